Context: an optimization exercise on an open-source flow, tuned for a short achievable clock period and few clock cycles. The choices shown serve that exercise and are no tape-out recipe. Only simulation tests tie the RTL to the original design; equivalence was not proved. Runs are listed by start time; runs that overlapped did not see each other's results, and the first one shown may already differ from the original design. The series may have gaps, and a smaller design here may also do less where the tests do not look.

==> flow/design.v <==
`timescale 1ns / 1ps
module pc_stage(
    input wire clk,
    input wire rst,
    input wire stall, 
    input wire pc_redir_en,
    input wire  [63 : 0] pre_pc,
    input wire  [63 : 0] pc_redir,
    output wire [63 : 0] pc,
    input  wire [31 : 0] imem_rdata,
    output wire [31 : 0] inst
    );
    parameter PC_START_RESET = 64'h00000000_80000000;
    wire [63:0] pc_d;
    reg [63:0]  pc_q;
    always @(posedge clk or posedge rst) begin 
        if (rst) 
            pc_q <= PC_START_RESET; 
        else if (1'b1) 
            pc_q <= pc_d; 
    end
    assign pc_d = pc_redir_en ? pc_redir : stall ? pc_q : pre_pc;
    assign pc   = pc_q;
    assign inst = imem_rdata;
endmodule
module if_pre_decode(
    input wire [63:0]   pc_i,
    input wire [31:0]     inst_i,
    output wire predict_is_yes,
    output wire [63:0]  pre_pc_o
);
    wire is_bxx    = (inst_i[6:0] == 7'b1100011);    
    wire is_jal    = (inst_i[6:0] == 7'b1101111   );    
    wire is_jalr   = (inst_i[6:0] == 7'b1100111  ) && (inst_i[14:12] == 3'b000);
    wire [11:0] B_imm       = {inst_i[31],inst_i[7],inst_i[30:25],inst_i[11:8]  };
     wire [63:0]  rv64_b_imm = {{51{inst_i[31]}},B_imm,1'b0};
    wire [63:0] j_imm   = {{44{inst_i[31]}}, inst_i[19:12], inst_i[20], inst_i[30:21], 1'b0};
    wire [63:0] branch_target =  
                                 is_jal                      ? j_imm :
                                (is_bxx & rv64_b_imm[63])    ? rv64_b_imm : 'd4;
   assign predict_is_yes = (is_bxx & rv64_b_imm[63]) || (is_jalr);
    assign pre_pc_o  =  pc_i + branch_target;
endmodule
module if_pipline(
    input wire clk,
    input wire rst,
    input wire flush,
    input wire stall,
    input wire [63:0] pc_i,
    input wire [31:0] inst_i,
    input wire predict_is_yes_i,
    output reg difftest_flush_o,
    output reg predict_is_yes_o,
    output reg [63:0] pc_o,
    output reg [31:0] inst_o
);
    wire [63:0] pc_d;
    wire [31:0] inst_d;
    wire predict_is_yes_d;
    always @(posedge clk or posedge rst) begin 
        if (rst) 
            pc_o <= 'd0; 
        else if (1'b1) 
            pc_o <= pc_d; 
    end
    assign pc_d   = flush ? 'd0 : stall ? pc_o : pc_i;
    always @(posedge clk or posedge rst) begin 
        if (rst) 
            inst_o <= 'd0; 
        else if (1'b1) 
            inst_o <= inst_d; 
    end
    assign inst_d = flush ? 'd0 : stall ? inst_o : inst_i;
    always @(posedge clk or posedge rst) begin 
        if (rst) 
            predict_is_yes_o <= 'd0; 
        else if (1'b1) 
            predict_is_yes_o <= predict_is_yes_d; 
    end
    assign predict_is_yes_d = flush ? 'd0 : stall ? predict_is_yes_o : predict_is_yes_i;
    always @(posedge clk or posedge rst) begin 
        if (rst) 
            difftest_flush_o <= 'd0; 
        else if (1'b1) 
            difftest_flush_o <= flush; 
    end
endmodule
module decode(
    input wire [63:0]  pc_i,
    input wire [31:0]  inst_i,
    input wire predict_is_yes_i,
    input wire [63:0]  wb_data_i,
    input wire [63:0]  ex_data_comb_i,
    input wire [63:0]  mem_data_comb_i,
    input wire [1:0]   if_rs1_foward_type_i,
    input wire [1:0]   if_rs2_foward_type_i,
    input wire [63:0]  load_data_i,
    input wire         load_forward_rs1_en,
    input wire         load_forward_rs2_en,
    input wire [63:0]  rs1_data_i,
    input wire [63:0]  rs2_data_i,
    output wire flush_and_pc_redir_en,
    output wire [63:0] pc_redir,
    output wire [4:0] rs1_addr_o,
    output wire [4:0] rs2_addr_o,
    output wire       rs1_r_en_o,
    output wire       rs2_r_en_o,
    output wire [7:0]   aluop_o, 
    output wire [2:0]  alusel_o, 
    output wire [63:0]        rs1_data_o,
    output wire [63:0]        rs2_data_o,
    output wire [63:0]        pc_addr_o,
    output wire [4:0]         wb_addr_o, 
    output wire               wb_en_o,
    output wire               mem_r_en_o,
    output wire               mem_w_en_o,
    output wire [7:0]         mem_mask_o,
    output wire               mem_load_is_signed_o,
    output wire [63:0]        difftest_pc_o,
    output wire [63:0]        mem_wr_data_o
);
  wire [63:0] id_rs1;
  wire [63:0] id_rs2;
  wire [31:0]              branch_add_result;
  wire [31:0]              branch_rs2_complement_sel;
  wire [31:0]         branch_pc_addr;
  wire branch_check;
  wire [1:0] branch_check_type;
  wire [6:0] opcode       = inst_i[6:0];
  wire [4:0] rv64_rd_addr = inst_i[11:7];
  wire [2:0] rv64_func3   = inst_i[14:12];
  wire [6:0] rv64_func7   = inst_i[31:25];
  wire [4:0] rv64_rs1     = inst_i[19:15];
  wire [4:0] rv64_rs2     = inst_i[24:20];
  wire [11:0] I_imm       = inst_i[31:20];
  wire [19:0] U_imm       = inst_i[31:12];
  wire [19:0] J_imm       = {inst_i[31],inst_i[19:12],inst_i[20],inst_i[30:21]};
  wire [11:0] B_imm       = {inst_i[31],inst_i[7],inst_i[30:25],inst_i[11:8]  };
  wire [11:0] S_imm       = {inst_i[31:25],inst_i[11:7]};
  wire opcode_1_0_00  = (opcode[1:0] == 2'b00 );
  wire opcode_1_0_01  = (opcode[1:0] == 2'b01 );
  wire opcode_1_0_10  = (opcode[1:0] == 2'b10 );
  wire opcode_1_0_11  = (opcode[1:0] == 2'b11 );
  wire opcode_4_2_000 = (opcode[4:2] == 3'b000);
  wire opcode_4_2_001 = (opcode[4:2] == 3'b001);
  wire opcode_4_2_010 = (opcode[4:2] == 3'b010);
  wire opcode_4_2_011 = (opcode[4:2] == 3'b011);
  wire opcode_4_2_100 = (opcode[4:2] == 3'b100);
  wire opcode_4_2_101 = (opcode[4:2] == 3'b101);
  wire opcode_4_2_110 = (opcode[4:2] == 3'b110);
  wire opcode_4_2_111 = (opcode[4:2] == 3'b111);
  wire opcode_6_5_00  = (opcode[6:5] == 2'b00 );
  wire opcode_6_5_01  = (opcode[6:5] == 2'b01 );
  wire opcode_6_5_10  = (opcode[6:5] == 2'b10 );
  wire opcode_6_5_11  = (opcode[6:5] == 2'b11 );
  wire rv64_func3_000 = (rv64_func3 == 3'b000);
  wire rv64_func3_001 = (rv64_func3 == 3'b001);
  wire rv64_func3_010 = (rv64_func3 == 3'b010);
  wire rv64_func3_011 = (rv64_func3 == 3'b011);
  wire rv64_func3_100 = (rv64_func3 == 3'b100);
  wire rv64_func3_101 = (rv64_func3 == 3'b101);
  wire rv64_func3_110 = (rv64_func3 == 3'b110);
  wire rv64_func3_111 = (rv64_func3 == 3'b111);
  wire rv64_func7_0000000 = (rv64_func7 == 7'b0000000);
  wire rv64_func7_0100000 = (rv64_func7 == 7'b0100000);
  wire rv64_func7_0000001 = (rv64_func7 == 7'b0000001);
  wire rv64_func7_0000101 = (rv64_func7 == 7'b0000101);
  wire rv64_func7_0001001 = (rv64_func7 == 7'b0001001);
  wire rv64_func7_0001101 = (rv64_func7 == 7'b0001101);
  wire rv64_func7_0010101 = (rv64_func7 == 7'b0010101);
  wire rv64_func7_0100001 = (rv64_func7 == 7'b0100001);
  wire rv64_func7_0010001 = (rv64_func7 == 7'b0010001);
  wire rv64_func7_0101101 = (rv64_func7 == 7'b0101101);
  wire rv64_func7_1111111 = (rv64_func7 == 7'b1111111);
  wire rv64_func7_0000100 = (rv64_func7 == 7'b0000100); 
  wire rv64_func7_0001000 = (rv64_func7 == 7'b0001000); 
  wire rv64_func7_0001100 = (rv64_func7 == 7'b0001100); 
  wire rv64_func7_0101100 = (rv64_func7 == 7'b0101100); 
  wire rv64_func7_0010000 = (rv64_func7 == 7'b0010000); 
  wire rv64_func7_0010100 = (rv64_func7 == 7'b0010100); 
  wire rv64_func7_1100000 = (rv64_func7 == 7'b1100000); 
  wire rv64_func7_1110000 = (rv64_func7 == 7'b1110000); 
  wire rv64_func7_1010000 = (rv64_func7 == 7'b1010000); 
  wire rv64_func7_1101000 = (rv64_func7 == 7'b1101000); 
  wire rv64_func7_1111000 = (rv64_func7 == 7'b1111000); 
  wire rv64_func7_1010001 = (rv64_func7 == 7'b1010001);  
  wire rv64_func7_1110001 = (rv64_func7 == 7'b1110001);  
  wire rv64_func7_1100001 = (rv64_func7 == 7'b1100001);  
  wire rv64_func7_1101001 = (rv64_func7 == 7'b1101001);  
  wire rv64_rs1_x0        = (rv64_rs1      == 5'b00000);
  wire rv64_rd_addr_x0    = (rv64_rd_addr  == 5'b00000);
  wire rv64_rd_addr_x2    = (rv64_rd_addr  == 5'b00010);
  wire rv64_rs2_x0        = (rv64_rs2      == 5'b00000);
  wire rv64_rs1_x31       = (rv64_rs1      == 5'b11111);
  wire rv64_rd_addr_x31   = (rv64_rd_addr  == 5'b11111);
  wire rv64_op_I     = opcode_6_5_00 & opcode_4_2_110 & opcode_1_0_11;
  wire rv32_op_imm   = opcode_6_5_00 & opcode_4_2_100 & opcode_1_0_11;
  wire rv64_op_csr   = opcode_6_5_11 & opcode_4_2_100 & opcode_1_0_11;
  wire rv64_op_load  = opcode_6_5_00 & opcode_4_2_000 & opcode_1_0_11; 
  wire rv64_op_lui   = opcode_6_5_01 & opcode_4_2_101 & opcode_1_0_11;
  wire rv32_op_R     = opcode_6_5_01 & opcode_4_2_100 & opcode_1_0_11;
  wire rv64_op_R     = opcode_6_5_01 & opcode_4_2_110 & opcode_1_0_11;
  wire rv64_op_auipc = opcode_6_5_00 & opcode_4_2_101 & opcode_1_0_11;
  wire rv64_op_jal   = opcode_6_5_11 & opcode_4_2_011 & opcode_1_0_11;
  wire rv64_op_jalr  = opcode_6_5_11 & opcode_4_2_001 & opcode_1_0_11;
  wire rv64_op_B     = opcode_6_5_11 & opcode_4_2_000 & opcode_1_0_11;
  wire rv64_op_S     = opcode_6_5_01 & opcode_4_2_000 & opcode_1_0_11;
  wire I_type  = rv32_op_imm | rv64_op_load | rv64_op_I;
  wire U_type  = rv64_op_lui | rv64_op_auipc;
  wire R_type  = rv32_op_R   | rv64_op_R;
  wire J_type  = rv64_op_jal | rv64_op_jalr;
  wire B_type  = rv64_op_B;
  wire S_type  = rv64_op_S;
  wire CSR_type= rv64_op_csr;
  wire rv64_imm_sel_i = I_type;               
  wire rv64_imm_sel_u = U_type;
  wire rv64_imm_sel_j = J_type;
  wire rv64_imm_sel_b = B_type;
  wire rv64_imm_sel_s = S_type;
  wire [63:0]  rv64_i_imm = {{52{inst_i[31]}},I_imm};
  wire [63:0]  rv64_u_imm = {{32{U_imm[19]}},U_imm,{12{1'b0}}};
  wire [63:0]  rv64_j_imm = {{43{inst_i[31]}},J_imm,1'b0};
  wire [63:0]  rv64_b_imm = {{51{inst_i[31]}},B_imm,1'b0};
  wire [63:0]  rv64_s_imm = {{52{inst_i[31]}},S_imm};
  wire [63:0]  rv64_imm   = ({64{rv64_imm_sel_i}} & rv64_i_imm)
                          | ({64{rv64_imm_sel_u}} & rv64_u_imm)
                          | ({64{rv64_imm_sel_j}} & rv64_j_imm)
                          | ({64{rv64_imm_sel_s}} & rv64_s_imm)
                          | ({64{rv64_imm_sel_b}} & rv64_b_imm);
  wire rv64_inst_addiw = rv64_op_I    && rv64_func3_000;
  wire rv64_inst_addi  = rv32_op_imm  && rv64_func3_000;
  wire rv64_inst_ori   = rv32_op_imm  && rv64_func3_110;
  wire rv64_inst_andi  = rv32_op_imm  && rv64_func3_111;
  wire rv64_inst_xori  = rv32_op_imm  && rv64_func3_100;
  wire rv64_inst_slli  = rv32_op_imm  && rv64_func3_001;
  wire rv64_inst_srli  = rv32_op_imm  && rv64_func3_101;
  wire rv64_inst_srai  = rv32_op_imm  && rv64_func3_101 && I_imm[10];
  wire rv64_inst_slti  = rv32_op_imm  && rv64_func3_010;
  wire rv64_inst_sltiu = rv32_op_imm  && rv64_func3_011;
  wire rv64_inst_sraiw = rv64_op_I    && rv64_func3_101 && rv64_func7_0100000;
  wire rv64_inst_srliw = rv64_op_I    && rv64_func3_101 && rv64_func7_0000000;
  wire rv64_inst_slliw = rv64_op_I    && rv64_func3_001 && rv64_func7_0000000;
  wire rv64_inst_jalr  = rv64_op_jalr && rv64_func3_000;
  wire rv64_inst_lb    = rv64_op_load && rv64_func3_000;
  wire rv64_inst_lh    = rv64_op_load && rv64_func3_001;
  wire rv64_inst_lw    = rv64_op_load && rv64_func3_010;
  wire rv64_inst_lwu   = rv64_op_load && rv64_func3_110;
  wire rv64_inst_lbu   = rv64_op_load && rv64_func3_100;
  wire rv64_inst_lhu   = rv64_op_load && rv64_func3_101;
  wire rv64_inst_ld    = rv64_op_load && rv64_func3_011;
  wire rv64_inst_lui   = rv64_op_lui;
  wire rv64_inst_auipc = rv64_op_auipc;
  wire rv64_inst_jal   = rv64_op_jal;  
  wire rv64_inst_beq   = rv64_op_B && rv64_func3_000;
  wire rv64_inst_bne   = rv64_op_B && rv64_func3_001;
  wire rv64_inst_blt   = rv64_op_B && rv64_func3_100;
  wire rv64_inst_bge   = rv64_op_B && rv64_func3_101;
  wire rv64_inst_bltu  = rv64_op_B && rv64_func3_110;
  wire rv64_inst_bgeu  = rv64_op_B && rv64_func3_111;
  wire beq_cond;
  wire bne_cond;
  wire blt_cond;
  wire bge_cond;
  wire bltu_cond;
  wire bgeu_cond;
  wire rv64_inst_add   = rv32_op_R && rv64_func3_000 && rv64_func7_0000000;
  wire rv64_inst_sub   = rv32_op_R && rv64_func3_000 && rv64_func7_0100000;
  wire rv64_inst_and   = rv32_op_R && rv64_func3_111 && rv64_func7_0000000;
  wire rv64_inst_xor   = rv32_op_R && rv64_func3_100 && rv64_func7_0000000;
  wire rv64_inst_or    = rv32_op_R && rv64_func3_110 && rv64_func7_0000000;
  wire rv64_inst_sll   = rv32_op_R && rv64_func3_001 && rv64_func7_0000000;
  wire rv64_inst_srl   = rv32_op_R && rv64_func3_101 && rv64_func7_0000000;
  wire rv64_inst_srlw  = rv64_op_R && rv64_func3_101 && rv64_func7_0000000;
  wire rv64_inst_sra   = rv32_op_R && rv64_func3_101 && rv64_func7_0100000;
  wire rv64_inst_slt   = rv32_op_R && rv64_func3_010 && rv64_func7_0000000;
  wire rv64_inst_sltu  = rv32_op_R && rv64_func3_011 && rv64_func7_0000000;
  wire rv64_inst_sllw  = rv64_op_R && rv64_func3_001 && rv64_func7_0000000;
  wire rv64_inst_sraw  = rv64_op_R && rv64_func3_101 && rv64_func7_0100000;
  wire rv64_inst_addw  = rv64_op_R && rv64_func3_000 && rv64_func7_0000000;
  wire rv64_inst_subw  = rv64_op_R && rv64_func3_000 && rv64_func7_0100000;
  wire rv64_inst_div   = rv32_op_R && rv64_func3_100 && rv64_func7_0000001;
  wire rv64_inst_divu  = rv32_op_R && rv64_func3_101 && rv64_func7_0000001;
  wire rv64_inst_rem   = rv32_op_R && rv64_func3_110 && rv64_func7_0000001;
  wire rv64_inst_remu  = rv32_op_R && rv64_func3_111 && rv64_func7_0000001;
  wire rv64_inst_sb  = rv64_op_S && rv64_func3_000;
  wire rv64_inst_sh  = rv64_op_S && rv64_func3_001;
  wire rv64_inst_sw  = rv64_op_S && rv64_func3_010;
  wire rv64_inst_sd  = rv64_op_S && rv64_func3_011;
  wire rv64_rd_en           = I_type | U_type | R_type | J_type;
  wire rv64_rs1_en          = I_type | R_type | B_type | S_type;
  wire rv64_rs2_en          = R_type | B_type | S_type;
  wire rs2_is_imm           = I_type | U_type | S_type;
  wire rs1_is_pc            = J_type | rv64_inst_auipc;
  assign id_rs1 = (if_rs1_foward_type_i == 2'b01) ? ex_data_comb_i  :
                  load_forward_rs1_en ? load_data_i:
                  (if_rs1_foward_type_i == 2'b11) ? mem_data_comb_i : 
                  (if_rs1_foward_type_i == 2'b10) ? wb_data_i       :
                                                    rs1_data_i      ;
  assign id_rs2 = (if_rs2_foward_type_i == 2'b01) ? ex_data_comb_i  :
                  load_forward_rs2_en ? load_data_i :
                  (if_rs2_foward_type_i == 2'b11) ? mem_data_comb_i : 
                  (if_rs2_foward_type_i == 2'b10) ? wb_data_i       :
                                                    rs2_data_i  ;             
  assign flush_and_pc_redir_en =  rv64_inst_jalr ? 'd1 : (branch_check != predict_is_yes_i) ? 'd1: 'd0;
  assign branch_check_type     =  rv64_inst_jalr ? 2'b10 : (
                                  ({2{(predict_is_yes_i & (!branch_check))}} & 2'b01)   
                                | ({2{((!predict_is_yes_i) & (branch_check))}} & 2'b11)); 
  assign mem_mask_o = ({8{(rv64_inst_sb | rv64_inst_lb | rv64_inst_lbu)}}                   & 8'b0000_0001 )
                    | ({8{(rv64_inst_sh | rv64_inst_lh | rv64_inst_lhu)}}                   & 8'b0000_0011 )
                    | ({8{(rv64_inst_sw | rv64_inst_lw | rv64_inst_lwu)}}                   & 8'b0000_1111 )
                    | ({8{(rv64_inst_sd | rv64_inst_ld )}}                                  & 8'b1111_1111 );
  assign mem_load_is_signed_o = !(rv64_inst_lbu | rv64_inst_lhu | rv64_inst_lwu);
  assign rs1_r_en_o   = rv64_rs1_en | rv64_inst_jalr;
  assign rs2_r_en_o   = rv64_rs2_en;
  assign rs1_addr_o    = rv64_rs1&{5{rv64_rs1_en| | rv64_inst_jalr}};
  assign rs2_addr_o    = rv64_rs2&{5{rv64_rs2_en}};
  assign beq_cond = (id_rs1 == id_rs2) && rv64_inst_beq;
  assign bne_cond = (id_rs1 != id_rs2) && rv64_inst_bne;
  assign blt_cond = ($signed(id_rs1) < $signed(id_rs2)) && rv64_inst_blt;
  assign bge_cond = ($signed(id_rs1) >= $signed(id_rs2)) && rv64_inst_bge;
  assign bltu_cond = (id_rs1 < id_rs2) && rv64_inst_bltu;
  assign bgeu_cond = (id_rs1 >= id_rs2) && rv64_inst_bgeu;
  assign branch_check = beq_cond | bne_cond | blt_cond | bge_cond | bltu_cond | bgeu_cond ;
  assign alusel_o =   ({3{(rv64_inst_ori |rv64_inst_xori |rv64_inst_andi|rv64_inst_lui |rv64_inst_and|rv64_inst_xor|rv64_inst_or)}} & 3'b001)
                    | ({3{(rv64_inst_sll |rv64_inst_slli |rv64_inst_srl |rv64_inst_srlw| rv64_inst_srliw|rv64_inst_srli|rv64_inst_sra|rv64_inst_srai| rv64_inst_sraiw | rv64_inst_sllw | rv64_inst_sraw | rv64_inst_slliw)}} & 3'b010)
                    | ({3{(rv64_inst_sltiu|rv64_inst_sltu|rv64_inst_slti | rv64_inst_slt )}} & 3'b110)
                    | ({3{(rv64_inst_subw)}} & 3'b011)
                    | ({3{(rv64_inst_ld|rv64_inst_lwu|rv64_inst_sd|rv64_inst_sw|rv64_inst_sh|rv64_inst_sb|rv64_inst_auipc|rv64_inst_addw|rv64_inst_lw|rv64_inst_addiw|rv64_inst_addi|rv64_inst_add  |rv64_inst_sub |rv64_inst_slti|rv64_inst_sltiu|rv64_inst_slt|rv64_inst_sltu|rv64_op_load|rv64_inst_jal | rv64_inst_jalr)}} & 3'b100);
  assign aluop_o  =   ({8{(rv64_inst_ori  |rv64_inst_lui|rv64_inst_or)}}                   & 8'b0010_0101    )
                    | ({8{(rv64_inst_xori |rv64_inst_xor )}}                               & 8'b0101_1011  )
                    | ({8{(rv64_inst_andi |rv64_inst_and )}}                               & 8'b0101_1001  )
                    | ({8{(rv64_inst_sll  |rv64_inst_slli)}}                               & 8'b0111_1100   )
                    | ({8{(rv64_inst_srl  |rv64_inst_srli)}}                               & 8'b0000_0010   )
                    | ({8{(rv64_inst_addi |rv64_inst_add |rv64_op_load|rv64_inst_sb|rv64_inst_sh|rv64_inst_sw|rv64_inst_sd| rv64_inst_ld
                          |rv64_inst_lwu  |rv64_inst_jal | rv64_inst_auipc | rv64_inst_jalr|rv64_inst_lw)}}  & 8'b0010_0000   )
                    | ({8{(rv64_inst_sub )}}                                               & 8'b0010_0010   )
                    | ({8{(rv64_inst_sra  |rv64_inst_srai)}}                               & 8'b0000_0011   )
                    | ({8{(rv64_inst_slti |rv64_inst_slt )}}                               & 8'b0010_1010  )
                    | ({8{(rv64_inst_sltiu|rv64_inst_sltu)}}                               & 8'b0010_1011  )
                    | ({8{(rv64_inst_srlw | rv64_inst_srliw)}}                             & 8'b1100_0000  )
                    | ({8{(rv64_inst_subw)}}                                               & 8'b0010_1111  )
                    | ({8{(rv64_inst_div)}}                                                & 8'b00011010   )
                    | ({8{(rv64_inst_divu)}}                                               & 8'b00011011  )
                    | ({8{(rv64_inst_rem)}}                                                & 8'b1011_0000   )
                    | ({8{(rv64_inst_remu)}}                                               & 8'b1011_0001  )
                    | ({8{rv64_inst_addiw | rv64_inst_addw}}                               & 8'b0101_1101  )
                    | ({8{rv64_inst_sllw  | rv64_inst_slliw}}                              & 8'b0101_1111  )
                    | ({8{rv64_inst_sraiw | rv64_inst_sraw }}                              & 8'b1000_0000  );
  assign pc_addr_o = pc_i;  
  assign pc_redir = ((pc_i + 64'd4)    &{64{(branch_check_type == 2'b01)}})
                  | (((id_rs1+rv64_i_imm)&(64'hffff_ffff_ffff_fffe)) &{64{(branch_check_type == 2'b10)}})
                  | ((pc_i+ rv64_b_imm)&{64{(branch_check_type == 2'b11)}}) ;
  assign mem_r_en_o = rv64_inst_lb | rv64_inst_lbu | rv64_inst_lh | rv64_inst_lhu | rv64_inst_lw | rv64_inst_lwu | rv64_inst_ld;
  assign mem_w_en_o = rv64_inst_sb | rv64_inst_sh  | rv64_inst_sw | rv64_inst_sd;
  assign mem_wr_data_o = rv64_inst_sb ? {56'd0,id_rs2[7:0]} : 
                         rv64_inst_sh ? {48'd0,id_rs2[15:0]}:
                         rv64_inst_sw ? {32'd0,id_rs2[31:0]}: 
                         rv64_inst_sd ? id_rs2:'d0;
  assign wb_en_o    =  rv64_rd_en; 
  assign wb_addr_o  =  {5{rv64_rd_en}}&rv64_rd_addr;
  assign rs1_data_o = rv64_rs1_en ? id_rs1 : 
                      rs1_is_pc   ? pc_i   :
                                 64'h00000000_00000000;
  assign rs2_data_o = rs2_is_imm  ? rv64_imm : 
                      rv64_rs2_en ? id_rs2   : 
                      (rv64_op_jal|rv64_inst_jalr) ?  'd4     :
                       64'h00000000_00000000;
  assign difftest_pc_o = pc_i; 
endmodule
module hazard(
    input wire       id_inst_is_load_i,
    input wire [4:0] id_rd_addr_i,
    input wire [4:0] if_rs1_addr_i,
    input wire [4:0] if_rs2_addr_i,
    output wire stall
);
    wire addr_is_eq = (id_rd_addr_i ==  if_rs1_addr_i) || (id_rd_addr_i ==  if_rs2_addr_i);
    assign stall = id_inst_is_load_i && addr_is_eq;
endmodule
module id_pipline(
    input wire clk,
    input wire rst,
    input wire [31:0] inst_i,
    input wire [7:0]   aluop_i, 
    input wire [2:0]  alusel_i, 
    input wire [63:0]        rs1_data_i,
    input wire [63:0]        rs2_data_i,
    input wire [63:0]        pc_addr_i,
    input wire [4:0]         wb_addr_i, 
    input wire               wb_en_i,
    input wire               hazard_flush_i,
    input wire               mem_r_en_i,
    input wire               mem_w_en_i,
    input wire               mem_is_signed_i,
    input wire [7:0]         mem_mask_i,
    input wire [63:0]        mem_wr_data_i,
    input wire [4:0]         rs1_addr_id_i,
    input wire [4:0]         rs2_addr_id_i,
    input wire [63:0]        difftest_pc_i,
    input wire               difftest_flush_i,
    output reg               mem_is_signed_o,
    output reg               difftest_flush_o,
    output reg [31:0]        inst_o,
    output reg [63:0]        difftest_pc_o,
    output reg [4:0]         rs1_addr_id_o,
    output reg [4:0]         rs2_addr_id_o,
    output reg [7:0]   aluop_o, 
    output reg [2:0]  alusel_o, 
    output reg [63:0]        rs1_data_pipline_o,
    output reg [63:0]        rs2_data_pipline_o,
    output reg [63:0]        pc_addr_o,
    output reg [4:0]         wb_addr_o, 
    output reg               wb_en_o,
    output reg               mem_r_en_o,
    output reg               mem_w_en_o,
    output reg [7:0]         mem_mask_o,
    output reg [63:0]        mem_wr_data_o
);
wire [7:0] aluop_new_i;
    always @(posedge clk or posedge rst) begin 
        if (rst) 
            aluop_o <= 'd0; 
        else if (1'b1) 
            aluop_o <= aluop_new_i; 
    end
assign aluop_new_i = hazard_flush_i ? 'd0 : aluop_i;
wire [2:0] alusel_new_i;
    always @(posedge clk or posedge rst) begin 
        if (rst) 
            alusel_o <= 'd0; 
        else if (1'b1) 
            alusel_o <= alusel_new_i; 
    end
assign alusel_new_i = hazard_flush_i ? 'd0 : alusel_i;
wire [63:0] rs1_data_new_i;
    always @(posedge clk or posedge rst) begin 
        if (rst) 
            rs1_data_pipline_o <= 'd0; 
        else if (1'b1) 
            rs1_data_pipline_o <= rs1_data_new_i; 
    end
assign rs1_data_new_i = hazard_flush_i ? 'd0 : rs1_data_i;
wire [63:0] rs2_data_new_i;
    always @(posedge clk or posedge rst) begin 
        if (rst) 
            rs2_data_pipline_o <= 'd0; 
        else if (1'b1) 
            rs2_data_pipline_o <= rs2_data_new_i; 
    end
assign rs2_data_new_i = hazard_flush_i ? 'd0 : rs2_data_i;
wire [63:0] pc_addr_new_i;
    always @(posedge clk or posedge rst) begin 
        if (rst) 
            pc_addr_o <= 'd0; 
        else if (1'b1) 
            pc_addr_o <= pc_addr_new_i; 
    end
assign pc_addr_new_i = hazard_flush_i ? 'd0 : pc_addr_i;
wire [4:0] wb_addr_new_i;
    always @(posedge clk or posedge rst) begin 
        if (rst) 
            wb_addr_o <= 'd0; 
        else if (1'b1) 
            wb_addr_o <= wb_addr_new_i; 
    end
assign wb_addr_new_i = hazard_flush_i ? 'd0 : wb_addr_i;
wire wb_en_new_i;
    always @(posedge clk or posedge rst) begin 
        if (rst) 
            wb_en_o <= 'd0; 
        else if (1'b1) 
            wb_en_o <= wb_en_new_i; 
    end
assign wb_en_new_i = hazard_flush_i ? 'd0 : wb_en_i;
wire mem_is_signed_new_i;
    always @(posedge clk or posedge rst) begin 
        if (rst) 
            mem_is_signed_o <= 'd0; 
        else if (1'b1) 
            mem_is_signed_o <= mem_is_signed_new_i; 
    end
assign mem_is_signed_new_i = hazard_flush_i ? 'd0 : mem_is_signed_i;
wire mem_r_en_new_i;
    always @(posedge clk or posedge rst) begin 
        if (rst) 
            mem_r_en_o <= 'd0; 
        else if (1'b1) 
            mem_r_en_o <= mem_r_en_new_i; 
    end
assign mem_r_en_new_i = hazard_flush_i ? 'd0 : mem_r_en_i;
wire mem_w_en_new_i;
    always @(posedge clk or posedge rst) begin 
        if (rst) 
            mem_w_en_o <= 'd0; 
        else if (1'b1) 
            mem_w_en_o <= mem_w_en_new_i; 
    end
assign mem_w_en_new_i = hazard_flush_i ? 'd0 : mem_w_en_i;
wire [7:0] mem_mask_new_i;
    always @(posedge clk or posedge rst) begin 
        if (rst) 
            mem_mask_o <= 'd0; 
        else if (1'b1) 
            mem_mask_o <= mem_mask_new_i; 
    end
assign mem_mask_new_i = hazard_flush_i ? 'd0 : mem_mask_i;
wire[63:0] mem_wr_data_new_i;
    always @(posedge clk or posedge rst) begin 
        if (rst) 
            mem_wr_data_o <= 'd0; 
        else if (1'b1) 
            mem_wr_data_o <= mem_wr_data_new_i; 
    end
assign mem_wr_data_new_i = hazard_flush_i ? 'd0 : mem_wr_data_i;
wire [4:0] rs1_addr_id_new_i;
    always @(posedge clk or posedge rst) begin 
        if (rst) 
            rs1_addr_id_o <= 'd0; 
        else if (1'b1) 
            rs1_addr_id_o <= rs1_addr_id_new_i; 
    end
assign rs1_addr_id_new_i = hazard_flush_i ? 'd0 : rs1_addr_id_i;
wire [4:0] rs2_addr_id_new_i;
    always @(posedge clk or posedge rst) begin 
        if (rst) 
            rs2_addr_id_o <= 'd0; 
        else if (1'b1) 
            rs2_addr_id_o <= rs2_addr_id_new_i; 
    end
assign rs2_addr_id_new_i = hazard_flush_i ? 'd0 : rs2_addr_id_i;
wire [31:0] inst_new_i;
    always @(posedge clk or posedge rst) begin 
        if (rst) 
            inst_o <= 'd0; 
        else if (1'b1) 
            inst_o <= inst_new_i; 
    end
assign inst_new_i = hazard_flush_i ? 'd0 : inst_i;
wire[63:0] difftest_pc_new_i;
    always @(posedge clk or posedge rst) begin 
        if (rst) 
            difftest_pc_o <= 'd0; 
        else if (1'b1) 
            difftest_pc_o <= difftest_pc_new_i; 
    end
assign difftest_pc_new_i = hazard_flush_i ? 'd0 : difftest_pc_i;
wire  difftest_flush_new_i;
    always @(posedge clk or posedge rst) begin 
        if (rst) 
            difftest_flush_o <= 'd0; 
        else if (1'b1) 
            difftest_flush_o <= difftest_flush_new_i; 
    end
assign difftest_flush_new_i = hazard_flush_i ? 'd1 : difftest_flush_i;
endmodule
module alu(
    input wire [7:0]    aluop_i,
    input wire [2:0]   alusel_i,
    input wire [63:0]         rs1_data_i,
    input wire [63:0]         rs2_data_i,
    input wire [63:0]         forward_load_data_i,
    input wire                forward_load_rs1_en,
    input wire                forward_load_rs2_en,
    output wire [63:0]     wb_data_o
);
    wire [63:0] pccount;
    wire [63:0] logiccount;
    reg [63:0]  shiftcount;
    reg  [63:0] arithmeticcount;
    wire [63:0] add_result;
    wire [63:0] rs2_complement_sel;
    wire compare_result;
    wire rv32_aluop_or             = ( aluop_i  == 8'b0010_0101  );
    wire rv32_aluop_and            = ( aluop_i  == 8'b0101_1001);
    wire rv32_aluop_xor            = ( aluop_i  == 8'b0101_1011);
    wire rv32_aluop_shift_left     = ( aluop_i  == 8'b0111_1100 );
    wire rv32_aluop_shift_signed   = ( aluop_i  == 8'b0000_0011 );
    wire rv32_aluop_shift_right    = ( aluop_i  == 8'b0000_0010 );
    wire rv32_aluop_add            = ( aluop_i  == 8'b0010_0000 );
    wire rv32_aluop_sub            = ( aluop_i  == 8'b0010_0010 );
    wire rv32_aluop_slti           = ( aluop_i  == 8'b0010_1010);
    wire rv32_aluop_sltu           = ( aluop_i  == 8'b0010_1011);
    wire rv32_aluop_divu           = ( aluop_i  == 8'b00011011);
    wire rv32_aluop_div            = ( aluop_i  == 8'b00011010 );
    wire rv32_aluop_remu           = ( aluop_i  == 8'b1011_0001);
    wire rv32_aluop_rem            = ( aluop_i  == 8'b1011_0000 );
    wire rv64_aluop_addiw          = ( aluop_i  == 8'b0101_1101);
    wire rv32_alusel_logic         = ( alusel_i == 3'b001);
    wire rv32_alusel_shift         = ( alusel_i == 3'b010);
    wire rv32_alusel_arithmetic    = ( alusel_i == 3'b100);
    wire rv32_alusel_compare       = ( alusel_i == 3'b110);
    wire rv32_alusel_subw          = ( alusel_i == 3'b011);
    wire [63:0] alu_rs1;
    wire [63:0] alu_rs2;
    wire [63:0] rv64_alu_result;
    wire [31:0] rv32_arithmetic_result=((({32{alu_rs1[31]}})<<(6'd32-({1'b0,alu_rs2[4:0]}))) | (alu_rs1[31:0]>>alu_rs2[4:0]));
    wire [64:0]   sltu_intern = {1'b0,alu_rs1} - {1'b0,alu_rs2};   
    wire [63:0] unsigned_result;
    reg  [63:0] subwcount;
    wire [63:0]   sltu_result = {63'b0 , sltu_intern[64]};  
    wire [31:0]   sub_result  = alu_rs1[31:0] - alu_rs2[31:0];
    wire [63:0]   slt_result  = {63'b0, compare_result};
    reg  [63:0]   signed_result;
    reg [63:0]   comparecount; 
    assign alu_rs1 = forward_load_rs1_en ? forward_load_data_i :  rs1_data_i;
    assign alu_rs2 = forward_load_rs2_en ? forward_load_data_i :  rs2_data_i;
    assign rs2_complement_sel   = (rv32_aluop_sub||rv32_aluop_slti) ?((~alu_rs2)+1):(alu_rs2);
    assign add_result = alu_rs1 + rs2_complement_sel;
    assign compare_result =  ( alu_rs1[63] && (~alu_rs2[63]))                    
                        || (((~alu_rs1[63])&& (~alu_rs2[63]))&&add_result[63])
                        || ((( alu_rs1[63])&& ( alu_rs2[63]))&&add_result[63]); 
    always @(*) signed_result  = {63'd0,compare_result};
always @(*) begin
    arithmeticcount = 'd0;
    shiftcount      = 'd0;
    case (aluop_i)
      8'b0010_0000:   arithmeticcount = add_result;
      8'b0010_0010:   arithmeticcount = alu_rs1 - alu_rs2;
      8'b0101_1101:  begin 
                     arithmeticcount[31:0] = alu_rs1[31:0] + alu_rs2[31:0];
                     arithmeticcount[63:32] = {32{arithmeticcount[31]}};  
                     end
        8'b0111_1100:   shiftcount = alu_rs1 << alu_rs2[5:0];
        8'b0000_0010:   shiftcount = alu_rs1 >> alu_rs2[5:0];
        8'b0000_0011:   shiftcount = ((({64{alu_rs1[63]}})<<(7'd64-({1'b0,alu_rs2[5:0]}))) | (alu_rs1>>alu_rs2[5:0]));
        8'b0101_1111:  begin shiftcount[31:0] = alu_rs1[31:0] << alu_rs2[4:0];
                             shiftcount[63:32] = {32{shiftcount[31]}};  
                       end
        8'b1000_0000:  begin 
                      shiftcount[31:0] = rv32_arithmetic_result;               
                      shiftcount[63:32] = {32{alu_rs1[31]}};  
                      end
        8'b1100_0000:begin 
                      shiftcount[31:0]  = alu_rs1[31:0] >> alu_rs2[4:0];              
                      shiftcount[63:32] = {32{shiftcount[31]}};  
                      end
      default:   begin 
                      arithmeticcount = 'd0;
                      shiftcount      = 'd0; 
                 end
    endcase
  end
  always @(*) begin
    case (aluop_i)
      8'b0010_1010: comparecount = slt_result;
      8'b0010_1011: comparecount = sltu_result; 
      default: comparecount = 'd0; 
    endcase
  end
   always @(*) begin
    case (aluop_i)
      8'b0010_1111: begin
                    subwcount[31:0]  = sub_result;
                    subwcount[63:32] ={32{sub_result[31]}}; 
                    end
      default: subwcount = 'd0; 
    endcase
  end
    assign logiccount =  ({64{rv32_aluop_or }}   & (alu_rs1 | alu_rs2))
                       | ({64{rv32_aluop_and}}   & (alu_rs1 & alu_rs2))
                       | ({64{rv32_aluop_xor}}   & (alu_rs1 ^ alu_rs2));
    assign wb_data_o  = ({64{rv32_alusel_logic}}      & logiccount)
                       |({64{rv32_alusel_shift}}      & shiftcount)
                       |({64{rv32_alusel_compare}}    & comparecount)
                       |({64{rv32_alusel_subw}}       & subwcount)
                       |({64{rv32_alusel_arithmetic}} & arithmeticcount);
endmodule 
module fowarding(
    input  wire [4:0] if_rs1_addr_i,
    input  wire [4:0] if_rs2_addr_i,
    input  wire [4:0] id_rs1_addr_i,
    input  wire [4:0] id_rs2_addr_i,
    input  wire [4:0] ex_rd_addr_i,
    input  wire       ex_rd_en_i,
    input  wire       ex_inst_is_load_i,
    input  wire [4:0] mem_rd_addr_i,
    input  wire       mem_rd_en_i,
    input wire  wb_inst_is_load_i,
    input  wire [4:0] wb_rd_addr_i,
    input  wire       wb_rd_en_i,
    output wire       id_foward_rs1_en,
    output wire       id_foward_rs2_en,
    output wire       load_forward_rs1_en,
    output wire       load_forward_rs2_en,
    output wire [1:0] if_rs1_foward_type,
    output wire [1:0] if_rs2_foward_type 
);
    wire ex_cond  = ex_rd_en_i  && (ex_rd_addr_i != 'd0);
    wire mem_cond = mem_rd_en_i && (mem_rd_addr_i != 'd0);
    wire wb_cond  = wb_rd_en_i  && (wb_rd_addr_i != 'd0);
    assign if_rs1_foward_type = (ex_cond  && (if_rs1_addr_i == ex_rd_addr_i))   ? 2'b01 : 
                                (mem_cond && (if_rs1_addr_i == mem_rd_addr_i))  ? 2'b11 :
                                (wb_cond  && (if_rs1_addr_i == wb_rd_addr_i))   ? 2'b10 :
                                                                                  2'd0  ;
    assign if_rs2_foward_type = (ex_cond  && (if_rs2_addr_i == ex_rd_addr_i))   ? 2'b01 : 
                                (mem_cond && (if_rs2_addr_i == mem_rd_addr_i))  ? 2'b11 :
                                (wb_cond  && (if_rs2_addr_i == wb_rd_addr_i))   ? 2'b10 : 
                                                                                  2'd0  ;
    assign load_forward_rs1_en = (id_rs1_addr_i == wb_rd_addr_i) && wb_cond && wb_inst_is_load_i;
    assign load_forward_rs2_en = (id_rs2_addr_i == wb_rd_addr_i) && wb_cond && wb_inst_is_load_i;
    assign id_foward_rs1_en = (if_rs1_addr_i == mem_rd_addr_i) && mem_cond && ex_inst_is_load_i;
    assign id_foward_rs2_en = (if_rs2_addr_i == mem_rd_addr_i) && mem_cond && ex_inst_is_load_i;
endmodule
module ex_pipline(
    input wire clk,
    input wire rst,
    input wire [63:0]     wb_data_i,
    input wire [4:0]      wb_addr_i, 
    input wire            wb_en_i,
    input wire [31:0]     inst_i,
    input wire [63:0]     pc_i, 
    input wire            difftest_flush_i, 
    input wire            mem_is_signed_i,
    input wire            mem_r_en_i,
    input wire            mem_w_en_i,
    input wire [7:0]      mem_mask_i,
    input wire [63:0]     mem_wr_data_i,
    output reg [31:0]     inst_o,
    output reg [63:0]     pc_o,
    output reg [63:0]     wb_data_o,
    output reg [4:0]      wb_addr_o, 
    output reg            wb_en_o,
    output reg            difftest_flush_o,
    output reg            mem_is_signed_o,
    output reg            mem_r_en_o,
    output reg            mem_w_en_o,
    output reg [7:0]      mem_mask_o,
    output reg [63:0]     mem_wr_data_o
);
wire [63:0] mem_wr_data_temp_i;
    always @(posedge clk or posedge rst) begin 
        if (rst) 
            wb_data_o <= 'd0; 
        else if (1'b1) 
            wb_data_o <= wb_data_i; 
    end
    always @(posedge clk or posedge rst) begin 
        if (rst) 
            wb_addr_o <= 'd0; 
        else if (1'b1) 
            wb_addr_o <= wb_addr_i; 
    end
    always @(posedge clk or posedge rst) begin 
        if (rst) 
            wb_en_o <= 'd0; 
        else if (1'b1) 
            wb_en_o <= wb_en_i; 
    end
    always @(posedge clk or posedge rst) begin 
        if (rst) 
            mem_r_en_o <= 'd0; 
        else if (1'b1) 
            mem_r_en_o <= mem_r_en_i; 
    end
    always @(posedge clk or posedge rst) begin 
        if (rst) 
            mem_w_en_o <= 'd0; 
        else if (1'b1) 
            mem_w_en_o <= mem_w_en_i; 
    end
    always @(posedge clk or posedge rst) begin 
        if (rst) 
            mem_mask_o <= 'd0; 
        else if (1'b1) 
            mem_mask_o <= mem_mask_i; 
    end
    always @(posedge clk or posedge rst) begin 
        if (rst) 
            mem_wr_data_o <= 'd0; 
        else if (1'b1) 
            mem_wr_data_o <= mem_wr_data_temp_i; 
    end
assign mem_wr_data_temp_i = mem_wr_data_i; 
    always @(posedge clk or posedge rst) begin 
        if (rst) 
            inst_o <= 'd0; 
        else if (1'b1) 
            inst_o <= inst_i; 
    end
    always @(posedge clk or posedge rst) begin 
        if (rst) 
            pc_o <= 'd0; 
        else if (1'b1) 
            pc_o <= pc_i; 
    end
    always @(posedge clk or posedge rst) begin 
        if (rst) 
            difftest_flush_o <= 'd0; 
        else if (1'b1) 
            difftest_flush_o <= difftest_flush_i; 
    end
    always @(posedge clk or posedge rst) begin 
        if (rst) 
            mem_is_signed_o <= 'd0; 
        else if (1'b1) 
            mem_is_signed_o <= mem_is_signed_i; 
    end
endmodule
module mem_ctrl(
    input rst,
    input clk,
    input wire mem_load_is_signed,
    input wire [7:0]mem_byte_enble,  
    input wire [63:0]mem_addr, 
    input wire mem_rd_en,
    input wire mem_wr_en,
    input wire [63:0]mem_wr_data, 
    output reg [63:0]mem_rd_data,
    output wire ram_wr_en,
    output wire ram_rd_en,
    output reg  [63:0]ram_wmask,
    output wire [63:0]ram_addr,
    output reg  [63:0]ram_wr_data,
    input  wire [63:0]ram_rd_data
);
    reg [63:0] sb_ram_wmask   ;
    reg [63:0] sb_ram_wr_data ;
    reg [63:0] sh_ram_wmask   ;
    reg [63:0] sh_ram_wr_data ;
    reg [63:0] sw_ram_wmask   ;
    reg [63:0] sw_ram_wr_data ;
    reg [63:0] sd_ram_wmask   ;
    reg [63:0] sd_ram_wr_data ;
    reg [63:0] lb_ram_rd_data ;
    reg [63:0] lh_ram_rd_data ;
    reg [63:0] lw_ram_rd_data ;
    reg [63:0] ld_ram_rd_data ;
    assign ram_addr = mem_addr;
    assign ram_wr_en = rst ? 0 : mem_wr_en;
    assign ram_rd_en = rst ? 0 : mem_rd_en;
    wire sb_signal = mem_wr_en & (mem_byte_enble == 8'b0000_0001);
    wire sh_signal = mem_wr_en & (mem_byte_enble == 8'b0000_0011);
    wire sw_signal = mem_wr_en & (mem_byte_enble == 8'b0000_1111);
    wire sd_signal = mem_wr_en & (mem_byte_enble == 8'b1111_1111);
    wire lb_signal = mem_rd_en & (mem_byte_enble == 8'b0000_0001);
    wire lh_signal = mem_rd_en & (mem_byte_enble == 8'b0000_0011);
    wire lw_signal = mem_rd_en & (mem_byte_enble == 8'b0000_1111);
    wire ld_signal = mem_rd_en & (mem_byte_enble == 8'b1111_1111);
    always @(*) begin
        if(rst)begin
            ram_wmask   = 64'h00000000_00000000;
            ram_wr_data = 64'h00000000_00000000;
        end 
        else if(sb_signal)begin
            ram_wmask   = sb_ram_wmask  ;
            ram_wr_data = sb_ram_wr_data;
        end 
        else if(sh_signal)begin
            ram_wmask   = sh_ram_wmask  ;
            ram_wr_data = sh_ram_wr_data;
        end
        else if(sw_signal)begin
            ram_wmask   = sw_ram_wmask  ;
            ram_wr_data = sw_ram_wr_data;           
        end
        else if(sd_signal)begin
            ram_wmask   = sd_ram_wmask  ;
            ram_wr_data = sd_ram_wr_data;        
        end
        else begin
            ram_wmask   = 64'h00000000_00000000;
            ram_wr_data = 64'h00000000_00000000;
        end
    end
    always @(*) begin
        if(rst)
            mem_rd_data = 64'h00000000_00000000;
        else if(lb_signal)
            mem_rd_data = lb_ram_rd_data;
        else if(lh_signal)
            mem_rd_data = lh_ram_rd_data;
        else if(lw_signal)
            mem_rd_data = lw_ram_rd_data;
        else if(ld_signal)
            mem_rd_data = ld_ram_rd_data;
        else
            mem_rd_data = 64'h00000000_00000000;
    end
    always @(sb_signal or mem_addr[2:0] or mem_wr_data[7:0]) begin
        if(sb_signal)begin
            case(mem_addr[2:0])
                3'd0:begin 
                    sb_ram_wmask   = 64'h0000_0000_0000_00FF;
                    sb_ram_wr_data = {56'd0,mem_wr_data[7:0]};
                end
                3'd1:begin 
                    sb_ram_wmask   = 64'h0000_0000_0000_FF00;
                    sb_ram_wr_data = {48'd0,mem_wr_data[7:0],8'd0};
                end
                3'd2:begin 
                    sb_ram_wmask   = 64'h0000_0000_00FF_0000;
                    sb_ram_wr_data = {40'd0,mem_wr_data[7:0],16'd0};
                end
                3'd3:begin 
                    sb_ram_wmask   = 64'h0000_0000_FF00_0000;
                    sb_ram_wr_data = {32'd0,mem_wr_data[7:0],24'd0};
                end
                3'd4:begin 
                    sb_ram_wmask   = 64'h0000_00FF_0000_0000;
                    sb_ram_wr_data = {24'd0,mem_wr_data[7:0],32'd0};
                end
                3'd5:begin 
                    sb_ram_wmask   = 64'h0000_FF00_0000_0000;
                    sb_ram_wr_data = {16'd0,mem_wr_data[7:0],40'd0};
                end
                3'd6:begin 
                    sb_ram_wmask   = 64'h00FF_0000_0000_0000;
                    sb_ram_wr_data = {8'd0,mem_wr_data[7:0],48'd0};
                end
                3'd7:begin 
                    sb_ram_wmask   = 64'hFF00_0000_0000_0000;
                    sb_ram_wr_data = {mem_wr_data[7:0],56'd0};
                end
            endcase
        end
        else begin
            sb_ram_wmask   = 64'h00000000_00000000;
            sb_ram_wr_data = 64'h00000000_00000000;
        end
    end
    always @(sh_signal or mem_addr[2:1] or mem_wr_data[15:0]) begin
        if(sh_signal)begin
            case(mem_addr[2:1])
                2'd0:begin  
                    sh_ram_wmask   = 64'h0000_0000_0000_FFFF;
                    sh_ram_wr_data = {48'd0,mem_wr_data[15:0]};
                end
                2'd1:begin  
                    sh_ram_wmask   = 64'h0000_0000_FFFF_0000;
                    sh_ram_wr_data = {32'd0,mem_wr_data[15:0],16'd0};
                end
                2'd2:begin  
                    sh_ram_wmask   = 64'h0000_FFFF_0000_0000;
                    sh_ram_wr_data = {16'd0,mem_wr_data[15:0],32'd0};
                end
                2'd3:begin  
                    sh_ram_wmask   = 64'hFFFF_0000_0000_0000;
                    sh_ram_wr_data = {mem_wr_data[15:0],48'd0};
                end
            endcase
        end
        else begin
            sh_ram_wmask   = 64'h00000000_00000000;
            sh_ram_wr_data = 64'h00000000_00000000;
        end
    end
    always @(sw_signal or mem_addr[2] or mem_wr_data[31:0]) begin
        if(sw_signal)begin
            case(mem_addr[2])
                1'b0:begin  
                    sw_ram_wmask   = 64'h0000_0000_FFFF_FFFF;
                    sw_ram_wr_data = {32'd0,mem_wr_data[31:0]};
                end
                1'b1:begin  
                    sw_ram_wmask   = 64'hFFFF_FFFF_0000_0000;
                    sw_ram_wr_data = {mem_wr_data[31:0],32'd0};
                end
            endcase
        end
        else begin
            sw_ram_wmask   = 64'h00000000_00000000;
            sw_ram_wr_data = 64'h00000000_00000000;
        end
    end
    always @(sd_signal or mem_wr_data) begin
        if(sd_signal) begin
            sd_ram_wmask   = 64'hFFFF_FFFF_FFFF_FFFF;
            sd_ram_wr_data = mem_wr_data;
        end
        else begin
            sd_ram_wmask   = 64'h00000000_00000000;
            sd_ram_wr_data = 64'h00000000_00000000;
        end
    end
    always @(lb_signal or mem_addr[2:0] or ram_rd_data or mem_load_is_signed) begin
        if(lb_signal)
            case(mem_addr[2:0])
                3'd0:lb_ram_rd_data = {{56{mem_load_is_signed ? ram_rd_data [7]:1'b0}},ram_rd_data[ 7: 0]};
                3'd1:lb_ram_rd_data = {{56{mem_load_is_signed ? ram_rd_data[15]:1'b0}},ram_rd_data[15: 8]};
                3'd2:lb_ram_rd_data = {{56{mem_load_is_signed ? ram_rd_data[23]:1'b0}},ram_rd_data[23:16]};
                3'd3:lb_ram_rd_data = {{56{mem_load_is_signed ? ram_rd_data[31]:1'b0}},ram_rd_data[31:24]};
                3'd4:lb_ram_rd_data = {{56{mem_load_is_signed ? ram_rd_data[39]:1'b0}},ram_rd_data[39:32]};
                3'd5:lb_ram_rd_data = {{56{mem_load_is_signed ? ram_rd_data[47]:1'b0}},ram_rd_data[47:40]};
                3'd6:lb_ram_rd_data = {{56{mem_load_is_signed ? ram_rd_data[55]:1'b0}},ram_rd_data[55:48]};
                3'd7:lb_ram_rd_data = {{56{mem_load_is_signed ? ram_rd_data[63]:1'b0}},ram_rd_data[63:56]};
            endcase
        else 
            lb_ram_rd_data = 64'h00000000_00000000;
    end
    always @(lh_signal or mem_addr[2:1] or ram_rd_data or mem_load_is_signed) begin
        if(lh_signal)
            case(mem_addr[2:1])
                2'd0:lh_ram_rd_data = {{48{mem_load_is_signed ? ram_rd_data[15]:1'b0}},ram_rd_data[15: 0]};
                2'd1:lh_ram_rd_data = {{48{mem_load_is_signed ? ram_rd_data[31]:1'b0}},ram_rd_data[31:16]};
                2'd2:lh_ram_rd_data = {{48{mem_load_is_signed ? ram_rd_data[47]:1'b0}},ram_rd_data[47:32]};
                2'd3:lh_ram_rd_data = {{48{mem_load_is_signed ? ram_rd_data[63]:1'b0}},ram_rd_data[63:48]};
            endcase
        else
            lh_ram_rd_data = 64'h00000000_00000000;
    end
    always @(lw_signal or mem_addr[2] or ram_rd_data or mem_load_is_signed) begin
        if(lw_signal)
            case(mem_addr[2])
            1'b0:lw_ram_rd_data = {{32{mem_load_is_signed ? ram_rd_data[31]:1'b0}},ram_rd_data[31: 0]};
            1'b1:lw_ram_rd_data = {{32{mem_load_is_signed ? ram_rd_data[63]:1'b0}},ram_rd_data[63:32]};
            endcase
        else
            lw_ram_rd_data = 64'h00000000_00000000;
    end
    always @(ld_signal or ram_rd_data) begin
        if(ld_signal)
            ld_ram_rd_data = ram_rd_data;
        else
            ld_ram_rd_data = 64'h00000000_00000000;
    end
endmodule
module mem_pipline(
    input wire clk,
    input wire rst,
    input wire [63:0]     mem_load_data_i,
    input wire [63:0]     wb_data_i,
    input wire [4:0]      wb_addr_i, 
    input wire            wb_en_i,
    input wire [31:0]     inst_i,
    input wire [63:0]     pc_i,
    input wire            difftest_flush_i,
    output reg            difftest_flush_o,
    input wire            inst_is_load_i,
    output reg [63:0]     pc_o,
    output reg [31:0]     inst_o,
    output reg [63:0]     mem_load_data_o,
    output reg [63:0]     wb_data_o,
    output reg [4:0]      wb_addr_o, 
    output reg            wb_en_o,
    output reg            inst_is_load_o         
);
    always @(posedge clk or posedge rst) begin 
        if (rst) 
            wb_data_o <= 'd0; 
        else if (1'b1) 
            wb_data_o <= wb_data_i; 
    end
    always @(posedge clk or posedge rst) begin 
        if (rst) 
            wb_addr_o <= 'd0; 
        else if (1'b1) 
            wb_addr_o <= wb_addr_i; 
    end
    always @(posedge clk or posedge rst) begin 
        if (rst) 
            wb_en_o <= 'd0; 
        else if (1'b1) 
            wb_en_o <= wb_en_i; 
    end
    always @(posedge clk or posedge rst) begin 
        if (rst) 
            inst_is_load_o <= 'd0; 
        else if (1'b1) 
            inst_is_load_o <= inst_is_load_i; 
    end
    always @(posedge clk or posedge rst) begin 
        if (rst) 
            mem_load_data_o <= 'd0; 
        else if (1'b1) 
            mem_load_data_o <= mem_load_data_i; 
    end
    always @(posedge clk or posedge rst) begin 
        if (rst) 
            inst_o <= 'd0; 
        else if (1'b1) 
            inst_o <= inst_i; 
    end
    always @(posedge clk or posedge rst) begin 
        if (rst) 
            pc_o <= 'd0; 
        else if (1'b1) 
            pc_o <= pc_i; 
    end
    always @(posedge clk or posedge rst) begin 
        if (rst) 
            difftest_flush_o <= 'd0; 
        else if (1'b1) 
            difftest_flush_o <= difftest_flush_i; 
    end
endmodule
module wbu(
    input  wire [63:0]     mem_load_data_i,
    input  wire [63:0]     wb_data_i,
    input  wire            wb_en_i,
    input  wire            inst_is_load_i,
    output wire [63:0]     wb_data_result         
);
    assign wb_data_result = (wb_en_i && inst_is_load_i) ? mem_load_data_i : wb_data_i;
endmodule
module regfile(
    input  wire clk,
	input  wire rst,
	input  wire  [4  : 0] w_addr,
	input  wire  [63 : 0] w_data,
	input  wire 		  w_ena,
	input  wire  [4  : 0] r_addr1,
	output reg   [63 : 0] r_data1,
	input  wire 		  r_ena1,
	input  wire  [4  : 0] r_addr2,
	output reg   [63 : 0] r_data2,
	input  wire 		  r_ena2
    );
	reg [63 : 0] 	regs[0 : 31];
	always @(posedge clk) 
	begin
		if ( rst == 1'b1 ) 
		begin
			regs[ 0] <= 64'h00000000_00000000;
			regs[ 1] <= 64'h00000000_00000000;
			regs[ 2] <= 64'h00000000_00000000;
			regs[ 3] <= 64'h00000000_00000000;
			regs[ 4] <= 64'h00000000_00000000;
			regs[ 5] <= 64'h00000000_00000000;
			regs[ 6] <= 64'h00000000_00000000;
			regs[ 7] <= 64'h00000000_00000000;
			regs[ 8] <= 64'h00000000_00000000;
			regs[ 9] <= 64'h00000000_00000000;
			regs[10] <= 64'h00000000_00000000;
			regs[11] <= 64'h00000000_00000000;
			regs[12] <= 64'h00000000_00000000;
			regs[13] <= 64'h00000000_00000000;
			regs[14] <= 64'h00000000_00000000;
			regs[15] <= 64'h00000000_00000000;
			regs[16] <= 64'h00000000_00000000;
			regs[17] <= 64'h00000000_00000000;
			regs[18] <= 64'h00000000_00000000;
			regs[19] <= 64'h00000000_00000000;
			regs[20] <= 64'h00000000_00000000;
			regs[21] <= 64'h00000000_00000000;
			regs[22] <= 64'h00000000_00000000;
			regs[23] <= 64'h00000000_00000000;
			regs[24] <= 64'h00000000_00000000;
			regs[25] <= 64'h00000000_00000000;
			regs[26] <= 64'h00000000_00000000;
			regs[27] <= 64'h00000000_00000000;
			regs[28] <= 64'h00000000_00000000;
			regs[29] <= 64'h00000000_00000000;
			regs[30] <= 64'h00000000_00000000;
			regs[31] <= 64'h00000000_00000000;
		end
		else 
		begin
			if ((w_ena == 1'b1) && (w_addr != 5'h00))	
				regs[w_addr] <= w_data;
		end
	end
	always @(*) begin
		if (rst == 1'b1)
			r_data1 = 64'h00000000_00000000;
		else if (r_ena1 == 1'b1)
			r_data1 = regs[r_addr1];
		else
			r_data1 = 64'h00000000_00000000;
	end
	always @(*) begin
		if (rst == 1'b1)
			r_data2 = 64'h00000000_00000000;
		else if (r_ena2 == 1'b1)
			r_data2 = regs[r_addr2];
		else
			r_data2 = 64'h00000000_00000000;
	end
endmodule
module ljt_core(
    input         clock,
    input         reset,
    output [63:0] imem_addr,
    input  [31:0] imem_rdata,
    output [63:0] dmem_addr,
    output        dmem_ren,
    input  [63:0] dmem_rdata,
    output        dmem_wen,
    output [7:0]  dmem_wstrb,
    output [63:0] dmem_wdata,
    output        commit_valid,
    output [63:0] commit_pc,
    output [31:0] commit_inst,
    output        commit_rd_wen,
    output [4:0]  commit_rd,
    output [63:0] commit_rd_wdata
);
wire decode_redir_en;
wire [63:0] ram_wmask;
wire [63 : 0] pc;
wire [31 : 0] inst;
wire pc_redir_en;
wire [63 : 0] pc_redir;
wire [63:0] if_pipline_pc;
wire [31:0] if_pipline_inst;
wire [63:0] pre_pc;
wire predict_is_yes;
wire predict_is_yes_o;
wire flush_and_pc_redir_en;
wire [4:0] rs1_addr_id,rs2_addr_id; 
wire [7:0]   aluop_decode;
wire [2:0]  alusel_decode;
wire rs1_r_en_o,rs2_r_en_o;
wire [63:0] rs1_data_o;
wire [63:0] rs2_data_o;
wire [63:0] pc_addr_o;
wire [4:0] wb_addr_o;
wire wb_en_o;
wire mem_r_en_o,mem_w_en_o;
wire [7:0] mem_mask_o;
wire [63:0] mem_wr_data_o,difftest_pc_o,difftest_pc_id;
wire [31:0] inst_id_o,inst_ex_o,inst_mem_o;
wire rs1_r_ena;
wire [4 : 0]rs1_r_addr;
wire rs2_r_ena;
wire [4 : 0]rs2_r_addr;
wire rd_w_ena;
wire [4 : 0]rd_w_addr;
wire [4 : 0]inst_type;
wire [7 : 0]inst_opcode;
wire [63 : 0]op1;
wire [63 : 0]op2;
wire [63 : 0] r_data1;
wire [63 : 0] r_data2;
wire [63:0] pc_addr_id,pc_addr_id_i;
wire [63:0] rs1_data_i,rs2_data_i,pc_addr_i;
wire wb_en_i;
wire [4:0] wb_addr_i;
wire mem_r_en_i,mem_w_en_i;
wire [7:0] mem_mask_i;
wire [63:0] mem_wr_data_i;
wire [7:0] aluop_id,aluop_i;
wire [2:0]  alusel_id,alusel_i;
wire [4:0] rs1_addr_id_i,rs2_addr_id_i;
wire stall;
wire [4:0] wb_addr_exe,wb_addr_alu;
wire       wb_en_exe,wb_en_alu;
wire [63:0] wb_data_alu;
wire [7:0]  mem_mask_alu;
wire [63:0] mem_wr_data_alu;
wire mem_r_en_alu,mem_w_en_alu;
wire [63:0] rs1_data_alu;
wire [63:0] rs2_data_alu;
wire [4 : 0]inst_type_o;
wire [1:0] alu_rs1_foward_type,if_rs1_foward_type;
wire [1:0] alu_rs2_foward_type,if_rs2_foward_type;
wire [63:0] pc_o_ex;
wire [63:0] pc_o_mem;
wire [63 : 0]rd_data;
wire mem_rd_en;
wire mem_wr_en;
wire [63:0] mem_addr;
wire [63:0] mem_wr_data,mem_rd_data;
wire [7:0] mem_byte_enble;
wire [63:0] mem_load_data;
wire [63:0] wb_regfile_data;
wire [4:0]  wb_addr;
wire        wb_w_en;
wire        inst_is_load_mem;
wire [63:0]   wb_data_result;
pc_stage u_pc_stage(
  .clk                (clock),
  .rst                (reset),
  .stall              (stall),
  .pc_redir_en        (flush_and_pc_redir_en),
  .pre_pc             (pre_pc),
  .pc_redir           (pc_redir),
  .imem_rdata         (imem_rdata),
  .pc                 (pc),
  .inst               (inst)
);
if_pre_decode u_if_pre_decode(
  .pc_i               (pc),
  .inst_i             (inst),
  .predict_is_yes     (predict_is_yes),
  .pre_pc_o           (pre_pc)
);
wire difftest_flush_o;
if_pipline  u_if_pipline (
    .clk              ( clock  ),
    .rst              ( reset  ),
    .flush            (flush_and_pc_redir_en),
    .stall            (stall),
    .pc_i             ( pc     ),
    .inst_i           ( inst   ),
    .predict_is_yes_i (predict_is_yes),
    .difftest_flush_o (difftest_flush_o),
    .predict_is_yes_o (predict_is_yes_o),
    .pc_o             ( if_pipline_pc    ),
    .inst_o           ( if_pipline_inst  )
);
wire mem_load_is_signed_id_comb;
decode  u_decode (
    .pc_i                    ( if_pipline_pc           ),
    .inst_i                  ( if_pipline_inst         ),
    .load_data_i             ( mem_rd_data),
    .load_forward_rs1_en     ( id_foward_rs1_en),
    .load_forward_rs2_en     ( id_foward_rs2_en),
    .wb_data_i               ( wb_data_result          ),
    .predict_is_yes_i        ( predict_is_yes_o        ),
    .rs1_data_i              ( rs1_data_i              ),
    .rs2_data_i              ( rs2_data_i              ),
    .ex_data_comb_i          ( wb_data_alu                ),
    .mem_data_comb_i         ( mem_addr          ),
    .if_rs1_foward_type_i    ( if_rs1_foward_type      ),
    .if_rs2_foward_type_i    ( if_rs2_foward_type      ),
    .flush_and_pc_redir_en   ( decode_redir_en         ),
    .pc_redir                ( pc_redir                ),
    .aluop_o                 ( aluop_i                 ),
    .alusel_o                ( alusel_i                ),
    .rs1_addr_o              ( rs1_addr_id_i           ),
    .rs2_addr_o              ( rs2_addr_id_i           ),
    .rs1_r_en_o              ( rs1_r_en_o              ),
    .rs2_r_en_o              ( rs2_r_en_o              ),
    .rs1_data_o              ( rs1_data_o              ),
    .rs2_data_o              ( rs2_data_o              ),
    .pc_addr_o               ( pc_addr_o               ),
    .wb_addr_o               ( wb_addr_o               ),
    .wb_en_o                 ( wb_en_o                 ),
    .difftest_pc_o           ( difftest_pc_o           ),
    .mem_r_en_o              ( mem_r_en_o              ),
    .mem_w_en_o              ( mem_w_en_o              ),
    .mem_mask_o              ( mem_mask_o              ),
    .mem_load_is_signed_o    ( mem_load_is_signed_id_comb),
    .mem_wr_data_o           ( mem_wr_data_o           )
);
hazard  u_hazard (
    .id_inst_is_load_i       ( mem_r_en_alu        ),
    .id_rd_addr_i            ( wb_addr_alu         ),
    .if_rs1_addr_i           ( rs1_addr_id_i       ),
    .if_rs2_addr_i           ( rs2_addr_id_i       ),
    .stall                   ( stall               )
);
wire difftest_flush_id_o;
wire mem_is_signed_id_o;
id_pipline  u_id_pipline (
    .clk                     ( clock           ),
    .rst                     ( reset           ),
    .mem_is_signed_i         (mem_load_is_signed_id_comb),
    .difftest_pc_i            (difftest_pc_o   ), 
    .inst_i                  ( if_pipline_inst ),
    .aluop_i                 ( aluop_i         ),
    .alusel_i                ( alusel_i        ),
    .hazard_flush_i          ( stall           ),
    .rs1_data_i              ( rs1_data_o      ),
    .rs2_data_i              ( rs2_data_o      ),
    .pc_addr_i               ( if_pipline_pc       ),
    .wb_addr_i               ( wb_addr_o       ),
    .wb_en_i                 ( wb_en_o         ),
    .mem_r_en_i              ( mem_r_en_o      ),
    .mem_w_en_i              ( mem_w_en_o      ),
    .mem_mask_i              ( mem_mask_o      ),
    .mem_wr_data_i           ( mem_wr_data_o   ),
    .rs1_addr_id_i           ( rs1_addr_id_i),
    .rs2_addr_id_i           ( rs2_addr_id_i),
    .difftest_flush_i        ( difftest_flush_o || stall),
    .difftest_pc_o           ( difftest_pc_id    ),
    .difftest_flush_o        ( difftest_flush_id_o),
    .inst_o                  ( inst_id_o),
    .aluop_o                 ( aluop_id),
    .alusel_o                ( alusel_id),
    .rs1_addr_id_o           ( rs1_addr_id), 
    .rs2_addr_id_o           ( rs2_addr_id), 
    .rs1_data_pipline_o      ( rs1_data_alu      ),
    .rs2_data_pipline_o      ( rs2_data_alu      ),
    .pc_addr_o               ( pc_addr_id      ),
    .wb_addr_o               ( wb_addr_alu       ),
    .wb_en_o                 ( wb_en_alu         ),
    .mem_r_en_o              ( mem_r_en_alu      ),
    .mem_w_en_o              ( mem_w_en_alu      ),
    .mem_mask_o              ( mem_mask_alu      ),
    .mem_is_signed_o         ( mem_is_signed_id_o),
    .mem_wr_data_o           ( mem_wr_data_alu   )
);
alu  u_alu (
    .rs1_data_i              ( rs1_data_alu          ),
    .rs2_data_i              ( rs2_data_alu          ),
    .aluop_i                 (aluop_id),
    .alusel_i                (alusel_id),
    .forward_load_rs1_en     (1'b0),
    .forward_load_rs2_en     (1'b0),
    .forward_load_data_i     (mem_load_data),
    .wb_data_o               ( wb_data_alu           )
);
wire load_forward_rs1_en,load_forward_rs2_en;
wire id_foward_rs1_en,id_foward_rs2_en;
fowarding  u_fowarding (
    .if_rs1_addr_i           ( rs1_addr_id_i     ),
    .if_rs2_addr_i           ( rs2_addr_id_i    ),
    .id_rs1_addr_i           ( rs1_addr_id     ),
    .id_rs2_addr_i           ( rs2_addr_id    ),
    .wb_rd_addr_i            ( wb_addr     ), 
    .wb_rd_en_i              ( wb_w_en     ), 
    .wb_inst_is_load_i       ( inst_is_load_mem),
    .ex_rd_addr_i            ( wb_addr_alu      ),
    .ex_rd_en_i              ( wb_en_alu        ),
    .ex_inst_is_load_i       ( mem_rd_en),
    .id_foward_rs1_en        ( id_foward_rs1_en),
    .id_foward_rs2_en        ( id_foward_rs2_en),
    .mem_rd_addr_i           ( wb_addr_exe    ),
    .mem_rd_en_i             ( wb_en_exe       ),
    .if_rs1_foward_type         ( if_rs1_foward_type   ),
    .if_rs2_foward_type         ( if_rs2_foward_type   ),
    .load_forward_rs1_en     ( load_forward_rs1_en   ),
    .load_forward_rs2_en     ( load_forward_rs2_en   )
);
wire difftest_flush_ex_o;
wire mem_is_signed_ex_o;
ex_pipline  u_ex_pipline (
    .clk                     ( clock             ),
    .rst                     ( reset             ),
    .inst_i                  ( inst_id_o         ),
    .pc_i                    ( difftest_pc_id        ),
    .wb_data_i               ( wb_data_alu       ),
    .wb_addr_i               ( wb_addr_alu       ),
    .wb_en_i                 ( wb_en_alu         ),
    .mem_is_signed_i         ( mem_is_signed_id_o),
    .mem_r_en_i              ( mem_r_en_alu      ),
    .mem_w_en_i              ( mem_w_en_alu    ),
    .mem_mask_i              ( mem_mask_alu      ),
    .mem_wr_data_i           ( mem_wr_data_alu   ),
    .difftest_flush_i        ( difftest_flush_id_o),
    .difftest_flush_o        ( difftest_flush_ex_o),
    .inst_o                  ( inst_ex_o         ),
    .pc_o                    ( pc_o_ex           ),
    .wb_data_o               ( mem_addr       ),
    .wb_addr_o               ( wb_addr_exe     ),
    .wb_en_o                 ( wb_en_exe         ),
    .mem_is_signed_o         ( mem_is_signed_ex_o),
    .mem_r_en_o              ( mem_rd_en      ),
    .mem_w_en_o              ( mem_wr_en      ),
    .mem_mask_o              ( mem_byte_enble  ),
    .mem_wr_data_o           ( mem_wr_data     )
);
mem_ctrl  u_mem_ctrl (
    .rst                     ( reset                   ),
    .clk                     ( clock                   ),
    .mem_load_is_signed      ( mem_is_signed_ex_o),
    .mem_byte_enble          ( mem_byte_enble        ),
    .mem_addr                ( mem_addr              ),
    .mem_rd_en               ( mem_rd_en             ),
    .mem_wr_en               ( mem_wr_en             ),
    .mem_wr_data             ( mem_wr_data           ),
    .mem_rd_data             ( mem_rd_data           ),
    .ram_wr_en               ( dmem_wen              ),
    .ram_rd_en               ( dmem_ren              ),
    .ram_wmask               ( ram_wmask             ),
    .ram_addr                ( dmem_addr             ),
    .ram_wr_data             ( dmem_wdata            ),
    .ram_rd_data             ( dmem_rdata            )
);
wire difftest_flush_mem_o;
mem_pipline  u_mem_pipline (
    .clk                     ( clock               ),
    .rst                     ( reset               ),
    .mem_load_data_i         ( mem_rd_data   ),
    .wb_data_i               ( mem_addr         ),
    .wb_addr_i               ( wb_addr_exe         ),
    .wb_en_i                 ( wb_en_exe           ),
    .inst_is_load_i          ( mem_rd_en    ),
    .inst_i                  ( inst_ex_o    ),
    .pc_i                    ( pc_o_ex),
    .difftest_flush_i        (difftest_flush_ex_o),
    .difftest_flush_o        (difftest_flush_mem_o),
    .pc_o                    ( pc_o_mem),
    .inst_o                  ( inst_mem_o   ),
    .mem_load_data_o         ( mem_load_data   ),
    .wb_data_o               ( wb_regfile_data   ),
    .wb_addr_o               ( wb_addr         ),
    .wb_en_o                 ( wb_w_en           ),
    .inst_is_load_o          ( inst_is_load_mem   )
);
wbu  u_wbu (
    .mem_load_data_i         ( mem_load_data     ),
    .wb_data_i               ( wb_regfile_data   ),
    .wb_en_i                 ( wb_w_en           ),
    .inst_is_load_i          ( inst_is_load_mem  ),
    .wb_data_result          ( wb_data_result    )
);
regfile Regfile(
  .clk                (clock),
  .rst                (reset),
  .w_addr             (wb_addr),
  .w_data             (wb_data_result),
  .w_ena              (wb_w_en),
  .r_addr1            (rs1_addr_id_i),
  .r_data1            (rs1_data_i),
  .r_ena1             (rs1_r_en_o),
  .r_addr2            (rs2_addr_id_i),
  .r_data2            (rs2_data_i),
  .r_ena2             (rs2_r_en_o)
);
assign flush_and_pc_redir_en = decode_redir_en & ~stall;
assign imem_addr = pc;
assign dmem_wstrb = {ram_wmask[56], ram_wmask[48], ram_wmask[40], ram_wmask[32],
                     ram_wmask[24], ram_wmask[16], ram_wmask[8],  ram_wmask[0]};
assign commit_valid    = (inst_mem_o != 32'd0) && (difftest_flush_mem_o != 1'b1);
assign commit_pc       = pc_o_mem;
assign commit_inst     = inst_mem_o;
assign commit_rd_wen   = wb_w_en;
assign commit_rd       = wb_addr;
assign commit_rd_wdata = wb_data_result;
endmodule
==> flow/run.sh <==
#!/bin/bash
# synth_recipe.tcl (not shown) runs the flow's synth.tcl, then flattens the netlist and writes it again
# the make line also repeats each setting of config.mk as NAME=value (left out here)
make -C /OpenROAD-flow-scripts/flow DESIGN_CONFIG=/design/flow/config.mk WORK_HOME=/design/flow/orfs CLKGATE_MAP_FILE= SYNTH_SCRIPT=/design/flow/synth_recipe.tcl finish
==> flow/config.mk <==
export PLATFORM = sky130hd
export DESIGN_NAME = ljt_core
export DESIGN_NICKNAME = ljt_core
export VERILOG_FILES = /design/flow/design.v
export SDC_FILE = /design/flow/constraint.sdc
export NUM_CORES = 4
export LEC_CHECK = 0
export CAP_MARGIN = 20
export CELL_PAD_IN_SITES_DETAIL_PLACEMENT = 1
export CELL_PAD_IN_SITES_GLOBAL_PLACEMENT = 1
export CORE_MARGIN = 2
export CORE_UTILIZATION = 22
export PLACE_DENSITY = 0.35
export SLEW_MARGIN = 20
==> flow/constraint.sdc <==
create_clock -name core_clock -period 13.0 [get_ports {clock}]
set_input_delay 2.6000 -clock core_clock [delete_from_list [all_inputs] [get_ports {clock}]]
set_output_delay 2.6000 -clock core_clock [all_outputs]
set_load 0.01 [all_outputs]
==> run notes, run 1 <==
Outcome: no timing/DRC/antenna violations
Fin crit period: 12460 ps
Worst clock skew: 143 ps
Cell Area, Synth: 182000 µm²
DR pass1 iterations: 12
Clock root cell: clkbuf_16
Final Hold Vio Count: 0
Final wirelength: 1410000 µm
Residual DRC: 0
Sequential-to-total area share from yosys stat: 46.7%
Std cell rows: 334
H-tree levels: 5
Maximum clock path buffer count: 4
Ratio of cells with drive above 1 in the final layout: 10.5%
Post-synth top area share: 33.7%
Worst EP required: 13990 ps
Top reg by flops: Regfile.regs
Core Region: 827000 µm²
Remaining global-route overflow: 0
Top FF cell, synth: edfxtp_1
Critical path startpoint category: flip-flop
Clock-pin slew on the worst setup and hold paths: 60 ps
Vias: 177000
Final Setup Violations: 0
Largest net degree at the start of global routing: 160
Hold path cells: 0
R2R cell count: 42
Measured slew at the worst slew-check pin: 1410 ps
Yosys Warn Count: 8
DP HPWL: 986000 µm
Vias per cell: 5.60
Max-slew violations: 0
FMAX: 80.2 MHz
# Post-CTS Setup Buffers: 0
Routed Antenna Nets: 0
Vias in the first global route: 177000
Crit-path slowest cell: nor3_1
Top cells by area, synth: edfxtp_1, dfrtp_1, nor2_1
Worst min path class: flip-flop to flip-flop
Post-synthesis average cell area: 9.08 µm²
Yosys reg bits: 2993
Gpl congestion: 0.995
Crit. End Element: flip-flop
Synth Instances: 20100
GRT Total Usage: 32.4%
Num CTS Buffers: 410
EDFF count, synth: 2048
Slew HR: 6.15%
Setup ws final: 535 ps
Routed wire length per instance: 44.6 µm
Initial antenna violation count: 179
Max-Cap Viols: 0
Die area: 836000 µm²
Largest register FFs: 2048
Worst-path fanout max: 25
Drt initial violations: 19300
Die Ht: 915 µm
Count leader, synth: nor2_1
Clock sinks: 2993
Worst skew pair latency: 1160 ps
Starting density of the core: 22.1%
CP max stage delay: 1090 ps
# IOs: 467
Area grow syn2layout: 19.7%
Share of synthesized registers carrying an async set or reset: 31.6%
Most instantiated cells after synthesis: nor2_1, nand2_1, edfxtp_1
Final #Nets: 20800
DIE WIDTH: 915 µm
WP data arrival: 13460 ps
# port buffers: 466
Yosys top cell by area: edfxtp_1
Place WS: -563 ps
Crit Path Class: flip-flop to flip-flop
Final critical-path share of the clock period: 95.9%
WHS: 275 ps
Synth cell types: 98
Most used cell along the critical path: buf_4
CTS tree: yes
First-pass GRT wire length: 1830000 µm
[through the flow]
step	util [%]	TNS, ps	instance area, µm²	cells
5_1_grt	26.4	-13.4	218000	31500
4_1_cts	26.4	0	218000	31500
6_report	26.4	0	218000	31600
3_3_place_gp	24.7	-36550	205000	30700
3_5_place_dp	24.8	-51690	205000	30700
2_1_floorplan	-	0	183000	20200
[cell type report]
cell class	count	area, µm²
timing repair buffer	1476	13400
clock buffer	528	11200
tap	10900	13700
clock inverter	227	2220
inverter	421	1590
antenna	88	220
fill	94000	608000
sequential	2993	85200
multi-input combinational	14900	90900
[layout by cell type, fill, tap and decap left out, types with 246 or more instances in the layout]
cell type / instances
a211oi_1: 904
a21oi_1: 1357
a221oi_1: 266
a311oi_1: 246
a31oi_1: 409
buf_4: 912
clkbuf_16: 417
clkdlybuf4s50_1: 465
dfrtp_1: 929
edfxtp_1: 2048
ha_1: 508
inv_1: 411
mux2i_1: 297
nand2_1: 2689
nand3_1: 305
nor2_1: 3012
nor2b_1: 579
nor3_1: 248
o21ai_0: 736
xnor2_1: 291
[kinds of logic (layout without fill, tap and decap cells)]
kind of cell	after synthesis	in the layout	synth area share [%]
xor gates and xnor gates	426	426	2.05
and+or+nand+nor	7597	7597	17.8
DFF	2993	2993	46.7
muxes	576	576	3.75
adders and majority gates	514	514	3.55
AOI/OAI and AO/OA	5735	5735	21.5
buffers and inverters	2254	2652	4.69
other	1	152	0.00206
[final timing paths]
kind	start	end	slack [ps]
max	u_id_pipline.aluop_o[6]	u_if_pipline.pc_o[60]	540
min	u_ex_pipline.inst_o[5]	u_mem_pipline.inst_o[5]	280
max reg2reg	u_id_pipline.aluop_o[6]	u_if_pipline.pc_o[60]	540
min reg2reg	u_ex_pipline.inst_o[5]	u_mem_pipline.inst_o[5]	280
max in group asynchronous	reset	u_if_pipline.pc_o[4]	7690
min in group asynchronous	reset	u_mem_pipline.mem_load_data_o[7]	1760
[worst max-delay path, delay by kind of cell, from the launching register on]
family	cells	cell delay (ps)
AO/OA/AOI/OAI	19	5350
flip-flops	1	460
adder cells (fa/ha/maj)	3	1030
XOR/XNOR	1	140
buffers and inverters	6	1510
AND/OR/NAND/NOR	13	3800
[routing by layer]
metal | vias to the layer above | routed length [µm] | track usage (%)
met5 | - | 287 | 0
met4 | 40 | 75600 | 14.3
met3 | 1518 | 74600 | 3.95
met2 | 6425 | 622000 | 50.7
met1 | 95100 | 635000 | 44.8
li1 | 73700 | - | -
[what timing repair did]
item / in CTS / in global routing
endpoints found under the setup margin: 159 / 159
hold buffers: 0 / 0
resized for setup: 4 / 12
pin swaps: 0 / 1
Testbench counts, summed over its fixed seeds: cycles 201,464.
Power of run 1 is not shown: the default activity estimate is doubtful for this run.
==> run 2: changes to the inputs <==
==> flow/design.v (replaced) <==
module ljt_core(
    input         clock,
    input         reset,
    output [63:0] imem_addr,
    input  [31:0] imem_rdata,
    output [63:0] dmem_addr,
    output        dmem_ren,
    input  [63:0] dmem_rdata,
    output        dmem_wen,
    output [7:0]  dmem_wstrb,
    output [63:0] dmem_wdata,
    output        commit_valid,
    output [63:0] commit_pc,
    output [31:0] commit_inst,
    output        commit_rd_wen,
    output [4:0]  commit_rd,
    output [63:0] commit_rd_wdata
);
localparam [63:0] PC_START = 64'h0000_0000_8000_0000;
localparam BTB_N   = 32;      
localparam BTB_IB  = 5;       
localparam BTB_TB  = 14;      
localparam BIM_IB  = 8;       
localparam [1:0] K_BR  = 2'd0;
localparam [1:0] K_JMP = 2'd1;
localparam [1:0] K_RET = 2'd2;
reg  [63:0] pc_f;
reg         d_valid;
reg  [31:0] d_inst;
reg  [63:0] d_pc;
reg  [63:0] d_npc;
reg  [1:0]  d_ctr;
reg         e_valid;
reg  [63:0] e_pc;
reg  [31:0] e_inst;
reg  [63:0] e_npc;
reg  [63:0] e_a, e_b, e_sd, e_imm;
reg  [1:0]  e_sela, e_selb, e_sels;      
reg         e_op_add, e_op_sub, e_op_addw, e_op_subw;
reg         e_op_sll, e_op_srl, e_op_sra, e_op_sllw, e_op_srlw, e_op_sraw;
reg         e_op_slt, e_op_sltu, e_op_xor, e_op_or, e_op_and, e_op_passb;
reg         e_is_load, e_is_store, e_is_br, e_is_jalr, e_is_ret;
reg  [2:0]  e_f3;
reg         e_wen;
reg  [4:0]  e_rd;
reg  [1:0]  e_ctr;
reg  [63:0] e_btarget, e_pc4;
reg         m_valid;
reg  [63:0] m_pc;
reg  [31:0] m_inst;
reg  [63:0] m_res;
reg         m_ren, m_wr;
reg  [7:0]  m_wstrb;
reg  [63:0] m_wdata;
reg  [2:0]  m_f3;
reg         m_wen;
reg  [4:0]  m_rd;
reg         w_valid;
reg  [63:0] w_pc;
reg  [31:0] w_inst;
reg  [63:0] w_data;
reg         w_wen;
reg  [4:0]  w_rd;
reg                 btb_v   [0:BTB_N-1];
reg  [BTB_TB-1:0]   btb_tag [0:BTB_N-1];
reg  [1:0]          btb_k   [0:BTB_N-1];
reg  [31:1]         btb_t   [0:BTB_N-1];
reg  [1:0]          bim     [0:(1<<BIM_IB)-1];
reg  [63:0]         ras0, ras1, ras2, ras3;
reg                 rst_q;
reg  [63:0] rf [0:31];
wire [BTB_IB-1:0] f_bi   = pc_f[BTB_IB+1:2];
wire [BTB_TB-1:0] f_tag  = pc_f[BTB_TB+BTB_IB+1:BTB_IB+2];
wire              f_hit  = btb_v[f_bi] && (btb_tag[f_bi] == f_tag);
wire [1:0]        f_k    = btb_k[f_bi];
wire [1:0]        f_ctr  = bim[pc_f[BIM_IB+1:2]];
wire              f_take = f_hit && ((f_k != K_BR) || f_ctr[1]);
wire [63:0]       f_tgt  = (f_k == K_RET) ? ras0 : {pc_f[63:32], btb_t[f_bi], 1'b0};
wire [63:0]       f_pc4  = pc_f + 64'd4;
wire [63:0]       f_npc  = f_take ? f_tgt : f_pc4;
wire [6:0] d_opc = d_inst[6:0];
wire [4:0] d_rd  = d_inst[11:7];
wire [2:0] d_f3  = d_inst[14:12];
wire [4:0] d_rs1 = d_inst[19:15];
wire [4:0] d_rs2 = d_inst[24:20];
wire       d_f7b5 = d_inst[30];
wire d_lui   = (d_opc == 7'b0110111);
wire d_auipc = (d_opc == 7'b0010111);
wire d_jal   = (d_opc == 7'b1101111);
wire d_jalr  = (d_opc == 7'b1100111);
wire d_br    = (d_opc == 7'b1100011);
wire d_load  = (d_opc == 7'b0000011);
wire d_store = (d_opc == 7'b0100011);
wire d_opi   = (d_opc == 7'b0010011);
wire d_opiw  = (d_opc == 7'b0011011);
wire d_opr   = (d_opc == 7'b0110011);
wire d_oprw  = (d_opc == 7'b0111011);
wire [63:0] d_immi = {{52{d_inst[31]}}, d_inst[31:20]};
wire [63:0] d_imms = {{52{d_inst[31]}}, d_inst[31:25], d_inst[11:7]};
wire [63:0] d_immb = {{52{d_inst[31]}}, d_inst[7], d_inst[30:25], d_inst[11:8], 1'b0};
wire [63:0] d_immu = {{32{d_inst[31]}}, d_inst[31:12], 12'd0};
wire [63:0] d_immj = {{44{d_inst[31]}}, d_inst[19:12], d_inst[20], d_inst[30:21], 1'b0};
wire d_uses_rs1 = d_jalr | d_br | d_load | d_store | d_opi | d_opiw | d_opr | d_oprw;
wire d_uses_rs2 = d_br | d_store | d_opr | d_oprw;
wire d_b_is_rs2 = d_br | d_opr | d_oprw;
wire d_writes   = d_lui | d_auipc | d_jal | d_jalr | d_load | d_opi | d_opiw | d_opr | d_oprw;
wire d_is_link_rd  = (d_rd  == 5'd1) || (d_rd  == 5'd5);
wire d_is_link_rs1 = (d_rs1 == 5'd1) || (d_rs1 == 5'd5);
wire d_call  = (d_jal | d_jalr) & d_is_link_rd;
wire d_ret   = d_jalr & d_is_link_rs1 & ~d_is_link_rd;
wire [2:0] f3 = d_f3;
wire d_alu_r  = d_opr;
wire d_alu_i  = d_opi;
wire d_op_add  = d_load | d_store | (d_alu_i & f3 == 3'd0) | (d_alu_r & f3 == 3'd0 & ~d_f7b5);
wire d_op_sub  = d_alu_r & f3 == 3'd0 & d_f7b5;
wire d_op_addw = (d_opiw & f3 == 3'd0) | (d_oprw & f3 == 3'd0 & ~d_f7b5);
wire d_op_subw = d_oprw & f3 == 3'd0 & d_f7b5;
wire d_op_sll  = (d_alu_i | d_alu_r) & f3 == 3'd1;
wire d_op_srl  = (d_alu_i | d_alu_r) & f3 == 3'd5 & ~d_f7b5;
wire d_op_sra  = (d_alu_i | d_alu_r) & f3 == 3'd5 & d_f7b5;
wire d_op_sllw = (d_opiw | d_oprw) & f3 == 3'd1;
wire d_op_srlw = (d_opiw | d_oprw) & f3 == 3'd5 & ~d_f7b5;
wire d_op_sraw = (d_opiw | d_oprw) & f3 == 3'd5 & d_f7b5;
wire d_op_slt  = (d_alu_i | d_alu_r) & f3 == 3'd2;
wire d_op_sltu = (d_alu_i | d_alu_r) & f3 == 3'd3;
wire d_op_xor  = (d_alu_i | d_alu_r) & f3 == 3'd4;
wire d_op_or   = (d_alu_i | d_alu_r) & f3 == 3'd6;
wire d_op_and  = (d_alu_i | d_alu_r) & f3 == 3'd7;
wire d_op_passb = d_lui | d_auipc | d_jal | d_jalr;
wire w_fwd = w_valid & w_wen & (w_rd != 5'd0);
wire [63:0] d_rf1 = (d_rs1 == 5'd0) ? 64'd0 : rf[d_rs1];
wire [63:0] d_rf2 = (d_rs2 == 5'd0) ? 64'd0 : rf[d_rs2];
wire [63:0] d_r1  = (w_fwd && w_rd == d_rs1) ? w_data : d_rf1;
wire [63:0] d_r2  = (w_fwd && w_rd == d_rs2) ? w_data : d_rf2;
wire        d_take_pred = d_jal | (d_br & d_ctr[1]);
wire [63:0] d_tgt_imm   = d_jal ? d_immj : d_br ? d_immb : d_immu;
wire [63:0] d_pcimm     = d_pc + d_tgt_imm;             
wire [63:0] d_pc4       = d_pc + 64'd4;
wire [63:0] d_chk_imm = d_take_pred ? d_tgt_imm : 64'd4;
wire [63:0] d_cx  = d_pc ^ d_chk_imm ^ d_npc;
wire [63:0] d_cco = (d_pc & d_chk_imm) | ((d_pc ^ d_chk_imm) & d_cx);
wire        d_npc_ok = ~d_cx[0] & (d_cx[63:1] == d_cco[62:0]);
wire [63:0] d_target = d_take_pred ? d_pcimm : d_pc4;
wire [63:0] d_a = d_r1;
wire [63:0] d_b = d_b_is_rs2 ? d_r2 :
                  (d_jal | d_jalr) ? d_pc4 :
                  d_auipc ? d_pcimm :
                  d_lui ? d_immu :
                  d_store ? d_imms : d_immi;
wire e_fwdable = e_valid & e_wen & (e_rd != 5'd0);
wire m_fwdable = m_valid & m_wen & (m_rd != 5'd0);
wire d_a_m = d_uses_rs1 & e_fwdable & (e_rd == d_rs1);
wire d_a_w = d_uses_rs1 & m_fwdable & (m_rd == d_rs1);
wire d_b_m = d_b_is_rs2 & e_fwdable & (e_rd == d_rs2);
wire d_b_w = d_b_is_rs2 & m_fwdable & (m_rd == d_rs2);
wire d_s_m = d_store & e_fwdable & (e_rd == d_rs2);
wire d_s_w = d_store & m_fwdable & (m_rd == d_rs2);
wire stall = d_valid & e_valid & e_is_load & (e_rd != 5'd0) &
             ((d_uses_rs1 & (e_rd == d_rs1)) | (d_uses_rs2 & (e_rd == d_rs2)));
wire [63:0] ea = e_sela[1] ? m_res : e_sela[0] ? w_data : e_a;
wire [63:0] eb = e_selb[1] ? m_res : e_selb[0] ? w_data : e_b;
wire [63:0] es = e_sels[1] ? m_res : e_sels[0] ? w_data : e_sd;
wire [63:0] e_sum  = ea + eb;
wire [63:0] e_dif  = ea - eb;
wire        e_lts  = $signed(ea) < $signed(eb);
wire        e_ltu  = ea < eb;
wire        e_eq   = (ea == eb);
wire [5:0]  e_sh   = eb[5:0];
wire [63:0] e_sll  = ea << e_sh;
wire [63:0] e_srl  = ea >> e_sh;
wire [63:0] e_sra  = $signed(ea) >>> e_sh;
wire [31:0] e_sllw = ea[31:0] << eb[4:0];
wire [31:0] e_srlw = ea[31:0] >> eb[4:0];
wire [31:0] e_sraw = $signed(ea[31:0]) >>> eb[4:0];
wire [63:0] e_res =
      ({64{e_op_add}}   & e_sum)
    | ({64{e_op_sub}}   & e_dif)
    | ({64{e_op_addw}}  & {{32{e_sum[31]}}, e_sum[31:0]})
    | ({64{e_op_subw}}  & {{32{e_dif[31]}}, e_dif[31:0]})
    | ({64{e_op_sll}}   & e_sll)
    | ({64{e_op_srl}}   & e_srl)
    | ({64{e_op_sra}}   & e_sra)
    | ({64{e_op_sllw}}  & {{32{e_sllw[31]}}, e_sllw})
    | ({64{e_op_srlw}}  & {{32{e_srlw[31]}}, e_srlw})
    | ({64{e_op_sraw}}  & {{32{e_sraw[31]}}, e_sraw})
    | {63'd0, (e_op_slt & e_lts) | (e_op_sltu & e_ltu)}
    | ({64{e_op_xor}}   & (ea ^ eb))
    | ({64{e_op_or}}    & (ea | eb))
    | ({64{e_op_and}}   & (ea & eb))
    | ({64{e_op_passb}} & eb);
reg e_taken;
always @(*) begin
    case (e_f3)
        3'd0: e_taken = e_eq;
        3'd1: e_taken = ~e_eq;
        3'd4: e_taken = e_lts;
        3'd5: e_taken = ~e_lts;
        3'd6: e_taken = e_ltu;
        3'd7: e_taken = ~e_ltu;
        default: e_taken = 1'b0;
    endcase
end
wire [63:0] e_jt   = {e_npc[63:1], ea[0] ^ e_imm[0]};
wire [63:0] e_cx   = ea ^ e_imm ^ e_jt;
wire [63:0] e_cco  = (ea & e_imm) | ((ea ^ e_imm) & e_cx);
wire        e_jalr_ok = (e_cx[63:1] == e_cco[62:0]);
wire [63:0] e_jsum = ea + e_imm;
wire [63:0] e_jtarget = {e_jsum[63:1], 1'b0};
wire e_br_wrong   = e_is_br & (e_taken != e_ctr[1]);
wire e_jalr_wrong = e_is_jalr & ~e_jalr_ok;
wire e_redirect   = e_valid & (e_br_wrong | e_jalr_wrong);
wire [63:0] e_target = e_is_jalr ? e_jtarget : (e_ctr[1] ? e_pc4 : e_btarget);
wire [2:0]  e_off   = ea[2:0] + eb[2:0];
wire [7:0]  e_smask = (e_f3[1:0] == 2'd0) ? 8'h01 :
                      (e_f3[1:0] == 2'd1) ? 8'h03 :
                      (e_f3[1:0] == 2'd2) ? 8'h0f : 8'hff;
wire [7:0]  e_wstrb = e_smask << e_off;
wire [63:0] e_wdata = es << {e_off, 3'b000};
wire d_redirect = d_valid & ~stall & ~d_jalr & ~d_npc_ok;
wire [63:0] m_sh = dmem_rdata >> {m_res[2:0], 3'b000};
reg  [63:0] m_ld;
always @(*) begin
    case (m_f3)
        3'd0: m_ld = {{56{m_sh[7]}},  m_sh[7:0]};
        3'd1: m_ld = {{48{m_sh[15]}}, m_sh[15:0]};
        3'd2: m_ld = {{32{m_sh[31]}}, m_sh[31:0]};
        3'd4: m_ld = {56'd0, m_sh[7:0]};
        3'd5: m_ld = {48'd0, m_sh[15:0]};
        3'd6: m_ld = {32'd0, m_sh[31:0]};
        default: m_ld = m_sh;
    endcase
end
always @(posedge clock or posedge reset) begin
    if (reset) begin
        pc_f    <= PC_START;
        d_valid <= 1'b0;
        e_valid <= 1'b0;
        m_valid <= 1'b0;
        m_ren   <= 1'b0;
        m_wr    <= 1'b0;
        w_valid <= 1'b0;
    end else begin
        if (e_redirect)      pc_f <= e_target;
        else if (d_redirect) pc_f <= d_target;
        else if (!stall)     pc_f <= f_npc;
        if (e_redirect)      d_valid <= 1'b0;
        else if (!stall)     d_valid <= ~d_redirect;
        e_valid <= d_valid & ~stall & ~e_redirect;
        m_valid <= e_valid;
        m_ren   <= e_valid & e_is_load;
        m_wr    <= e_valid & e_is_store;
        w_valid <= m_valid;
    end
end
always @(posedge clock) begin
    if (!stall) begin
        d_inst <= imem_rdata;
        d_pc   <= pc_f;
        d_npc  <= f_npc;
        d_ctr  <= f_ctr;
    end
    e_pc      <= d_pc;
    e_inst    <= d_inst;
    e_npc     <= d_npc;
    e_a       <= d_a;
    e_b       <= d_b;
    e_sd      <= d_r2;
    e_imm     <= d_immi;
    e_sela    <= {d_a_m, d_a_w & ~d_a_m};
    e_selb    <= {d_b_m, d_b_w & ~d_b_m};
    e_sels    <= {d_s_m, d_s_w & ~d_s_m};
    e_op_add  <= d_op_add;
    e_op_sub  <= d_op_sub;
    e_op_addw <= d_op_addw;
    e_op_subw <= d_op_subw;
    e_op_sll  <= d_op_sll;
    e_op_srl  <= d_op_srl;
    e_op_sra  <= d_op_sra;
    e_op_sllw <= d_op_sllw;
    e_op_srlw <= d_op_srlw;
    e_op_sraw <= d_op_sraw;
    e_op_slt  <= d_op_slt;
    e_op_sltu <= d_op_sltu;
    e_op_xor  <= d_op_xor;
    e_op_or   <= d_op_or;
    e_op_and  <= d_op_and;
    e_op_passb <= d_op_passb;
    e_is_load <= d_load;
    e_is_store <= d_store;
    e_is_br   <= d_br;
    e_is_jalr <= d_jalr;
    e_is_ret  <= d_ret;
    e_f3      <= d_f3;
    e_wen     <= d_writes;
    e_rd      <= d_rd;
    e_ctr     <= d_ctr;
    e_btarget <= d_pcimm;
    e_pc4     <= d_pc4;
    m_pc    <= e_pc;
    m_inst  <= e_inst;
    m_res   <= e_res;
    m_wstrb <= e_wstrb;
    m_wdata <= e_wdata;
    m_f3    <= e_f3;
    m_wen   <= e_wen;
    m_rd    <= e_rd;
    w_pc   <= m_pc;
    w_inst <= m_inst;
    w_data <= m_ren ? m_ld : m_res;
    w_wen  <= m_wen;
    w_rd   <= m_rd;
    if (w_valid && w_wen && w_rd != 5'd0)
        rf[w_rd] <= w_data;
end
always @(posedge clock) rst_q <= reset;
wire e_upd_br   = e_valid & e_is_br;
wire e_btb_wr   = e_redirect & (e_is_jalr | e_taken);
wire d_btb_wr   = d_redirect & ~e_redirect;
wire [BTB_IB-1:0] btb_wi   = e_btb_wr ? e_pc[BTB_IB+1:2] : d_pc[BTB_IB+1:2];
wire [BTB_TB-1:0] btb_wtag = e_btb_wr ? e_pc[BTB_TB+BTB_IB+1:BTB_IB+2] : d_pc[BTB_TB+BTB_IB+1:BTB_IB+2];
wire [1:0]        btb_wk   = e_btb_wr ? (e_is_jalr ? (e_is_ret ? K_RET : K_JMP) : K_BR)
                                      : (d_jal ? K_JMP : K_BR);
wire [31:1]       btb_wt   = e_btb_wr ? (e_is_jalr ? e_jtarget[31:1] : e_btarget[31:1]) : d_pcimm[31:1];
wire              btb_wv   = e_btb_wr | d_take_pred;
integer i;
always @(posedge clock) begin
    if (rst_q) begin
        for (i = 0; i < BTB_N; i = i + 1) btb_v[i] <= 1'b0;
        for (i = 0; i < (1<<BIM_IB); i = i + 1) bim[i] <= 2'b01;
    end else begin
        if (e_btb_wr | d_btb_wr)
            btb_v[btb_wi] <= btb_wv;
        if (e_upd_br)
            bim[e_pc[BIM_IB+1:2]] <= e_taken ? ((e_ctr == 2'b11) ? 2'b11 : e_ctr + 2'b01)
                                             : ((e_ctr == 2'b00) ? 2'b00 : e_ctr - 2'b01);
    end
end
always @(posedge clock) begin
    if (e_btb_wr | d_btb_wr) begin
        btb_tag[btb_wi] <= btb_wtag;
        btb_k[btb_wi]   <= btb_wk;
        btb_t[btb_wi]   <= btb_wt;
    end
end
wire d_adv = d_valid & ~stall & ~e_redirect;
always @(posedge clock) begin
    if (rst_q) begin
        ras0 <= 64'd0; ras1 <= 64'd0; ras2 <= 64'd0; ras3 <= 64'd0;
    end else if (d_adv & d_call & d_ret) begin
        ras0 <= d_pc4;
    end else if (d_adv & d_call) begin
        ras0 <= d_pc4; ras1 <= ras0; ras2 <= ras1; ras3 <= ras2;
    end else if (d_adv & d_ret) begin
        ras0 <= ras1; ras1 <= ras2; ras2 <= ras3;
    end
end
assign imem_addr  = pc_f;
assign dmem_addr  = m_res;
assign dmem_ren   = m_ren;
assign dmem_wen   = m_wr;
assign dmem_wstrb = m_wstrb;
assign dmem_wdata = m_wdata;
assign commit_valid    = w_valid;
assign commit_pc       = w_pc;
assign commit_inst     = w_inst;
assign commit_rd_wen   = w_wen;
assign commit_rd       = w_rd;
assign commit_rd_wdata = w_data;
endmodule
==> run 2 against run 1 <==
Wire length increased by 2.7%; largest cell class is now registers; still clean on timing, DRC and antenna; synthesized cell count is 5.9% lower; critical endpoint is now btb_tag[13][11]; via count is 2.9% higher.
==> run notes, run 2 <==
Outcome: no timing/DRC/antenna violations
DR pass1 iterations: 6 (-6)
Clock sinks: 5495 (+84%)
Std cell rows: 402 (+20%)
Hold_buf cts: 0 (unchanged)
WP data arrival: 11430 ps (-2030 ps)
Clock root cell: clkbuf_16
Vias in the first global route: 188000 (+6.6%)
Post-CTS resize count: 0 (-4)
Final Setup Violations: 0 (unchanged)
Sequential-to-total area share from yosys stat: 58.0% (+11 points)
Maximum clock path buffer count: 5 (+1)
Yosys reg bits: 5495 (+84%)
Num CTS Buffers: 703 (+71%)
Post-synthesis average cell area: 13.9 µm² (+54%)
Share of synthesized registers carrying an async set or reset: 1.27% (-30 points)
FMAX: 93.5 MHz (+17%)
Final Hold Vio Count: 0 (unchanged)
Residual DRC: 0 (unchanged)
Most common cell after layout, fill and taps aside: edfxtp_1
Largest net degree at the start of global routing: 162 (+1.3%)
Max-Cap Viols: 0 (unchanged)
# IOs: 467 (unchanged)
Final #Nets: 20100 (-3.4%)
CTS tree: yes
Ratio of cells with drive above 1 in the final layout: 21.5% (+11 points)
Crit. End Element: flip-flop
Worst clock skew: 153 ps (+10.1 ps)
Yosys Warn Count: 1 (-7)
Regs by FF count: rf (2048), btb_t (992), bim (512)
EDFF count, synth: 4258 (+110%)
Worst EP required: 13740 ps (-250 ps)
Slew HR: 9.13% (+3.0 points)
Post-synth top area share: 48.5% (+15 points)
Yosys top cell by area: edfxtp_1
Most frequent cells in the layout: edfxtp_1, mux4_2, nand2_1
Cell Area, Synth: 264000 µm² (+45%)
Vias per cell: 5.01 (-11%)
Top FF cell, synth: edfxtp_1
# fillers: 128000 (+36%)
Clock-pin slew on the worst setup and hold paths: 60 ps (about the same)
DP HPWL: 1020000 µm (+3.1%)
Routed wire length per instance: 39.8 µm (-11%)
Critical path startpoint category: flip-flop
Vias: 182000 (+2.9%)
Crit Path Class: flip-flop to flip-flop
Largest register FFs: 2048 (unchanged)
# port buffers: 466 (unchanged)
Die Ht: 1100 µm (+20%)
H-tree levels: 6 (+1)
Most instantiated cells after synthesis: edfxtp_1, mux4_2, nand2_1
Worst-path fanout max: 27 (+8.0%)
Gpl congestion: 0.931 (-6.4%)
Remaining global-route overflow: 0 (unchanged)
Setup TNS: 0 ps (unchanged)
Area grow syn2layout: 19.5%
Xor/xnor share of the synthesized area: 1.30% (-0.74 points)
Starting density of the core: 22.0% (-0.026 points)
Simple-gate portion of the synthesized area: 6.91% (-11 points)
Worst min path class: flip-flop to flip-flop
Routed Antenna Nets: 0 (unchanged)
Count leader, synth: edfxtp_1
Synth Instances: 18900 (-5.9%)
Largest family of logic cells by synthesized area: multiplexers
Measured slew at the worst slew-check pin: 1350 ps (-54.5 ps)
Final wirelength: 1450000 µm (+2.7%)
Adder and majority cell fraction of the synthesized area: 2.52% (-1.0 points)
Drt initial violations: 17200 (-11%)
Core Region: 1200000 µm² (+45%)
DIE WIDTH: 1100 µm (+20%)
Die area: 1210000 µm² (+44%)
Multi-input gate area: 105000 µm² (+15%)
Post-synthesis compound-gate area fraction: 9.13% (-12 points)
Register Area: 153000 µm² (+80%)
Initial antenna violation count: 147 (-18%)
First-pass GRT wire length: 1900000 µm (+3.8%)
Synth cell types: 101 (+3.1%)
Top reg by flops: rf
Fin crit period: 10690 ps (-1770 ps)
Worst skew pair latency: 1210 ps (+50 ps)
# Post-CTS Setup Buffers: 0 (unchanged)
Top cells by area, synth: edfxtp_1, mux4_2, dfxtp_1
Final critical-path share of the clock period: 82.3% (-14 points)
Max-slew violations: 0 (unchanged)
RSZ-0062 raised after global routing: no
Post-synthesis mux area share: 19.3% (+16 points)
GRT Total Usage: 23.2% (-9.1 points)
[run 2: changes by cell type after synthesis, moves of 206 or more]
cell / delta
a311oi_1: -243
dfrtp_1: -875
a31oi_1: -337
nor2b_1: -489
mux4_2: +1791
nand2_1: -1214
dfxtp_1: +1167
a211oi_1: -770
a22o_1: -206
nor2_1: -2048
edfxtp_1: +2210
mux2i_1: +462
clkbuf_1: -479
[run 2: area by class of cell]
class | instances | share of cell area, %
sequential | 5495 | 48.6
multi-input combinational | 11600 | 33.3
tap | 16000 | 6.33
clock buffer | 962 | 6.18
timing repair buffer | 1359 | 3.82
clock inverter | 337 | 1.06
inverter | 436 | 0.528
antenna | 194 | 0.154
[run 2: kinds of logic (layout without fill, tap and decap cells)]
kind of cell	count (synthesis)	after routing
other cells	1	258
xor+xnor	392	392
fa+ha+maj	454	454
buf+inv	1911	3094
simple gates	4071	4071
mux	2750	2750
compound gates	3843	3843
flops	5495	5495
[run 2: path summary, 6_finish.rpt]
path                            slack [ps]  cells past startpoint      start               to
max in group asynchronous             9710                      3      reset         pc_f[42]
worst min-delay path                   280                      0    m_f3[1]       w_inst[13]
worst max register to register        2310                     21  e_selb[0]  btb_tag[13][11]
worst min register to register         280                      0    m_f3[1]       w_inst[13]
min in group asynchronous             1940                      2      reset         pc_f[10]
worst max-delay path                  2310                     21  e_selb[0]  btb_tag[13][11]
[run 2: critical path, stage by stage, from the launching register on]
cell	delay, ps
dfxtp_4	750
buf_4	490
mux2i_1	130
o21ai_0	780
inv_1	230
ha_1	510
or3_1	450
nor3_1	830
nand4_1	710
a31oi_1	600
or3_1	270
o311ai_4	140
buf_4	220
xnor2_1	330
o21ai_4	100
buf_4	320
nor2_2	900
buf_4	400
a32oi_2	140
buf_4	310
nor2_4	860
buf_4	620
[run 2: routing by layer]
metal	track usage, %	share of wire, %	up-vias
li1	-	-	75300
met1	30.9	44	100000
met2	38.6	48	5027
met3	2.63	3.9	1465
met4	9.46	4.6	30
met5	0	0.014	-
[run 2: per-stage QoR]
| stage | util, % | hold slack, ps | cell area, µm² | cells | worst slack, ps |
|---|---|---|---|---|---|
| 2_1_floorplan | - | 310 | 264000 | 19000 | 3910 |
| 3_3_place_gp | 24.3 | 310 | 291000 | 34800 | 2430 |
| 3_5_place_dp | 24.4 | 313 | 292000 | 34800 | 2430 |
| 4_1_cts | 26.3 | 289 | 315000 | 36100 | 2450 |
| 5_1_grt | 26.3 | 295 | 315000 | 36300 | 2340 |
| 6_report | 26.3 | 284 | 315000 | 36300 | 2310 |
Testbench counts for the RTL of run 2, summed over its fixed seeds: cycles 191,668.
Power of run 2 is not shown: the default activity estimate is doubtful for this run.
==> run 3: changes to the inputs <==
--- a/flow/design.v
+++ b/flow/design.v
@@ -18,11 +18,8 @@
 );
 localparam [63:0] PC_START = 64'h0000_0000_8000_0000;
-localparam BTB_N   = 32;      
-localparam BTB_IB  = 5;       
-localparam BTB_TB  = 14;      
+localparam BTB_N   = 8;       
+localparam BTB_IB  = 3;       
+localparam BTB_TB  = 12;      
 localparam BIM_IB  = 8;       
-localparam [1:0] K_BR  = 2'd0;
-localparam [1:0] K_JMP = 2'd1;
-localparam [1:0] K_RET = 2'd2;
 reg  [63:0] pc_f;
 reg         d_valid;
@@ -37,8 +34,9 @@
 reg  [63:0] e_a, e_b, e_sd, e_imm;
 reg  [1:0]  e_sela, e_selb, e_sels;      
+reg         e_la, e_lb, e_ls;            
 reg         e_op_add, e_op_sub, e_op_addw, e_op_subw;
 reg         e_op_sll, e_op_srl, e_op_sra, e_op_sllw, e_op_srlw, e_op_sraw;
 reg         e_op_slt, e_op_sltu, e_op_xor, e_op_or, e_op_and, e_op_passb;
-reg         e_is_load, e_is_store, e_is_br, e_is_jalr, e_is_ret;
+reg         e_is_load, e_is_store, e_is_br, e_is_jalr, e_is_ret, e_is_call;
 reg  [2:0]  e_f3;
 reg         e_wen;
@@ -64,5 +62,4 @@
 reg                 btb_v   [0:BTB_N-1];
 reg  [BTB_TB-1:0]   btb_tag [0:BTB_N-1];
-reg  [1:0]          btb_k   [0:BTB_N-1];
 reg  [31:1]         btb_t   [0:BTB_N-1];
 reg  [1:0]          bim     [0:(1<<BIM_IB)-1];
@@ -73,10 +70,20 @@
 wire [BTB_TB-1:0] f_tag  = pc_f[BTB_TB+BTB_IB+1:BTB_IB+2];
 wire              f_hit  = btb_v[f_bi] && (btb_tag[f_bi] == f_tag);
-wire [1:0]        f_k    = btb_k[f_bi];
 wire [1:0]        f_ctr  = bim[pc_f[BIM_IB+1:2]];
-wire              f_take = f_hit && ((f_k != K_BR) || f_ctr[1]);
-wire [63:0]       f_tgt  = (f_k == K_RET) ? ras0 : {pc_f[63:32], btb_t[f_bi], 1'b0};
+wire [63:0]       f_jtgt = {pc_f[63:32], btb_t[f_bi], 1'b0};
 wire [63:0]       f_pc4  = pc_f + 64'd4;
-wire [63:0]       f_npc  = f_take ? f_tgt : f_pc4;
+wire [63:0]       f_ras  = (e_valid & e_is_call) ? e_pc4 : ras0;
+wire [31:0]       fi     = imem_rdata;
+wire              f_jal  = (fi[6:0] == 7'b1101111);
+wire              f_br   = (fi[6:0] == 7'b1100011);
+wire              f_jalr = (fi[6:0] == 7'b1100111);
+wire              f_ret  = f_jalr & ((fi[19:15] == 5'd1) | (fi[19:15] == 5'd5)) &
+                           ~((fi[11:7] == 5'd1) | (fi[11:7] == 5'd5));
+wire [63:0]       f_off  = f_jal ? {{44{fi[31]}}, fi[19:12], fi[20], fi[30:21], 1'b0}
+                                 : {{52{fi[31]}}, fi[7], fi[30:25], fi[11:8], 1'b0};
+wire [63:0]       f_tgt  = pc_f + f_off;
+wire              f_take = f_jal | (f_br & f_ctr[1]);
+wire [63:0]       f_npc  = f_take ? f_tgt :
+                           (f_ret ? f_ras : ((f_jalr & f_hit) ? f_jtgt : f_pc4));
 wire [6:0] d_opc = d_inst[6:0];
 wire [4:0] d_rd  = d_inst[11:7];
@@ -133,13 +140,6 @@
 wire [63:0] d_r1  = (w_fwd && w_rd == d_rs1) ? w_data : d_rf1;
 wire [63:0] d_r2  = (w_fwd && w_rd == d_rs2) ? w_data : d_rf2;
-wire        d_take_pred = d_jal | (d_br & d_ctr[1]);
-wire [63:0] d_tgt_imm   = d_jal ? d_immj : d_br ? d_immb : d_immu;
-wire [63:0] d_pcimm     = d_pc + d_tgt_imm;             
+wire [63:0] d_pcimm     = d_pc + (d_br ? d_immb : d_immu);    
 wire [63:0] d_pc4       = d_pc + 64'd4;
-wire [63:0] d_chk_imm = d_take_pred ? d_tgt_imm : 64'd4;
-wire [63:0] d_cx  = d_pc ^ d_chk_imm ^ d_npc;
-wire [63:0] d_cco = (d_pc & d_chk_imm) | ((d_pc ^ d_chk_imm) & d_cx);
-wire        d_npc_ok = ~d_cx[0] & (d_cx[63:1] == d_cco[62:0]);
-wire [63:0] d_target = d_take_pred ? d_pcimm : d_pc4;
 wire [63:0] d_a = d_r1;
 wire [63:0] d_b = d_b_is_rs2 ? d_r2 :
@@ -150,4 +150,8 @@
 wire e_fwdable = e_valid & e_wen & (e_rd != 5'd0);
 wire m_fwdable = m_valid & m_wen & (m_rd != 5'd0);
+wire e_ldfwd = e_valid & e_is_load & (e_rd != 5'd0);
+wire d_a_l = d_uses_rs1 & e_ldfwd & (e_rd == d_rs1);
+wire d_b_l = d_b_is_rs2 & e_ldfwd & (e_rd == d_rs2);
+wire d_s_l = d_store & e_ldfwd & (e_rd == d_rs2);
 wire d_a_m = d_uses_rs1 & e_fwdable & (e_rd == d_rs1);
 wire d_a_w = d_uses_rs1 & m_fwdable & (m_rd == d_rs1);
@@ -156,14 +160,31 @@
 wire d_s_m = d_store & e_fwdable & (e_rd == d_rs2);
 wire d_s_w = d_store & m_fwdable & (m_rd == d_rs2);
-wire stall = d_valid & e_valid & e_is_load & (e_rd != 5'd0) &
+wire stall = d_valid & (d_br | d_jalr) & e_ldfwd &
              ((d_uses_rs1 & (e_rd == d_rs1)) | (d_uses_rs2 & (e_rd == d_rs2)));
-wire [63:0] ea = e_sela[1] ? m_res : e_sela[0] ? w_data : e_a;
-wire [63:0] eb = e_selb[1] ? m_res : e_selb[0] ? w_data : e_b;
-wire [63:0] es = e_sels[1] ? m_res : e_sels[0] ? w_data : e_sd;
+wire [63:0] m_sh = dmem_rdata >> {m_res[2:0], 3'b000};
+reg  [63:0] m_ld;
+always @(*) begin
+    case (m_f3)
+        3'd0: m_ld = {{56{m_sh[7]}},  m_sh[7:0]};
+        3'd1: m_ld = {{48{m_sh[15]}}, m_sh[15:0]};
+        3'd2: m_ld = {{32{m_sh[31]}}, m_sh[31:0]};
+        3'd4: m_ld = {56'd0, m_sh[7:0]};
+        3'd5: m_ld = {48'd0, m_sh[15:0]};
+        3'd6: m_ld = {32'd0, m_sh[31:0]};
+        default: m_ld = m_sh;
+    endcase
+end
+wire [63:0] ba = e_sela[1] ? m_res : e_sela[0] ? w_data : e_a;
+wire [63:0] bb = e_selb[1] ? m_res : e_selb[0] ? w_data : e_b;
+wire [63:0] ea = e_la ? m_ld : ba;
+wire [63:0] eb = e_lb ? m_ld : bb;
+wire [63:0] es = e_ls ? m_ld : (e_sels[1] ? m_res : e_sels[0] ? w_data : e_sd);
 wire [63:0] e_sum  = ea + eb;
 wire [63:0] e_dif  = ea - eb;
 wire        e_lts  = $signed(ea) < $signed(eb);
 wire        e_ltu  = ea < eb;
-wire        e_eq   = (ea == eb);
+wire        b_lts  = $signed(ba) < $signed(bb);
+wire        b_ltu  = ba < bb;
+wire        b_eq   = (ba == bb);
 wire [5:0]  e_sh   = eb[5:0];
 wire [63:0] e_sll  = ea << e_sh;
@@ -192,18 +213,18 @@
 always @(*) begin
     case (e_f3)
-        3'd0: e_taken = e_eq;
-        3'd1: e_taken = ~e_eq;
-        3'd4: e_taken = e_lts;
-        3'd5: e_taken = ~e_lts;
-        3'd6: e_taken = e_ltu;
-        3'd7: e_taken = ~e_ltu;
+        3'd0: e_taken = b_eq;
+        3'd1: e_taken = ~b_eq;
+        3'd4: e_taken = b_lts;
+        3'd5: e_taken = ~b_lts;
+        3'd6: e_taken = b_ltu;
+        3'd7: e_taken = ~b_ltu;
         default: e_taken = 1'b0;
     endcase
 end
-wire [63:0] e_jt   = {e_npc[63:1], ea[0] ^ e_imm[0]};
-wire [63:0] e_cx   = ea ^ e_imm ^ e_jt;
-wire [63:0] e_cco  = (ea & e_imm) | ((ea ^ e_imm) & e_cx);
+wire [63:0] e_jt   = {e_npc[63:1], ba[0] ^ e_imm[0]};
+wire [63:0] e_cx   = ba ^ e_imm ^ e_jt;
+wire [63:0] e_cco  = (ba & e_imm) | ((ba ^ e_imm) & e_cx);
 wire        e_jalr_ok = (e_cx[63:1] == e_cco[62:0]);
-wire [63:0] e_jsum = ea + e_imm;
+wire [63:0] e_jsum = ba + e_imm;
 wire [63:0] e_jtarget = {e_jsum[63:1], 1'b0};
 wire e_br_wrong   = e_is_br & (e_taken != e_ctr[1]);
@@ -217,18 +238,5 @@
 wire [7:0]  e_wstrb = e_smask << e_off;
 wire [63:0] e_wdata = es << {e_off, 3'b000};
-wire d_redirect = d_valid & ~stall & ~d_jalr & ~d_npc_ok;
-wire [63:0] m_sh = dmem_rdata >> {m_res[2:0], 3'b000};
-reg  [63:0] m_ld;
-always @(*) begin
-    case (m_f3)
-        3'd0: m_ld = {{56{m_sh[7]}},  m_sh[7:0]};
-        3'd1: m_ld = {{48{m_sh[15]}}, m_sh[15:0]};
-        3'd2: m_ld = {{32{m_sh[31]}}, m_sh[31:0]};
-        3'd4: m_ld = {56'd0, m_sh[7:0]};
-        3'd5: m_ld = {48'd0, m_sh[15:0]};
-        3'd6: m_ld = {32'd0, m_sh[31:0]};
-        default: m_ld = m_sh;
-    endcase
-end
+wire [63:0] pc_next = e_redirect ? e_target : stall ? pc_f : f_npc;
 always @(posedge clock or posedge reset) begin
     if (reset) begin
@@ -241,9 +249,7 @@
         w_valid <= 1'b0;
     end else begin
-        if (e_redirect)      pc_f <= e_target;
-        else if (d_redirect) pc_f <= d_target;
-        else if (!stall)     pc_f <= f_npc;
+        pc_f <= pc_next;
         if (e_redirect)      d_valid <= 1'b0;
-        else if (!stall)     d_valid <= ~d_redirect;
+        else if (!stall)     d_valid <= 1'b1;
         e_valid <= d_valid & ~stall & ~e_redirect;
         m_valid <= e_valid;
@@ -267,7 +273,10 @@
     e_sd      <= d_r2;
     e_imm     <= d_immi;
-    e_sela    <= {d_a_m, d_a_w & ~d_a_m};
-    e_selb    <= {d_b_m, d_b_w & ~d_b_m};
-    e_sels    <= {d_s_m, d_s_w & ~d_s_m};
+    e_sela    <= {d_a_m & ~d_a_l, d_a_w & ~d_a_m};
+    e_selb    <= {d_b_m & ~d_b_l, d_b_w & ~d_b_m};
+    e_sels    <= {d_s_m & ~d_s_l, d_s_w & ~d_s_m};
+    e_la      <= d_a_l;
+    e_lb      <= d_b_l;
+    e_ls      <= d_s_l;
     e_op_add  <= d_op_add;
     e_op_sub  <= d_op_sub;
@@ -291,4 +300,5 @@
     e_is_jalr <= d_jalr;
     e_is_ret  <= d_ret;
+    e_is_call <= d_call;
     e_f3      <= d_f3;
     e_wen     <= d_writes;
@@ -315,12 +325,22 @@
 always @(posedge clock) rst_q <= reset;
 wire e_upd_br   = e_valid & e_is_br;
-wire e_btb_wr   = e_redirect & (e_is_jalr | e_taken);
-wire d_btb_wr   = d_redirect & ~e_redirect;
-wire [BTB_IB-1:0] btb_wi   = e_btb_wr ? e_pc[BTB_IB+1:2] : d_pc[BTB_IB+1:2];
-wire [BTB_TB-1:0] btb_wtag = e_btb_wr ? e_pc[BTB_TB+BTB_IB+1:BTB_IB+2] : d_pc[BTB_TB+BTB_IB+1:BTB_IB+2];
-wire [1:0]        btb_wk   = e_btb_wr ? (e_is_jalr ? (e_is_ret ? K_RET : K_JMP) : K_BR)
-                                      : (d_jal ? K_JMP : K_BR);
-wire [31:1]       btb_wt   = e_btb_wr ? (e_is_jalr ? e_jtarget[31:1] : e_btarget[31:1]) : d_pcimm[31:1];
-wire              btb_wv   = e_btb_wr | d_take_pred;
+wire e_btb_wr   = e_valid & e_is_jalr & ~e_is_ret & ~e_jalr_ok;
+reg                 u_btb;
+reg  [BTB_IB-1:0]   u_bi;
+reg  [BTB_TB-1:0]   u_tag;
+reg  [31:1]         u_t;
+reg                 u_bim;
+reg  [BIM_IB-1:0]   u_bimi;
+reg  [1:0]          u_ctr;
+always @(posedge clock) begin
+    u_btb  <= e_btb_wr & ~rst_q;
+    u_bi   <= e_pc[BTB_IB+1:2];
+    u_tag  <= e_pc[BTB_TB+BTB_IB+1:BTB_IB+2];
+    u_t    <= e_jtarget[31:1];
+    u_bim  <= e_upd_br & ~rst_q;
+    u_bimi <= e_pc[BIM_IB+1:2];
+    u_ctr  <= e_taken ? ((e_ctr == 2'b11) ? 2'b11 : e_ctr + 2'b01)
+                      : ((e_ctr == 2'b00) ? 2'b00 : e_ctr - 2'b01);
+end
 integer i;
 always @(posedge clock) begin
@@ -329,41 +349,59 @@
         for (i = 0; i < (1<<BIM_IB); i = i + 1) bim[i] <= 2'b01;
     end else begin
-        if (e_btb_wr | d_btb_wr)
-            btb_v[btb_wi] <= btb_wv;
-        if (e_upd_br)
-            bim[e_pc[BIM_IB+1:2]] <= e_taken ? ((e_ctr == 2'b11) ? 2'b11 : e_ctr + 2'b01)
-                                             : ((e_ctr == 2'b00) ? 2'b00 : e_ctr - 2'b01);
+        if (u_btb)
+            btb_v[u_bi] <= 1'b1;
+        if (u_bim)
+            bim[u_bimi] <= u_ctr;
     end
 end
 always @(posedge clock) begin
-    if (e_btb_wr | d_btb_wr) begin
-        btb_tag[btb_wi] <= btb_wtag;
-        btb_k[btb_wi]   <= btb_wk;
-        btb_t[btb_wi]   <= btb_wt;
+    if (u_btb) begin
+        btb_tag[u_bi] <= u_tag;
+        btb_t[u_bi]   <= u_t;
     end
 end
-wire d_adv = d_valid & ~stall & ~e_redirect;
+wire e_push = e_valid & e_is_call;
+wire e_pop  = e_valid & e_is_ret;
 always @(posedge clock) begin
     if (rst_q) begin
         ras0 <= 64'd0; ras1 <= 64'd0; ras2 <= 64'd0; ras3 <= 64'd0;
-    end else if (d_adv & d_call & d_ret) begin
-        ras0 <= d_pc4;
-    end else if (d_adv & d_call) begin
-        ras0 <= d_pc4; ras1 <= ras0; ras2 <= ras1; ras3 <= ras2;
-    end else if (d_adv & d_ret) begin
+    end else if (e_push & e_pop) begin
+        ras0 <= e_pc4;
+    end else if (e_push) begin
+        ras0 <= e_pc4; ras1 <= ras0; ras2 <= ras1; ras3 <= ras2;
+    end else if (e_pop) begin
         ras0 <= ras1; ras1 <= ras2; ras2 <= ras3;
     end
 end
-assign imem_addr  = pc_f;
-assign dmem_addr  = m_res;
-assign dmem_ren   = m_ren;
+reg  [63:0] o_pc;
+reg  [63:0] o_daddr;
+reg         o_ren;
+reg         o_cvalid;
+reg  [63:0] o_cdata;
+reg         o_cwen;
+reg  [4:0]  o_crd;
+always @(posedge clock) begin
+    o_pc     <= reset ? PC_START : pc_next;
+    if (e_valid & (e_is_load | e_is_store))
+        o_daddr <= e_res;
+    o_ren    <= e_valid & e_is_load;
+    o_cvalid <= reset ? 1'b0 : m_valid;
+    if (m_valid) begin
+        o_cdata <= m_ren ? m_ld : m_res;
+        o_cwen  <= m_wen;
+        o_crd   <= m_rd;
+    end
+end
+assign imem_addr  = o_pc;
+assign dmem_addr  = o_daddr;
+assign dmem_ren   = o_ren;
 assign dmem_wen   = m_wr;
 assign dmem_wstrb = m_wstrb;
 assign dmem_wdata = m_wdata;
-assign commit_valid    = w_valid;
+assign commit_valid    = o_cvalid;
 assign commit_pc       = w_pc;
 assign commit_inst     = w_inst;
-assign commit_rd_wen   = w_wen;
-assign commit_rd       = w_rd;
-assign commit_rd_wdata = w_data;
+assign commit_rd_wen   = o_cwen;
+assign commit_rd       = o_crd;
+assign commit_rd_wdata = o_cdata;
 endmodule
==> flow/flow/run.sh (new file) <==
#!/bin/bash
set -o pipefail
bash standard.sh SETUP_SLACK_MARGIN=8.5 finish > standard_flow.log 2>&1
==> flow/standard.sh (new file) <==
#!/bin/bash
# synth_recipe.tcl (not shown) runs the flow's synth.tcl, then flattens the netlist and writes it again
# the make line also repeats each setting of config.mk as NAME=value (left out here)
make -C /OpenROAD-flow-scripts/flow DESIGN_CONFIG=/design/flow/config.mk WORK_HOME=/design/flow/orfs CLKGATE_MAP_FILE= SYNTH_SCRIPT=/design/flow/synth_recipe.tcl "${@:-finish}"
--- a/flow/config.mk
+++ b/flow/config.mk
@@ -10,5 +10,5 @@
 export CELL_PAD_IN_SITES_GLOBAL_PLACEMENT = 1
 export CORE_MARGIN = 2
-export CORE_UTILIZATION = 22
-export PLACE_DENSITY = 0.35
+export CORE_UTILIZATION = 45
+export PLACE_DENSITY = 0.55
 export SLEW_MARGIN = 20
removed: flow/run.sh
==> run 3 against run 2 <==
Critical path depth grew 1; critical path type is now primary input to flip-flop; area after synthesis shrank 13%; worst setup slack gained 3400 ps; sequential share of layout area shrank 4.5 points; cell count shrank 27%.
==> run notes, run 3 <==
Final wirelength: 1140000 µm (-21%)
Worst clock skew: 110 ps (-42.8 ps)
Top FF cell, synth: edfxtp_1
Largest register FFs: 2048 (unchanged)
Final #Nets: 19900 (-0.98%)
Final critical-path share of the clock period: 56.0% (-26 points)
R2R setup slack: 6160 ps (+3850 ps)
CTS tree: yes
Routed Antenna Nets: 0 (unchanged)
Most instantiated cells after synthesis: edfxtp_1, nand2_1, nor2_1
Clock-pin slew on the worst setup and hold paths: 60 ps (about the same)
CP max stage delay: 610 ps (-290 ps)
Post-synthesis average cell area: 12.7 µm² (-9.0%)
Regs by FF count: rf (2048), bim (512), btb_t (248)
# port buffers: 466 (unchanged)
Worst skew pair latency: 1160 ps (-50 ps)
Slew HR: 7.75% (-1.4 points)
Most common cell after layout, fill and taps aside: edfxtp_1
Maximum clock path buffer count: 4 (-1)
Gpl congestion: 1.06 (+14%)
R2R cell count: 17 (-19%)
EDFF count, synth: 3199 (-25%)
First-pass GRT wire length: 1530000 µm (-19%)
DP HPWL: 787000 µm (-23%)
Std cell rows: 262 (-35%)
# IOs: 467 (unchanged)
Count leader, synth: edfxtp_1
Yosys top cell by area: edfxtp_1
Routed wire length per instance: 42.9 µm (+7.7%)
FMAX: 137 MHz (+47%)
Starting density of the core: 45.2% (+23 points)
Die area: 518000 µm² (-57%)
RSZ-0062 raised after global routing: yes
Drt initial violations: 25300 (+47%)
Critical path startpoint category: primary input
Residual DRC: 0 (unchanged)
Final Setup Violations: 0 (unchanged)
Max-Cap Viols: 0 (unchanged)
Vias per cell: 6.86 (+37%)
GRT Total Usage: 42.8% (+20 points)
Remaining global-route overflow: 0 (unchanged)
DIE WIDTH: 720 µm (-35%)
Most frequent cells in the layout: edfxtp_1, nand2_1, mux4_2
Max-slew violations: 0 (unchanged)
Synth Instances: 18200 (-3.9%)
Worst EP required: 13800 ps (+60 ps)
Setup TNS: 0 ps (unchanged)
Crit Path Class: primary input to flip-flop
Cell Area, Synth: 231000 µm² (-13%)
Share of synthesized registers carrying an async set or reset: 1.54% (+0.26 points)
Ratio of cells with drive above 1 in the final layout: 28.6% (+7.1 points)
Num CTS Buffers: 481 (-32%)
Crit-path slowest cell: mux4_2
Initial antenna violation count: 135 (-8.2%)
Hold path cells: 0 (unchanged)
Worst-path cell chain: buf_8, mux2i_2, mux4_2, or4b_4, buf_12, buf_12, and3_4, nor2_4, nand2_1, o21ai_0, ha_1, inv_1, nand4_1, o21ai_0, a21oi_1, o21bai_1, o31ai_4, buf_6, o211ai_1, a311oi_2, nor3_4, o221ai_2
Measured slew at the worst slew-check pin: 1370 ps (+16.0 ps)
Largest net degree at the start of global routing: 180 (+11%)
Post-synth top area share: 41.7% (-6.8 points)
Final Hold Vio Count: 0 (unchanged)
R2R Path End: o_daddr[62]
Synth cell types: 106 (+5.0%)
# fillers: 49700 (-61%)
DR pass1 iterations: 8 (+2)
Area grow syn2layout: 21.6%
Worst min path class: flip-flop to flip-flop
Top reg by flops: rf
Crit. End Element: flip-flop
Outcome: no timing/DRC/antenna violations
Vias: 182000 (+0.028%)
Crit path from: dmem_rdata[23]
Reg2reg start: e_la
Sequential-to-total area share from yosys stat: 53.5% (-4.5 points)
Die Ht: 720 µm (-35%)
Clock sinks: 4549 (-17%)
Yosys reg bits: 4549 (-17%)
Worst setup path endpoint: o_daddr[0]
Fin crit period: 7270 ps (-3420 ps)
WHS: 278 ps (-5.80 ps)
Clock root cell: clkbuf_16
Yosys Warn Count: 1 (unchanged)
H-tree levels: 5 (-1)
Worst-path fanout max: 10 (-63%)
Top cells by area, synth: edfxtp_1, mux4_2, dfxtp_1
Core Region: 510000 µm² (-57%)
WP data arrival: 8070 ps (-3360 ps)
Vias in the first global route: 178000 (-5.6%)
run 3: cells by family (layout without fill, tap and decap cells):
group | Yosys count | in the layout | synth area share, %
muxes | 2533 | 2536 | 19.5
other | 1 | 167 | 0.00163
xor gates and xnor gates | 431 | 431 | 1.64
AOI/OAI and AO/OA | 3905 | 3906 | 10.9
adders and majority gates | 516 | 516 | 3.02
buffers and inverters | 1739 | 3215 | 2.91
and+or+nand+nor | 4502 | 4506 | 8.52
DFF | 4549 | 4549 | 53.5
run 3: worst min-delay path by stage:
stage	from	end	slack [ps]
2_1_floorplan	e_inst[0]	m_inst[0]	310
3_3_place_gp	e_pc[46]	m_pc[46]	310
3_5_place_dp	m_inst[4]	w_inst[4]	310
4_1_cts	m_pc[26]	w_pc[26]	270
5_1_grt	e_pc[2]	m_pc[2]	270
6_report	m_pc[26]	w_pc[26]	280
run 3: metal layers:
layer	share of wire (%)	track usage, %
met1	38	56.8
met2	42	60.9
met3	12	13.3
met4	7.9	27.1
met5	0.088	0.176
run 3: what timing repair did:
action	4_1_cts	5_1_grt
gates resized for setup	2471	676
cloned	32	8
setup buffers	557	235
hold buffers	0	0
setup endpoints to repair	1196	594
pin swaps	337	342
run 3: area by class of cell:
class	count	area, µm²	area share, %
inverters	388	1630	0.580
flip-flops and latches	4549	124000	44.1
well taps	6732	8420	3.00
repair inverters	1	8.76	0.00312
clock inverters	275	2760	0.985
multi-input cells	12000	112000	40.0
repair buffers	1929	18500	6.59
clock buffers	622	13100	4.68
diodes	103	258	0.0919
run 3: worst max-delay path, delay by kind of cell:
kind	cells	cell delay, ps
AO/OA/AOI/OAI	8	1920
AND/OR/NAND/NOR	6	1570
buffers and inverters	5	770
multiplexers	2	690
adder cells (fa/ha/maj)	1	510
run 3: stage by stage:
step	area (µm²)	instances	util [%]	worst slack, ps
6_report	280000	26600	55.0	5730
5_1_grt	280000	26500	55.0	5640
4_1_cts	275000	26200	53.9	5890
3_5_place_dp	246000	24700	48.3	2610
3_3_place_gp	246000	24700	48.2	2610
2_1_floorplan	233000	18200	-	5460
Testbench counts for the RTL of run 3, summed over its fixed seeds: cycles 181,375.
Power of run 3 is not shown: the default activity estimate is doubtful for this run.
==> run 4: changes to the inputs <==
--- a/flow/design.v
+++ b/flow/design.v
@@ -18,6 +18,6 @@
 );
 localparam [63:0] PC_START = 64'h0000_0000_8000_0000;
-localparam BTB_N   = 8;       
-localparam BTB_IB  = 3;       
+localparam BTB_N   = 32;      
+localparam BTB_IB  = 5;       
 localparam BTB_TB  = 12;      
 localparam BIM_IB  = 8;       
@@ -32,10 +32,9 @@
 reg  [31:0] e_inst;
 reg  [63:0] e_npc;
-reg  [63:0] e_a, e_b, e_sd, e_imm;
-reg  [1:0]  e_sela, e_selb, e_sels;      
-reg         e_la, e_lb, e_ls;            
+reg  [63:0] e_a, e_b, e_sd;
+reg         e_ls;                        
 reg         e_op_add, e_op_sub, e_op_addw, e_op_subw;
 reg         e_op_sll, e_op_srl, e_op_sra, e_op_sllw, e_op_srlw, e_op_sraw;
-reg         e_op_slt, e_op_sltu, e_op_xor, e_op_or, e_op_and, e_op_passb;
+reg         e_op_slt, e_op_sltu, e_op_xor, e_op_or, e_op_and, e_op_passb, e_op_link;
 reg         e_is_load, e_is_store, e_is_br, e_is_jalr, e_is_ret, e_is_call;
 reg  [2:0]  e_f3;
@@ -71,5 +70,5 @@
 wire              f_hit  = btb_v[f_bi] && (btb_tag[f_bi] == f_tag);
 wire [1:0]        f_ctr  = bim[pc_f[BIM_IB+1:2]];
-wire [63:0]       f_jtgt = {pc_f[63:32], btb_t[f_bi], 1'b0};
+wire [63:0]       f_btgt = {pc_f[63:32], btb_t[f_bi], 1'b0};
 wire [63:0]       f_pc4  = pc_f + 64'd4;
 wire [63:0]       f_ras  = (e_valid & e_is_call) ? e_pc4 : ras0;
@@ -80,10 +79,6 @@
 wire              f_ret  = f_jalr & ((fi[19:15] == 5'd1) | (fi[19:15] == 5'd5)) &
                            ~((fi[11:7] == 5'd1) | (fi[11:7] == 5'd5));
-wire [63:0]       f_off  = f_jal ? {{44{fi[31]}}, fi[19:12], fi[20], fi[30:21], 1'b0}
-                                 : {{52{fi[31]}}, fi[7], fi[30:25], fi[11:8], 1'b0};
-wire [63:0]       f_tgt  = pc_f + f_off;
-wire              f_take = f_jal | (f_br & f_ctr[1]);
-wire [63:0]       f_npc  = f_take ? f_tgt :
-                           (f_ret ? f_ras : ((f_jalr & f_hit) ? f_jtgt : f_pc4));
+wire              f_take = f_jal | (f_br & f_ctr[1]) | (f_jalr & ~f_ret);
+wire [63:0]       f_npc  = f_ret ? f_ras : ((f_take & f_hit) ? f_btgt : f_pc4);
 wire [6:0] d_opc = d_inst[6:0];
 wire [4:0] d_rd  = d_inst[11:7];
@@ -134,5 +129,6 @@
 wire d_op_or   = (d_alu_i | d_alu_r) & f3 == 3'd6;
 wire d_op_and  = (d_alu_i | d_alu_r) & f3 == 3'd7;
-wire d_op_passb = d_lui | d_auipc | d_jal | d_jalr;
+wire d_op_passb = d_lui | d_auipc;
+wire d_op_link  = d_jal | d_jalr;
 wire w_fwd = w_valid & w_wen & (w_rd != 5'd0);
 wire [63:0] d_rf1 = (d_rs1 == 5'd0) ? 64'd0 : rf[d_rs1];
@@ -140,26 +136,31 @@
 wire [63:0] d_r1  = (w_fwd && w_rd == d_rs1) ? w_data : d_rf1;
 wire [63:0] d_r2  = (w_fwd && w_rd == d_rs2) ? w_data : d_rf2;
-wire [63:0] d_pcimm     = d_pc + (d_br ? d_immb : d_immu);    
+wire        d_take   = d_jal | (d_br & d_ctr[1]);
+wire [63:0] d_off    = d_jal ? d_immj : d_immb;
+wire [63:0] d_tgt    = d_pc + d_off;
+wire [63:0] d_cx     = d_pc ^ d_off ^ d_npc;
+wire [63:0] d_cco    = (d_pc & d_off) | ((d_pc ^ d_off) & d_cx);
+wire        d_npc_ok = ~d_cx[0] & (d_cx[63:1] == d_cco[62:0]);
+wire        d_redirect = d_valid & d_take & ~d_npc_ok & ~stall;
+wire [63:0] d_auipc_v   = d_pc + d_immu;
 wire [63:0] d_pc4       = d_pc + 64'd4;
-wire [63:0] d_a = d_r1;
-wire [63:0] d_b = d_b_is_rs2 ? d_r2 :
-                  (d_jal | d_jalr) ? d_pc4 :
-                  d_auipc ? d_pcimm :
-                  d_lui ? d_immu :
-                  d_store ? d_imms : d_immi;
-wire e_fwdable = e_valid & e_wen & (e_rd != 5'd0);
+wire d_sel_imms = d_store;
+wire d_sel_immi = d_load | d_opi | d_opiw | d_jalr;
+wire [63:0] d_b_other = ({64{d_auipc}}    & d_auipc_v)
+                      | ({64{d_lui}}      & d_immu)
+                      | ({64{d_sel_imms}} & d_imms)
+                      | ({64{d_sel_immi}} & d_immi);
+wire e_fwdable = e_valid & e_wen & (e_rd != 5'd0) & ~e_is_load;
 wire m_fwdable = m_valid & m_wen & (m_rd != 5'd0);
 wire e_ldfwd = e_valid & e_is_load & (e_rd != 5'd0);
-wire d_a_l = d_uses_rs1 & e_ldfwd & (e_rd == d_rs1);
-wire d_b_l = d_b_is_rs2 & e_ldfwd & (e_rd == d_rs2);
 wire d_s_l = d_store & e_ldfwd & (e_rd == d_rs2);
-wire d_a_m = d_uses_rs1 & e_fwdable & (e_rd == d_rs1);
-wire d_a_w = d_uses_rs1 & m_fwdable & (m_rd == d_rs1);
-wire d_b_m = d_b_is_rs2 & e_fwdable & (e_rd == d_rs2);
-wire d_b_w = d_b_is_rs2 & m_fwdable & (m_rd == d_rs2);
-wire d_s_m = d_store & e_fwdable & (e_rd == d_rs2);
-wire d_s_w = d_store & m_fwdable & (m_rd == d_rs2);
-wire stall = d_valid & (d_br | d_jalr) & e_ldfwd &
-             ((d_uses_rs1 & (e_rd == d_rs1)) | (d_uses_rs2 & (e_rd == d_rs2)));
+wire d_a_e = d_uses_rs1 & e_fwdable & (e_rd == d_rs1);
+wire d_a_m = d_uses_rs1 & m_fwdable & (m_rd == d_rs1);
+wire d_b_e = d_b_is_rs2 & e_fwdable & (e_rd == d_rs2);
+wire d_b_m = d_b_is_rs2 & m_fwdable & (m_rd == d_rs2);
+wire d_s_e = d_store & e_fwdable & (e_rd == d_rs2);
+wire d_s_m = d_store & m_fwdable & (m_rd == d_rs2);
+wire stall = d_valid & e_ldfwd &
+             ((d_uses_rs1 & (e_rd == d_rs1)) | (d_b_is_rs2 & (e_rd == d_rs2)));
 wire [63:0] m_sh = dmem_rdata >> {m_res[2:0], 3'b000};
 reg  [63:0] m_ld;
@@ -175,16 +176,16 @@
     endcase
 end
-wire [63:0] ba = e_sela[1] ? m_res : e_sela[0] ? w_data : e_a;
-wire [63:0] bb = e_selb[1] ? m_res : e_selb[0] ? w_data : e_b;
-wire [63:0] ea = e_la ? m_ld : ba;
-wire [63:0] eb = e_lb ? m_ld : bb;
-wire [63:0] es = e_ls ? m_ld : (e_sels[1] ? m_res : e_sels[0] ? w_data : e_sd);
+wire [63:0] m_fin = m_ren ? m_ld : m_res;
+wire [63:0] ea = e_a;
+wire [63:0] eb = e_b;
+wire [63:0] es = e_ls ? m_ld : e_sd;
 wire [63:0] e_sum  = ea + eb;
-wire [63:0] e_dif  = ea - eb;
-wire        e_lts  = $signed(ea) < $signed(eb);
-wire        e_ltu  = ea < eb;
-wire        b_lts  = $signed(ba) < $signed(bb);
-wire        b_ltu  = ba < bb;
-wire        b_eq   = (ba == bb);
+wire [64:0] e_dif65 = {1'b0, ea} - {1'b0, eb};
+wire [63:0] e_dif  = e_dif65[63:0];
+wire        e_ltu  = e_dif65[64];
+wire        e_lts  = (ea[63] ^ eb[63]) ? ea[63] : e_dif65[63];
+wire        b_lts  = e_lts;
+wire        b_ltu  = e_ltu;
+wire        b_eq   = (ea == eb);
 wire [5:0]  e_sh   = eb[5:0];
 wire [63:0] e_sll  = ea << e_sh;
@@ -209,5 +210,6 @@
     | ({64{e_op_or}}    & (ea | eb))
     | ({64{e_op_and}}   & (ea & eb))
-    | ({64{e_op_passb}} & eb);
+    | ({64{e_op_passb}} & eb)
+    | ({64{e_op_link}}  & e_pc4);
 reg e_taken;
 always @(*) begin
@@ -222,10 +224,9 @@
     endcase
 end
-wire [63:0] e_jt   = {e_npc[63:1], ba[0] ^ e_imm[0]};
-wire [63:0] e_cx   = ba ^ e_imm ^ e_jt;
-wire [63:0] e_cco  = (ba & e_imm) | ((ba ^ e_imm) & e_cx);
+wire [63:0] e_jt   = {e_npc[63:1], ea[0] ^ eb[0]};
+wire [63:0] e_cx   = ea ^ eb ^ e_jt;
+wire [63:0] e_cco  = (ea & eb) | ((ea ^ eb) & e_cx);
 wire        e_jalr_ok = (e_cx[63:1] == e_cco[62:0]);
-wire [63:0] e_jsum = ba + e_imm;
-wire [63:0] e_jtarget = {e_jsum[63:1], 1'b0};
+wire [63:0] e_jtarget = {e_sum[63:1], 1'b0};
 wire e_br_wrong   = e_is_br & (e_taken != e_ctr[1]);
 wire e_jalr_wrong = e_is_jalr & ~e_jalr_ok;
@@ -238,5 +239,5 @@
 wire [7:0]  e_wstrb = e_smask << e_off;
 wire [63:0] e_wdata = es << {e_off, 3'b000};
-wire [63:0] pc_next = e_redirect ? e_target : stall ? pc_f : f_npc;
+wire [63:0] pc_next = e_redirect ? e_target : d_redirect ? d_tgt : stall ? pc_f : f_npc;
 always @(posedge clock or posedge reset) begin
     if (reset) begin
@@ -251,5 +252,5 @@
         pc_f <= pc_next;
         if (e_redirect)      d_valid <= 1'b0;
-        else if (!stall)     d_valid <= 1'b1;
+        else if (!stall)     d_valid <= ~d_redirect;
         e_valid <= d_valid & ~stall & ~e_redirect;
         m_valid <= e_valid;
@@ -269,13 +270,7 @@
     e_inst    <= d_inst;
     e_npc     <= d_npc;
-    e_a       <= d_a;
-    e_b       <= d_b;
-    e_sd      <= d_r2;
-    e_imm     <= d_immi;
-    e_sela    <= {d_a_m & ~d_a_l, d_a_w & ~d_a_m};
-    e_selb    <= {d_b_m & ~d_b_l, d_b_w & ~d_b_m};
-    e_sels    <= {d_s_m & ~d_s_l, d_s_w & ~d_s_m};
-    e_la      <= d_a_l;
-    e_lb      <= d_b_l;
+    e_a       <= d_a_e ? e_res : d_a_m ? m_fin : d_r1;
+    e_b       <= d_b_e ? e_res : d_b_m ? m_fin : (d_b_is_rs2 ? d_r2 : d_b_other);
+    e_sd      <= d_s_e ? e_res : d_s_m ? m_fin : d_r2;
     e_ls      <= d_s_l;
     e_op_add  <= d_op_add;
@@ -295,4 +290,5 @@
     e_op_and  <= d_op_and;
     e_op_passb <= d_op_passb;
+    e_op_link <= d_op_link;
     e_is_load <= d_load;
     e_is_store <= d_store;
@@ -305,5 +301,5 @@
     e_rd      <= d_rd;
     e_ctr     <= d_ctr;
-    e_btarget <= d_pcimm;
+    e_btarget <= d_tgt;
     e_pc4     <= d_pc4;
     m_pc    <= e_pc;
@@ -317,5 +313,5 @@
     w_pc   <= m_pc;
     w_inst <= m_inst;
-    w_data <= m_ren ? m_ld : m_res;
+    w_data <= m_fin;
     w_wen  <= m_wen;
     w_rd   <= m_rd;
@@ -325,5 +321,7 @@
 always @(posedge clock) rst_q <= reset;
 wire e_upd_br   = e_valid & e_is_br;
-wire e_btb_wr   = e_valid & e_is_jalr & ~e_is_ret & ~e_jalr_ok;
+wire e_btb_jr   = e_valid & e_is_jalr & ~e_is_ret & ~e_jalr_ok;
+wire e_btb_br   = e_valid & e_is_br & e_taken & ~e_ctr[1];
+wire d_btb_wr   = d_redirect & ~e_redirect;
 reg                 u_btb;
 reg  [BTB_IB-1:0]   u_bi;
@@ -334,8 +332,8 @@
 reg  [1:0]          u_ctr;
 always @(posedge clock) begin
-    u_btb  <= e_btb_wr & ~rst_q;
-    u_bi   <= e_pc[BTB_IB+1:2];
-    u_tag  <= e_pc[BTB_TB+BTB_IB+1:BTB_IB+2];
-    u_t    <= e_jtarget[31:1];
+    u_btb  <= (e_btb_jr | e_btb_br | d_btb_wr) & ~rst_q;
+    u_bi   <= (e_btb_jr | e_btb_br) ? e_pc[BTB_IB+1:2] : d_pc[BTB_IB+1:2];
+    u_tag  <= (e_btb_jr | e_btb_br) ? e_pc[BTB_TB+BTB_IB+1:BTB_IB+2] : d_pc[BTB_TB+BTB_IB+1:BTB_IB+2];
+    u_t    <= (e_btb_jr | e_btb_br) ? (e_is_jalr ? e_jtarget[31:1] : e_btarget[31:1]) : d_tgt[31:1];
     u_bim  <= e_upd_br & ~rst_q;
     u_bimi <= e_pc[BIM_IB+1:2];
@@ -388,5 +386,5 @@
     o_cvalid <= reset ? 1'b0 : m_valid;
     if (m_valid) begin
-        o_cdata <= m_ren ? m_ld : m_res;
+        o_cdata <= m_fin;
         o_cwen  <= m_wen;
         o_crd   <= m_rd;
==> run 4 against run 3 <==
Register-to-register slack better by 1300 ps; critical path depth is 7 higher; non-clock buffer count is 66 lower; the layout now fails its checks (max-capacitance violations, max-slew violations).
==> run notes, run 4 <==
Maximum clock path buffer count: 4 (unchanged)
Die area: 596000 µm² (+15%)
DIE WIDTH: 772 µm (+7.3%)
Largest net degree at the start of global routing: 181 (+0.56%)
H-tree levels: 6 (+1)
Worst-path fanout max: 4 (-6)
Clock-pin slew on the worst setup and hold paths: 70 ps (about the same)
# port buffers: 466 (unchanged)
Post-synthesis compound-gate area fraction: 8.88% (-2.0 points)
Final Hold Vio Count: 0 (unchanged)
Top FF cell, synth: edfxtp_1
Clock root cell: clkbuf_16
Synth cell types: 106 (unchanged)
Area grow syn2layout: 20.3%
DP HPWL: 844000 µm (+7.2%)
Most used cell along the critical path: buf_6
Ratio of cells with drive above 1 in the final layout: 29.4% (+0.75 points)
GRT Total Usage: 41.5% (-1.3 points)
Worst EP required: 14040 ps (+240 ps)
Std cell rows: 282 (+7.6%)
Yosys Warn Count: 1 (unchanged)
Worst clock skew: 66.4 ps (-43.7 ps)
Most common cell after layout, fill and taps aside: edfxtp_1
Crit-path slowest cell: or4_4
Family with the most delay on the worst path: compound AO/OA/AOI/OAI gates
Fin crit period: 5570 ps (-1710 ps)
CP max stage delay: 520 ps (-90 ps)
Clock sinks: 5616 (+23%)
Vias in the first global route: 188000 (+6.0%)
Largest family of logic cells by synthesized area: multiplexers
Post-synthesis average cell area: 14.0 µm² (+10%)
Vias: 194000 (+6.5%)
Post-synthesis mux area share: 19.1% (-0.35 points)
# fillers: 55800 (+12%)
DR pass1 iterations: 6 (-2)
Top cells by area, synth: edfxtp_1, mux4_2, dfxtp_1
Max-slew violations: 4 (+4)
Largest register FFs: 2048 (unchanged)
Worst min path class: flip-flop to flip-flop
Hold_buf cts: 0 (unchanged)
Starting density of the core: 45.1% (-0.15 points)
Die Ht: 772 µm (+7.3%)
Setup TNS: 0 ps (unchanged)
FMAX: 180 MHz (+31%)
Final critical-path share of the clock period: 42.8% (-13 points)
Top reg by flops: rf
Core Region: 589000 µm² (+16%)
Routed wire length per instance: 44.4 µm (+3.7%)
Crit Path Class: flip-flop to flip-flop
Drt initial violations: 27100 (+7.1%)
Residual DRC: 0 (unchanged)
Gpl congestion: 1.08 (+1.8%)
Final #Nets: 20600 (+3.4%)
CTS tree: yes
WP data arrival: 6610 ps (-1460 ps)
Slew HR: -1.59% (-9.3 points)
First-pass GRT wire length: 1680000 µm (+9.7%)
Final wirelength: 1270000 µm (+11%)
Routed Antenna Nets: 0 (unchanged)
Most Used Layer, Global Route: met2
Most frequent cells in the layout: edfxtp_1, mux4_2, nor2_1
Max-Cap Viols: 1 (+1)
Crit. End Element: flip-flop
Blocking Checks: max-capacitance violations, max-slew violations
Xor/xnor share of the synthesized area: 1.54% (-0.093 points)
Initial antenna violation count: 151 (+12%)
Post-synth top area share: 47.9% (+6.2 points)
Critical path startpoint category: flip-flop
Cell Area, Synth: 266000 µm² (+15%)
Regs by FF count: rf (2048), btb_t (992), bim (512)
M1 GR Usage: 55.9% (-0.85 points)
Outcome: finished with violations
RSZ-0062 raised after global routing: yes
GR Util met3: 12.2% (-1.1 points)
Simple-gate portion of the synthesized area: 6.87% (-1.7 points)
Remaining global-route overflow: 0 (unchanged)
Count leader, synth: edfxtp_1
Yosys reg bits: 5616 (+23%)
EDFF count, synth: 4232 (+32%)
Yosys top cell by area: edfxtp_1
Most instantiated cells after synthesis: edfxtp_1, mux4_2, nor2_1
Final Setup Violations: 0 (unchanged)
Share of synthesized registers carrying an async set or reset: 1.25% (-0.29 points)
Worst path buffer plus inverter count: 8 (+3)
Measured slew at the worst slew-check pin: 1510 ps (+138 ps)
Synth Instances: 18900 (+4.2%)
Adder and majority cell fraction of the synthesized area: 2.37% (-0.64 points)
Sequential-to-total area share from yosys stat: 58.4% (+4.9 points)
Num CTS Buffers: 616 (+28%)
Met2 Use GR: 59.1% (-1.8 points)
# IOs: 467 (unchanged)
Worst skew pair latency: 1150 ps (about the same)
Vias per cell: 6.80 (-0.79%)
run 4: worst paths after layout:
check | slack, ps | cells past startpoint | to | startpoint
worst max register to register | 7430 | 29 | o_pc[0] | e_a[16]
worst min register to register | 320 | 0 | w_pc[53] | m_pc[53]
max in group asynchronous | 9950 | 3 | m_ren | reset
worst min-delay path | 320 | 0 | w_pc[53] | m_pc[53]
min in group asynchronous | 1840 | 2 | pc_f[3] | reset
worst max-delay path | 7430 | 29 | o_pc[0] | e_a[16]
run 4: final cells by class:
class | count | area (µm²) | share of cell area [%]
Antenna cell | 102 | 255 | 0.0799
Clock buffer | 797 | 16500 | 5.17
Clock inverter | 333 | 3360 | 1.05
Inverter | 482 | 1970 | 0.616
Multi-Input combinational cell | 11500 | 112000 | 35.2
Sequential cell | 5616 | 156000 | 48.7
Tap cell | 7810 | 9770 | 3.06
Timing Repair Buffer | 1863 | 19500 | 6.10
run 4: kinds of logic (layout without fill, tap and decap cells):
kind of cell    Yosys count  after routing
mux                    2631           2631
compound gates         3611           3614
buf+inv                1908           3475
simple gates           4281           4290
xor+xnor                468            468
fa+ha+maj               427            427
flops                  5616           5616
other cells               1            166
run 4: metal layers:
layer | up-vias | wire length (µm)
li1 | 75800 | -
met1 | 103000 | 488000
met2 | 12200 | 537000
met3 | 2664 | 145000
met4 | 60 | 95800
met5 | - | 572
run 4: through the flow:
step,hold slack [ps],instances,area [µm²],utilization [%],setup WS [ps]
4_1_cts,323,28200,315000,53.5,7670
3_3_place_gp,311,26600,284000,48.2,4150
2_1_floorplan,310,19000,268000,-,7520
6_report,321,28500,319000,54.2,7430
5_1_grt,330,28400,319000,54.2,7430
3_5_place_dp,313,26600,284000,48.2,4020
run 4: timing repair:
item                       in CTS  in global routing
resized for setup            1940                500
setup buffers                 413                192
cloned                         71                 11
setup endpoints to repair    1728                549
pin swaps                     232                183
Testbench counts for the RTL of run 4, summed over its fixed seeds: cycles 188,115.
Power of run 4 is not shown: the default activity estimate is doubtful for this run.
==> run 5: changes to the inputs <==
--- a/flow/design.v
+++ b/flow/design.v
@@ -20,5 +20,5 @@
 localparam BTB_N   = 32;      
 localparam BTB_IB  = 5;       
-localparam BTB_TB  = 12;      
+localparam BTB_TB  = 8;       
 localparam BIM_IB  = 8;       
 reg  [63:0] pc_f;
@@ -28,8 +28,17 @@
 reg  [63:0] d_npc;
 reg  [1:0]  d_ctr;
+reg         d_take;      
+reg         d_hit;       
+reg         d_bad_q;     
+reg  [63:0] d_tgt_q;
+reg  [63:0] d_off;       
 reg         e_valid;
+reg         r_red;        
+reg  [63:0] r_tgt;
+wire        e_live = e_valid & ~r_red;    
 reg  [63:0] e_pc;
 reg  [31:0] e_inst;
-reg  [63:0] e_npc;
+reg  [63:1] e_jc0, e_jc1;    
+reg         e_imm0, e_npc0;
 reg  [63:0] e_a, e_b, e_sd;
 reg         e_ls;                        
@@ -42,4 +51,5 @@
 reg  [4:0]  e_rd;
 reg  [1:0]  e_ctr;
+reg         e_m_eq, e_m_ne, e_m_lt, e_m_ge, e_m_ltu, e_m_geu;   
 reg  [63:0] e_btarget, e_pc4;
 reg         m_valid;
@@ -72,5 +82,5 @@
 wire [63:0]       f_btgt = {pc_f[63:32], btb_t[f_bi], 1'b0};
 wire [63:0]       f_pc4  = pc_f + 64'd4;
-wire [63:0]       f_ras  = (e_valid & e_is_call) ? e_pc4 : ras0;
+wire [63:0]       f_ras  = (e_live & e_is_call) ? e_pc4 : ras0;
 wire [31:0]       fi     = imem_rdata;
 wire              f_jal  = (fi[6:0] == 7'b1101111);
@@ -80,5 +90,4 @@
                            ~((fi[11:7] == 5'd1) | (fi[11:7] == 5'd5));
 wire              f_take = f_jal | (f_br & f_ctr[1]) | (f_jalr & ~f_ret);
-wire [63:0]       f_npc  = f_ret ? f_ras : ((f_take & f_hit) ? f_btgt : f_pc4);
 wire [6:0] d_opc = d_inst[6:0];
 wire [4:0] d_rd  = d_inst[11:7];
@@ -136,11 +145,12 @@
 wire [63:0] d_r1  = (w_fwd && w_rd == d_rs1) ? w_data : d_rf1;
 wire [63:0] d_r2  = (w_fwd && w_rd == d_rs2) ? w_data : d_rf2;
-wire        d_take   = d_jal | (d_br & d_ctr[1]);
-wire [63:0] d_off    = d_jal ? d_immj : d_immb;
 wire [63:0] d_tgt    = d_pc + d_off;
 wire [63:0] d_cx     = d_pc ^ d_off ^ d_npc;
 wire [63:0] d_cco    = (d_pc & d_off) | ((d_pc ^ d_off) & d_cx);
 wire        d_npc_ok = ~d_cx[0] & (d_cx[63:1] == d_cco[62:0]);
-wire        d_redirect = d_valid & d_take & ~d_npc_ok & ~stall;
+wire        d_redirect = d_valid & d_take & ~d_hit & ~stall & ~d_bad_q & ~r_red;
+wire        d_bad      = d_valid & d_take &  d_hit & ~d_npc_ok & ~stall & ~d_bad_q & ~r_red;
+wire [63:1] d_jc0 = d_npc[63:1] - d_immi[63:1];
+wire [63:1] d_jc1 = d_npc[63:1] + ~d_immi[63:1];      
 wire [63:0] d_auipc_v   = d_pc + d_immu;
 wire [63:0] d_pc4       = d_pc + 64'd4;
@@ -151,7 +161,7 @@
                       | ({64{d_sel_imms}} & d_imms)
                       | ({64{d_sel_immi}} & d_immi);
-wire e_fwdable = e_valid & e_wen & (e_rd != 5'd0) & ~e_is_load;
+wire e_fwdable = e_live & e_wen & (e_rd != 5'd0) & ~e_is_load;
 wire m_fwdable = m_valid & m_wen & (m_rd != 5'd0);
-wire e_ldfwd = e_valid & e_is_load & (e_rd != 5'd0);
+wire e_ldfwd = e_live & e_is_load & (e_rd != 5'd0);
 wire d_s_l = d_store & e_ldfwd & (e_rd == d_rs2);
 wire d_a_e = d_uses_rs1 & e_fwdable & (e_rd == d_rs1);
@@ -181,8 +191,7 @@
 wire [63:0] es = e_ls ? m_ld : e_sd;
 wire [63:0] e_sum  = ea + eb;
-wire [64:0] e_dif65 = {1'b0, ea} - {1'b0, eb};
-wire [63:0] e_dif  = e_dif65[63:0];
-wire        e_ltu  = e_dif65[64];
-wire        e_lts  = (ea[63] ^ eb[63]) ? ea[63] : e_dif65[63];
+wire [63:0] e_dif  = ea - eb;
+wire        e_lts  = $signed(ea) < $signed(eb);
+wire        e_ltu  = ea < eb;
 wire        b_lts  = e_lts;
 wire        b_ltu  = e_ltu;
@@ -195,10 +204,6 @@
 wire [31:0] e_srlw = ea[31:0] >> eb[4:0];
 wire [31:0] e_sraw = $signed(ea[31:0]) >>> eb[4:0];
-wire [63:0] e_res =
-      ({64{e_op_add}}   & e_sum)
-    | ({64{e_op_sub}}   & e_dif)
-    | ({64{e_op_addw}}  & {{32{e_sum[31]}}, e_sum[31:0]})
-    | ({64{e_op_subw}}  & {{32{e_dif[31]}}, e_dif[31:0]})
-    | ({64{e_op_sll}}   & e_sll)
+wire [63:0] e_res_fast =
+      ({64{e_op_sll}}   & e_sll)
     | ({64{e_op_srl}}   & e_srl)
     | ({64{e_op_sra}}   & e_sra)
@@ -212,4 +217,15 @@
     | ({64{e_op_passb}} & eb)
     | ({64{e_op_link}}  & e_pc4);
+wire        e_sel_sum_lo = e_op_add | e_op_addw;
+wire        e_sel_dif_lo = e_op_sub | e_op_subw;
+wire [63:0] e_res;
+assign e_res[31:0]  = ({32{e_sel_sum_lo}} & e_sum[31:0])
+                    | ({32{e_sel_dif_lo}} & e_dif[31:0])
+                    | e_res_fast[31:0];
+assign e_res[63:32] = ({32{e_op_add}}  & e_sum[63:32])
+                    | ({32{e_op_sub}}  & e_dif[63:32])
+                    | ({32{e_op_addw & e_sum[31]}})
+                    | ({32{e_op_subw & e_dif[31]}})
+                    | e_res_fast[63:32];
 reg e_taken;
 always @(*) begin
@@ -224,12 +240,11 @@
     endcase
 end
-wire [63:0] e_jt   = {e_npc[63:1], ea[0] ^ eb[0]};
-wire [63:0] e_cx   = ea ^ eb ^ e_jt;
-wire [63:0] e_cco  = (ea & eb) | ((ea ^ eb) & e_cx);
-wire        e_jalr_ok = (e_cx[63:1] == e_cco[62:0]);
+wire        e_jalr_ok = ~e_npc0 & ((ea[0] & e_imm0) ? (ea[63:1] == e_jc1) : (ea[63:1] == e_jc0));
 wire [63:0] e_jtarget = {e_sum[63:1], 1'b0};
-wire e_br_wrong   = e_is_br & (e_taken != e_ctr[1]);
+wire e_br_wrong   = (e_m_eq & b_eq)   | (e_m_ne & ~b_eq)
+                  | (e_m_lt & b_lts)  | (e_m_ge & ~b_lts)
+                  | (e_m_ltu & b_ltu) | (e_m_geu & ~b_ltu);
 wire e_jalr_wrong = e_is_jalr & ~e_jalr_ok;
-wire e_redirect   = e_valid & (e_br_wrong | e_jalr_wrong);
+wire e_redirect   = e_live & (e_br_wrong | e_jalr_wrong);
 wire [63:0] e_target = e_is_jalr ? e_jtarget : (e_ctr[1] ? e_pc4 : e_btarget);
 wire [2:0]  e_off   = ea[2:0] + eb[2:0];
@@ -239,5 +254,8 @@
 wire [7:0]  e_wstrb = e_smask << e_off;
 wire [63:0] e_wdata = es << {e_off, 3'b000};
-wire [63:0] pc_next = e_redirect ? e_target : d_redirect ? d_tgt : stall ? pc_f : f_npc;
+wire        f_sel_btb = ~stall & ~d_redirect & ~f_ret & f_take & f_hit;
+wire [63:0] pc_other  = d_redirect ? d_tgt : stall ? pc_f : f_ret ? f_ras : f_pc4;
+wire [63:0] pc_nr     = f_sel_btb ? f_btgt : pc_other;
+wire [63:0] pc_next   = r_red ? r_tgt : d_bad_q ? d_tgt_q : pc_nr;
 always @(posedge clock or posedge reset) begin
     if (reset) begin
@@ -245,4 +263,6 @@
         d_valid <= 1'b0;
         e_valid <= 1'b0;
+        r_red   <= 1'b0;
+        d_bad_q <= 1'b0;
         m_valid <= 1'b0;
         m_ren   <= 1'b0;
@@ -251,10 +271,12 @@
     end else begin
         pc_f <= pc_next;
-        if (e_redirect)      d_valid <= 1'b0;
+        d_bad_q <= d_bad & ~e_redirect;
+        if (r_red | d_bad_q) d_valid <= 1'b0;
         else if (!stall)     d_valid <= ~d_redirect;
-        e_valid <= d_valid & ~stall & ~e_redirect;
-        m_valid <= e_valid;
-        m_ren   <= e_valid & e_is_load;
-        m_wr    <= e_valid & e_is_store;
+        e_valid <= d_valid & ~stall & ~r_red & ~d_bad_q;
+        r_red   <= e_redirect;
+        m_valid <= e_live;
+        m_ren   <= e_live & e_is_load;
+        m_wr    <= e_live & e_is_store;
         w_valid <= m_valid;
     end
@@ -264,10 +286,19 @@
         d_inst <= imem_rdata;
         d_pc   <= pc_f;
-        d_npc  <= f_npc;
+        d_npc  <= pc_nr;
+        d_hit  <= f_hit;
         d_ctr  <= f_ctr;
+        d_take <= f_jal | (f_br & f_ctr[1]);
+        d_off  <= f_jal ? {{44{fi[31]}}, fi[19:12], fi[20], fi[30:21], 1'b0}
+                        : {{52{fi[31]}}, fi[7], fi[30:25], fi[11:8], 1'b0};
     end
     e_pc      <= d_pc;
     e_inst    <= d_inst;
-    e_npc     <= d_npc;
+    e_jc0     <= d_jc0;
+    e_jc1     <= d_jc1;
+    e_imm0    <= d_immi[0];
+    e_npc0    <= d_npc[0];
+    d_tgt_q   <= d_tgt;
+    r_tgt     <= e_target;
     e_a       <= d_a_e ? e_res : d_a_m ? m_fin : d_r1;
     e_b       <= d_b_e ? e_res : d_b_m ? m_fin : (d_b_is_rs2 ? d_r2 : d_b_other);
@@ -301,4 +332,10 @@
     e_rd      <= d_rd;
     e_ctr     <= d_ctr;
+    e_m_eq    <= d_br & (((d_f3 == 3'd0) & ~d_ctr[1]) | ((d_f3 == 3'd1) &  d_ctr[1]));
+    e_m_ne    <= d_br & (((d_f3 == 3'd0) &  d_ctr[1]) | ((d_f3 == 3'd1) & ~d_ctr[1]));
+    e_m_lt    <= d_br & (((d_f3 == 3'd4) & ~d_ctr[1]) | ((d_f3 == 3'd5) &  d_ctr[1]));
+    e_m_ge    <= d_br & (((d_f3 == 3'd4) &  d_ctr[1]) | ((d_f3 == 3'd5) & ~d_ctr[1]));
+    e_m_ltu   <= d_br & (((d_f3 == 3'd6) & ~d_ctr[1]) | ((d_f3 == 3'd7) &  d_ctr[1]));
+    e_m_geu   <= d_br & (((d_f3 == 3'd6) &  d_ctr[1]) | ((d_f3 == 3'd7) & ~d_ctr[1]));
     e_btarget <= d_tgt;
     e_pc4     <= d_pc4;
@@ -320,25 +357,32 @@
 end
 always @(posedge clock) rst_q <= reset;
-wire e_upd_br   = e_valid & e_is_br;
-wire e_btb_jr   = e_valid & e_is_jalr & ~e_is_ret & ~e_jalr_ok;
-wire e_btb_br   = e_valid & e_is_br & e_taken & ~e_ctr[1];
-wire d_btb_wr   = d_redirect & ~e_redirect;
-reg                 u_btb;
-reg  [BTB_IB-1:0]   u_bi;
-reg  [BTB_TB-1:0]   u_tag;
-reg  [31:1]         u_t;
-reg                 u_bim;
-reg  [BIM_IB-1:0]   u_bimi;
-reg  [1:0]          u_ctr;
+wire e_upd_br   = e_live & e_is_br;
+reg                 q_ebr, q_taken, q_ejr, q_jok, q_dwr, q_ered;
+reg  [1:0]          q_ctr;
+reg  [63:0]         q_epc, q_dpc;
+reg  [31:1]         q_etgt, q_dtgt;
 always @(posedge clock) begin
-    u_btb  <= (e_btb_jr | e_btb_br | d_btb_wr) & ~rst_q;
-    u_bi   <= (e_btb_jr | e_btb_br) ? e_pc[BTB_IB+1:2] : d_pc[BTB_IB+1:2];
-    u_tag  <= (e_btb_jr | e_btb_br) ? e_pc[BTB_TB+BTB_IB+1:BTB_IB+2] : d_pc[BTB_TB+BTB_IB+1:BTB_IB+2];
-    u_t    <= (e_btb_jr | e_btb_br) ? (e_is_jalr ? e_jtarget[31:1] : e_btarget[31:1]) : d_tgt[31:1];
-    u_bim  <= e_upd_br & ~rst_q;
-    u_bimi <= e_pc[BIM_IB+1:2];
-    u_ctr  <= e_taken ? ((e_ctr == 2'b11) ? 2'b11 : e_ctr + 2'b01)
-                      : ((e_ctr == 2'b00) ? 2'b00 : e_ctr - 2'b01);
+    q_ebr   <= e_live & e_is_br & ~rst_q;
+    q_taken <= e_taken;
+    q_ctr   <= e_ctr;
+    q_ejr   <= e_live & e_is_jalr & ~e_is_ret & ~rst_q;
+    q_jok   <= e_jalr_ok;
+    q_epc   <= e_pc;
+    q_etgt  <= e_is_jalr ? e_jtarget[31:1] : e_btarget[31:1];
+    q_dwr   <= (d_redirect | d_bad) & ~rst_q;
+    q_ered  <= e_redirect;
+    q_dpc   <= d_pc;
+    q_dtgt  <= d_tgt[31:1];
 end
+wire q_e_wr = (q_ejr & ~q_jok) | (q_ebr & q_taken & ~q_ctr[1]);
+wire q_d_wr = q_dwr & ~q_ered;
+wire              u_btb = q_e_wr | q_d_wr;
+wire [BTB_IB-1:0] u_bi  = q_e_wr ? q_epc[BTB_IB+1:2] : q_dpc[BTB_IB+1:2];
+wire [BTB_TB-1:0] u_tag = q_e_wr ? q_epc[BTB_TB+BTB_IB+1:BTB_IB+2] : q_dpc[BTB_TB+BTB_IB+1:BTB_IB+2];
+wire [31:1]       u_t   = q_e_wr ? q_etgt : q_dtgt;
+wire              u_bim  = q_ebr;
+wire [BIM_IB-1:0] u_bimi = q_epc[BIM_IB+1:2];
+wire [1:0]        u_ctr  = q_taken ? ((q_ctr == 2'b11) ? 2'b11 : q_ctr + 2'b01)
+                                   : ((q_ctr == 2'b00) ? 2'b00 : q_ctr - 2'b01);
 integer i;
 always @(posedge clock) begin
@@ -359,6 +403,6 @@
     end
 end
-wire e_push = e_valid & e_is_call;
-wire e_pop  = e_valid & e_is_ret;
+wire e_push = e_live & e_is_call;
+wire e_pop  = e_live & e_is_ret;
 always @(posedge clock) begin
     if (rst_q) begin
@@ -381,13 +425,10 @@
 always @(posedge clock) begin
     o_pc     <= reset ? PC_START : pc_next;
-    if (e_valid & (e_is_load | e_is_store))
-        o_daddr <= e_res;
-    o_ren    <= e_valid & e_is_load;
+    o_daddr  <= e_sum & {64{e_live & (e_is_load | e_is_store)}};
+    o_ren    <= e_live & e_is_load;
     o_cvalid <= reset ? 1'b0 : m_valid;
-    if (m_valid) begin
-        o_cdata <= m_fin;
-        o_cwen  <= m_wen;
-        o_crd   <= m_rd;
-    end
+    o_cdata  <= m_fin & {64{m_valid}};
+    o_cwen   <= m_wen & m_valid;
+    o_crd    <= m_rd & {5{m_valid}};
 end
 assign imem_addr  = o_pc;
==> flow/flow/run.sh (replaced) <==
#!/bin/bash
set -o pipefail
bash standard.sh SETUP_SLACK_MARGIN=8.6 finish > standard_flow.log 2>&1
--- a/flow/config.mk
+++ b/flow/config.mk
@@ -6,9 +6,9 @@
 export NUM_CORES = 4
 export LEC_CHECK = 0
-export CAP_MARGIN = 20
+export CAP_MARGIN = 35
 export CELL_PAD_IN_SITES_DETAIL_PLACEMENT = 1
 export CELL_PAD_IN_SITES_GLOBAL_PLACEMENT = 1
 export CORE_MARGIN = 2
-export CORE_UTILIZATION = 45
-export PLACE_DENSITY = 0.55
-export SLEW_MARGIN = 20
+export CORE_UTILIZATION = 50
+export PLACE_DENSITY = 0.6
+export SLEW_MARGIN = 35
==> run 5 against run 4 <==
The run now finishes clean; clock skew up 17 ps; synthesized cell count up 5.9%; utilization up 4.7 points; cell count about the same; worst setup slack better by 930 ps; die area down 8.5%; wire length down 1.8%; design area down 0.82%; count of clock-buffer cells in the layout unchanged; largest cell class unchanged; highest routed layer unchanged.
==> run notes, run 5 <==
CTS tree: yes
Core Region: 537000 µm² (-8.8%)
Cell Area, Synth: 270000 µm² (+1.6%)
Outcome: no timing/DRC/antenna violations
Clock root cell: clkbuf_16
Final #Nets: 21300 (+3.3%)
R2R setup slack: 8360 ps (+930 ps)
Worst-path fanout max: 17 (+13)
Crit. End Element: flip-flop
Post-synth top area share: 44.4% (-3.5 points)
Worst-path cell chain: buf_4, buf_4, nor2_2, buf_8, a22o_1, a211o_1, a32oi_4, a2111oi_4, buf_6, a31oi_4, o21ai_4, buf_6, buf_4, nor3b_4, o21ai_1, a21bo_2, a311oi_1
H-tree levels: 6 (unchanged)
Gpl congestion: 1.08 (+0.21%)
# port buffers: 466 (unchanged)
Largest register FFs: 2048 (unchanged)
Most common cell after layout, fill and taps aside: edfxtp_1
Area grow syn2layout: 17.5%
Worst min path class: flip-flop to flip-flop
Max-Cap Viols: 0 (-1)
Crit-path slowest cell: dfrtp_4
FMAX: 216 MHz (+20%)
Worst clock skew: 83.1 ps (+16.7 ps)
Yosys reg bits: 5626 (+0.18%)
Clock sinks: 5626 (+0.18%)
WP data arrival: 5640 ps (-970 ps)
Yosys top cell by area: edfxtp_1
Max-slew violations: 0 (-4)
Num CTS Buffers: 601 (-2.4%)
Cell Area, Placed: 287000 µm² (+1.1%)
# IOs: 467 (unchanged)
Final critical-path share of the clock period: 35.7% (-7.2 points)
Final wirelength: 1240000 µm (-1.8%)
Measured slew at the worst slew-check pin: 1210 ps (-295 ps)
Clock-pin slew on the worst setup and hold paths: 60 ps (about the same)
Sequential-to-total area share from yosys stat: 56.7% (-1.7 points)
Die Ht: 738 µm (-4.4%)
Ratio of cells with drive above 1 in the final layout: 25.6% (-3.8 points)
GRT Total Usage: 44.4% (+2.9 points)
First-pass GRT wire length: 1670000 µm (-0.26%)
Vias in the first global route: 197000 (+4.9%)
Top cells by area, synth: edfxtp_1, mux4_2, dfxtp_1
Maximum clock path buffer count: 4 (unchanged)
Worst skew pair latency: 1160 ps (about the same)
Top FF cell, synth: edfxtp_1
Most used cell along the critical path: buf_4
DIE WIDTH: 738 µm (-4.4%)
R2R cell count: 17 (-41%)
Most frequent cells in the layout: edfxtp_1, mux4_2, dfxtp_1
Slew HR: 18.8% (+20 points)
Largest net degree at the start of global routing: 180 (-0.55%)
Final Hold Vio Count: 0 (unchanged)
Vias per cell: 7.09 (+4.2%)
Remaining global-route overflow: 0 (unchanged)
Crit path from: pc_f[4]
Hold_buf cts: 0 (unchanged)
Placed cells: 26900 (+1.3%)
DR pass1 iterations: 9 (+3)
Worst EP required: 14000 ps (-40 ps)
Routed wire length per instance: 43.6 µm (-1.9%)
Fin crit period: 4640 ps (-931 ps)
Post-synthesis average cell area: 13.4 µm² (-4.1%)
Yosys Warn Count: 1 (unchanged)
Synth Instances: 20100 (+5.9%)
Final Non-Filler Cells: 28500 (+0.070%)
RSZ-0062 raised after global routing: yes
Drt initial violations: 32000 (+18%)
Share of synthesized registers carrying an async set or reset: 1.28% (+0.033 points)
Worst setup path endpoint: o_pc[44]
Die area: 545000 µm² (-8.5%)
CP max stage delay: 560 ps (+40 ps)
Critical path startpoint category: flip-flop
Crit Path Class: flip-flop to flip-flop
Vias: 202000 (+4.3%)
Routed Antenna Nets: 0 (unchanged)
Std cell rows: 269 (-4.6%)
Synth cell types: 114 (+7.5%)
Count leader, synth: edfxtp_1
Utilization after layout: 59.0% (+4.7 points)
Top reg by flops: rf
Regs by FF count: rf (2048), btb_t (992), bim (512)
Setup TNS: 0 ps (unchanged)
Reg2reg start: pc_f[4]
Starting density of the core: 50.2% (+5.1 points)
EDFF count, synth: 3985 (-5.8%)
R2R Path End: o_pc[44]
DP HPWL: 832000 µm (-1.3%)
Most instantiated cells after synthesis: edfxtp_1, mux4_2, dfxtp_1
Post-Layout Inst Area: 317000 µm² (-0.82%)
Initial antenna violation count: 149 (-1.3%)
Residual DRC: 0 (unchanged)
Final Setup Violations: 0 (unchanged)
==> run 5: cell type report <==
cell class / count / area (µm²)
Sequential cell: 5626 / 153000
Clock inverter: 306 / 3330
Fill cell: 50800 / 220000
Inverter: 524 / 2090
Antenna cell: 71 / 178
Timing Repair Buffer: 1609 / 16600
Clock buffer: 797 / 16500
Tap cell: 7181 / 8980
Multi-Input combinational cell: 12400 / 116000
==> run 5: logic make-up (layout without fill, tap and decap cells) <==
group | Yosys count | in the layout | share of synthesized area, %
muxes | 2704 | 2704 | 19.0
other | 1 | 135 | 0.00139
DFF | 5626 | 5626 | 56.7
adders and majority gates | 411 | 411 | 2.09
AOI/OAI and AO/OA | 3993 | 3994 | 9.65
xor gates and xnor gates | 511 | 511 | 1.66
buffers and inverters | 2097 | 3236 | 3.05
and+or+nand+nor | 4715 | 4719 | 7.86
==> run 5: per-layer routing <==
| layer | GRT usage (%) | wire (µm) |
|---|---|---|
| met1 | 58.5 | 453000 |
| met2 | 63.0 | 523000 |
| met3 | 15.1 | 168000 |
| met4 | 28.3 | 98100 |
| met5 | 0 | 407 |
==> run 5: what timing repair did <==
action | CTS | global route
pin swaps | 86 | 123
resized for setup | 1313 | 532
cloned | 32 | 17
setup endpoints to repair | 2240 | 657
buffers inserted | 184 | 184
==> run 5: worst max-delay path: cells and delay by family, from the launching register on <==
kind	cells	cell delay, ps
buffers and inverters	6	1240
AO/OA/AOI/OAI	9	1870
flip-flops	1	560
AND/OR/NAND/NOR	2	740
==> run 5: how the worst min path moves through the flow <==
stage                 end       start  slack, ps  depth (start not counted)
5_1_grt        w_inst[30]  m_inst[30]        310                          0
4_1_cts        w_inst[30]  m_inst[30]        300                          0
6_report       w_inst[30]  m_inst[30]        300                          0
3_5_place_dp     m_pc[48]    e_pc[48]        310                          0
2_1_floorplan   m_inst[0]   e_inst[0]        310                          0
3_3_place_gp     w_pc[56]    m_pc[56]        310                          0
==> run 5: stage by stage <==
step                hold WS [ps]  worst slack [ps]
floorplan                    310              7440
global placement             310              5530
detailed placement           313              5540
CTS                          301              8530
global route                 307              8330
finish                       299              8360
Testbench counts for the RTL of run 5, summed over its fixed seeds: cycles 190,354.
Power of run 5 is not shown: the default activity estimate is doubtful for this run.
==> run 6: changes to the inputs <==
--- a/flow/design.v
+++ b/flow/design.v
@@ -76,8 +76,9 @@
 reg                 rst_q;
 reg  [63:0] rf [0:31];
-wire [BTB_IB-1:0] f_bi   = pc_f[BTB_IB+1:2];
-wire [BTB_TB-1:0] f_tag  = pc_f[BTB_TB+BTB_IB+1:BTB_IB+2];
+reg  [14:2]       f_lk;
+wire [BTB_IB-1:0] f_bi   = f_lk[BTB_IB+1:2];
+wire [BTB_TB-1:0] f_tag  = f_lk[BTB_TB+BTB_IB+1:BTB_IB+2];
 wire              f_hit  = btb_v[f_bi] && (btb_tag[f_bi] == f_tag);
-wire [1:0]        f_ctr  = bim[pc_f[BIM_IB+1:2]];
+wire [1:0]        f_ctr  = bim[f_lk[BIM_IB+1:2]];
 wire [63:0]       f_btgt = {pc_f[63:32], btb_t[f_bi], 1'b0};
 wire [63:0]       f_pc4  = pc_f + 64'd4;
@@ -242,9 +243,13 @@
 wire        e_jalr_ok = ~e_npc0 & ((ea[0] & e_imm0) ? (ea[63:1] == e_jc1) : (ea[63:1] == e_jc0));
 wire [63:0] e_jtarget = {e_sum[63:1], 1'b0};
-wire e_br_wrong   = (e_m_eq & b_eq)   | (e_m_ne & ~b_eq)
-                  | (e_m_lt & b_lts)  | (e_m_ge & ~b_lts)
+wire e_br_fast    = (e_m_eq & b_eq)   | (e_m_ne & ~b_eq);
+wire e_br_slow    = (e_m_lt & b_lts)  | (e_m_ge & ~b_lts)
                   | (e_m_ltu & b_ltu) | (e_m_geu & ~b_ltu);
+wire e_br_wrong   = e_br_fast | e_br_slow;
 wire e_jalr_wrong = e_is_jalr & ~e_jalr_ok;
 wire e_redirect   = e_live & (e_br_wrong | e_jalr_wrong);
+wire e_red_fast   = e_live & e_br_fast;
+wire e_red_slow   = e_live & (e_br_slow | e_jalr_wrong);
+wire [63:0] e_btgt_sel = e_ctr[1] ? e_pc4 : e_btarget;
 wire [63:0] e_target = e_is_jalr ? e_jtarget : (e_ctr[1] ? e_pc4 : e_btarget);
 wire [2:0]  e_off   = ea[2:0] + eb[2:0];
@@ -257,5 +262,5 @@
 wire [63:0] pc_other  = d_redirect ? d_tgt : stall ? pc_f : f_ret ? f_ras : f_pc4;
 wire [63:0] pc_nr     = f_sel_btb ? f_btgt : pc_other;
-wire [63:0] pc_next   = r_red ? r_tgt : d_bad_q ? d_tgt_q : pc_nr;
+wire [63:0] pc_next   = e_red_fast ? e_btgt_sel : r_red ? r_tgt : d_bad_q ? d_tgt_q : pc_nr;
 always @(posedge clock or posedge reset) begin
     if (reset) begin
@@ -272,8 +277,8 @@
         pc_f <= pc_next;
         d_bad_q <= d_bad & ~e_redirect;
-        if (r_red | d_bad_q) d_valid <= 1'b0;
+        if (r_red | d_bad_q | e_red_fast) d_valid <= 1'b0;
         else if (!stall)     d_valid <= ~d_redirect;
-        e_valid <= d_valid & ~stall & ~r_red & ~d_bad_q;
-        r_red   <= e_redirect;
+        e_valid <= d_valid & ~stall & ~r_red & ~d_bad_q & ~e_red_fast;
+        r_red   <= e_red_slow;
         m_valid <= e_live;
         m_ren   <= e_live & e_is_load;
@@ -425,4 +430,5 @@
 always @(posedge clock) begin
     o_pc     <= reset ? PC_START : pc_next;
+    f_lk     <= reset ? PC_START[14:2] : pc_next[14:2];
     o_daddr  <= e_sum & {64{e_live & (e_is_load | e_is_store)}};
     o_ren    <= e_live & e_is_load;
==> run 6 against run 5 <==
Still clean; via count grew 1.4%; maximum frequency shrank 0.12%; worst hold slack gained 20 ps; die area is essentially flat; global-route usage grew 0.50 points; register-to-register slack is essentially flat; cell count grew 0.66%; flip-flop and latch count is the same; utilization grew 0.64 points; critical endpoint is now e_b[2]; highest routed layer unchanged.
==> run notes, run 6 <==
Outcome: no timing/DRC/antenna violations
Largest net degree at the start of global routing: 192 (+6.7%)
Post-synthesis average cell area: 13.5 µm² (about the same)
Critical path startpoint category: flip-flop
Worst min path class: flip-flop to flip-flop
Cell Area, Placed: 287000 µm² (about the same)
# fillers: 50600 (-0.29%)
Hold Path Sink: m_inst[5]
Top FF cell, synth: edfxtp_1
Area grow syn2layout: 18.6%
R2R cell count: 9 (-8)
WP data arrival: 5560 ps (-80 ps)
Vias per cell: 7.14 (+0.77%)
Clock sinks: 5626 (unchanged)
Clock root cell: clkbuf_16
Post-synth top area share: 44.3% (about the same)
Initial antenna violation count: 157 (+5.4%)
Fin crit period: 4640 ps (+5.40 ps)
FMAX: 215 MHz (-0.12%)
Std cell rows: 269 (unchanged)
Ratio of cells with drive above 1 in the final layout: 27.5% (+1.9 points)
Met2 WL: 532000 µm (+1.6%)
Final Hold Vio Count: 0 (unchanged)
Share of synthesized registers carrying an async set or reset: 1.28% (unchanged)
Measured slew at the worst slew-check pin: 1160 ps (-56.2 ps)
CTS tree: yes
DR pass1 iterations: 9 (unchanged)
Crit Path Class: flip-flop to flip-flop
Residual DRC: 0 (unchanged)
GRT Total Usage: 44.9% (+0.50 points)
R2R setup slack: 8360 ps (about the same)
# port buffers: 466 (unchanged)
Largest register FFs: 2048 (unchanged)
DIE WIDTH: 739 µm (about the same)
Routed length on met3: 168000 µm (-0.13%)
Maximum clock path buffer count: 4 (unchanged)
Max-Cap Viols: 0 (unchanged)
Top cells by area, synth: edfxtp_1, mux4_2, dfxtp_1
# IOs: 467 (unchanged)
Regs by FF count: rf (2048), btb_t (992), bim (512)
Yosys reg bits: 5626 (unchanged)
Hold path cells: 0 (unchanged)
R2R Path End: e_b[2]
Die Ht: 739 µm (about the same)
Final #Nets: 21400 (+0.82%)
Count leader, synth: edfxtp_1
Post-Layout Inst Area: 320000 µm² (+1.1%)
Most common cell after layout, fill and taps aside: edfxtp_1
Yosys Warn Count: 1 (unchanged)
Starting density of the core: 50.3% (about the same)
Vias: 205000 (+1.4%)
Core Region: 537000 µm² (unchanged)
Routed wire length per instance: 44.1 µm (+1.1%)
Gpl congestion: 1.08 (-0.19%)
Yosys top cell by area: edfxtp_1
Hold_buf cts: 0 (unchanged)
Most frequent cells in the layout: edfxtp_1, mux4_2, nor2_1
Worst EP required: 13920 ps (-80 ps)
Most instantiated cells after synthesis: edfxtp_1, mux4_2, dfxtp_1
Max-slew violations: 0 (unchanged)
Cell Area, Synth: 270000 µm² (about the same)
Final critical-path share of the clock period: 35.7% (+0.042 points)
Final wirelength: 1260000 µm (+1.7%)
Num CTS Buffers: 601 (unchanged)
Die area: 546000 µm² (about the same)
Worst skew pair latency: 1150 ps (about the same)
EDFF count, synth: 3985 (unchanged)
Wl on met1: 463000 µm (+2.1%)
Top Layer Used: met5
Routed Antenna Nets: 0 (unchanged)
Slew HR: 22.4% (+3.6 points)
Synth cell types: 110 (-3.5%)
Setup TNS: 0 ps (unchanged)
Top reg by flops: rf
Worst-path fanout max: 25 (+8)
RSZ-0062 raised after global routing: yes
Crit. End Element: flip-flop
Drt initial violations: 32200 (+0.52%)
First-pass GRT wire length: 1700000 µm (+1.4%)
Worst clock skew: 91.3 ps (+8.19 ps)
Final Setup Violations: 0 (unchanged)
DP HPWL: 845000 µm (+1.5%)
Hold_sp: e_inst[5]
Vias in the first global route: 200000 (+1.1%)
H-tree levels: 6 (unchanged)
Synth Instances: 20100 (+0.050%)
Remaining global-route overflow: 0 (unchanged)
Clock-pin slew on the worst setup and hold paths: 70 ps (about the same)
Sequential-to-total area share from yosys stat: 56.6% (about the same)
==> run 6: cell types whose count changed after synthesis, sizes merged, moves of 24 or more <==
cell / before / now
a211oi: 254 / 179
a21o: 463 / 160
a21oi: 1138 / 1248
a221o: 37 / 63
a221oi: 45 / 83
a31oi: 100 / 125
and2: 115 / 141
mux2: 108 / 230
mux2i: 674 / 613
nand3: 484 / 453
nor2b: 132 / 92
o211ai: 124 / 96
o21ai: 781 / 805
o21bai: 108 / 310
==> run 6: how the worst max path moves through the flow <==
stage | startpoint | to | slack (ps) | cells past startpoint
floorplan | d_off[20] | e_jc1[62] | 7200 | 15
global placement | imem_rdata[3] | o_pc[36] | 5430 | 12
detailed placement | imem_rdata[3] | o_pc[36] | 5360 | 12
CTS | f_lk[2] | d_npc[48] | 8440 | 19
global route | f_lk[3] | o_pc[33] | 8360 | 21
finish | flip-flop | e_b[2] | 8360 | 9
==> run 6: area by class of cell <==
cell class | instances | area (µm²) | share of cell area (%)
Clock inverter | 277 | 3130 | 0.978
Timing Repair inverter | 2 | 20.0 | 0.00625
Multi-Input combinational cell | 12400 | 117000 | 36.5
Antenna cell | 87 | 218 | 0.0680
Timing Repair Buffer | 1776 | 18800 | 5.86
Sequential cell | 5626 | 153000 | 47.9
Clock buffer | 823 | 16700 | 5.23
Tap cell | 7181 | 8980 | 2.81
Inverter | 522 | 2150 | 0.672
==> run 6: cells by family after synthesis <==
family	Yosys count	synth area share, %
AOI/OAI and AO/OA	3992	9.58
xor gates and xnor gates	517	1.68
adders and majority gates	411	2.09
buffers and inverters	2097	3.04
DFF	5626	56.6
muxes	2758	19.2
other	1	0.00139
and+or+nand+nor	4666	7.75
==> run 6: repair_timing <==
item,CTS,global route
pin swaps,116,168
cloned,46,20
gates resized for setup,1758,552
setup endpoints to repair,1208,435
hold endpoints to repair,0,0
buffers inserted,312,183
==> run 6: per-layer routing <==
metal  track usage (%)  up-vias
met4              28.1      102
met5                 0        -
met3              13.9     3350
met1              59.9   107000
li1                  -    79600
met2              64.1    15200
==> run 6: through the flow <==
| step | std cells | setup slack, ps | hold slack [ps] | util [%] |
|---|---|---|---|---|
| after detailed placement | 26900 | 5360 | 313 | 53.5 |
| after global placement | 26900 | 5430 | 310 | 53.2 |
| final | 28700 | 8360 | 318 | 59.6 |
| after floorplan | 20100 | 7200 | 310 | - |
| after CTS | 28400 | 8440 | 319 | 58.7 |
| after global routing | 28600 | 8360 | 329 | 59.6 |
==> run 6: worst max-delay path, cell delays in order, from the launching register on <==
cell     delay [ps]
dfxtp_4         840
buf_4           630
buf_6           490
mux4_2          350
mux2i_1         180
o21ai_2         610
a21oi_1         190
a21oi_1         420
a21oi_1          70
o21ai_0         570
Testbench counts for the RTL of run 6, summed over its fixed seeds: cycles 188,895.
Power of run 6 is not shown: the default activity estimate is doubtful for this run.
==> run 7: changes to the inputs <==
==> flow/flow/run.sh (replaced) <==
#!/bin/bash
set -o pipefail
bash standard.sh SETUP_SLACK_MARGIN=8.8 finish > standard_flow.log 2>&1
==> run 7 against run 6 <==
Critical path type is now primary input to flip-flop; count of clock-buffer cells in the layout is 21 lower; critical endpoint is now o_pc[36]; register-to-register slack better by 40 ps; flip-flop and latch count stayed put; still clean on timing, DRC and antenna; global-route usage is 1.0 points higher; design area is 1.1% higher; highest routed layer unchanged.
==> run notes, run 7 <==
Outcome: no timing/DRC/antenna violations
Yosys Warn Count: 1 (unchanged)
Hold_sp: m_inst[23]
Crit Path Class: primary input to flip-flop
Core Region: 537000 µm² (unchanged)
Sequential-to-total area share from yosys stat: 56.6% (unchanged)
Final wirelength: 1290000 µm (+2.1%)
Residual DRC: 0 (unchanged)
Most instantiated cells after synthesis: edfxtp_1, mux4_2, dfxtp_1
Critical path startpoint category: primary input
Die area: 546000 µm² (unchanged)
Most frequent cells in the layout: edfxtp_1, mux4_2, nor2_1
Cell Area, Synth: 270000 µm² (unchanged)
Synth cell types: 110 (unchanged)
Utilization after layout: 60.3% (+0.69 points)
Largest register FFs: 2048 (unchanged)
Die Ht: 739 µm (unchanged)
Max-Cap Viols: 0 (unchanged)
Setup ws final: 8390 ps (+30.0 ps)
R2R setup slack: 8400 ps (+40 ps)
DP HPWL: 860000 µm (+1.7%)
Routed Antenna Nets: 0 (unchanged)
DR pass1 iterations: 9 (unchanged)
DIE WIDTH: 739 µm (unchanged)
# IOs: 467 (unchanged)
Post-synthesis mux area share: 19.2% (unchanged)
Remaining global-route overflow: 0 (unchanged)
Worst-path cell chain: buf_8, or4b_4, nor3_4, buf_12, nand2_8, nand3_4, a2111oi_4, buf_6, buf_12, buf_12, buf_12, buf_16, buf_4, a21oi_4, o31ai_2, a221o_1, and2_1
Post-synth top area share: 44.3% (unchanged)
Top reg by flops: rf
Gpl congestion: 1.06 (-1.2%)
Final Setup Violations: 0 (unchanged)
Vias per cell: 7.22 (+1.0%)
Placed cells: 26900 (+0.0074%)
Final Hold Vio Count: 0 (unchanged)
Fin crit period: 4610 ps (-30.0 ps)
WP data arrival: 5600 ps (+40 ps)
Vias: 208000 (+1.5%)
Reg2reg start: e_b[1]
Final #Nets: 21600 (+0.63%)
Synth Instances: 20100 (unchanged)
R2R Path End: e_b[21]
Post-synthesis average cell area: 13.5 µm² (unchanged)
Simple-gate portion of the synthesized area: 7.75% (unchanged)
Maximum clock path buffer count: 4 (unchanged)
Crit. End Element: flip-flop
Worst setup path endpoint: o_pc[36]
Worst path buffer plus inverter count: 8 (+6)
Worst-path fanout max: 6 (-76%)
Crit path from: imem_rdata[16]
Share of synthesized registers carrying an async set or reset: 1.28% (unchanged)
Family with the most delay on the worst path: buffers and inverters
Place WS: 5420 ps (+59.6 ps)
CTS tree: yes
Initial antenna violation count: 114 (-27%)
Most common cell after layout, fill and taps aside: edfxtp_1
Clock root cell: clkbuf_16
First-pass GRT wire length: 1730000 µm (+1.9%)
RSZ-0062 raised after global routing: yes
Worst min path class: flip-flop to flip-flop
Critical path depth: 17 (+8)
Setup TNS: 0 ps (unchanged)
FMAX: 217 MHz (+0.65%)
Drt initial violations: 31700 (-1.6%)
Slew HR: 18.8% (-3.6 points)
Vias in the first global route: 203000 (+1.7%)
R2R cell count: 15 (+6)
Ratio of cells with drive above 1 in the final layout: 30.8% (+3.3 points)
Top FF cell, synth: edfxtp_1
Final Non-Filler Cells: 28800 (+0.50%)
Top cells by area, synth: edfxtp_1, mux4_2, dfxtp_1
Adder and majority cell fraction of the synthesized area: 2.09% (unchanged)
Starting density of the core: 50.3% (unchanged)
Num CTS Buffers: 600 (-0.17%)
Worst skew pair latency: 1140 ps (about the same)
Routed wire length per instance: 44.7 µm (+1.6%)
Post-synthesis compound-gate area fraction: 9.58% (unchanged)
CP max stage delay: 550 ps (-290 ps)
Largest family of logic cells by synthesized area: multiplexers
Max-slew violations: 0 (unchanged)
Yosys top cell by area: edfxtp_1
Hold_buf cts: 0 (unchanged)
Most used cell along the critical path: buf_12
# port buffers: 466 (unchanged)
Count leader, synth: edfxtp_1
Clock-pin slew on the worst setup and hold paths: 60 ps (about the same)
Regs by FF count: rf (2048), btb_t (992), bim (512)
Area grow syn2layout: 20.0%
Crit-path slowest cell: or4b_4
Largest net degree at the start of global routing: 187 (-2.6%)
EDFF count, synth: 3985 (unchanged)
Yosys reg bits: 5626 (unchanged)
Std cell rows: 269 (unchanged)
Worst clock skew: 79.7 ps (-11.6 ps)
Clock sinks: 5626 (unchanged)
Final critical-path share of the clock period: 35.5% (-0.23 points)
Measured slew at the worst slew-check pin: 1210 ps (+52.4 ps)
GRT Total Usage: 45.9% (+1.0 points)
H-tree levels: 6 (unchanged)
Worst EP required: 13990 ps (+70 ps)
Xor/xnor share of the synthesized area: 1.68% (unchanged)
[run 7: cell counts after synthesis]
No cell type changed its count.
[run 7: cells by family (layout without fill, tap and decap cells)]
logic type | after synthesis | count (layout)
AND/OR/NAND/NOR | 4666 | 4667
buffers and inverters | 2097 | 3527
other | 1 | 168
multiplexers | 2758 | 2758
flip-flops | 5626 | 5626
adder cells (fa/ha/maj) | 411 | 411
AO/OA/AOI/OAI | 3992 | 3993
XOR/XNOR | 517 | 517
[run 7: final cells by class]
| cell class | instances | area, µm² |
|---|---|---|
| clock buffers | 802 | 16700 |
| multi-input cells | 12400 | 119000 |
| inverters | 522 | 2160 |
| flip-flops and latches | 5626 | 154000 |
| diodes | 104 | 260 |
| well taps | 7181 | 8980 |
| repair inverters | 1 | 16.3 |
| fillers | 50300 | 213000 |
| repair buffers | 1915 | 20400 |
| clock inverters | 287 | 3120 |
[run 7: worst min path at each step]
stage,end,depth (start not counted)
2_1_floorplan,m_inst[0],0
3_3_place_gp,w_inst[27],0
3_5_place_dp,m_inst[29],0
4_1_cts,w_inst[23],0
5_1_grt,m_pc[62],0
6_report,w_inst[23],0
[run 7: repair_timing]
action / in CTS / in global routing
cloned: 63 / 13
pin swaps: 206 / 228
buffers inserted: 427 / 198
resized for setup: 3266 / 696
endpoints found under the hold margin: 0 / 0
endpoints found under the setup margin: 1545 / 611
[run 7: per-stage QoR]
step / hold WS [ps] / cell area [µm²]
2_1_floorplan: 310 / 272000
3_3_place_gp: 311 / 286000
3_5_place_dp: 313 / 288000
4_1_cts: 291 / 318000
5_1_grt: 296 / 324000
6_report: 292 / 324000
[run 7: per-layer routing]
metal / GRT usage [%] / share of wire, % / wire length [µm]
met4: 30.3 / 8.3 / 107000
met1: 59.6 / 36 / 462000
met3: 15.5 / 14 / 174000
met2: 65.7 / 42 / 546000
met5: 0 / 0.046 / 597
Power of run 7 is not shown: the default activity estimate is doubtful for this run.

[static timing again, ports no longer ideal]
How much do the figures lean on ideal ports? The routed layouts below were timed once more, with nothing changed but the port constraints.
Step 1 (the two cells are an assumption about what drives the block):
set clk [get_ports {clock}]
set_driving_cell -lib_cell sky130_fd_sc_hd__clkbuf_16 $clk
set_driving_cell -lib_cell sky130_fd_sc_hd__buf_2 [delete_from_list [all_inputs] $clk]
Step 2 times the ports against the registers' clock, not the clock port: input delays grow and output delays shrink by t, the midpoint of the rising clock arrivals with the driver on.
Slacks: ideal / step 1 / step 2; pairs: ideal / step 1.
| run | t, ns | setup slack, ns | worst setup path after step 2 | clock arrival spread, ns | worst data-port slew with drivers (ns) |
|---|---|---|---|---|---|
| run 1 | 1.258 | 0.535 / 0.535 / 0.535 | register to register | 0.145 / 0.145 | 0.14 |
| run 2 | 1.291 | 2.305 / 2.305 / 2.305 | register to register | 0.155 / 0.155 | 0.08 |
| run 3 | 1.196 | 5.725 / 5.773 / 4.577 | input to register | 0.146 / 0.146 | 0.13 |
| run 4 | 1.268 | 7.434 / 7.434 / 6.921 | input to register | 0.066 / 0.067 | 0.09 |
| run 5 | 1.264 | 8.364 / 8.364 / 7.147 | input to register | 0.083 / 0.083 | 0.39 |
| run 6 | 1.252 | 8.359 / 8.359 / 7.265 | input to register | 0.091 / 0.091 | 0.27 |
| run 7 | 1.239 | 8.389 / 8.404 / 7.247 | input to register | 0.085 / 0.084 | 0.34 |
The setup slack of run 5, which loses most, moves by 0.000 ns with the drivers and by -1.217 ns with both steps.
